Background: an optimization exercise with open tools, aiming at small area. Do not read the settings as production practice. Where RTL was checked, it was by simulation tests only, not by an equivalence proof against the original. Order is by start time. A run may have started before the one above it ended, and the first run may already hold edits. Not every run is shown, and edits may drop behaviour that the tests do not exercise. For runs 1, 4 to 6 and 14, only the layout was checked, not whether the RTL still works. No driver is modelled on the clock port, so clocking that relies on it looks cheaper here than on a real chip.

<file path="design/flow/run.sh">
#!/bin/bash
# synth_recipe.tcl (not shown) runs the flow's synth.tcl, then flattens the netlist and writes it again
# the make line also repeats each setting of config.mk as NAME=value (left out here)
make -C /OpenROAD-flow-scripts/flow DESIGN_CONFIG=/design/flow/config.mk WORK_HOME=/design/flow/orfs CLKGATE_MAP_FILE= SYNTH_SCRIPT=/design/flow/synth_recipe.tcl finish
</file>
<file path="design/flow/config.mk">
export PLATFORM = sky130hd
export DESIGN_NAME = viterbi
export DESIGN_NICKNAME = viterbi
export VERILOG_FILES = /design/flow/design.v
export SDC_FILE = /design/flow/constraint.sdc
export NUM_CORES = 4
export LEC_CHECK = 0
export CAP_MARGIN = 20
export CORE_MARGIN = 2
export CORE_UTILIZATION = 40
export SLEW_MARGIN = 20
</file>
<file path="design/flow/constraint.sdc">
create_clock -name core_clock -period 12.0 [get_ports {clk}]
set_input_delay 2.4000 -clock core_clock [delete_from_list [all_inputs] [get_ports {clk}]]
set_output_delay 2.4000 -clock core_clock [all_outputs]
set_load 0.01 [all_outputs]
</file>
<file path="design/flow/design.v">
module dff(D, Q, Clock, Reset);
	parameter CARDINALITY = 1;
	input  [CARDINALITY-1:0] D;
	output reg [CARDINALITY-1:0] Q;
	input Clock;
	input Reset;
	always @(posedge Clock)
		if (Reset != 0) Q <= D;
		else Q <= 0;
endmodule
`timescale 1ns / 1ps
module subset_decode(in0, in1, in2, in3, in4, in5, in6, in7, s0, s1, s2, s3, sout0, sout1, sout2, sout3, clk, reset);
    input [2:0] in0;
    input [2:0] in1;
    input [2:0] in2;
    input [2:0] in3;
    input [2:0] in4;
    input [2:0] in5;
    input [2:0] in6;
    input [2:0] in7;
    output [2:0] s0;
    output [2:0] s1;
    output [2:0] s2;
    output [2:0] s3;
    output sout0;
    output sout1;
    output sout2;
    output sout3;
    input clk;
    input reset;
	 wire [2:0] sub0,sub1,sub2,sub3,sub4,sub5,sub6,sub7;
	dff #(3) subout0(in0, sub0, clk, reset);
	dff #(3) subout1(in1, sub1, clk, reset);
	dff #(3) subout2(in2, sub2, clk, reset);
	dff #(3) subout3(in3, sub3, clk, reset);
	dff #(3) subout4(in4, sub4, clk, reset);
	dff #(3) subout5(in5, sub5, clk, reset);
	dff #(3) subout6(in6, sub6, clk, reset);
	dff #(3) subout7(in7, sub7, clk, reset);
	function [2:0] subset_decode; input [2:0] a,b;
	begin
	subset_decode = 0;
	if (a<=b) subset_decode = a; else subset_decode = b;
	end
	endfunction
	function set_control; input [2:0] a,b;
	begin
	if (a<=b) set_control = 0; else set_control = 1;
	end
	endfunction
	assign s0 = subset_decode (sub0,sub4);
	assign s1 = subset_decode (sub1,sub5);
	assign s2 = subset_decode (sub2,sub6);
	assign s3 = subset_decode (sub3,sub7);
	assign sout0 = set_control(sub0,sub4);
	assign sout1 = set_control(sub1,sub5);
	assign sout2 = set_control(sub2,sub6);
	assign sout3 = set_control(sub3,sub7);
endmodule
`timescale 1ns / 1ps
module metric(m_in0, m_in1, m_in2, m_in3, m_out0, m_out1, m_out2, m_out3, clk, reset);
    input [4:0] m_in0;
    input [4:0] m_in1;
    input [4:0] m_in2;
    input [4:0] m_in3;
    output [4:0] m_out0;
    output [4:0] m_out1;
    output [4:0] m_out2;
    output [4:0] m_out3;
    input clk;
    input reset;
	dff #(5) metric3(m_in3, m_out3, clk, reset);
	dff #(5) metric2(m_in2, m_out2, clk, reset);
	dff #(5) metric1(m_in1, m_out1, clk, reset);
	dff #(5) metric0(m_in0, m_out0, clk, reset);
endmodule
`timescale 1ns / 1ps
module compute_metric(m_out0, m_out1, m_out2, m_out3, s0, s1, s2, s3, p0_0, p2_0, p0_1, p2_1, p1_2, p3_2, p1_3, p3_3, error);
    input [4:0] m_out0;
    input [4:0] m_out1;
    input [4:0] m_out2;
    input [4:0] m_out3;
    input [2:0] s0;
    input [2:0] s1;
    input [2:0] s2;
    input [2:0] s3;
    output [4:0] p0_0;
    output [4:0] p2_0;
    output [4:0] p0_1;
    output [4:0] p2_1;
    output [4:0] p1_2;
    output [4:0] p3_2;
    output [4:0] p1_3;
    output [4:0] p3_3;
    output error;
	 assign
	p0_0 = m_out0 + s0,
	p2_0 = m_out2 + s2,
	p0_1 = m_out0 + s2,
	p2_1 = m_out2 + s0,
	p1_2 = m_out1 + s1,
	p3_2 = m_out3 + s3,
	p1_3 = m_out1 + s3,
	p3_3 = m_out3 + s1;
	function is_error; input x1,x2,x3,x4,x5,x6,x7,x8;
	begin
	if (x1||x2||x3||x4||x5||x6||x7||x8) is_error = 1;
	else is_error = 0;
	end
	endfunction
	assign 
	error = is_error(p0_0[4],p2_0[4],p0_1[4],p2_1[4],
	p1_2[4],p3_2[4],p1_3[4],p3_3[4]);
endmodule
`timescale 1ns / 1ps
module compare_select(p0_0, p2_0, p0_1, p2_1, p1_2, p3_2, p1_3, p3_3, out0, out1, out2, out3, ACS0, ACS1, ACS2, ACS3);
    input [4:0] p0_0;
    input [4:0] p2_0;
    input [4:0] p0_1;
    input [4:0] p2_1;
    input [4:0] p1_2;
    input [4:0] p3_2;
    input [4:0] p1_3;
    input [4:0] p3_3;
    output [4:0] out0;
    output [4:0] out1;
    output [4:0] out2;
    output [4:0] out3;
    output ACS0;
    output ACS1;
    output ACS2;
    output ACS3;
	function [4:0] find_min_metric; input [4:0] a,b;
		begin
			if (a <= b) find_min_metric = a; else find_min_metric = b;
		end
	endfunction
	function set_control; input [4:0] a,b;
		begin
			if (a <= b) set_control = 0; else set_control = 1;
		end
	endfunction
	assign out0 = find_min_metric(p0_0,p2_0);
	assign out1 = find_min_metric(p0_1,p2_1);
	assign out2 = find_min_metric(p1_2,p3_2);
	assign out3 = find_min_metric(p1_3,p3_3);
	assign ACS0 = set_control (p0_0,p2_0);
	assign ACS1 = set_control (p0_1,p2_1);
	assign ACS2 = set_control (p1_2,p3_2);
	assign ACS3 = set_control (p1_3,p3_3);
endmodule
`timescale 1ns / 1ps
module reduce(in0, in1, in2, in3, m_in0, m_in1, m_in2, m_in3, control);
    input [4:0] in0;
    input [4:0] in1;
    input [4:0] in2;
    input [4:0] in3;
    output [4:0] m_in0;
    output [4:0] m_in1;
    output [4:0] m_in2;
    output [4:0] m_in3;
    output [1:0] control;
	wire [4:0] smallest;
function [4:0] find_smallest;
input [4:0] in0,in1,in2,in3; reg [4:0] a,b;
begin
if(in0 <= in1) a = in0; else a = in1;
if(in2 <= in3) b = in2; else b = in3;
if(a <= b) find_smallest = a;
else find_smallest = b;
end
endfunction
function [1:0] smallest_no;
input [4:0] in0,in1,in2,in3,smallest;
begin
if(smallest == in0) smallest_no = 0;
else if (smallest == in1) smallest_no = 1;
else if (smallest == in2) smallest_no = 2;
else smallest_no = 3;
end
endfunction
assign smallest = find_smallest(in0,in1,in2,in3);
assign m_in0 = in0 - smallest;
assign m_in1 = in1 - smallest;
assign m_in2 = in2 - smallest;
assign m_in3 = in3 - smallest;
assign control = smallest_no(in0,in1,in2,in3,smallest);
endmodule
`timescale 1ns / 1ps
module pathin(sout0, sout1, sout2, sout3, ACS0, ACS1, ACS2, ACS3, path0, clk, reset);
    input sout0;
    input sout1;
    input sout2;
    input sout3;
    input ACS0;
    input ACS1;
    input ACS2;
    input ACS3;
    input clk;
    input reset;
    output [11:0] path0;
	wire [2:0] sig0,sig1,sig2,sig3; wire [11:0] path_in;
	dff #(12) firstpath(path_in,path0,clk,reset);
	function [2:0] subset0; input sout0;
	begin
	if(sout0 == 0) subset0 = 0; else subset0 = 4;
	end
	endfunction
	function [2:0] subset1; input sout1;
	begin
	if(sout1 == 0) subset1 = 1; else subset1 = 5;
	end
	endfunction
	function [2:0] subset2; input sout2;
	begin
	if(sout2 == 0) subset2 = 2; else subset2 = 6;
	end
	endfunction
	function [2:0] subset3; input sout3;
	begin
	if(sout3 == 0) subset3 = 3; else subset3 = 7;
	end
	endfunction
	function [2:0] find_path; input [2:0] a,b; input control;
	begin
	if(control==0) find_path = a; else find_path = b;
	end
	endfunction
	assign sig0 = subset0(sout0);
	assign sig1 = subset1(sout1);
	assign sig2 = subset2(sout2);
	assign sig3 = subset3(sout3);
	assign path_in[11:9] = find_path(sig0,sig2,ACS0);
	assign path_in[ 8:6] = find_path(sig2,sig0,ACS1);
	assign path_in[ 5:3] = find_path(sig1,sig3,ACS2);
	assign path_in[ 2:0] = find_path(sig3,sig1,ACS3);
endmodule
`timescale 1ns / 1ps
module path(in, out, clk, reset, ACS0, ACS1, ACS2, ACS3);
    input [11:0] in;
    output [11:0] out;
    input clk;
    input reset;
    input ACS0;
    input ACS1;
    input ACS2;
    input ACS3;
	 wire [11:0] p_in;
	dff #(12) path0(p_in,out,clk,reset);
	function [2:0] shift_path; input [2:0] a,b; input control;
	begin
	if (control == 0) shift_path = a; else shift_path = b;
	end
	endfunction
	assign p_in[11:9] = shift_path(in[11:9],in[5:3],ACS0);
	assign p_in[ 8:6] = shift_path(in[11:9],in[5:3],ACS1);
	assign p_in[ 5:3] = shift_path(in[8: 6],in[2:0],ACS2);
	assign p_in[ 2:0] = shift_path(in[8: 6],in[2:0],ACS3);
endmodule
`timescale 1ns / 1ps
module path_memory(p0, p1, p2, p3, path0, clk, reset, ACS0, ACS1, ACS2, ACS3);
    output [2:0] p0;
    output [2:0] p1;
    output [2:0] p2;
    output [2:0] p3;
    input [11:0] path0;
    input clk;
    input reset;
    input ACS0;
    input ACS1;
    input ACS2;
    input ACS3;
	 wire [11:0]out1,out2,out3,out4,out5,out6,out7,out8,out9,out10,out11;
	path x1 (path0,out1 ,clk,reset,ACS0,ACS1,ACS2,ACS3),
	x2 (out1, out2 ,clk,reset,ACS0,ACS1,ACS2,ACS3),
	x3 (out2, out3 ,clk,reset,ACS0,ACS1,ACS2,ACS3),
	x4 (out3, out4 ,clk,reset,ACS0,ACS1,ACS2,ACS3),
	x5 (out4, out5 ,clk,reset,ACS0,ACS1,ACS2,ACS3),
	x6 (out5, out6 ,clk,reset,ACS0,ACS1,ACS2,ACS3),
	x7 (out6, out7 ,clk,reset,ACS0,ACS1,ACS2,ACS3),
	x8 (out7, out8 ,clk,reset,ACS0,ACS1,ACS2,ACS3),
	x9 (out8, out9 ,clk,reset,ACS0,ACS1,ACS2,ACS3),
	x10(out9, out10,clk,reset,ACS0,ACS1,ACS2,ACS3),
	x11(out10,out11,clk,reset,ACS0,ACS1,ACS2,ACS3);
	assign p0 = out11[11:9];
	assign p1 = out11[ 8:6];
	assign p2 = out11[ 5:3];
	assign p3 = out11[ 2:0];
endmodule
`timescale 1ns / 1ps
module out_decision(p0, p1, p2, p3, control, out);
    input [2:0] p0;
    input [2:0] p1;
    input [2:0] p2;
    input [2:0] p3;
    input [1:0] control;
    output [2:0] out;
		function [2:0] decide;
	input [2:0] p0,p1,p2,p3; input [1:0] control;
	begin
	if(control == 0) decide = p0;
	else if(control == 1) decide = p1;
	else if(control == 2) decide = p2;
	else decide = p3;
	end
	endfunction
	assign out = decide(p0,p1,p2,p3,control);
endmodule
`timescale 1ns / 1ps
module viterbi(in0, in1, in2, in3, in4, in5, in6, in7, out, clk, reset, error);
    input [2:0] in0;
    input [2:0] in1;
    input [2:0] in2;
    input [2:0] in3;
    input [2:0] in4;
    input [2:0] in5;
    input [2:0] in6;
    input [2:0] in7;
    output [2:0] out;
    input clk;
    input reset;
    output error;
	 wire sout0,sout1,sout2,sout3;
    wire [2:0] s0,s1,s2,s3;
    wire [4:0] m_in0,m_in1,m_in2,m_in3;
    wire [4:0] m_out0,m_out1,m_out2,m_out3;
    wire [4:0] p0_0,p2_0,p0_1,p2_1,p1_2,p3_2,p1_3,p3_3;
    wire ACS0,ACS1,ACS2,ACS3;
    wire [4:0] out0,out1,out2,out3;
    wire [1:0] control;
    wire [2:0] p0,p1,p2,p3;
    wire [11:0] path0;
    subset_decode u1(in0,in1,in2,in3,in4,in5,in6,in7,
	s0,s1,s2,s3,sout0,sout1,sout2,sout3,clk,reset);
	metric u2(m_in0,m_in1,m_in2,m_in3,m_out0,
	m_out1,m_out2,m_out3,clk,reset);
	compute_metric u3(m_out0,m_out1,m_out2,m_out3,s0,s1,s2,s3,
	p0_0,p2_0,p0_1,p2_1,p1_2,p3_2,p1_3,p3_3,error);
	compare_select u4(p0_0,p2_0,p0_1,p2_1,p1_2,p3_2,p1_3,p3_3,
	out0,out1,out2,out3,ACS0,ACS1,ACS2,ACS3);
	reduce u5(out0,out1,out2,out3,
	m_in0,m_in1,m_in2,m_in3,control);
	pathin u6(sout0,sout1,sout2,sout3,
	ACS0,ACS1,ACS2,ACS3,path0,clk,reset);
	path_memory u7(p0,p1,p2,p3,path0,clk,reset,
	ACS0,ACS1,ACS2,ACS3);
	out_decision u8(p0,p1,p2,p3,control,out);
endmodule
</file>
==> results of run 1 <==
[per-stage QoR]
step / setup WS, ns / instances / instance area [um2] / hold WS (ns)
2_1_floorplan: 0.836 / 1168 / 10100 / 0.432
3_3_place_gp: 0.210 / 1501 / 10800 / 0.439
3_5_place_dp: 0.125 / 1501 / 10800 / 0.441
4_1_cts: 0.00905 / 1533 / 11400 / 0.450
5_1_grt: 0.118 / 1541 / 11600 / 0.471
6_report: 0.663 / 1541 / 11600 / 0.448
[Yosys cell counts (13+ instances only)]
cell type    n  area share [%]
xnor2_1     18             1.6
xor2_1      13             1.1
nand2_1    172             6.4
a21o_1      21             1.6
and2_1      31             1.9
nor3_1      14            0.70
a21oi_1    102             5.1
inv_1       72             2.7
nor2b_1     15            0.93
mux2i_1     71             7.1
nor2_1     107             4.0
dfxtp_1    185              37
clkbuf_1    36             1.3
ha_1        77             9.6
nand3_1     13            0.65
o21ai_0     23             1.1
[state kept, by name, summed over array words and instances (netlist names), 5 cells and up]
signal	flops
u7.x9.path0.Q	12
u2.metric2.Q	5
u7.x10.path0.Q	12
u7.x11.path0.Q	12
u2.metric0.Q	5
u7.x4.path0.Q	12
u7.x1.path0.Q	12
u2.metric3.Q	5
u7.x7.path0.Q	12
u7.x2.path0.Q	12
u7.x5.path0.Q	12
u7.x3.path0.Q	12
u2.metric1.Q	5
u7.x8.path0.Q	12
u7.x6.path0.Q	12
u6.firstpath.Q	9
[worst min-delay path by stage]
stage	from	endpoint	cells past startpoint
3_3_place_gp	u7.x8.path0.Q[1]	u7.x9.path0.Q[1]	2
2_1_floorplan	u6.firstpath.Q[1]	u7.x1.path0.Q[1]	2
3_5_place_dp	u7.x9.path0.Q[1]	u7.x10.path0.Q[1]	2
6_report	u7.x7.path0.Q[2]	u7.x8.path0.Q[2]	2
4_1_cts	u7.x7.path0.Q[2]	u7.x8.path0.Q[2]	2
5_1_grt	u7.x10.path0.Q[2]	u7.x11.path0.Q[5]	2
[timing repair]
action / 4_1_cts / 5_1_grt
endpoints found under the setup margin: 3 / 3
pin swaps: 0 / 5
endpoints found under the hold margin: 0 / 0
setup buffers: 0 / 8
gates resized for setup: 12 / 43
[layer usage]
layer	routed length [um]	track usage, %	part of all wire [%]
met3	706	2.57	2.9
met2	11800	33.1	49
met4	715	7.20	2.9
met1	11100	23.8	46
met5	0	0	0
[critical path: cells and delay by family, from the launching register on]
family / cells / cell delay [ns]
multiplexers: 2 / 0.65
AO/OA/AOI/OAI: 16 / 2.95
AND/OR/NAND/NOR: 7 / 1.51
flip-flops: 1 / 0.32
buffers and inverters: 6 / 0.63
adder cells (fa/ha/maj): 7 / 2.43
[area by class of cell]
type	count	area share, %
multi-input combinational	864	52.7
sequential	185	31.8
timing repair buffer	57	4.46
clock buffer	19	3.80
tap	330	3.55
inverter	73	2.37
clock inverter	13	1.34
[cell families (layout without fill, tap and decap cells)]
kind of cell / after synthesis / in the layout / synth area share [%]
AOI/OAI and AO/OA: 256 / 256 / 17.6
xor gates and xnor gates: 31 / 31 / 2.69
adders and majority gates: 90 / 90 / 12.0
buffers and inverters: 119 / 162 / 4.57
DFF: 185 / 185 / 36.8
muxes: 80 / 80 / 8.06
and+or+nand+nor: 407 / 407 / 18.4
==> results.py, run 1 <==
metrics = {
    "place": {
        "post-dp-hpwl_mm": 17.2,
        "io_buffers": 29,
        "place.gp.congestion": 0.879,
    },
    "critical_path": {
        "crit_path_max_incr_delay_ns": 0.58,
        "critPathSlowestCell": "fa_2",
        "rr_endpoint": "u2.metric3.Q[4]",
        "arrival_ns": 8.94,
        "rr_worst_depth": 40,
        "crit_fanout": 7,
        "cp-end-kind": "primary output",
        "cp-start-kind": "flop",
        "r2r_slack_ns": 3.23,
        "worstSetupPathType": "reg2out",
        "crit_path_end": "out[1]",
        "reg2reg_from": "u1.subout6.Q[1]",
        "path_common_cell": "ha_1",
        "required_ns": 9.60,
        "crit_path_start": "u1.subout6.Q[1]",
    },
    "sta": {
        "grt_setup_unrepaired": "no",
        "slew_headroom_pct": 32.3,
        "setup_violations": 0,
        "fin_crit_ns": 11.34,
        "tightest_slew_ns": 1.01,
        "fin_setup_tns_ns": 0,
        "finalClockSkew_ns": 0.0173,
        "finalCritPeriodShare_pct": 94.5,
        "finalHoldViolations": 0,
        "final_max_slew_viol_count": 0,
        "max_freq_mhz": 88.2,
    },
    "clocking": {
        "clk_path_buf_depth": 2,
        "ctsHoldBuffers": 0,
        "cts_sinks": 185,
        "cts.clk_slew.worst_paths_ns": 0.07,
        "cts-root-buf": "clkbuf_16",
        "clk_latency_ns": 0.43,
        "cts_made_buffers": 17,
        "htree_levels": 4,
        "cts_tree": "yes",
    },
    "grt": {
        "grt_first_pass_wirelength_mm": 40.1,
        "grt_max_degree": 115,
        "grt_usage_pct": 19.0,
        "grt_pass1_vias": 8093,
        "antenna_found_initial": 0,
        "grt-ovfl-total": 0,
    },
    "die": {
        "die_area_mm2": 0.0265,
        "core_mm2": 0.0250,
        "ioPinCount": 30,
        "die_w_um": 163,
        "rows": 58,
        "die_h_um": 163,
        "start_util_pct": 40.4,
    },
    "finish": {
        "fill_cells": 2398,
        "multi_input_area_mm2": 0.00613,
        "drive_gt1_share_pct": 10.4,
        "antennaDiodeCount": 0,
        "synthToLayoutAreaGrowth_pct": 15.6,
        "utilization_pct": 46.6,
        "seq_area_mm2": 0.00370,
        "fin_nets": 1312,
        "mostFrequentLayoutCells": "dfxtp_1 (185), nand2_1 (172), nor2_1 (107), a21oi_1 (95), ha_1 (77)",
        "layout_commonest_cell": "dfxtp_1",
    },
    "yosys": {
        "ys_seq_elements": 185,
        "yosysSeqAreaShare_pct": 36.8,
        "synthCells": 1168,
        "avgSynthCellArea_um2": 8.63,
        "yosysWarnings": 10,
        "netlist_area_mm2": 0.0101,
        "async_flop_share_pct": 0,
        "synthFlopType": "dfxtp_1",
        "synth_edf_count": 0,
        "synthesis.nets": 1282,
        "ys_types": 85,
    },
    "detailed_routing": {
        "via_per_inst": 5.28,
        "ant_nets": 0,
        "wirelength_mm": 24.3,
        "drc": 0,
        "vias": 8138,
        "drtPass1Iterations": 7,
        "drt-initial-drc-count": 436,
        "route.detailed.wl_per_inst_um": 15.8,
    },
    "outcome": {
        "status": "no timing/DRC/antenna violations",
    },
    "run": {
        "cap_violations": 0,
    },
    "worst_hold_path": {
        "hold_class": "reg2reg",
    },
}
Power of run 1 is left out: the tool's default activity adds up to more than one toggle a clock period on the data nets, which glitch-free logic cannot reach.
==> run 2: changes to the inputs <==
==> design/flow/design.v (replaced) <==
module viterbi(in0, in1, in2, in3, in4, in5, in6, in7, out, clk, reset, error);
    input [2:0] in0;
    input [2:0] in1;
    input [2:0] in2;
    input [2:0] in3;
    input [2:0] in4;
    input [2:0] in5;
    input [2:0] in6;
    input [2:0] in7;
    output [2:0] out;
    input clk;
    input reset;
    output error;
    wire sl0 = in0 > in4;
    wire sl1 = in1 > in5;
    wire sl2 = in2 > in6;
    wire sl3 = in3 > in7;
    reg [2:0] s0, s1, s2, s3;
    reg [3:0] sel;                   
    always @(posedge clk) begin
        if (!reset) begin
            s0 <= 3'd0; s1 <= 3'd0; s2 <= 3'd0; s3 <= 3'd0; sel <= 4'd0;
        end else begin
            s0 <= sl0 ? in4 : in0;
            s1 <= sl1 ? in5 : in1;
            s2 <= sl2 ? in6 : in2;
            s3 <= sl3 ? in7 : in3;
            sel <= {sl3, sl2, sl1, sl0};
        end
    end
    reg [3:0] m0, m1, m2, m3;
    wire [4:0] p0_0 = m0 + s0;
    wire [4:0] p2_0 = m2 + s2;
    wire [4:0] p0_1 = m0 + s2;
    wire [4:0] p2_1 = m2 + s0;
    wire [4:0] p1_2 = m1 + s1;
    wire [4:0] p3_2 = m3 + s3;
    wire [4:0] p1_3 = m1 + s3;
    wire [4:0] p3_3 = m3 + s1;
    assign error = p0_0[4] | p2_0[4] | p0_1[4] | p2_1[4] |
                   p1_2[4] | p3_2[4] | p1_3[4] | p3_3[4];
    wire a0 = p0_0 > p2_0;
    wire a1 = p0_1 > p2_1;
    wire a2 = p1_2 > p3_2;
    wire a3 = p1_3 > p3_3;
    wire [4:0] n0 = a0 ? p2_0 : p0_0;
    wire [4:0] n1 = a1 ? p2_1 : p0_1;
    wire [4:0] n2 = a2 ? p3_2 : p1_2;
    wire [4:0] n3 = a3 ? p3_3 : p1_3;
    wire b01 = n0 > n1;
    wire b23 = n2 > n3;
    wire [4:0] na = b01 ? n1 : n0;
    wire [4:0] nb = b23 ? n3 : n2;
    wire bab = na > nb;
    wire [4:0] mn = bab ? nb : na;
    wire [1:0] control = {bab, bab ? b23 : b01};
    wire [4:0] d0 = n0 - mn;
    wire [4:0] d1 = n1 - mn;
    wire [4:0] d2 = n2 - mn;
    wire [4:0] d3 = n3 - mn;
    always @(posedge clk) begin
        if (!reset) begin
            m0 <= 4'd0; m1 <= 4'd0; m2 <= 4'd0; m3 <= 4'd0;
        end else begin
            m0 <= d0[3:0]; m1 <= d1[3:0]; m2 <= d2[3:0]; m3 <= d3[3:0];
        end
    end
    reg [3:0] ah [0:11];
    reg [3:0] sh [0:11];
    integer i;
    always @(posedge clk) begin
        ah[0] <= {a3, a2, a1, a0};
        sh[0] <= sel;
        for (i = 1; i < 12; i = i + 1) begin
            ah[i] <= ah[i-1];
            sh[i] <= sh[i-1];
        end
    end
    reg [3:0] cnt;
    always @(posedge clk) begin
        if (!reset) cnt <= 4'd0;
        else if (cnt != 4'd12) cnt <= cnt + 4'd1;
    end
    wire valid = cnt == 4'd12;
    wire [1:0] idx [0:11];
    assign idx[0] = control;
    genvar g;
    generate
        for (g = 0; g < 11; g = g + 1) begin : tb
            assign idx[g+1] = {ah[g][idx[g]], idx[g][1]};
        end
    endgenerate
    wire [1:0] j = idx[11];
    wire [1:0] k = {ah[11][j] ^ j[0], j[1]};
    wire [2:0] pt = {sh[11][k], k};
    assign out = valid ? pt : 3'd0;
endmodule
==> run 2 against run 1 <==
- non-clock buffer count shrank 16
- die area shrank 35%
- highest routed layer unchanged
- global-route usage shrank 2.1 points
- critical path depth fell by 2
- critical path type unchanged
- final cell count fell by 41%
- wire length decreased by 46%
==> results.py, run 2 <==
metrics = {
    "die": {
        "rows": 46,
        "die_h_um": 131,
        "die_w_um": 131,
        "die_area_mm2": 0.0171,
        "start_util_pct": 40.8,
        "core_mm2": 0.0158,
        "ioPinCount": 30,
    },
    "detailed_routing": {
        "drc": 0,
        "route.detailed.wl_per_inst_um": 14.2,
        "via_per_inst": 4.93,
        "wirelength_mm": 13.0,
        "ant_nets": 0,
        "drt-initial-drc-count": 118,
        "drtPass1Iterations": 4,
        "vias": 4514,
    },
    "critical_path": {
        "cp-end-kind": "primary output",
        "rr_endpoint": "m0[3]",
        "worstSetupPathType": "reg2out",
        "crit_buf_inv": 3,
        "arrival_ns": 9.13,
        "critPathSlowestCell": "fa_1",
        "crit_path_max_incr_delay_ns": 0.56,
        "critical_path.top_delay_family": "compound AO/OA/AOI/OAI gates",
        "required_ns": 9.60,
        "reg2reg_from": "s3[0]",
        "cp-start-kind": "flop",
        "crit_fanout": 9,
        "r2r_slack_ns": 5.35,
        "path_common_cell": "ha_1",
        "rr_worst_depth": 30,
    },
    "yosys": {
        "synthCells": 630,
        "synthTopCellsByCount": "dfxtp_1 (132), ha_1 (86), inv_1 (66)",
        "synthFlopType": "dfxtp_1",
        "synth.most_common_cell": "dfxtp_1",
        "avgSynthCellArea_um2": 10.2,
        "netlist_area_mm2": 0.00643,
        "synth.area.top_cells": "dfxtp_1 (41%), ha_1 (17%), mux2i_1 (6.1%)",
        "ys_types": 52,
        "yosys.area.top_type_share_pct": 41.1,
        "ys_seq_elements": 132,
        "yosysSeqAreaShare_pct": 41.1,
        "synthesis.nets": 754,
        "yosysWarnings": 3,
        "async_flop_share_pct": 0,
        "synth_edf_count": 0,
        "synth_top_cell_by_area": "dfxtp_1",
    },
    "clocking": {
        "htree_levels": 4,
        "cts_tree": "yes",
        "clk_latency_ns": 0.42,
        "cts-root-buf": "clkbuf_16",
        "ctsHoldBuffers": 0,
        "cts_made_buffers": 17,
        "cts_sinks": 132,
        "clk_path_buf_depth": 2,
        "cts.clk_slew.worst_paths_ns": 0.06,
    },
    "finish": {
        "mostFrequentLayoutCells": "dfxtp_1 (130), ha_1 (86), inv_1 (66), nor2_1 (44), a21oi_1 (38)",
        "fin_nets": 811,
        "synthToLayoutAreaGrowth_pct": 23.2,
        "layout_commonest_cell": "dfxtp_1",
        "fill_cells": 1419,
        "top_regs": "ah: 48 flops, sh: 48 flops",
        "drive_gt1_share_pct": 13.3,
        "antennaDiodeCount": 0,
        "finalInstanceArea_mm2": 0.00792,
    },
    "sta": {
        "max_freq_mhz": 86.7,
        "setup_violations": 0,
        "tightest_slew_ns": 0.723,
        "finalCritPeriodShare_pct": 96.1,
        "finalClockSkew_ns": 0.00466,
        "slew_headroom_pct": 51.3,
        "final_max_slew_viol_count": 0,
        "fin_crit_ns": 11.53,
        "finalHoldViolations": 0,
    },
    "worst_hold_path": {
        "hold_class": "reg2reg",
        "timing.hold.worst.start": "sel[0]",
        "holdPathEnd": "sh[0][0]",
        "hold_depth": 0,
    },
    "grt": {
        "grt_usage_pct": 16.9,
        "grt_max_degree": 32,
        "grt-ovfl-total": 0,
        "grt_pass1_vias": 4802,
        "grt_first_pass_wirelength_mm": 22.2,
        "antenna_found_initial": 0,
    },
    "run": {
        "cap_violations": 0,
    },
    "place": {
        "place_area_mm2": 0.00700,
        "place.gp.congestion": 0.865,
        "post-dp-hpwl_mm": 9.91,
        "io_buffers": 29,
    },
    "outcome": {
        "status": "no timing/DRC/antenna violations",
    },
}
[run 2: what timing repair did]
action                                  4_1_cts  5_1_grt
cloned                                        0        1
setup buffers                                 3        4
endpoints found under the setup margin        3        3
resized for setup                            12       35
pin swaps                                     0        3
[run 2: layout make-up]
cell class	count	area, um2	area share (%)
clock buffer	18	439	5.54
multi-input combinational	429	3730	47.1
timing repair buffer	41	403	5.09
inverter	66	248	3.13
tap	216	270	3.41
sequential	132	2650	33.4
clock inverter	14	188	2.37
[run 2: cells by family after synthesis]
group / after synthesis / synth area share [%]
AO/OA/AOI/OAI: 121 / 12.0
adder cells (fa/ha/maj): 98 / 20.5
XOR/XNOR: 29 / 3.95
AND/OR/NAND/NOR: 134 / 10.8
flip-flops: 132 / 41.1
multiplexers: 46 / 7.57
buffers and inverters: 70 / 4.09
[run 2: worst max path at each step]
stage | start | endpoint | cells after the start
floorplan | s3[0] | out[2] | 34
global placement | s1[0] | out[2] | 35
detailed placement | s1[0] | out[2] | 36
CTS | s3[0] | out[2] | 36
global route | m2[1] | out[1] | 36
finish | s3[0] | out[1] | 36
[run 2: layer usage]
| layer | global-route usage [%] | vias to the layer above | wire length [um] |
|---|---|---|---|
| met5 | 0 | - | 0 |
| met4 | 6.95 | 0 | 273 |
| met1 | 19.8 | 2114 | 5930 |
| met2 | 29.2 | 66 | 6460 |
| li1 | - | 2314 | - |
| met3 | 4.72 | 20 | 380 |
[run 2: through the flow]
| step | hold slack (ns) | setup slack (ns) | utilization, % | std cells | TNS (ns) |
|---|---|---|---|---|---|
| 3_5_place_dp | 0.312 | 0.0628 | 44.4 | 875 | 0 |
| 6_report | 0.324 | 0.469 | 50.2 | 916 | 0 |
| 4_1_cts | 0.326 | 0.0174 | 48.9 | 910 | 0 |
| 5_1_grt | 0.332 | -0.00312 | 50.2 | 916 | -0.00312 |
| 2_1_floorplan | 0.310 | 1.57 | - | 630 | 0 |
| 3_3_place_gp | 0.310 | 0.490 | 44.4 | 875 | 0 |
Power of run 2 is left out for the same reason.
==> run 3: changes to the inputs <==
==> design/flow/flow/run.sh (new file) <==
#!/bin/bash
# Own layout flow: the standard layout (standard.sh), with one change in
# synthesis: ABC maps the logic with an area-oriented script (flow/area.abc)
# instead of ORFS's delay-oriented one, and without ORFS's Kogge-Stone adder
# map and full/half-adder extraction.  Everything else, flip-flops and their
# names included, is the standard synthesis and layout.
set -euo pipefail
W=$(pwd)
ORIG=$(grep -o 'SYNTH_SCRIPT=[^ ]*' standard.sh | head -1 | cut -d= -f2- | tr -d "'\"")
sed "s#SYNTH_SCRIPT=[^ ]*#SYNTH_SCRIPT=$W/flow/synth_wrap.tcl#" standard.sh > my_standard.sh
export ORIG_SYNTH_SCRIPT="$ORIG"
export MY_ABC_SCRIPT="$W/flow/area.abc"
export ADDER_MAP_FILE=
export SYNTH_OPERATIONS_ARGS=-noshare
bash my_standard.sh synth > synth.log 2>&1
bash my_standard.sh > layout.log 2>&1
==> design/flow/flow/area.abc (new file) <==
strash
dch -f
amap
topo
==> design/flow/flow/synth_wrap.tcl (new file) <==
# Runs the standard flow's synthesis script unchanged, except that the abc call uses
# MY_ABC_SCRIPT (area-oriented) in place of its -script, without -D.
proc abc {args} {
  set out {}
  set skip 0
  foreach a $args {
    if { $skip } { set skip 0; continue }
    if { $a eq "-script" || $a eq "-D" } { set skip 1; continue }
    lappend out $a
  }
  yosys abc -script $::env(MY_ABC_SCRIPT) {*}$out
}
source $::env(ORIG_SYNTH_SCRIPT)
==> design/flow/standard.sh (new file) <==
#!/bin/bash
# synth_recipe.tcl (not shown) runs the flow's synth.tcl, then flattens the netlist and writes it again
# the make line also repeats each setting of config.mk as NAME=value (left out here)
make -C /OpenROAD-flow-scripts/flow DESIGN_CONFIG=/design/flow/config.mk WORK_HOME=/design/flow/orfs CLKGATE_MAP_FILE= SYNTH_SCRIPT=/design/flow/synth_recipe.tcl "${@:-finish}"
removed: design/flow/run.sh
==> run 3 against run 2 <==
- sequential share of layout area rose by 5.4 points
- critical path depth is 16 higher
- still clean on timing, DRC and antenna
- highest routed layer unchanged
- wire length decreased by 6.8%
- area after synthesis shrank 22%
- flip-flop and latch count did not move
- clock-buffer cell count is 1 lower
- worst hold slack worse by 0.0024 ns
- synthesized cell count decreased by 5.1%
==> results.py, run 3 <==
metrics = {
    "sta": {
        "max_freq_mhz": 86.8,
        "fin_setup_tns_ns": 0,
        "setup_violations": 0,
        "tightest_slew_ns": 0.847,
        "finalClockSkew_ns": 0.00553,
        "slew_headroom_pct": 42.9,
        "fin_crit_ns": 11.52,
        "finalCritPeriodShare_pct": 96.0,
        "finalHoldViolations": 0,
        "final_max_slew_viol_count": 0,
    },
    "critical_path": {
        "path_common_cell": "buf_4",
        "cp-end-kind": "primary output",
        "crit_fanout": 7,
        "rr_worst_depth": 32,
        "required_ns": 9.60,
        "crit_buf_inv": 17,
        "critPathSlowestCell": "dfxtp_1",
        "arrival_ns": 9.12,
        "reg2reg_from": "s0[1]",
        "rr_endpoint": "m1[3]",
        "crit_path_max_incr_delay_ns": 0.39,
        "r2r_slack_ns": 5.45,
        "worstSetupPathType": "reg2out",
        "cp-start-kind": "flop",
        "critical_path.top_delay_family": "compound AO/OA/AOI/OAI gates",
    },
    "yosys": {
        "synthTopCellsByCount": "dfxtp_1 (132), clkinv_1 (98), nor2_1 (73)",
        "avgSynthCellArea_um2": 8.37,
        "yosysWarnings": 3,
        "synth_mux_area_share_pct": 0,
        "synth_top_cell_by_area": "dfxtp_1",
        "async_flop_share_pct": 0,
        "synth_compound_area_share_pct": 27.5,
        "synth_top_family_by_area": "compound AO/OA/AOI/OAI gates",
        "synth-xor-area-share_pct": 0,
        "synthAdderAreaFrac_pct": 0,
        "synth.most_common_cell": "dfxtp_1",
        "netlist_area_mm2": 0.00500,
        "synthesis.nets": 624,
        "synth.area.top_cells": "dfxtp_1 (53%), o22ai_1 (8.9%), clkinv_1 (7.4%)",
        "yosysSeqAreaShare_pct": 52.8,
        "synth-simple-area-share_pct": 12.3,
        "synthCells": 598,
        "yosys.area.top_type_share_pct": 52.8,
        "ys_seq_elements": 132,
        "synth_edf_count": 0,
        "ys_types": 26,
        "synthFlopType": "dfxtp_1",
    },
    "detailed_routing": {
        "via_per_inst": 5.22,
        "wirelength_mm": 12.2,
        "route.detailed.wl_per_inst_um": 14.1,
        "drt-initial-drc-count": 268,
        "vias": 4497,
        "ant_nets": 0,
        "drtPass1Iterations": 5,
        "drc": 0,
    },
    "run": {
        "cap_violations": 0,
    },
    "finish": {
        "synthToLayoutAreaGrowth_pct": 36.1,
        "top_regs": "ah: 48 flops, sh: 48 flops",
        "antennaDiodeCount": 0,
        "drive_gt1_share_pct": 23.3,
        "layout_commonest_cell": "dfxtp_1",
        "mostFrequentLayoutCells": "dfxtp_1 (130), clkinv_1 (69), nor2_1 (65), o21ai_0 (47), o22ai_1 (43)",
        "fin_nets": 707,
        "finalInstanceArea_mm2": 0.00681,
    },
    "place": {
        "place.gp.congestion": 0.914,
        "io_buffers": 29,
        "place_area_mm2": 0.00572,
        "post-dp-hpwl_mm": 8.39,
    },
    "die": {
        "start_util_pct": 41.3,
        "rows": 40,
        "die_area_mm2": 0.0134,
        "die_h_um": 116,
        "core_mm2": 0.0121,
        "die_w_um": 116,
        "ioPinCount": 30,
    },
    "grt": {
        "grt-ovfl-total": 0,
        "grt_first_pass_wirelength_mm": 19.1,
        "grt_max_degree": 26,
        "antenna_found_initial": 0,
        "grt_pass1_vias": 4256,
        "grt_usage_pct": 18.5,
    },
    "outcome": {
        "status": "no timing/DRC/antenna violations",
    },
    "clocking": {
        "clk_path_buf_depth": 2,
        "clk_latency_ns": 0.42,
        "cts_made_buffers": 17,
        "cts.clk_slew.worst_paths_ns": 0.06,
        "cts-root-buf": "clkbuf_16",
        "cts_tree": "yes",
        "htree_levels": 4,
        "cts_sinks": 132,
    },
    "worst_hold_path": {
        "hold_depth": 0,
        "holdPathEnd": "sh[2][1]",
        "hold_class": "reg2reg",
        "timing.hold.worst.start": "sh[1][1]",
    },
}
==> run 3: cell count changes in the layout (fill, tap and decap cells not counted), sizes merged, moves of 12 or more <==
cell	previous run	this run
mux2i	40	0
a22oi	1	24
a31oi	12	0
clkinv	3	80
fa	12	0
o21ai	22	61
inv	74	26
xnor2	19	0
ha	86	0
nor2	47	73
a21o	25	0
buf	12	35
o22ai	2	71
==> run 3: worst reg2reg max path, delay by kind of cell, from the launching register on <==
kind	cells	cell delay (ns)
compound gates	19	3.91
buf+inv	7	1.25
flops	1	0.39
simple gates	6	0.89
==> run 3: timing repair <==
| action | 4_1_cts | 5_1_grt |
|---|---|---|
| resized for setup | 27 | 93 |
| pin swaps | 1 | 15 |
| hold buffers | 0 | 0 |
| setup buffers | 0 | 13 |
| endpoints found under the setup margin | 3 | 3 |
| hold endpoints to repair | 0 | 0 |
==> run 3: worst max-delay path by stage <==
stage          startpoint      to  cells after the start
4_1_cts             s2[1]  out[2]                     55
2_1_floorplan       s2[1]  out[2]                     53
3_5_place_dp        s2[1]  out[2]                     50
6_report            s0[1]  out[2]                     52
3_3_place_gp        s2[1]  out[2]                     49
5_1_grt             m3[1]  out[2]                     53
==> run 3: metrics by stage <==
stage / utilization (%) / hold WS [ns] / setup slack (ns) / instances
2_1_floorplan: - / 0.310 / 0.0730 / 598
3_3_place_gp: 47.2 / 0.310 / 0.0122 / 817
3_5_place_dp: 47.2 / 0.312 / -0.540 / 817
4_1_cts: 53.1 / 0.322 / 0.0389 / 849
5_1_grt: 56.2 / 0.326 / -0.0646 / 862
6_report: 56.2 / 0.321 / 0.484 / 862
==> run 3: logic make-up (layout without fill, tap and decap cells) <==
group | count (synthesis) | in the layout
AND/OR/NAND/NOR | 147 | 147
AO/OA/AOI/OAI | 221 | 221
buffers and inverters | 98 | 194
flip-flops | 132 | 132
==> run 3: cell type report <==
type	instances	area (um2)
clock buffers	17	425
clock inverters	15	158
fillers	1071	5300
inverters	98	403
multi-input cells	368	2410
flip-flops and latches	132	2650
well taps	168	210
repair buffers	64	554
==> run 3: metal layers <==
layer,part of all wire [%],wire (um),GRT usage (%)
met3,4.7,567,6.17
met4,2.5,301,9.21
met5,0,0,0
met2,50,6040,30.8
met1,43,5240,21.4
Power of run 3 is left out for the same reason.
==> run 4: changes to the inputs <==
==> design/flow/design.v (replaced) <==
module viterbi(in0, in1, in2, in3, in4, in5, in6, in7, out, clk, reset, error);
    input [2:0] in0;
    input [2:0] in1;
    input [2:0] in2;
    input [2:0] in3;
    input [2:0] in4;
    input [2:0] in5;
    input [2:0] in6;
    input [2:0] in7;
    output [2:0] out;
    input clk;
    input reset;
    output error;
    wire sl0 = in0 > in4;
    wire sl1 = in1 > in5;
    wire sl2 = in2 > in6;
    wire sl3 = in3 > in7;
    reg [2:0] s0, s1, s2, s3;
    reg [3:0] sel;                   
    always @(posedge clk) begin
        if (!reset) begin
            s0 <= 3'd0; s1 <= 3'd0; s2 <= 3'd0; s3 <= 3'd0; sel <= 4'd0;
        end else begin
            s0 <= sl0 ? in4 : in0;
            s1 <= sl1 ? in5 : in1;
            s2 <= sl2 ? in6 : in2;
            s3 <= sl3 ? in7 : in3;
            sel <= {sl3, sl2, sl1, sl0};
        end
    end
    reg [3:0] m0, m1, m2, m3;
    wire smA = m0 > m2, ssA = s0 > s2;
    wire smB = m1 > m3, ssB = s1 > s3;
    wire [3:0] mlA = smA ? m2 : m0, mhA = smA ? m0 : m2;
    wire [3:0] mlB = smB ? m3 : m1, mhB = smB ? m1 : m3;
    wire [2:0] slA = ssA ? s2 : s0, shA = ssA ? s0 : s2;
    wire [2:0] slB = ssB ? s3 : s1, shB = ssB ? s1 : s3;
    wire [3:0] dA = mhA - mlA, dB = mhB - mlB;
    wire [2:0] eA = shA - slA, eB = shB - slB;
    wire [4:0] baseA = mlA + slA, baseB = mlB + slB;     
    wire [4:0] topA = mhA + shA, topB = mhB + shB;       
    assign error = topA[4] | topB[4];
    wire dgtA = dA > eA, dltA = dA < eA;
    wire dgtB = dB > eB, dltB = dB < eB;
    wire [3:0] dlA = dgtA ? eA : dA, dlB = dgtB ? eB : dB;    
    wire a0 = smA ? (ssA | dgtA) : (ssA & dltA);
    wire a1 = smA ? (~ssA | dgtA) : (~ssA & dltA);
    wire a2 = smB ? (ssB | dgtB) : (ssB & dltB);
    wire a3 = smB ? (~ssB | dgtB) : (~ssB & dltB);
    wire b01 = (smA & (s0 < s2)) | (ssA & (m0 < m2));       
    wire b23 = (smB & (s1 < s3)) | (ssB & (m1 < m3));       
    wire bab = baseA > baseB;
    wire [1:0] control = {bab, bab ? b23 : b01};
    wire [4:0] hi = bab ? baseA : baseB, lo = bab ? baseB : baseA;
    wire [4:0] o = hi - lo;
    wire [3:0] oA = bab ? o[3:0] : 4'd0, oB = bab ? 4'd0 : o[3:0];
    wire [3:0] hA = oA + dlA, hB = oB + dlB;
    wire alA = smA == ssA, alB = smB == ssB;                   
    always @(posedge clk) begin
        if (!reset) begin
            m0 <= 4'd0; m1 <= 4'd0; m2 <= 4'd0; m3 <= 4'd0;
        end else begin
            m0 <= alA ? oA : hA;
            m1 <= alA ? hA : oA;
            m2 <= alB ? oB : hB;
            m3 <= alB ? hB : oB;
        end
    end
    reg [3:0] ah [0:11];
    reg [3:0] sh [0:11];
    integer i;
    always @(posedge clk) begin
        ah[0] <= {a3, a2, a1, a0};
        sh[0] <= sel;
        for (i = 1; i < 12; i = i + 1) begin
            ah[i] <= ah[i-1];
            sh[i] <= sh[i-1];
        end
    end
    reg [3:0] cnt;
    always @(posedge clk) begin
        if (!reset) cnt <= 4'd0;
        else if (cnt != 4'd12) cnt <= cnt + 4'd1;
    end
    wire valid = cnt == 4'd12;
    wire [12:0] h;
    assign h[0] = control[0];
    assign h[1] = control[1];
    genvar g;
    generate
        for (g = 0; g < 11; g = g + 1) begin : trace
            wire t1 = h[g] ? ah[g][3] : ah[g][2];
            wire t0 = h[g] ? ah[g][1] : ah[g][0];
            assign h[g+2] = h[g+1] ? t1 : t0;
        end
    endgenerate
    wire x = h[12] ? (h[11] ? ~ah[11][3] : ah[11][2]) : (h[11] ? ~ah[11][1] : ah[11][0]);
    wire sb = x ? (h[12] ? sh[11][3] : sh[11][2]) : (h[12] ? sh[11][1] : sh[11][0]);
    assign out = valid ? {sb, x, h[12]} : 3'd0;
endmodule
==> design/flow/flow/run.sh (replaced) <==
#!/bin/bash
# Own layout flow: the standard layout (standard.sh) with these changes:
#  * synthesis: ABC maps the logic with an area-oriented script (flow/area.abc)
#    instead of ORFS's delay-oriented one, without ORFS's Kogge-Stone adder
#    map and full/half-adder extraction.  Flip-flops, their names and cells
#    are the standard synthesis's.
#  * port buffers are the smallest buffer, sky130_fd_sc_hd__buf_1 (every port
#    is still buffered);
#  * CTS uses small clock buffers and no dummy loads.
# Each tool's output goes to a log file in this folder.
set -euo pipefail
W=$(pwd)
ORIG=$(grep -o 'SYNTH_SCRIPT=[^ ]*' standard.sh | head -1 | cut -d= -f2- | tr -d "'\"")
sed "s#SYNTH_SCRIPT=[^ ]*#SYNTH_SCRIPT=$W/flow/synth_wrap.tcl#" standard.sh > my_standard.sh
export ORIG_SYNTH_SCRIPT="$ORIG"
export MY_ABC_SCRIPT="$W/flow/area.abc"
export ADDER_MAP_FILE=
export SYNTH_OPERATIONS_ARGS=-noshare
export BUFFER_PORTS_ARGS="-buffer_cell sky130_fd_sc_hd__buf_1"
export CTS_ARGS="-sink_clustering_enable -repair_clock_nets -dont_use_dummy_load -buf_list sky130_fd_sc_hd__clkbuf_2 sky130_fd_sc_hd__clkbuf_4"
bash my_standard.sh synth > synth.log 2>&1
bash my_standard.sh > layout.log 2>&1
==> run 4 against run 3 <==
- the flow now stops in clock tree synthesis (4_1_cts)
- area after synthesis decreased by 2.4%
- synthesized cell count down 2.8%
==> results.py, run 4 <==
metrics = {
    "outcome": {
        "toolErrorMsg": "[ERROR STA-0564] clock_tree_synthesis positional arguments not supported.",
        "status": "did not finish",
        "haltStage": "clock tree synthesis (4_1_cts)",
    },
    "yosys": {
        "synthTopCellsByCount": "dfxtp_1 (132), nor2_1 (95), clkinv_1 (79)",
        "avgSynthCellArea_um2": 8.41,
        "async_flop_share_pct": 0,
        "yosysWarnings": 3,
        "netlist_area_mm2": 0.00488,
        "synth.area.top_cells": "dfxtp_1 (54%), o22ai_1 (7.9%), nor2_1 (7.3%)",
        "synth.most_common_cell": "dfxtp_1",
        "synthesis.nets": 607,
        "ys_seq_elements": 132,
        "synthFlopType": "dfxtp_1",
        "synth_top_cell_by_area": "dfxtp_1",
        "ys_types": 24,
        "yosys.area.top_type_share_pct": 54.1,
        "synth_edf_count": 0,
        "synthCells": 581,
        "yosysSeqAreaShare_pct": 54.1,
    },
    "place": {
        "place.gp.congestion": 0.888,
        "post-dp-hpwl_mm": 7.65,
        "io_buffers": 29,
    },
    "die": {
        "rows": 40,
        "die_w_um": 115,
        "ioPinCount": 30,
        "die_h_um": 115,
        "start_util_pct": 40.8,
    },
}
run 4: cell count changes after synthesis, sizes merged, moves of 8 or more:
cell    previous run  this run
clkinv            98        79
nand2             42        50
o21ai             61        43
nor2              73        95
o22ai             71        62
run 4: worst max path at each step:
stage / endpoint / slack (ns) / cells past startpoint
global placement: out[2] / 0.33 / 44
floorplan: out[2] / 0.51 / 43
detailed placement: out[2] / -0.37 / 44
run 4: stage by stage:
step / cells / instance area [um2] / setup WS [ns]
after floorplan: 581 / 4880 / 0.506
after global placement: 764 / 5230 / 0.334
after detailed placement: 764 / 5230 / -0.372
run 4: cell families after synthesis:
group	share of synthesized area [%]
compound gates	24.9
simple gates	14.9
buf+inv	6.07
flops	54.1
==> run 5: changes to the inputs <==
==> design/flow/flow/run.sh (replaced) <==
#!/bin/bash
# Own layout flow: the standard layout (standard.sh), with one change in
# synthesis: ABC maps the logic with an area-oriented script (flow/area.abc)
# instead of ORFS's delay-oriented one, and without ORFS's Kogge-Stone adder
# map and full/half-adder extraction.  Everything else, flip-flops and their
# names included, is the standard synthesis and layout.
set -euo pipefail
W=$(pwd)
ORIG=$(grep -o 'SYNTH_SCRIPT=[^ ]*' standard.sh | head -1 | cut -d= -f2- | tr -d "'\"")
sed "s#SYNTH_SCRIPT=[^ ]*#SYNTH_SCRIPT=$W/flow/synth_wrap.tcl#" standard.sh > my_standard.sh
export ORIG_SYNTH_SCRIPT="$ORIG"
export MY_ABC_SCRIPT="$W/flow/area.abc"
export ADDER_MAP_FILE=
export SYNTH_OPERATIONS_ARGS=-noshare
bash my_standard.sh synth > synth.log 2>&1
bash my_standard.sh > layout.log 2>&1
==> run 5 against run 4 <==
- now clean on timing, DRC and antenna
- area after synthesis did not move
- synthesized cell count is the same
==> results.py, run 5 <==
metrics = {
    "die": {
        "die_area_mm2": 0.0131,
        "die_h_um": 115,
        "ioPinCount": 30,
        "start_util_pct": 40.8,
        "rows": 40,
        "core_mm2": 0.0120,
        "die_w_um": 115,
    },
    "critical_path": {
        "crit_fanout": 8,
        "path_common_cell": "clkinv_1",
        "required_ns": 9.60,
        "crit_path_start": "s1[2]",
        "crit_path_max_incr_delay_ns": 0.48,
        "cp-end-kind": "primary output",
        "arrival_ns": 8.78,
        "critPathSlowestCell": "clkdlybuf4s50_1",
        "reg2reg_from": "s1[2]",
        "cp-start-kind": "flop",
        "worstSetupPathType": "reg2out",
    },
    "finish": {
        "fin_nets": 667,
        "synthToLayoutAreaGrowth_pct": 27.6,
        "antennaDiodeCount": 0,
        "mostFrequentLayoutCells": "dfxtp_1 (132), nor2_1 (95), clkinv_1 (72), nand2_1 (50), o22ai_1 (49)",
        "utilization_pct": 52.1,
        "drive_gt1_share_pct": 10.4,
        "layout_commonest_cell": "dfxtp_1",
        "top_regs": "ah: 48 flops, sh: 48 flops",
    },
    "sta": {
        "final_max_slew_viol_count": 0,
        "tightest_slew_ns": 0.895,
        "fin_crit_ns": 11.18,
        "fin_setup_tns_ns": 0,
        "max_freq_mhz": 89.4,
        "finalCritPeriodShare_pct": 93.2,
        "finalClockSkew_ns": 0.00848,
        "setup_violations": 0,
        "slew_headroom_pct": 39.9,
        "finalHoldViolations": 0,
        "hold_ws_ns": 0.323,
    },
    "yosys": {
        "synth.area.top_cells": "dfxtp_1 (54%), o22ai_1 (7.9%), nor2_1 (7.3%)",
        "ys_seq_elements": 132,
        "synth-xor-area-share_pct": 0,
        "async_flop_share_pct": 0,
        "ys_types": 24,
        "netlist_area_mm2": 0.00488,
        "synth_mux_area_share_pct": 0,
        "synthesis.nets": 607,
        "synth_edf_count": 0,
        "avgSynthCellArea_um2": 8.41,
        "synthFlopType": "dfxtp_1",
        "synth.most_common_cell": "dfxtp_1",
        "synth_top_family_by_area": "compound AO/OA/AOI/OAI gates",
        "synth-simple-area-share_pct": 14.9,
        "synthAdderAreaFrac_pct": 0,
        "yosysWarnings": 3,
        "yosys.area.top_type_share_pct": 54.1,
        "synthTopCellsByCount": "dfxtp_1 (132), nor2_1 (95), clkinv_1 (79)",
        "synth_top_cell_by_area": "dfxtp_1",
        "synth_compound_area_share_pct": 24.9,
        "yosysSeqAreaShare_pct": 54.1,
        "synthCells": 581,
    },
    "clocking": {
        "clk_latency_ns": 0.42,
        "cts_sinks": 132,
        "cts.clk_slew.worst_paths_ns": 0.06,
        "htree_levels": 4,
        "cts-root-buf": "clkbuf_16",
        "clk_path_buf_depth": 2,
        "cts_made_buffers": 17,
        "cts_tree": "yes",
    },
    "run": {
        "cap_violations": 0,
    },
    "detailed_routing": {
        "route.detailed.wl_per_inst_um": 13.3,
        "drt-initial-drc-count": 316,
        "vias": 4160,
        "drtPass1Iterations": 5,
        "via_per_inst": 5.19,
        "drc": 0,
        "ant_nets": 0,
        "wirelength_mm": 10.6,
    },
    "worst_hold_path": {
        "hold_class": "reg2reg",
        "timing.hold.worst.start": "sh[6][1]",
    },
    "grt": {
        "antenna_found_initial": 0,
        "grt_max_degree": 32,
        "grt-ovfl-total": 0,
        "grt_first_pass_wirelength_mm": 17.0,
        "grt_usage_pct": 16.9,
        "grt_pass1_vias": 3812,
    },
    "place": {
        "io_buffers": 29,
        "post-dp-hpwl_mm": 7.65,
        "place.gp.congestion": 0.846,
    },
    "outcome": {
        "status": "no timing/DRC/antenna violations",
    },
}
-- run 5: cell counts after synthesis --
Identical to the previous run, type by type.
-- run 5: logic make-up (layout without fill, tap and decap cells) --
group,Yosys count,count (layout)
AO/OA/AOI/OAI,195,195
buffers and inverters,79,152
flip-flops,132,132
AND/OR/NAND/NOR,175,175
-- run 5: layer usage --
metal,track usage (%),up-vias,wire [um]
li1,-,2178,-
met1,20.7,1851,4860
met2,26.6,107,4940
met3,4.76,24,493
met4,9.59,0,328
met5,0,-,0
-- run 5: path summary, 6_finish.rpt --
kind         endpoint  slack (ns)  cells after the start
max reg2reg     m2[3]        6.46                     31
max            out[2]        0.82                     44
min          sh[7][1]        0.32                      0
min reg2reg  sh[7][1]        0.32                      0
-- run 5: cell type report --
cell class	instances	area, um2
Clock buffer	20	447
Sequential cell	132	2640
Timing Repair Buffer	41	380
Inverter	79	299
Tap cell	147	184
Fill cell	1100	5730
Clock inverter	12	131
Multi-Input combinational cell	370	2150
-- run 5: per-stage QoR --
stage | instances | cell area [um2] | worst slack, ns
CTS | 797 | 6070 | 0.0412
detailed placement | 765 | 5420 | -0.718
global placement | 765 | 5420 | 0.122
global route | 801 | 6230 | -0.100
finish | 801 | 6230 | 0.818
floorplan | 581 | 4880 | 0.506
-- run 5: repair_timing --
item	CTS	global route
setup endpoints to repair	3	3
pin swaps	0	2
gates cloned	0	0
hold buffers	0	0
setup buffers	0	4
gates resized for setup	13	31
-- run 5: critical path: cells and delay by family (launching register included) --
family | cells | cell delay [ns]
compound gates | 22 | 4.79
buf+inv | 15 | 2.38
simple gates | 7 | 0.80
flops | 1 | 0.38
Power of run 5 is left out for the same reason.
==> run 6: changes to the inputs <==
==> design/flow/flow/run.sh (replaced) <==
#!/bin/bash
# Own layout flow: the standard layout (standard.sh) with these changes:
#  * synthesis: ABC maps the logic with an area-oriented script (flow/area.abc)
#    instead of ORFS's delay-oriented one, without ORFS's Kogge-Stone adder
#    map and full/half-adder extraction.  Flip-flops, their names and cells
#    are the standard synthesis's.
#  * port buffers are the smallest buffer, sky130_fd_sc_hd__buf_1 (every port
#    is still buffered);
#  * CTS uses small clock buffers and no dummy loads.
# Each tool's output goes to a log file in this folder.
set -euo pipefail
W=$(pwd)
ORIG=$(grep -o 'SYNTH_SCRIPT=[^ ]*' standard.sh | head -1 | cut -d= -f2- | tr -d "'\"")
sed "s#SYNTH_SCRIPT=[^ ]*#SYNTH_SCRIPT=$W/flow/synth_wrap.tcl#" standard.sh > my_standard.sh
export ORIG_SYNTH_SCRIPT="$ORIG"
export MY_ABC_SCRIPT="$W/flow/area.abc"
export ADDER_MAP_FILE=
export SYNTH_OPERATIONS_ARGS=-noshare
export BUFFER_PORTS_ARGS="-buffer_cell sky130_fd_sc_hd__buf_1"
export CTS_ARGS="-sink_clustering_enable -repair_clock_nets -dont_use_dummy_load -buf_list sky130_fd_sc_hd__clkbuf_4"
bash my_standard.sh synth > synth.log 2>&1
bash my_standard.sh > layout.log 2>&1
==> run 6 against run 5 <==
- critical path depth increased by 2
- area after synthesis unchanged
- highest routed layer unchanged
- critical path type unchanged
- global-route usage is essentially flat
- clock-buffer cell count fell by 3
- still clean
- worst hold slack worse by 0.038 ns
- fmax grew 1.2%
- via count grew 0.41%
==> results.py, run 6 <==
metrics = {
    "outcome": {
        "status": "no timing/DRC/antenna violations",
    },
    "yosys": {
        "ys_seq_elements": 132,
        "yosys.area.top_type_share_pct": 54.1,
        "synthFlopType": "dfxtp_1",
        "synth.area.top_cells": "dfxtp_1 (54%), o22ai_1 (7.9%), nor2_1 (7.3%)",
        "async_flop_share_pct": 0,
        "synth-simple-area-share_pct": 14.9,
        "synth_mux_area_share_pct": 0,
        "synth_edf_count": 0,
        "synth_compound_area_share_pct": 24.9,
        "synthAdderAreaFrac_pct": 0,
        "synthTopCellsByCount": "dfxtp_1 (132), nor2_1 (95), clkinv_1 (79)",
        "netlist_area_mm2": 0.00488,
        "synthesis.nets": 607,
        "synthCells": 581,
        "avgSynthCellArea_um2": 8.41,
        "synth-xor-area-share_pct": 0,
        "synth_top_cell_by_area": "dfxtp_1",
        "synth_top_family_by_area": "compound AO/OA/AOI/OAI gates",
        "yosysWarnings": 3,
        "synth.most_common_cell": "dfxtp_1",
        "yosysSeqAreaShare_pct": 54.1,
        "ys_types": 24,
    },
    "clocking": {
        "cts_sinks": 132,
        "cts.clk_slew.worst_paths_ns": 0.12,
        "cts_tree": "yes",
        "clk_latency_ns": 0.53,
        "htree_levels": 4,
        "cts-root-buf": "clkbuf_4",
        "cts_made_buffers": 17,
        "clk_path_buf_depth": 2,
    },
    "sta": {
        "finalCritPeriodShare_pct": 92.1,
        "setup_violations": 0,
        "hold_ws_ns": 0.285,
        "slew_headroom_pct": 40.4,
        "fin_crit_ns": 11.05,
        "max_freq_mhz": 90.5,
        "final_max_slew_viol_count": 0,
        "tightest_slew_ns": 0.889,
        "finalHoldViolations": 0,
        "finalClockSkew_ns": 0.0367,
    },
    "grt": {
        "grt-ovfl-total": 0,
        "antenna_found_initial": 0,
        "grt_pass1_vias": 3896,
        "grt_first_pass_wirelength_mm": 17.2,
        "grt_max_degree": 32,
        "grt_usage_pct": 16.9,
    },
    "die": {
        "rows": 40,
        "die_h_um": 115,
        "start_util_pct": 40.8,
        "die_w_um": 115,
        "core_mm2": 0.0120,
        "ioPinCount": 30,
        "die_area_mm2": 0.0131,
    },
    "detailed_routing": {
        "ant_nets": 0,
        "route.detailed.wl_per_inst_um": 13.2,
        "drtPass1Iterations": 4,
        "via_per_inst": 5.31,
        "wirelength_mm": 10.4,
        "drc": 0,
        "vias": 4177,
        "drt-initial-drc-count": 324,
    },
    "critical_path": {
        "crit_buf_inv": 17,
        "cp-start-kind": "flop",
        "cp-end-kind": "primary output",
        "crit_path_max_incr_delay_ns": 0.39,
        "critPathSlowestCell": "dfxtp_1",
        "critical_path.top_delay_family": "compound AO/OA/AOI/OAI gates",
        "arrival_ns": 8.65,
        "worstSetupPathType": "reg2out",
        "required_ns": 9.60,
        "crit_fanout": 9,
    },
    "place": {
        "post-dp-hpwl_mm": 7.65,
        "place.gp.congestion": 0.888,
        "io_buffers": 29,
        "dpl.cell_count": 764,
        "place_area_mm2": 0.00523,
    },
    "finish": {
        "antennaDiodeCount": 0,
        "top_regs": "ah: 48 flops, sh: 48 flops",
        "layout_commonest_cell": "dfxtp_1",
        "fin_nets": 668,
        "mostFrequentLayoutCells": "dfxtp_1 (132), nor2_1 (95), clkinv_1 (71), nand2_1 (50), o22ai_1 (48)",
        "seq_area_mm2": 0.00264,
        "fill_cells": 1139,
        "fin_cells": 787,
        "utilization_pct": 47.0,
        "finalInstanceArea_mm2": 0.00562,
        "multi_input_area_mm2": 0.00216,
        "synthToLayoutAreaGrowth_pct": 15.1,
        "drive_gt1_share_pct": 9.06,
    },
    "worst_hold_path": {
        "hold_class": "reg2reg",
    },
    "run": {
        "cap_violations": 0,
    },
}
run 6: cell count changes in the layout (fill, tap and decap cells not counted), moves of 2 or more:
| cell | before | now |
|---|---|---|
| clkinv_4 | 2 | 0 |
| clkdlybuf4s50_1 | 29 | 0 |
| buf_1 | 0 | 29 |
| clkbuf_1 | 2 | 0 |
| clkbuf_16 | 17 | 0 |
| clkbuf_4 | 0 | 17 |
| clkinvlp_4 | 4 | 0 |
| bufinv_16 | 2 | 0 |
| clkinv_2 | 3 | 1 |
run 6: worst reg2reg max path: cells and delay by family (launching register included):
kind / cells / cell delay [ns]
compound gates: 16 / 2.95
buf+inv: 5 / 0.83
simple gates: 11 / 1.32
flops: 1 / 0.39
run 6: path summary, 6_finish.rpt:
| check | from | endpoint | slack, ns | depth (start not counted) |
|---|---|---|---|---|
| min reg2reg | sh[4][2] | sh[5][2] | 0.28 | 0 |
| min | sh[4][2] | sh[5][2] | 0.28 | 0 |
| max | m2[1] | out[2] | 0.95 | 46 |
| max reg2reg | m2[1] | m0[3] | 6.41 | 32 |
run 6: cell type report:
cell class	instances	area share [%]
Clock buffer	17	2.27
Multi-Input combinational cell	370	38.5
Sequential cell	132	47.0
Tap cell	147	3.27
Timing Repair Buffer	42	3.67
Inverter	79	5.30
run 6: logic make-up after synthesis:
family | Yosys count
flops | 132
buf+inv | 79
compound gates | 195
simple gates | 175
run 6: through the flow:
step / setup slack [ns] / setup TNS, ns
finish: 0.946 / 0
global route: -0.0345 / -0.0345
CTS: 0.00334 / 0
detailed placement: -0.372 / -0.572
global placement: 0.334 / 0
floorplan: 0.506 / 0
run 6: what timing repair did:
item / in CTS / in global routing
endpoints found under the setup margin: 3 / 3
resized for setup: 11 / 34
pin swaps: 0 / 2
buffers inserted: 0 / 6
hold buffers: 0 / 0
run 6: routing by layer:
layer / vias to the layer above / GRT usage (%) / part of all wire [%]
li1: 2160 / - / -
met1: 1904 / 19.5 / 45
met2: 95 / 28.0 / 49
met3: 18 / 5.61 / 5.0
met4: 0 / 8.29 / 1.6
met5: - / 0 / 0
Power of run 6 is left out for the same reason.
==> run 7: changes to the inputs <==
--- a/design/flow/design.v
+++ b/design/flow/design.v
@@ -15,19 +15,10 @@
     wire sl1 = in1 > in5;
     wire sl2 = in2 > in6;
     wire sl3 = in3 > in7;
-    reg [2:0] s0, s1, s2, s3;
-    reg [3:0] sel;                   
-    always @(posedge clk) begin
-        if (!reset) begin
-            s0 <= 3'd0; s1 <= 3'd0; s2 <= 3'd0; s3 <= 3'd0; sel <= 4'd0;
-        end else begin
-            s0 <= sl0 ? in4 : in0;
-            s1 <= sl1 ? in5 : in1;
-            s2 <= sl2 ? in6 : in2;
-            s3 <= sl3 ? in7 : in3;
-            sel <= {sl3, sl2, sl1, sl0};
-        end
-    end
+    wire [2:0] s0 = sl0 ? in4 : in0;
+    wire [2:0] s1 = sl1 ? in5 : in1;
+    wire [2:0] s2 = sl2 ? in6 : in2;
+    wire [2:0] s3 = sl3 ? in7 : in3;
     reg [3:0] m0, m1, m2, m3;
     wire smA = m0 > m2, ssA = s0 > s2;
     wire smB = m1 > m3, ssB = s1 > s3;
@@ -39,7 +30,7 @@
     wire [2:0] eA = shA - slA, eB = shB - slB;
     wire [4:0] baseA = mlA + slA, baseB = mlB + slB;     
     wire [4:0] topA = mhA + shA, topB = mhB + shB;       
-    assign error = topA[4] | topB[4];
+    wire err_n = topA[4] | topB[4];
     wire dgtA = dA > eA, dltA = dA < eA;
     wire dgtB = dB > eB, dltB = dB < eB;
     wire [3:0] dlA = dgtA ? eA : dA, dlB = dgtB ? eB : dB;    
@@ -50,27 +41,37 @@
     wire b01 = (smA & (s0 < s2)) | (ssA & (m0 < m2));       
     wire b23 = (smB & (s1 < s3)) | (ssB & (m1 < m3));       
     wire bab = baseA > baseB;
-    wire [1:0] control = {bab, bab ? b23 : b01};
+    wire [1:0] ctl_n = {bab, bab ? b23 : b01};
     wire [4:0] hi = bab ? baseA : baseB, lo = bab ? baseB : baseA;
     wire [4:0] o = hi - lo;
     wire [3:0] oA = bab ? o[3:0] : 4'd0, oB = bab ? 4'd0 : o[3:0];
     wire [3:0] hA = oA + dlA, hB = oB + dlB;
     wire alA = smA == ssA, alB = smB == ssB;                   
+    reg [1:0] control;    
+    reg err;
+    reg [3:0] acs;        
+    reg [3:0] sel;        
     always @(posedge clk) begin
         if (!reset) begin
             m0 <= 4'd0; m1 <= 4'd0; m2 <= 4'd0; m3 <= 4'd0;
+            control <= 2'd0; err <= 1'b0; acs <= 4'd0; sel <= 4'd0;
         end else begin
             m0 <= alA ? oA : hA;
             m1 <= alA ? hA : oA;
             m2 <= alB ? oB : hB;
             m3 <= alB ? hB : oB;
+            control <= ctl_n;
+            err <= err_n;
+            acs <= {a3, a2, a1, a0};
+            sel <= {sl3, sl2, sl1, sl0};
         end
     end
+    assign error = err;
     reg [3:0] ah [0:11];
     reg [3:0] sh [0:11];
     integer i;
     always @(posedge clk) begin
-        ah[0] <= {a3, a2, a1, a0};
+        ah[0] <= acs;
         sh[0] <= sel;
         for (i = 1; i < 12; i = i + 1) begin
             ah[i] <= ah[i-1];
--- a/design/flow/flow/run.sh
+++ b/design/flow/flow/run.sh
@@ -17,6 +17,6 @@
 export ADDER_MAP_FILE=
 export SYNTH_OPERATIONS_ARGS=-noshare
 export BUFFER_PORTS_ARGS="-buffer_cell sky130_fd_sc_hd__buf_1"
-export CTS_ARGS="-sink_clustering_enable -repair_clock_nets -dont_use_dummy_load -buf_list sky130_fd_sc_hd__clkbuf_4"
+export CTS_ARGS="-sink_clustering_enable -repair_clock_nets -dont_use_dummy_load -buf_list {sky130_fd_sc_hd__clkbuf_4 sky130_fd_sc_hd__clkbuf_8}"
 bash my_standard.sh synth > synth.log 2>&1
 bash my_standard.sh > layout.log 2>&1
--- a/design/flow/config.mk
+++ b/design/flow/config.mk
@@ -7,5 +7,5 @@
 export LEC_CHECK = 0
 export CAP_MARGIN = 20
 export CORE_MARGIN = 2
-export CORE_UTILIZATION = 40
+export CORE_UTILIZATION = 65
 export SLEW_MARGIN = 20
==> run 7 against run 6 <==
- register-to-register slack got worse by 1.9 ns
- critical path type is now in2reg
- highest routed layer unchanged
- still clean on timing, DRC and antenna
- global-route usage rose by 9.6 points
- first-iteration DRC count fell by 49%
- non-clock buffer count fell by 13
- fmax rose by 12%
- critical path depth fell by 7
- worst hold slack improved by 0.020 ns
- design area fell by 7.6%
- area after synthesis fell by 3.2%
- critical endpoint is now m2[3]
- largest cell class unchanged
==> results.py, run 7 <==
metrics = {
    "finish": {
        "drive_gt1_share_pct": 2.80,
        "multi_input_area_mm2": 0.00190,
        "seq_area_mm2": 0.00254,
        "antennaDiodeCount": 0,
        "fin_nets": 635,
        "finalInstanceArea_mm2": 0.00519,
        "synthToLayoutAreaGrowth_pct": 9.87,
        "top_regs": "ah: 48 flops, sh: 48 flops",
        "fin_cells": 706,
        "fill_cells": 577,
        "mostFrequentLayoutCells": "dfxtp_1 (127), nor2_1 (93), clkinv_1 (75), o22ai_1 (65), nand2_1 (45)",
        "utilization_pct": 72.8,
        "layout_commonest_cell": "dfxtp_1",
    },
    "yosys": {
        "ys_types": 31,
        "yosys.area.top_type_share_pct": 53.8,
        "async_flop_share_pct": 0,
        "synth_edf_count": 0,
        "netlist_area_mm2": 0.00473,
        "avgSynthCellArea_um2": 8.43,
        "synthCells": 561,
        "synthFlopType": "dfxtp_1",
        "yosysSeqAreaShare_pct": 53.8,
        "ys_seq_elements": 127,
        "synth.most_common_cell": "dfxtp_1",
        "synthTopCellsByCount": "dfxtp_1 (127), nor2_1 (93), clkinv_1 (75)",
        "synth_top_cell_by_area": "dfxtp_1",
        "synth.area.top_cells": "dfxtp_1 (54%), o22ai_1 (8.6%), nor2_1 (7.4%)",
        "synthesis.nets": 587,
        "yosysWarnings": 3,
    },
    "clocking": {
        "cts.clk_slew.worst_paths_ns": 0.07,
        "cts_made_buffers": 17,
        "ctsResizeCount": 0,
        "cts_tree": "yes",
        "post_cts_buffers": 0,
        "ctsHoldBuffers": 0,
        "cts-root-buf": "clkbuf_8",
        "clk_path_buf_depth": 2,
        "htree_levels": 4,
        "cts_sinks": 127,
        "clk_latency_ns": 0.41,
    },
    "detailed_routing": {
        "route.detailed.wl_per_inst_um": 14.0,
        "wirelength_mm": 9.88,
        "drtPass1Iterations": 6,
        "ant_nets": 0,
        "vias": 4038,
        "via_per_inst": 5.72,
        "drc": 0,
        "drt-initial-drc-count": 166,
    },
    "grt": {
        "grt_pass1_vias": 3773,
        "use_met2_pct": 46.7,
        "grt_usage_pct": 26.5,
        "grt-ovfl-total": 0,
        "antenna_found_initial": 0,
        "grt_first_pass_wirelength_mm": 16.1,
        "top_usage_layer": "met2",
        "grtUsageMet1_pct": 31.0,
        "grt_use_met3_pct": 6.28,
        "grt_max_degree": 27,
    },
    "outcome": {
        "status": "no timing/DRC/antenna violations",
    },
    "critical_path": {
        "crit_path_max_incr_delay_ns": 0.53,
        "worstSetupPathType": "in2reg",
        "arrival_ns": 10.14,
        "cp-start-kind": "input pin",
        "critPathSlowestCell": "a21oi_1",
        "crit_fanout": 9,
        "required_ns": 12.30,
        "cp-end-kind": "flop",
        "path_common_cell": "o21ai_0",
    },
    "sta": {
        "max_freq_mhz": 102,
        "finalCritPeriodShare_pct": 82.0,
        "fin_setup_tns_ns": 0,
        "tightest_slew_ns": 1.09,
        "finalClockSkew_ns": 0.0280,
        "slew_headroom_pct": 26.6,
        "grt_setup_unrepaired": "no",
        "final_max_slew_viol_count": 0,
        "finalHoldViolations": 0,
        "fin_crit_ns": 9.84,
        "setup_violations": 0,
    },
    "place": {
        "place_area_mm2": 0.00496,
        "post-dp-hpwl_mm": 7.41,
        "io_buffers": 29,
        "place.gp.congestion": 0.959,
        "dpl.cell_count": 689,
    },
    "run": {
        "cap_violations": 0,
    },
    "die": {
        "ioPinCount": 30,
        "core_mm2": 0.00714,
        "die_h_um": 89.3,
        "rows": 31,
        "die_w_um": 89.3,
        "die_area_mm2": 0.00797,
        "start_util_pct": 66.3,
    },
    "worst_hold_path": {
        "hold_class": "reg2reg",
    },
}
-- run 7: cell count changes after synthesis, moves of 5 or more --
| cell | change |
|---|---|
| nand2_1 | -5 |
| o32ai_1 | +5 |
| nor3_1 | -6 |
| a21oi_1 | +5 |
| dfxtp_1 | -5 |
| a22oi_1 | -7 |
-- run 7: cells by family after synthesis --
family / after synthesis / share of synthesized area (%)
AO/OA/AOI/OAI: 201 / 26.7
AND/OR/NAND/NOR: 158 / 13.6
buffers and inverters: 75 / 5.95
flip-flops: 127 / 53.8
-- run 7: per-layer routing --
layer  up-vias  share of wire (%)
met5         -                  0
met4         0                2.4
met3        27                4.3
met2       100                 50
met1      1821                 43
li1       2090                  -
-- run 7: final timing paths --
kind / from / to / slack (ns) / cells after the start
worst min-delay path: sh[3][1] / sh[4][1] / 0.31 / 0
worst min register to register: sh[3][1] / sh[4][1] / 0.31 / 0
worst max-delay path: in3[0] / m2[3] / 2.16 / 39
worst max register to register: m2[3] / m2[3] / 4.48 / 32
-- run 7: worst max-delay path: cells and delay by family --
family / cells / cell delay, ns
compound gates: 20 / 4.83
buf+inv: 8 / 1.47
simple gates: 11 / 1.43
-- run 7: metrics by stage --
step           setup slack [ns]  hold slack [ns]
2_1_floorplan              3.43            0.310
3_3_place_gp               2.35            0.310
3_5_place_dp               1.93            0.312
4_1_cts                    2.22            0.305
5_1_grt                    1.25            0.305
6_report                   2.16            0.305
-- run 7: area by class of cell --
class,count,area share (%)
tap,99,2.38
clock buffer,17,4.50
sequential,127,48.9
timing repair buffer,29,2.10
multi-input combinational,359,36.7
inverter,75,5.42
Power of run 7 is left out for the same reason.
==> run 8: changes to the inputs <==
--- a/design/flow/flow/run.sh
+++ b/design/flow/flow/run.sh
@@ -17,6 +17,6 @@
 export ADDER_MAP_FILE=
 export SYNTH_OPERATIONS_ARGS=-noshare
 export BUFFER_PORTS_ARGS="-buffer_cell sky130_fd_sc_hd__buf_1"
-export CTS_ARGS="-sink_clustering_enable -repair_clock_nets -dont_use_dummy_load -buf_list {sky130_fd_sc_hd__clkbuf_4 sky130_fd_sc_hd__clkbuf_8}"
+export CTS_ARGS="-sink_clustering_enable -repair_clock_nets -dont_use_dummy_load -buf_list sky130_fd_sc_hd__clkbuf_4"
 bash my_standard.sh synth > synth.log 2>&1
 bash my_standard.sh > layout.log 2>&1
--- a/design/flow/config.mk
+++ b/design/flow/config.mk
@@ -7,5 +7,5 @@
 export LEC_CHECK = 0
 export CAP_MARGIN = 20
 export CORE_MARGIN = 2
-export CORE_UTILIZATION = 65
+export CORE_UTILIZATION = 40
 export SLEW_MARGIN = 20
==> run 8 against run 7 <==
- final cell count up 6.4%
- die area up 59%
- wire length down 4.8%
- first-iteration DRC count up 87%
- worst setup slack worse by 0.13 ns
- via count down 0.77%
- clock-buffer cell count unchanged
- clock skew up 0.012 ns
- worst hold slack worse by 0.0045 ns
- sequential share of layout area up 0.42 points
==> results.py, run 8 <==
metrics = {
    "grt": {
        "grt_first_pass_wirelength_mm": 15.7,
        "antenna_found_initial": 0,
        "grt_max_degree": 27,
        "grt-ovfl-total": 0,
        "grt_pass1_vias": 3573,
        "grt_usage_pct": 15.2,
    },
    "die": {
        "ioPinCount": 30,
        "die_h_um": 113,
        "die_w_um": 113,
        "core_mm2": 0.0115,
        "start_util_pct": 41.2,
        "rows": 39,
        "die_area_mm2": 0.0127,
    },
    "clocking": {
        "ctsHoldBuffers": 0,
        "clk_path_buf_depth": 2,
        "cts_made_buffers": 17,
        "cts_sinks": 127,
        "post_cts_buffers": 0,
        "cts_tree": "yes",
        "clk_latency_ns": 0.48,
        "cts-root-buf": "clkbuf_4",
        "htree_levels": 4,
        "cts.clk_slew.worst_paths_ns": 0.12,
        "ctsResizeCount": 0,
    },
    "critical_path": {
        "cp-start-kind": "input pin",
        "crit_fanout": 9,
        "critPathSlowestCell": "a31oi_1",
        "crit_path_max_incr_delay_ns": 0.58,
        "worstSetupPathType": "in2reg",
        "cp-end-kind": "flop",
        "path_common_cell": "o21ai_0",
        "r2r_slack_ns": 4.79,
        "required_ns": 12.36,
        "rr_worst_depth": 34,
        "rr_endpoint": "m0[3]",
        "arrival_ns": 10.33,
        "reg2reg_from": "m1[1]",
    },
    "yosys": {
        "synth_top_family_by_area": "compound AO/OA/AOI/OAI gates",
        "synthesis.nets": 587,
        "yosysSeqAreaShare_pct": 53.8,
        "synth_mux_area_share_pct": 0,
        "synthTopCellsByCount": "dfxtp_1 (127), nor2_1 (93), clkinv_1 (75)",
        "synthFlopType": "dfxtp_1",
        "avgSynthCellArea_um2": 8.43,
        "netlist_area_mm2": 0.00473,
        "synth_compound_area_share_pct": 26.7,
        "synth-simple-area-share_pct": 13.6,
        "synth.area.top_cells": "dfxtp_1 (54%), o22ai_1 (8.6%), nor2_1 (7.4%)",
        "synth_top_cell_by_area": "dfxtp_1",
        "async_flop_share_pct": 0,
        "yosysWarnings": 3,
        "ys_types": 31,
        "yosys.area.top_type_share_pct": 53.8,
        "synthAdderAreaFrac_pct": 0,
        "ys_seq_elements": 127,
        "synthCells": 561,
        "synth.most_common_cell": "dfxtp_1",
        "synth-xor-area-share_pct": 0,
        "synth_edf_count": 0,
    },
    "finish": {
        "top_regs": "ah: 48 flops, sh: 48 flops",
        "mostFrequentLayoutCells": "dfxtp_1 (127), nor2_1 (93), clkinv_1 (75), o22ai_1 (65), nand2_1 (45)",
        "fin_nets": 636,
        "fill_cells": 1133,
        "antennaDiodeCount": 0,
        "seq_area_mm2": 0.00254,
        "drive_gt1_share_pct": 2.96,
        "layout_commonest_cell": "dfxtp_1",
        "multi_input_area_mm2": 0.00190,
        "fin_cells": 751,
        "synthToLayoutAreaGrowth_pct": 8.94,
    },
    "sta": {
        "fin_setup_tns_ns": 0,
        "finalCritPeriodShare_pct": 83.1,
        "fin_crit_ns": 9.97,
        "setup_violations": 0,
        "final_max_slew_viol_count": 0,
        "setup_slack_ns": 2.03,
        "finalHoldViolations": 0,
        "hold_ws_ns": 0.301,
        "tightest_slew_ns": 0.826,
        "max_freq_mhz": 100,
        "slew_headroom_pct": 44.6,
        "grt_setup_unrepaired": "no",
        "finalClockSkew_ns": 0.0403,
    },
    "worst_hold_path": {
        "hold_depth": 0,
        "holdPathEnd": "ah[6][1]",
        "timing.hold.worst.start": "ah[5][1]",
        "hold_class": "reg2reg",
    },
    "detailed_routing": {
        "vias": 4007,
        "via_per_inst": 5.34,
        "wirelength_mm": 9.40,
        "ant_nets": 0,
        "route.detailed.wl_per_inst_um": 12.5,
        "drc": 0,
        "drtPass1Iterations": 5,
        "drt-initial-drc-count": 310,
    },
    "run": {
        "cap_violations": 0,
    },
    "outcome": {
        "status": "no timing/DRC/antenna violations",
    },
    "place": {
        "place.gp.congestion": 0.881,
        "dpl.cell_count": 734,
        "post-dp-hpwl_mm": 7.09,
        "pre_cts_slack_ns": 1.86,
        "io_buffers": 29,
    },
}
==> run 8: how the worst max path moves through the flow <==
| stage | startpoint | end | slack, ns | depth (start not counted) |
|---|---|---|---|---|
| 3_5_place_dp | in3[0] | m2[3] | 1.86 | 41 |
| 2_1_floorplan | in4[1] | m0[3] | 3.43 | 40 |
| 4_1_cts | in3[0] | m0[3] | 2.29 | 39 |
| 6_report | in3[0] | m0[3] | 2.03 | 39 |
| 3_3_place_gp | in3[0] | m2[3] | 2.19 | 41 |
| 5_1_grt | in3[0] | m0[3] | 1.22 | 39 |
==> run 8: logic make-up after synthesis <==
| kind of cell | count (synthesis) |
|---|---|
| compound gates | 201 |
| buf+inv | 75 |
| flops | 127 |
| simple gates | 158 |
==> run 8: final cells by class <==
cell class / instances / area share [%]
multi-input combinational: 359 / 37.0
clock buffer: 17 / 2.48
tap: 143 / 3.47
inverter: 75 / 5.47
sequential: 127 / 49.4
timing repair buffer: 30 / 2.26
==> run 8: layer usage <==
metal	up-vias	wire, um	GRT usage [%]
li1	2092	-	-
met1	1808	4410	19.1
met4	0	181	5.45
met5	-	0	0
met3	18	401	4.50
met2	89	4420	24.9
==> run 8: metrics by stage <==
step / instance area [um2] / utilization, %
2_1_floorplan: 4730 / -
3_3_place_gp: 5020 / 43.8
3_5_place_dp: 5020 / 43.8
4_1_cts: 5150 / 44.9
5_1_grt: 5150 / 44.9
6_report: 5150 / 44.9
==> run 8: worst max-delay path: cells and delay by family <==
family                 cells  cell delay (ns)
buffers and inverters      8             1.63
AND/OR/NAND/NOR           11             1.37
AO/OA/AOI/OAI             20             4.93
Power of run 8 is left out for the same reason.
==> run 9: changes to the inputs <==
--- a/design/flow/flow/run.sh
+++ b/design/flow/flow/run.sh
@@ -17,6 +17,6 @@
 export ADDER_MAP_FILE=
 export SYNTH_OPERATIONS_ARGS=-noshare
 export BUFFER_PORTS_ARGS="-buffer_cell sky130_fd_sc_hd__buf_1"
-export CTS_ARGS="-sink_clustering_enable -repair_clock_nets -dont_use_dummy_load -buf_list sky130_fd_sc_hd__clkbuf_4"
+export CTS_ARGS="-sink_clustering_enable -repair_clock_nets -dont_use_dummy_load -sink_clustering_size 16 -sink_clustering_max_diameter 200 -buf_list sky130_fd_sc_hd__clkbuf_4"
 bash my_standard.sh synth > synth.log 2>&1
 bash my_standard.sh > layout.log 2>&1
==> run 9 against run 8 <==
- register-to-register slack is essentially flat
- first-iteration DRC count stayed put
- still clean
- fmax unchanged
- non-clock buffer count did not move
- worst setup slack unchanged
- worst hold slack did not move
- synthesized cell count unchanged
- area after synthesis unchanged
- highest routed layer unchanged
==> results.py, run 9 <==
metrics = {
    "yosys": {
        "synthesis.nets": 587,
        "yosysWarnings": 3,
        "synthFlopType": "dfxtp_1",
        "async_flop_share_pct": 0,
        "ys_seq_elements": 127,
        "synth.most_common_cell": "dfxtp_1",
        "synthTopCellsByCount": "dfxtp_1 (127), nor2_1 (93), clkinv_1 (75)",
        "avgSynthCellArea_um2": 8.43,
        "synth_top_cell_by_area": "dfxtp_1",
        "netlist_area_mm2": 0.00473,
        "yosys.area.top_type_share_pct": 53.8,
        "synth_edf_count": 0,
        "synth.area.top_cells": "dfxtp_1 (54%), o22ai_1 (8.6%), nor2_1 (7.4%)",
        "ys_types": 31,
        "synthCells": 561,
        "yosysSeqAreaShare_pct": 53.8,
    },
    "clocking": {
        "ctsResizeCount": 0,
        "cts_tree": "yes",
        "clk_path_buf_depth": 2,
        "cts.clk_slew.worst_paths_ns": 0.12,
        "ctsHoldBuffers": 0,
        "cts-root-buf": "clkbuf_4",
        "cts_sinks": 127,
        "clk_latency_ns": 0.48,
        "post_cts_buffers": 0,
        "htree_levels": 4,
        "cts_made_buffers": 17,
    },
    "die": {
        "die_area_mm2": 0.0127,
        "die_w_um": 113,
        "core_mm2": 0.0115,
        "rows": 39,
        "die_h_um": 113,
        "start_util_pct": 41.2,
        "ioPinCount": 30,
    },
    "finish": {
        "drive_gt1_share_pct": 2.96,
        "layout_commonest_cell": "dfxtp_1",
        "fin_nets": 636,
        "mostFrequentLayoutCells": "dfxtp_1 (127), nor2_1 (93), clkinv_1 (75), o22ai_1 (65), nand2_1 (45)",
        "antennaDiodeCount": 0,
        "utilization_pct": 44.9,
        "top_regs": "ah: 48 flops, sh: 48 flops",
        "synthToLayoutAreaGrowth_pct": 8.94,
    },
    "place": {
        "post-dp-hpwl_mm": 7.09,
        "place.gp.congestion": 0.881,
        "io_buffers": 29,
    },
    "critical_path": {
        "path_common_cell": "o21ai_0",
        "cp-start-kind": "input pin",
        "crit_path_max_incr_delay_ns": 0.58,
        "critPathSlowestCell": "a31oi_1",
        "cp-end-kind": "flop",
        "worstSetupPathType": "in2reg",
        "arrival_ns": 10.33,
        "crit_fanout": 9,
        "required_ns": 12.36,
    },
    "detailed_routing": {
        "route.detailed.wl_per_inst_um": 12.5,
        "via_per_inst": 5.34,
        "drc": 0,
        "vias": 4007,
        "ant_nets": 0,
        "drtPass1Iterations": 5,
        "wirelength_mm": 9.40,
        "drt-initial-drc-count": 310,
    },
    "grt": {
        "grt_first_pass_wirelength_mm": 15.7,
        "grt-ovfl-total": 0,
        "grt_usage_pct": 15.2,
        "grt_pass1_vias": 3573,
        "antenna_found_initial": 0,
        "grt_max_degree": 27,
    },
    "sta": {
        "finalCritPeriodShare_pct": 83.1,
        "grt_setup_unrepaired": "no",
        "final_max_slew_viol_count": 0,
        "finalClockSkew_ns": 0.0403,
        "max_freq_mhz": 100,
        "tightest_slew_ns": 0.826,
        "finalHoldViolations": 0,
        "fin_crit_ns": 9.97,
        "setup_violations": 0,
        "fin_setup_tns_ns": 0,
        "slew_headroom_pct": 44.6,
    },
    "outcome": {
        "status": "no timing/DRC/antenna violations",
    },
    "run": {
        "cap_violations": 0,
    },
    "worst_hold_path": {
        "hold_class": "reg2reg",
    },
}
## run 9: cell counts after synthesis
No cell type changed its count.
## run 9: per-stage QoR
step / setup WS [ns] / instances / instance area [um2] / hold slack [ns]
2_1_floorplan: 3.43 / 561 / 4730 / 0.310
3_3_place_gp: 2.19 / 734 / 5020 / 0.310
3_5_place_dp: 1.86 / 734 / 5020 / 0.312
4_1_cts: 2.29 / 751 / 5150 / 0.307
5_1_grt: 1.22 / 751 / 5150 / 0.305
6_report: 2.03 / 751 / 5150 / 0.301
## run 9: worst max-delay path: cells and delay by family
family	cells	cell delay, ns
simple gates	11	1.37
compound gates	20	4.93
buf+inv	8	1.63
## run 9: cell type report
| cell class | count | area, um2 |
|---|---|---|
| Sequential cell | 127 | 2540 |
| Clock buffer | 17 | 128 |
| Multi-Input combinational cell | 359 | 1900 |
| Timing Repair Buffer | 30 | 116 |
| Tap cell | 143 | 179 |
| Inverter | 75 | 282 |
| Fill cell | 1133 | 6320 |
## run 9: path summary, 6_finish.rpt
check,to,from,cells past startpoint,slack [ns]
max reg2reg,m0[3],m1[1],34,4.79
min,ah[6][1],ah[5][1],0,0.30
min reg2reg,ah[6][1],ah[5][1],0,0.30
max,m0[3],in3[0],39,2.03
## run 9: kinds of logic after synthesis
kind of cell	after synthesis	synth area share, %
simple gates	158	13.6
compound gates	201	26.7
flops	127	53.8
buf+inv	75	5.95
## run 9: per-layer routing
metal / up-vias / share of wire (%) / global-route usage, %
met3: 18 / 4.3 / 4.50
met4: 0 / 1.9 / 5.45
met1: 1808 / 47 / 19.1
met2: 89 / 47 / 24.9
li1: 2092 / - / -
met5: - / 0 / 0
Power of run 9 is left out for the same reason.
==> run 10: changes to the inputs <==
--- a/design/flow/flow/run.sh
+++ b/design/flow/flow/run.sh
@@ -17,6 +17,6 @@
 export ADDER_MAP_FILE=
 export SYNTH_OPERATIONS_ARGS=-noshare
 export BUFFER_PORTS_ARGS="-buffer_cell sky130_fd_sc_hd__buf_1"
-export CTS_ARGS="-sink_clustering_enable -repair_clock_nets -dont_use_dummy_load -sink_clustering_size 16 -sink_clustering_max_diameter 200 -buf_list sky130_fd_sc_hd__clkbuf_4"
+export CTS_ARGS="-sink_clustering_enable -repair_clock_nets -dont_use_dummy_load -sink_clustering_size 32 -sink_clustering_max_diameter 300 -buf_list sky130_fd_sc_hd__clkbuf_8"
 bash my_standard.sh synth > synth.log 2>&1
 bash my_standard.sh > layout.log 2>&1
==> run 10 against run 9 <==
- via count rose by 0.57%
- wire length rose by 0.80%
- still clean
- flip-flop and latch count did not move
- core utilization rose by 0.93 points
- final cell count did not move
- sequential share of layout area fell by 1.0 points
- clock-buffer cell count did not move
- worst setup slack got worse by 0.065 ns
- register-to-register slack got worse by 0.05 ns
- non-clock buffer count did not move
- synthesized cell count did not move
==> results.py, run 10 <==
metrics = {
    "sta": {
        "finalCritPeriodShare_pct": 83.6,
        "fin_crit_ns": 10.04,
        "grt_setup_unrepaired": "no",
        "fin_setup_tns_ns": 0,
        "finalClockSkew_ns": 0.0247,
        "tightest_slew_ns": 0.814,
        "final_max_slew_viol_count": 0,
        "setup_violations": 0,
        "setup_slack_ns": 1.96,
        "slew_headroom_pct": 45.4,
        "max_freq_mhz": 99.6,
        "finalHoldViolations": 0,
    },
    "yosys": {
        "async_flop_share_pct": 0,
        "yosysWarnings": 3,
        "synth.area.top_cells": "dfxtp_1 (54%), o22ai_1 (8.6%), nor2_1 (7.4%)",
        "synthFlopType": "dfxtp_1",
        "synth.most_common_cell": "dfxtp_1",
        "avgSynthCellArea_um2": 8.43,
        "synthTopCellsByCount": "dfxtp_1 (127), nor2_1 (93), clkinv_1 (75)",
        "synthesis.nets": 587,
        "synthCells": 561,
        "netlist_area_mm2": 0.00473,
        "ys_seq_elements": 127,
        "yosys.area.top_type_share_pct": 53.8,
        "synth_top_cell_by_area": "dfxtp_1",
        "ys_types": 31,
        "yosysSeqAreaShare_pct": 53.8,
        "synth_edf_count": 0,
    },
    "detailed_routing": {
        "drt-initial-drc-count": 272,
        "route.detailed.wl_per_inst_um": 12.6,
        "via_per_inst": 5.37,
        "wirelength_mm": 9.48,
        "ant_nets": 0,
        "drc": 0,
        "vias": 4030,
        "drtPass1Iterations": 5,
    },
    "place": {
        "io_buffers": 29,
        "place.gp.congestion": 0.881,
        "place_area_mm2": 0.00502,
        "pre_cts_slack_ns": 1.86,
        "post-dp-hpwl_mm": 7.09,
    },
    "clocking": {
        "cts_sinks": 127,
        "cts_made_buffers": 17,
        "clk_latency_ns": 0.42,
        "clk_path_buf_depth": 2,
        "cts-root-buf": "clkbuf_8",
        "post_cts_buffers": 0,
        "htree_levels": 4,
        "cts_tree": "yes",
        "cts.clk_slew.worst_paths_ns": 0.08,
        "ctsHoldBuffers": 0,
        "ctsResizeCount": 0,
    },
    "finish": {
        "fin_nets": 636,
        "antennaDiodeCount": 0,
        "mostFrequentLayoutCells": "dfxtp_1 (127), nor2_1 (93), clkinv_1 (75), o22ai_1 (65), nand2_1 (45)",
        "finalInstanceArea_mm2": 0.00526,
        "drive_gt1_share_pct": 2.96,
        "top_regs": "ah: 48 flops, sh: 48 flops",
        "layout_commonest_cell": "dfxtp_1",
        "utilization_pct": 45.8,
        "synthToLayoutAreaGrowth_pct": 11.2,
    },
    "grt": {
        "grt_first_pass_wirelength_mm": 15.8,
        "antenna_found_initial": 0,
        "grt-ovfl-total": 0,
        "grt_pass1_vias": 3594,
        "grt_usage_pct": 15.2,
        "grtUsageMet1_pct": 19.1,
        "use_met2_pct": 24.8,
        "grt_max_degree": 27,
        "grt_use_met3_pct": 3.91,
        "top_usage_layer": "met2",
    },
    "critical_path": {
        "required_ns": 12.31,
        "cp-start-kind": "input pin",
        "critPathSlowestCell": "a31oi_1",
        "path_common_cell": "o21ai_0",
        "worstSetupPathType": "in2reg",
        "crit_path_max_incr_delay_ns": 0.59,
        "arrival_ns": 10.34,
        "critical_path.top_delay_family": "compound AO/OA/AOI/OAI gates",
        "crit_buf_inv": 8,
        "crit_fanout": 9,
        "cp-end-kind": "flop",
    },
    "outcome": {
        "status": "no timing/DRC/antenna violations",
    },
    "die": {
        "start_util_pct": 41.2,
        "core_mm2": 0.0115,
        "die_area_mm2": 0.0127,
        "die_w_um": 113,
        "rows": 39,
        "ioPinCount": 30,
        "die_h_um": 113,
    },
    "worst_hold_path": {
        "hold_class": "reg2reg",
    },
    "run": {
        "cap_violations": 0,
    },
}
run 10: worst paths after layout:
path | depth (start not counted) | endpoint | start | slack [ns]
max | 39 | m0[3] | in3[0] | 1.96
min | 0 | sh[11][3] | sh[10][3] | 0.31
max reg2reg | 34 | m0[3] | m1[1] | 4.74
min reg2reg | 0 | sh[11][3] | sh[10][3] | 0.31
run 10: cell type report:
type,count,area (um2)
fillers,1106,6210
flip-flops and latches,127,2540
inverters,75,282
repair buffers,30,116
clock buffers,17,234
well taps,143,179
multi-input cells,359,1900
run 10: logic make-up (layout without fill, tap and decap cells):
family	count (synthesis)	after routing	synth area share [%]
buffers and inverters	75	122	5.95
AND/OR/NAND/NOR	158	158	13.6
flip-flops	127	127	53.8
AO/OA/AOI/OAI	201	201	26.7
run 10: layer usage:
metal,part of all wire [%],vias to the layer above
met5,0,-
met4,1.8,0
met3,4.3,15
met2,47,87
met1,47,1837
li1,-,2091
run 10: per-stage QoR:
| stage | hold slack [ns] | std cells |
|---|---|---|
| 2_1_floorplan | 0.310 | 561 |
| 5_1_grt | 0.317 | 751 |
| 3_5_place_dp | 0.312 | 734 |
| 4_1_cts | 0.315 | 751 |
| 3_3_place_gp | 0.310 | 734 |
| 6_report | 0.310 | 751 |
Power of run 10 is left out for the same reason.
==> run 11: changes to the inputs <==
--- a/design/flow/flow/run.sh
+++ b/design/flow/flow/run.sh
@@ -17,6 +17,6 @@
 export ADDER_MAP_FILE=
 export SYNTH_OPERATIONS_ARGS=-noshare
 export BUFFER_PORTS_ARGS="-buffer_cell sky130_fd_sc_hd__buf_1"
-export CTS_ARGS="-sink_clustering_enable -repair_clock_nets -dont_use_dummy_load -sink_clustering_size 32 -sink_clustering_max_diameter 300 -buf_list sky130_fd_sc_hd__clkbuf_8"
+export CTS_ARGS="-sink_clustering_enable -repair_clock_nets -dont_use_dummy_load -buf_list sky130_fd_sc_hd__clkbuf_4"
 bash my_standard.sh synth > synth.log 2>&1
 bash my_standard.sh > layout.log 2>&1
--- a/design/flow/config.mk
+++ b/design/flow/config.mk
@@ -7,5 +7,5 @@
 export LEC_CHECK = 0
 export CAP_MARGIN = 20
 export CORE_MARGIN = 2
-export CORE_UTILIZATION = 40
+export CORE_UTILIZATION = 70
 export SLEW_MARGIN = 20
==> run 11 against run 10 <==
- clock-buffer cell count unchanged
- via count increased by 3.9%
- critical path depth decreased by 13
- final cell count decreased by 8.8%
- first-iteration DRC count decreased by 10%
- fmax decreased by 1.2%
- still clean on timing, DRC and antenna
- largest cell class unchanged
- flip-flop and latch count unchanged
- clock skew increased by 0.012 ns
- worst setup slack got worse by 0.12 ns
==> results.py, run 11 <==
metrics = {
    "finish": {
        "mostFrequentLayoutCells": "dfxtp_1 (127), nor2_1 (93), clkinv_1 (75), o22ai_1 (65), nand2_1 (45)",
        "drive_gt1_share_pct": 2.96,
        "fin_nets": 636,
        "fin_cells": 685,
        "top_regs": "ah: 48 flops, sh: 48 flops",
        "synthToLayoutAreaGrowth_pct": 7.20,
        "layout_commonest_cell": "dfxtp_1",
        "antennaDiodeCount": 0,
    },
    "critical_path": {
        "crit_path_start": "control[1]",
        "worstSetupPathType": "reg2out",
        "r2r_slack_ns": 4.74,
        "required_ns": 9.60,
        "path_common_cell": "clkinv_1",
        "crit_fanout": 6,
        "crit_path_max_incr_delay_ns": 0.40,
        "critPathSlowestCell": "dfxtp_1",
        "cp-end-kind": "primary output",
        "reg2reg_from": "m1[1]",
        "cp-start-kind": "flop",
        "arrival_ns": 7.76,
    },
    "worst_hold_path": {
        "timing.hold.worst.start": "sh[6][1]",
        "hold_class": "reg2reg",
    },
    "die": {
        "ioPinCount": 30,
        "die_w_um": 86.2,
        "start_util_pct": 73.2,
        "die_area_mm2": 0.00743,
        "core_mm2": 0.00646,
        "die_h_um": 86.2,
        "rows": 29,
    },
    "yosys": {
        "synth_top_cell_by_area": "dfxtp_1",
        "synthesis.nets": 587,
        "yosys.area.top_type_share_pct": 53.8,
        "synth_edf_count": 0,
        "synthFlopType": "dfxtp_1",
        "yosysWarnings": 3,
        "synth.area.top_cells": "dfxtp_1 (54%), o22ai_1 (8.6%), nor2_1 (7.4%)",
        "synth.most_common_cell": "dfxtp_1",
        "avgSynthCellArea_um2": 8.43,
        "async_flop_share_pct": 0,
        "netlist_area_mm2": 0.00473,
        "synthCells": 561,
        "synthTopCellsByCount": "dfxtp_1 (127), nor2_1 (93), clkinv_1 (75)",
        "ys_types": 31,
        "yosysSeqAreaShare_pct": 53.8,
        "ys_seq_elements": 127,
    },
    "grt": {
        "grt_max_degree": 27,
        "grt_pass1_vias": 4117,
        "grt_usage_pct": 30.8,
        "grt_first_pass_wirelength_mm": 17.8,
        "grt-ovfl-total": 0,
        "antenna_found_initial": 0,
    },
    "run": {
        "cap_violations": 0,
    },
    "place": {
        "place.gp.congestion": 0.920,
        "dpl.cell_count": 668,
        "post-dp-hpwl_mm": 8.04,
        "io_buffers": 29,
    },
    "sta": {
        "grt_setup_unrepaired": "no",
        "finalClockSkew_ns": 0.0370,
        "fin_crit_ns": 10.16,
        "final_max_slew_viol_count": 0,
        "max_freq_mhz": 98.5,
        "finalHoldViolations": 0,
        "fin_setup_tns_ns": 0,
        "tightest_slew_ns": 0.798,
        "finalCritPeriodShare_pct": 84.6,
        "setup_violations": 0,
        "slew_headroom_pct": 46.3,
    },
    "clocking": {
        "clk_latency_ns": 0.51,
        "htree_levels": 4,
        "cts.clk_slew.worst_paths_ns": 0.10,
        "ctsHoldBuffers": 0,
        "cts_sinks": 127,
        "ctsResizeCount": 0,
        "post_cts_buffers": 0,
        "cts_tree": "yes",
        "cts-root-buf": "clkbuf_4",
        "cts_made_buffers": 17,
        "clk_path_buf_depth": 2,
    },
    "outcome": {
        "status": "no timing/DRC/antenna violations",
    },
    "detailed_routing": {
        "route.detailed.wl_per_inst_um": 15.4,
        "wirelength_mm": 10.6,
        "drt-initial-drc-count": 244,
        "drc": 0,
        "vias": 4189,
        "ant_nets": 0,
        "via_per_inst": 6.12,
        "drtPass1Iterations": 5,
    },
}
==> run 11: cell families after synthesis <==
kind of cell / share of synthesized area (%)
AOI/OAI and AO/OA: 26.7
buffers and inverters: 5.95
DFF: 53.8
and+or+nand+nor: 13.6
==> run 11: routing by layer <==
metal / part of all wire, % / vias to the layer above / global-route usage, %
met2: 50 / 160 / 53.6
met4: 4.2 / 0 / 16.1
li1: - / 2085 / -
met1: 40 / 1897 / 34.0
met5: 0 / - / 0
met3: 6.0 / 47 / 8.86
==> run 11: layout make-up <==
type                    count  area, um2
inverters                  75        282
well taps                  77       96.3
multi-input cells         359       1900
fillers                   443       1390
flip-flops and latches    127       2540
repair buffers             30        116
clock buffers              17        128
==> run 11: path summary, 6_finish.rpt <==
check / endpoint / cells past startpoint
setup / recovery: out[2] / 26
hold / removal: sh[7][1] / 0
setup reg to reg: m0[3] / 36
hold reg to reg: sh[7][1] / 0
==> run 11: critical path: cells and delay by family, from the launching register on <==
kind | cells | cell delay [ns]
compound gates | 13 | 4.40
flops | 1 | 0.40
buf+inv | 13 | 2.46
==> run 11: through the flow <==
step	utilization (%)	instance area (um2)	hold slack, ns	worst slack (ns)
after detailed placement	76.5	4940	0.312	1.93
after CTS	78.5	5070	0.298	1.83
final	78.5	5070	0.301	1.84
after global placement	76.5	4940	0.310	2.37
after global routing	78.5	5070	0.296	0.927
after floorplan	-	4730	0.310	3.43
Power of run 11 is left out for the same reason.
==> run 12: changes to the inputs <==
--- a/design/flow/design.v
+++ b/design/flow/design.v
@@ -22,13 +22,15 @@
     reg [3:0] m0, m1, m2, m3;
     wire smA = m0 > m2, ssA = s0 > s2;
     wire smB = m1 > m3, ssB = s1 > s3;
-    wire [3:0] mlA = smA ? m2 : m0, mhA = smA ? m0 : m2;
-    wire [3:0] mlB = smB ? m3 : m1, mhB = smB ? m1 : m3;
+    wire [3:0] mhA = smA ? m0 : m2;
+    wire [2:0] mlA = smA ? m2[2:0] : m0[2:0];     
+    wire [3:0] mhB = smB ? m1 : m3;
+    wire [2:0] mlB = smB ? m3[2:0] : m1[2:0];
     wire [2:0] slA = ssA ? s2 : s0, shA = ssA ? s0 : s2;
     wire [2:0] slB = ssB ? s3 : s1, shB = ssB ? s1 : s3;
-    wire [3:0] dA = mhA - mlA, dB = mhB - mlB;
+    wire [3:0] dA = mhA - {1'b0, mlA}, dB = mhB - {1'b0, mlB};
     wire [2:0] eA = shA - slA, eB = shB - slB;
-    wire [4:0] baseA = mlA + slA, baseB = mlB + slB;     
+    wire [3:0] baseA = mlA + slA, baseB = mlB + slB;       
     wire [4:0] topA = mhA + shA, topB = mhB + shB;       
     wire err_n = topA[4] | topB[4];
     wire dgtA = dA > eA, dltA = dA < eA;
@@ -42,8 +44,8 @@
     wire b23 = (smB & (s1 < s3)) | (ssB & (m1 < m3));       
     wire bab = baseA > baseB;
     wire [1:0] ctl_n = {bab, bab ? b23 : b01};
-    wire [4:0] hi = bab ? baseA : baseB, lo = bab ? baseB : baseA;
-    wire [4:0] o = hi - lo;
+    wire [3:0] hi = bab ? baseA : baseB, lo = bab ? baseB : baseA;
+    wire [3:0] o = hi - lo;
     wire [3:0] oA = bab ? o[3:0] : 4'd0, oB = bab ? 4'd0 : o[3:0];
     wire [3:0] hA = oA + dlA, hB = oB + dlB;
     wire alA = smA == ssA, alB = smB == ssB;                   
--- a/design/flow/config.mk
+++ b/design/flow/config.mk
@@ -7,5 +7,5 @@
 export LEC_CHECK = 0
 export CAP_MARGIN = 20
 export CORE_MARGIN = 2
-export CORE_UTILIZATION = 70
+export CORE_UTILIZATION = 40
 export SLEW_MARGIN = 20
==> run 12 against run 11 <==
- worst setup slack improved by 0.79 ns
- critical path type unchanged
- synthesized cell count fell by 1.4%
- flip-flop and latch count did not move
- register-to-register slack improved by 0.50 ns
- fmax rose by 8.4%
- still clean on timing, DRC and antenna
- critical path depth did not move
- design area rose by 0.72%
==> results.py, run 12 <==
metrics = {
    "outcome": {
        "status": "no timing/DRC/antenna violations",
    },
    "critical_path": {
        "required_ns": 9.60,
        "critPathSlowestCell": "o22ai_1",
        "path_common_cell": "clkinv_1",
        "crit_path_max_incr_delay_ns": 0.41,
        "worstSetupPathType": "reg2out",
        "cp-start-kind": "flop",
        "arrival_ns": 6.97,
        "crit_fanout": 6,
        "r2r_slack_ns": 5.24,
        "critical_path.top_delay_family": "compound AO/OA/AOI/OAI gates",
        "cp-end-kind": "primary output",
        "crit_buf_inv": 13,
    },
    "detailed_routing": {
        "drc": 0,
        "drtPass1Iterations": 4,
        "ant_nets": 0,
        "wirelength_mm": 8.85,
        "drt-initial-drc-count": 164,
        "via_per_inst": 5.24,
        "vias": 3889,
        "route.detailed.wl_per_inst_um": 11.9,
    },
    "worst_hold_path": {
        "hold_class": "reg2reg",
    },
    "clocking": {
        "cts-root-buf": "clkbuf_4",
        "clk_latency_ns": 0.49,
        "cts_made_buffers": 17,
        "cts_sinks": 127,
        "cts_tree": "yes",
        "ctsHoldBuffers": 0,
        "ctsResizeCount": 0,
        "post_cts_buffers": 0,
        "cts.clk_slew.worst_paths_ns": 0.09,
        "htree_levels": 4,
        "clk_path_buf_depth": 2,
    },
    "yosys": {
        "yosysWarnings": 3,
        "synth.most_common_cell": "dfxtp_1",
        "ys_types": 28,
        "synthesis.nets": 579,
        "yosys.area.top_type_share_pct": 54.2,
        "async_flop_share_pct": 0,
        "synth_top_cell_by_area": "dfxtp_1",
        "synth.area.top_cells": "dfxtp_1 (54%), o22ai_1 (8.5%), nor2_1 (7.0%)",
        "synthFlopType": "dfxtp_1",
        "synth_edf_count": 0,
        "synthCells": 553,
        "yosysSeqAreaShare_pct": 54.2,
        "netlist_area_mm2": 0.00469,
        "avgSynthCellArea_um2": 8.48,
        "synthTopCellsByCount": "dfxtp_1 (127), nor2_1 (88), clkinv_1 (77)",
        "ys_seq_elements": 127,
    },
    "die": {
        "die_w_um": 112,
        "rows": 39,
        "start_util_pct": 41.1,
        "die_h_um": 112,
        "core_mm2": 0.0114,
        "ioPinCount": 30,
        "die_area_mm2": 0.0126,
    },
    "sta": {
        "slew_headroom_pct": 42.3,
        "max_freq_mhz": 107,
        "fin_setup_tns_ns": 0,
        "finalHoldViolations": 0,
        "setup_slack_ns": 2.63,
        "finalClockSkew_ns": 0.0335,
        "finalCritPeriodShare_pct": 78.1,
        "setup_violations": 0,
        "tightest_slew_ns": 0.862,
        "fin_crit_ns": 9.37,
        "grt_setup_unrepaired": "no",
        "hold_ws_ns": 0.310,
        "final_max_slew_viol_count": 0,
    },
    "place": {
        "io_buffers": 29,
        "post-dp-hpwl_mm": 6.87,
        "place.gp.congestion": 0.832,
        "pre_cts_slack_ns": 2.62,
    },
    "grt": {
        "top_usage_layer": "met2",
        "grt_use_met3_pct": 4.75,
        "grt_first_pass_wirelength_mm": 15.0,
        "grt_pass1_vias": 3477,
        "use_met2_pct": 25.0,
        "grt_max_degree": 27,
        "grtUsageMet1_pct": 17.6,
        "grt_usage_pct": 14.8,
        "grt-ovfl-total": 0,
        "antenna_found_initial": 0,
    },
    "finish": {
        "mostFrequentLayoutCells": "dfxtp_1 (127), nor2_1 (88), clkinv_1 (77), o22ai_1 (64), nand2_1 (43)",
        "drive_gt1_share_pct": 2.84,
        "synthToLayoutAreaGrowth_pct": 8.86,
        "top_regs": "ah: 48 flops, sh: 48 flops",
        "antennaDiodeCount": 0,
        "layout_commonest_cell": "dfxtp_1",
        "fin_nets": 627,
    },
    "run": {
        "cap_violations": 0,
    },
}
-- run 12: cell count changes after synthesis, moves of 3 or more --
cell | before | now
a31oi_1 | 3 | 6
a211oi_1 | 1 | 5
o21ai_0 | 41 | 38
or2_0 | 4 | 0
nor2_1 | 93 | 88
-- run 12: final cells by class --
type	count	area, um2
Clock buffer	17	128
Fill cell	1161	6310
Inverter	77	289
Multi-Input combinational cell	349	1860
Sequential cell	127	2540
Tap cell	143	179
Timing Repair Buffer	29	109
-- run 12: cell families (layout without fill, tap and decap cells) --
family	after synthesis	after routing	synth area share (%)
simple gates	148	148	12.7
buf+inv	77	123	6.16
flops	127	127	54.2
compound gates	201	201	26.9
-- run 12: worst paths after layout --
path	depth (start not counted)	end	start
worst max-delay path	26	out[2]	control[1]
worst min-delay path	0	sh[8][1]	sh[7][1]
worst max register to register	26	m2[2]	m1[1]
worst min register to register	0	sh[8][1]	sh[7][1]
-- run 12: per-stage QoR --
step,utilization [%],cell area [um2],cells
6_report,44.7,5100,742
3_5_place_dp,43.6,4980,725
3_3_place_gp,43.6,4980,725
5_1_grt,44.7,5100,742
4_1_cts,44.7,5100,742
2_1_floorplan,-,4690,553
-- run 12: routing by layer --
| metal | up-vias | wire length (um) |
|---|---|---|
| met5 | - | 0 |
| met4 | 0 | 129 |
| met3 | 10 | 372 |
| met2 | 65 | 4260 |
| met1 | 1740 | 4090 |
| li1 | 2074 | - |
Power of run 12 is left out for the same reason.
==> run 13: changes to the inputs <==
--- a/design/flow/design.v
+++ b/design/flow/design.v
@@ -40,35 +40,31 @@
     wire a1 = smA ? (~ssA | dgtA) : (~ssA & dltA);
     wire a2 = smB ? (ssB | dgtB) : (ssB & dltB);
     wire a3 = smB ? (~ssB | dgtB) : (~ssB & dltB);
-    wire b01 = (smA & (s0 < s2)) | (ssA & (m0 < m2));       
-    wire b23 = (smB & (s1 < s3)) | (ssB & (m1 < m3));       
     wire bab = baseA > baseB;
-    wire [1:0] ctl_n = {bab, bab ? b23 : b01};
     wire [3:0] hi = bab ? baseA : baseB, lo = bab ? baseB : baseA;
     wire [3:0] o = hi - lo;
     wire [3:0] oA = bab ? o[3:0] : 4'd0, oB = bab ? 4'd0 : o[3:0];
     wire [3:0] hA = oA + dlA, hB = oB + dlB;
     wire alA = smA == ssA, alB = smB == ssB;                   
-    reg [1:0] control;    
     reg err;
     reg [3:0] acs;        
     reg [3:0] sel;        
     always @(posedge clk) begin
         if (!reset) begin
             m0 <= 4'd0; m1 <= 4'd0; m2 <= 4'd0; m3 <= 4'd0;
-            control <= 2'd0; err <= 1'b0; acs <= 4'd0; sel <= 4'd0;
+            err <= 1'b0; acs <= 4'd0; sel <= 4'd0;
         end else begin
             m0 <= alA ? oA : hA;
             m1 <= alA ? hA : oA;
             m2 <= alB ? oB : hB;
             m3 <= alB ? hB : oB;
-            control <= ctl_n;
             err <= err_n;
             acs <= {a3, a2, a1, a0};
             sel <= {sl3, sl2, sl1, sl0};
         end
     end
     assign error = err;
+    wire [1:0] control = (m0 == 4'd0) ? 2'd0 : (m1 == 4'd0) ? 2'd1 : (m2 == 4'd0) ? 2'd2 : 2'd3;
     reg [3:0] ah [0:11];
     reg [3:0] sh [0:11];
     integer i;
--- a/design/flow/flow/run.sh
+++ b/design/flow/flow/run.sh
@@ -6,8 +6,6 @@
 #    are the standard synthesis's.
 #  * port buffers are the smallest buffer, sky130_fd_sc_hd__buf_1 (every port
 #    is still buffered);
-#  * CTS uses small clock buffers and no dummy loads.
-# Each tool's output goes to a log file in this folder.
 set -euo pipefail
 W=$(pwd)
 ORIG=$(grep -o 'SYNTH_SCRIPT=[^ ]*' standard.sh | head -1 | cut -d= -f2- | tr -d "'\"")
@@ -18,5 +16,6 @@
 export SYNTH_OPERATIONS_ARGS=-noshare
 export BUFFER_PORTS_ARGS="-buffer_cell sky130_fd_sc_hd__buf_1"
 export CTS_ARGS="-sink_clustering_enable -repair_clock_nets -dont_use_dummy_load -buf_list sky130_fd_sc_hd__clkbuf_4"
+export POST_CTS_TCL="$W/flow/post_cts.tcl"
 bash my_standard.sh synth > synth.log 2>&1
 bash my_standard.sh > layout.log 2>&1
==> design/flow/flow/post_cts.tcl (new file) <==
set clk_slew_target 0.105
proc clkfix_is_clkbuf { inst } {
  return [string match "sky130_fd_sc_hd__clkbuf_*" [get_property $inst ref_name]]
}
proc clkfix_loads { inst } {
  set o [get_pins -of_objects $inst -filter "direction==output"]
  return [get_pins -of_objects [get_nets -of_objects $o] -filter "direction==input"]
}
proc clkfix_worst_slew { inst } {
  set worst 0
  foreach p [clkfix_loads $inst] {
    set s [get_property $p slew_max]
    if { $s > $worst } { set worst $s }
  }
  return $worst
}
set clkfix_bufs {}
foreach inst [get_cells *] { if { [clkfix_is_clkbuf $inst] } { lappend clkfix_bufs $inst } }
set clkfix_leaves {}
foreach b $clkfix_bufs {
  set drives_buf 0
  foreach p [clkfix_loads $b] {
    if { [clkfix_is_clkbuf [get_cells -of_objects $p]] } { set drives_buf 1 }
  }
  if { $drives_buf } {
    replace_cell $b sky130_fd_sc_hd__clkbuf_8
  } else {
    lappend clkfix_leaves $b
  }
}
estimate_parasitics -placement
foreach b $clkfix_leaves {
  foreach sz {sky130_fd_sc_hd__clkbuf_2 sky130_fd_sc_hd__clkbuf_4 sky130_fd_sc_hd__clkbuf_8 sky130_fd_sc_hd__clkbuf_16} {
    replace_cell $b $sz
    estimate_parasitics -placement
    if { [clkfix_worst_slew $b] < $clk_slew_target } { break }
  }
}
detailed_placement
check_placement -verbose
estimate_parasitics -placement
set clkfix_max 0
foreach p [get_pins -hierarchical */CLK] { set s [get_property $p slew_max]; if { $s > $clkfix_max } { set clkfix_max $s } }
puts "clock buffer sizing: worst flip-flop clock slew [format %.3f [expr { $clkfix_max * 1000 }]] ps (estimate)"
==> run 13 against run 12 <==
- area after synthesis shrank 1.3%
- first-iteration DRC count grew 68%
- largest cell class unchanged
- clock-buffer cell count is the same
- die area shrank 1.2%
- highest routed layer unchanged
- worst hold slack lost 0.021 ns
- still clean on timing, DRC and antenna
- critical endpoint unchanged
- core utilization shrank 0.24 points
- worst setup slack lost 0.79 ns
- register-to-register slack gained 0.39 ns
- design area shrank 0.96%
==> results.py, run 13 <==
metrics = {
    "outcome": {
        "status": "no timing/DRC/antenna violations",
    },
    "grt": {
        "grt_use_met3_pct": 4.52,
        "top_usage_layer": "met2",
        "grt-ovfl-total": 0,
        "grt_usage_pct": 15.0,
        "grt_pass1_vias": 3554,
        "grt_first_pass_wirelength_mm": 15.4,
        "antenna_found_initial": 0,
        "grt_max_degree": 25,
        "grtUsageMet1_pct": 18.6,
        "use_met2_pct": 24.2,
    },
    "detailed_routing": {
        "drtPass1Iterations": 4,
        "via_per_inst": 5.35,
        "ant_nets": 0,
        "route.detailed.wl_per_inst_um": 12.4,
        "vias": 3942,
        "drc": 0,
        "drt-initial-drc-count": 276,
        "wirelength_mm": 9.17,
    },
    "critical_path": {
        "critPathSlowestCell": "o22ai_1",
        "rr_worst_depth": 26,
        "cp-start-kind": "flop",
        "worstSetupPathType": "reg2out",
        "required_ns": 9.60,
        "crit_fanout": 6,
        "arrival_ns": 7.76,
        "crit_path_max_incr_delay_ns": 0.37,
        "cp-end-kind": "primary output",
        "path_common_cell": "clkinv_1",
    },
    "run": {
        "cap_violations": 0,
    },
    "yosys": {
        "synthCells": 548,
        "yosysWarnings": 3,
        "yosys.area.top_type_share_pct": 54.1,
        "synth_compound_area_share_pct": 26.6,
        "synthesis.nets": 574,
        "synthFlopType": "dfxtp_1",
        "ys_types": 30,
        "yosysSeqAreaShare_pct": 54.1,
        "synth-simple-area-share_pct": 13.1,
        "synth.area.top_cells": "dfxtp_1 (54%), o22ai_1 (8.4%), nor2_1 (7.6%)",
        "synth.most_common_cell": "dfxtp_1",
        "synth_top_family_by_area": "compound AO/OA/AOI/OAI gates",
        "synth-xor-area-share_pct": 0.189,
        "avgSynthCellArea_um2": 8.45,
        "synthAdderAreaFrac_pct": 0,
        "synthTopCellsByCount": "dfxtp_1 (125), nor2_1 (94), clkinv_1 (75)",
        "netlist_area_mm2": 0.00463,
        "ys_seq_elements": 125,
        "synth_edf_count": 0,
        "async_flop_share_pct": 0,
        "synth_top_cell_by_area": "dfxtp_1",
        "synth_mux_area_share_pct": 0,
    },
    "sta": {
        "slew_headroom_pct": 39.3,
        "fin_crit_ns": 10.16,
        "setup_violations": 0,
        "max_freq_mhz": 98.5,
        "final_max_slew_viol_count": 0,
        "grt_setup_unrepaired": "no",
        "fin_setup_tns_ns": 0,
        "finalClockSkew_ns": 0.0413,
        "finalCritPeriodShare_pct": 84.6,
        "tightest_slew_ns": 0.901,
        "finalHoldViolations": 0,
    },
    "finish": {
        "top_regs": "ah: 48 flops, sh: 48 flops",
        "mostFrequentLayoutCells": "dfxtp_1 (125), nor2_1 (94), clkinv_1 (75), o22ai_1 (62), a21oi_1 (40)",
        "antennaDiodeCount": 0,
        "finalInstanceArea_mm2": 0.00506,
        "layout_commonest_cell": "dfxtp_1",
        "drive_gt1_share_pct": 2.86,
        "fin_nets": 622,
        "synthToLayoutAreaGrowth_pct": 9.22,
    },
    "place": {
        "place.gp.congestion": 0.912,
        "io_buffers": 29,
        "post-dp-hpwl_mm": 6.99,
        "place_area_mm2": 0.00492,
    },
    "worst_hold_path": {
        "hold_class": "reg2reg",
        "hold_depth": 0,
    },
    "die": {
        "start_util_pct": 40.7,
        "die_h_um": 112,
        "die_w_um": 112,
        "die_area_mm2": 0.0125,
        "core_mm2": 0.0114,
        "rows": 39,
        "ioPinCount": 30,
    },
    "clocking": {
        "cts.clk_slew.worst_paths_ns": 0.09,
        "cts_tree": "yes",
        "cts_sinks": 125,
        "clk_latency_ns": 0.39,
    },
}
-- run 13: cell types whose count changed after synthesis, sizes merged, moves of 3 or more --
cell and change:
nand2 -8, a21oi +6, nor2 +6, a31oi -5
a211oi -4, o32ai +3
-- run 13: cell families (layout without fill, tap and decap cells) --
group                  Yosys count  after routing
AND/OR/NAND/NOR                150            150
AO/OA/AOI/OAI                  197            197
buffers and inverters           75            121
flip-flops                     125            125
XOR/XNOR                         1              1
-- run 13: path summary, 6_finish.rpt --
check | startpoint | to | slack [ns]
min reg2reg | sh[3][2] | sh[4][2] | 0.29
max | m1[2] | out[2] | 1.84
min | sh[3][2] | sh[4][2] | 0.29
max reg2reg | m1[2] | m2[3] | 5.63
-- run 13: routing by layer --
metal | routed length [um] | up-vias
met2 | 4310 | 106
met5 | 0 | -
met1 | 4220 | 1785
met3 | 455 | 16
met4 | 187 | 0
li1 | - | 2035
-- run 13: stage by stage --
stage	std cells	setup slack (ns)	hold slack, ns	utilization [%]
floorplan	548	3.34	0.310	-
global placement	720	2.81	0.311	43.2
detailed placement	720	2.39	0.312	43.2
global route	737	0.911	0.308	44.5
finish	737	1.84	0.289	44.5
-- run 13: worst max-delay path: cells and delay by family (launching register included) --
kind / cells / cell delay, ns
AOI/OAI and AO/OA: 15 / 4.21
and+or+nand+nor: 3 / 0.65
DFF: 1 / 0.35
buffers and inverters: 13 / 2.16
-- run 13: cell type report --
type	instances	area, um2
fillers	1133	6310
flip-flops and latches	125	2500
multi-input cells	348	1850
inverters	75	282
well taps	143	179
clock buffers	17	139
repair buffers	29	109
Power of run 13 is left out for the same reason.
==> run 14: changes to the inputs <==
--- a/design/flow/design.v
+++ b/design/flow/design.v
@@ -19,7 +19,15 @@
     wire [2:0] s1 = sl1 ? in5 : in1;
     wire [2:0] s2 = sl2 ? in6 : in2;
     wire [2:0] s3 = sl3 ? in7 : in3;
-    reg [3:0] m0, m1, m2, m3;
+    reg [4:0] db;
+    reg [2:0] dlAr, dlBr;
+    reg alAr, alBr;
+    wire [3:0] mag = db[4] ? -db[3:0] : db[3:0];
+    wire [3:0] loA = db[4] ? 4'd0 : mag, loB = db[4] ? mag : 4'd0;
+    wire [3:0] m0 = loA + (alAr ? 3'd0 : dlAr);
+    wire [3:0] m1 = loA + (alAr ? dlAr : 3'd0);
+    wire [3:0] m2 = loB + (alBr ? 3'd0 : dlBr);
+    wire [3:0] m3 = loB + (alBr ? dlBr : 3'd0);
     wire smA = m0 > m2, ssA = s0 > s2;
     wire smB = m1 > m3, ssB = s1 > s3;
     wire [3:0] mhA = smA ? m0 : m2;
@@ -40,24 +48,19 @@
     wire a1 = smA ? (~ssA | dgtA) : (~ssA & dltA);
     wire a2 = smB ? (ssB | dgtB) : (ssB & dltB);
     wire a3 = smB ? (~ssB | dgtB) : (~ssB & dltB);
-    wire bab = baseA > baseB;
-    wire [3:0] hi = bab ? baseA : baseB, lo = bab ? baseB : baseA;
-    wire [3:0] o = hi - lo;
-    wire [3:0] oA = bab ? o[3:0] : 4'd0, oB = bab ? 4'd0 : o[3:0];
-    wire [3:0] hA = oA + dlA, hB = oB + dlB;
+    wire [4:0] dAB = {1'b0, baseA} - {1'b0, baseB};      
     wire alA = smA == ssA, alB = smB == ssB;                   
     reg err;
     reg [3:0] acs;        
     reg [3:0] sel;        
     always @(posedge clk) begin
         if (!reset) begin
-            m0 <= 4'd0; m1 <= 4'd0; m2 <= 4'd0; m3 <= 4'd0;
+            db <= 5'd0; dlAr <= 3'd0; dlBr <= 3'd0; alAr <= 1'b0; alBr <= 1'b0;
             err <= 1'b0; acs <= 4'd0; sel <= 4'd0;
         end else begin
-            m0 <= alA ? oA : hA;
-            m1 <= alA ? hA : oA;
-            m2 <= alB ? oB : hB;
-            m3 <= alB ? hB : oB;
+            db <= dAB;
+            dlAr <= dlA[2:0]; dlBr <= dlB[2:0];
+            alAr <= alA; alBr <= alB;
             err <= err_n;
             acs <= {a3, a2, a1, a0};
             sel <= {sl3, sl2, sl1, sl0};
==> run 14 against run 13 <==
- non-clock buffer count stayed put
- critical path type unchanged
- clock-buffer cell count unchanged
- highest routed layer unchanged
- still clean
- synthesized cell count increased by 2.4%
- global-route usage is 1.1 points higher
- core utilization increased by 0.40 points
- critical path depth rose by 9
==> results.py, run 14 <==
metrics = {
    "die": {
        "die_w_um": 111,
        "start_util_pct": 40.7,
        "core_mm2": 0.0113,
        "die_h_um": 111,
        "rows": 39,
        "die_area_mm2": 0.0124,
        "ioPinCount": 30,
    },
    "sta": {
        "setup_violations": 0,
        "finalClockSkew_ns": 0.0330,
        "hold_ws_ns": 0.297,
        "fin_setup_tns_ns": 0,
        "fin_crit_ns": 10.89,
        "max_freq_mhz": 91.9,
        "finalHoldViolations": 0,
        "tightest_slew_ns": 0.694,
        "slew_headroom_pct": 53.5,
        "finalCritPeriodShare_pct": 90.7,
        "final_max_slew_viol_count": 0,
    },
    "grt": {
        "antenna_found_initial": 0,
        "grt_pass1_vias": 3793,
        "grt_max_degree": 18,
        "grt_usage_pct": 16.2,
        "grt_first_pass_wirelength_mm": 16.3,
        "grt-ovfl-total": 0,
    },
    "place": {
        "io_buffers": 29,
        "place.gp.congestion": 0.833,
        "post-dp-hpwl_mm": 6.99,
    },
    "detailed_routing": {
        "vias": 3889,
        "drc": 0,
        "drtPass1Iterations": 4,
        "route.detailed.wl_per_inst_um": 12.4,
        "wirelength_mm": 9.30,
        "ant_nets": 0,
        "via_per_inst": 5.19,
        "drt-initial-drc-count": 199,
    },
    "finish": {
        "top_regs": "ah: 48 flops, sh: 48 flops, db: 5 flops",
        "layout_commonest_cell": "dfxtp_1",
        "synthToLayoutAreaGrowth_pct": 10.1,
        "mostFrequentLayoutCells": "dfxtp_1 (122), clkinv_1 (93), nor2_1 (76), o22ai_1 (67), o21ai_0 (52)",
        "fill_cells": 1139,
        "fin_nets": 635,
        "drive_gt1_share_pct": 4.12,
        "antennaDiodeCount": 0,
        "utilization_pct": 44.9,
    },
    "critical_path": {
        "rr_endpoint": "dlBr[1]",
        "critPathSlowestCell": "dfxtp_1",
        "rr_worst_depth": 20,
        "r2r_slack_ns": 6.43,
        "path_common_cell": "clkinv_1",
        "crit_fanout": 6,
        "cp-start-kind": "flop",
        "arrival_ns": 8.49,
        "reg2reg_from": "db[0]",
        "required_ns": 9.60,
        "crit_path_start": "alAr",
        "cp-end-kind": "primary output",
        "crit_path_max_incr_delay_ns": 0.40,
        "worstSetupPathType": "reg2out",
    },
    "yosys": {
        "avgSynthCellArea_um2": 8.22,
        "synthTopCellsByCount": "dfxtp_1 (122), clkinv_1 (93), nor2_1 (76)",
        "yosys.area.top_type_share_pct": 53.0,
        "synth.area.top_cells": "dfxtp_1 (53%), o22ai_1 (10%), clkinv_1 (7.6%)",
        "ys_types": 28,
        "synth_top_cell_by_area": "dfxtp_1",
        "synthCells": 561,
        "synthFlopType": "dfxtp_1",
        "async_flop_share_pct": 0,
        "ys_seq_elements": 122,
        "synthesis.nets": 587,
        "synth_edf_count": 0,
        "yosysWarnings": 3,
        "synth.most_common_cell": "dfxtp_1",
        "netlist_area_mm2": 0.00461,
        "yosysSeqAreaShare_pct": 53.0,
    },
    "worst_hold_path": {
        "hold_depth": 0,
        "hold_class": "reg2reg",
        "holdPathEnd": "sh[5][1]",
        "timing.hold.worst.start": "sh[4][1]",
    },
    "run": {
        "cap_violations": 0,
    },
    "clocking": {
        "cts.clk_slew.worst_paths_ns": 0.08,
        "cts_sinks": 122,
        "cts_tree": "yes",
        "clk_latency_ns": 0.38,
    },
    "outcome": {
        "status": "no timing/DRC/antenna violations",
    },
}
[run 14: cell count changes after synthesis, moves of 6 or more]
| cell | change |
|---|---|
| o21ai_0 | +13 |
| o21a_1 | -8 |
| clkinv_1 | +18 |
| a22oi_1 | -17 |
| o32ai_1 | -6 |
| o22ai_1 | +12 |
| nor2_1 | -18 |
[run 14: kinds of logic after synthesis]
group | synth area share, %
compound gates | 26.0
simple gates | 13.5
flops | 53.0
buf+inv | 7.57
[run 14: critical path: cells and delay by family, from the launching register on]
family / cells / cell delay (ns)
AOI/OAI and AO/OA: 17 / 4.19
buffers and inverters: 16 / 2.58
DFF: 1 / 0.40
and+or+nand+nor: 7 / 0.92
[run 14: per-stage QoR]
stage | instances | area (um2) | worst slack (ns)
2_1_floorplan | 561 | 4610 | 2.47
3_5_place_dp | 733 | 4900 | 1.11
6_report | 750 | 5080 | 1.11
5_1_grt | 750 | 5080 | -0.0743
3_3_place_gp | 733 | 4900 | 1.60
[run 14: how the worst max path moves through the flow]
stage | endpoint | depth (start not counted)
2_1_floorplan | out[2] | 39
3_3_place_gp | out[2] | 40
3_5_place_dp | out[2] | 40
5_1_grt | out[2] | 40
6_report | out[2] | 40
[run 14: routing by layer]
| metal | vias to the layer above | track usage (%) | part of all wire (%) | wire length [um] |
|---|---|---|---|---|
| met5 | - | 0 | 0 | 0 |
| met4 | 0 | 8.23 | 3.3 | 305 |
| met1 | 1716 | 19.4 | 47 | 4330 |
| met2 | 72 | 25.8 | 45 | 4220 |
| met3 | 25 | 5.66 | 4.8 | 448 |
| li1 | 2076 | - | - | - |
[run 14: cell type report]
cell class,instances,area (um2),area share (%)
clock buffers,17,130,2.56
inverters,93,349,6.87
multi-input cells,346,1870,36.8
flip-flops and latches,122,2440,48.1
well taps,143,179,3.52
repair buffers,29,109,2.14
Power of run 14 is left out for the same reason.
==> run 15: changes to the inputs <==
--- a/design/flow/design.v
+++ b/design/flow/design.v
@@ -67,7 +67,10 @@
         end
     end
     assign error = err;
-    wire [1:0] control = (m0 == 4'd0) ? 2'd0 : (m1 == 4'd0) ? 2'd1 : (m2 == 4'd0) ? 2'd2 : 2'd3;
+    wire zA = db[4] | (db == 5'd0), zB = ~db[4];
+    wire zdA = dlAr == 3'd0, zdB = dlBr == 3'd0;
+    wire [1:0] control = (zA & (alAr | zdA)) ? 2'd0 : (zA & (~alAr | zdA)) ? 2'd1 :
+                         (zB & (alBr | zdB)) ? 2'd2 : 2'd3;
     reg [3:0] ah [0:11];
     reg [3:0] sh [0:11];
     integer i;
==> run 15 against run 14 <==
- clock skew increased by 0.019 ns
- via count shrank 1.5%
- worst hold slack got worse by 0.00059 ns
- sequential share of layout area increased by 0.73 points
- non-clock buffer count is the same
- flip-flop and latch count unchanged
- wire length shrank 3.2%
- clock-buffer cell count unchanged
- design area shrank 1.5%
==> results.py, run 15 <==
metrics = {
    "critical_path": {
        "crit_fanout": 6,
        "path_common_cell": "clkinv_1",
        "arrival_ns": 7.82,
        "crit_path_max_incr_delay_ns": 0.39,
        "worstSetupPathType": "reg2out",
        "reg2reg_from": "db[4]",
        "r2r_slack_ns": 6.06,
        "required_ns": 9.60,
        "cp-end-kind": "primary output",
        "critPathSlowestCell": "o22ai_1",
        "rr_worst_depth": 30,
        "cp-start-kind": "flop",
        "rr_endpoint": "db[3]",
    },
    "yosys": {
        "avgSynthCellArea_um2": 8.32,
        "synthesis.nets": 577,
        "synth.area.top_cells": "dfxtp_1 (53%), o22ai_1 (9.8%), clkinv_1 (6.6%)",
        "async_flop_share_pct": 0,
        "yosysSeqAreaShare_pct": 53.3,
        "synth_edf_count": 0,
        "netlist_area_mm2": 0.00458,
        "synth_top_cell_by_area": "dfxtp_1",
        "ys_types": 29,
        "yosys.area.top_type_share_pct": 53.3,
        "ys_seq_elements": 122,
        "synthFlopType": "dfxtp_1",
        "synthTopCellsByCount": "dfxtp_1 (122), clkinv_1 (81), nor2_1 (81)",
        "yosysWarnings": 3,
        "synthCells": 551,
        "synth.most_common_cell": "dfxtp_1",
    },
    "detailed_routing": {
        "ant_nets": 0,
        "wirelength_mm": 9.00,
        "drc": 0,
        "route.detailed.wl_per_inst_um": 12.2,
        "via_per_inst": 5.18,
        "drt-initial-drc-count": 215,
        "vias": 3830,
        "drtPass1Iterations": 5,
    },
    "grt": {
        "grt_usage_pct": 15.6,
        "grt_pass1_vias": 3503,
        "antenna_found_initial": 0,
        "grt-ovfl-total": 0,
        "grt_first_pass_wirelength_mm": 15.5,
        "grt_max_degree": 18,
    },
    "finish": {
        "antennaDiodeCount": 0,
        "mostFrequentLayoutCells": "dfxtp_1 (122), nor2_1 (81), clkinv_1 (81), o22ai_1 (72), o21ai_0 (50)",
        "synthToLayoutAreaGrowth_pct": 9.17,
        "top_regs": "ah: 48 flops, sh: 48 flops, db: 5 flops",
        "fin_nets": 625,
        "drive_gt1_share_pct": 2.85,
        "fill_cells": 1103,
        "layout_commonest_cell": "dfxtp_1",
    },
    "outcome": {
        "status": "no timing/DRC/antenna violations",
    },
    "sta": {
        "finalHoldViolations": 0,
        "slew_headroom_pct": 55.1,
        "finalCritPeriodShare_pct": 85.2,
        "fin_crit_ns": 10.22,
        "grt_setup_unrepaired": "no",
        "final_max_slew_viol_count": 0,
        "tightest_slew_ns": 0.667,
        "setup_violations": 0,
        "finalClockSkew_ns": 0.0517,
        "max_freq_mhz": 97.8,
        "fin_setup_tns_ns": 0,
    },
    "worst_hold_path": {
        "hold_class": "reg2reg",
        "hold_depth": 0,
        "holdPathEnd": "ah[2][3]",
        "timing.hold.worst.start": "ah[1][3]",
    },
    "die": {
        "die_w_um": 111,
        "die_area_mm2": 0.0123,
        "rows": 39,
        "die_h_um": 111,
        "start_util_pct": 40.5,
        "ioPinCount": 30,
        "core_mm2": 0.0113,
    },
    "clocking": {
        "cts_sinks": 122,
        "clk_latency_ns": 0.39,
        "cts_tree": "yes",
        "cts.clk_slew.worst_paths_ns": 0.09,
    },
    "place": {
        "place.gp.congestion": 0.889,
        "post-dp-hpwl_mm": 7.01,
        "io_buffers": 29,
    },
    "run": {
        "cap_violations": 0,
    },
}
## run 15: changes by cell type after synthesis, sizes merged, moves of 2 or more
| cell | before | now |
|---|---|---|
| clkinv | 93 | 81 |
| nor2 | 76 | 81 |
| a211oi | 4 | 7 |
| a31oi | 4 | 1 |
| o21a | 2 | 5 |
| a311oi | 0 | 2 |
| nand3 | 3 | 1 |
| o21ai | 52 | 50 |
| o22ai | 74 | 72 |
| or3 | 3 | 1 |
## run 15: how the worst max path moves through the flow
stage,start,endpoint,slack (ns),depth (start not counted)
floorplan,db[0],out[2],3.31,31
global placement,db[0],out[2],2.83,33
detailed placement,db[0],out[2],2.32,32
global route,db[0],out[2],0.71,33
finish,db[0],out[2],1.78,33
## run 15: final cells by class
cell class | instances | area [um2] | area share, %
clock buffer | 17 | 133 | 2.65
inverter | 81 | 304 | 6.08
multi-input combinational | 348 | 1840 | 36.7
sequential | 122 | 2440 | 48.8
tap | 143 | 179 | 3.58
timing repair buffer | 29 | 109 | 2.18
## run 15: logic make-up (layout without fill, tap and decap cells)
| kind of cell | count (synthesis) | after routing | share of synthesized area (%) |
|---|---|---|---|
| buffers and inverters | 81 | 127 | 6.63 |
| DFF | 122 | 122 | 53.3 |
| and+or+nand+nor | 149 | 149 | 13.7 |
| AOI/OAI and AO/OA | 199 | 199 | 26.4 |
## run 15: per-layer routing
layer	global-route usage, %	up-vias	wire length [um]
li1	-	2053	-
met1	19.1	1676	4220
met2	25.4	85	4260
met3	5.03	16	335
met4	6.67	0	189
met5	0	-	0
## run 15: worst max-delay path: cells and delay by family (launching register included)
family                 cells  cell delay, ns
DFF                        1            0.38
and+or+nand+nor            4            0.46
buffers and inverters     13            2.24
AOI/OAI and AO/OA         16            4.35
## run 15: metrics by stage
| step | setup WS [ns] | area [um2] | instances | hold WS [ns] | utilization [%] |
|---|---|---|---|---|---|
| floorplan | 3.31 | 4580 | 551 | 0.310 | - |
| global placement | 2.83 | 4870 | 723 | 0.311 | 43.0 |
| detailed placement | 2.32 | 4870 | 723 | 0.312 | 43.0 |
| global route | 0.709 | 5000 | 740 | 0.302 | 44.2 |
| finish | 1.78 | 5000 | 740 | 0.297 | 44.2 |
Power of run 15 is left out for the same reason.
==> run 16: changes to the inputs <==
--- a/design/flow/design.v
+++ b/design/flow/design.v
@@ -24,10 +24,14 @@
     reg alAr, alBr;
     wire [3:0] mag = db[4] ? -db[3:0] : db[3:0];
     wire [3:0] loA = db[4] ? 4'd0 : mag, loB = db[4] ? mag : 4'd0;
-    wire [3:0] m0 = loA + (alAr ? 3'd0 : dlAr);
-    wire [3:0] m1 = loA + (alAr ? dlAr : 3'd0);
-    wire [3:0] m2 = loB + (alBr ? 3'd0 : dlBr);
-    wire [3:0] m3 = loB + (alBr ? dlBr : 3'd0);
+    wire [2:0] xA = alAr ? 3'd0 : dlAr, yA = alAr ? dlAr : 3'd0;
+    wire [2:0] xB = alBr ? 3'd0 : dlBr, yB = alBr ? dlBr : 3'd0;
+    wire gA = ~db[4];
+    wire [3:0] hx = mag + (gA ? xA : xB), hy = mag + (gA ? yA : yB);
+    wire [3:0] m0 = gA ? hx : {1'b0, xA};
+    wire [3:0] m1 = gA ? hy : {1'b0, yA};
+    wire [3:0] m2 = gA ? {1'b0, xB} : hx;
+    wire [3:0] m3 = gA ? {1'b0, yB} : hy;
     wire smA = m0 > m2, ssA = s0 > s2;
     wire smB = m1 > m3, ssB = s1 > s3;
     wire [3:0] mhA = smA ? m0 : m2;
==> run 16 against run 15 <==
- clock-buffer cell count unchanged
- critical path depth down 3
- worst hold slack better by 0.019 ns
- area after synthesis decreased by 1.6%
- sequential share of layout area rose by 0.58 points
- via count decreased by 1.4%
- final cell count is 3.1% lower
- global-route usage increased by 0.38 points
- first-iteration DRC count grew 3.3%
- core utilization grew 1.0 points
- synthesized cell count decreased by 3.8%
- worst setup slack got worse by 0.48 ns
- largest cell class unchanged
==> results.py, run 16 <==
metrics = {
    "critical_path": {
        "r2r_slack_ns": 5.62,
        "worstSetupPathType": "reg2out",
        "crit_fanout": 23,
        "required_ns": 9.60,
        "cp-start-kind": "flop",
        "rr_worst_depth": 31,
        "critical_path.top_delay_family": "compound AO/OA/AOI/OAI gates",
        "critPathSlowestCell": "dfxtp_2",
        "crit_buf_inv": 14,
        "path_common_cell": "clkinv_1",
        "reg2reg_from": "db[4]",
        "crit_path_max_incr_delay_ns": 0.60,
        "arrival_ns": 8.30,
        "cp-end-kind": "primary output",
        "rr_endpoint": "db[4]",
    },
    "sta": {
        "fin_setup_tns_ns": 0,
        "slew_headroom_pct": 51.5,
        "finalCritPeriodShare_pct": 89.2,
        "setup_violations": 0,
        "final_max_slew_viol_count": 0,
        "fin_crit_ns": 10.70,
        "max_freq_mhz": 93.4,
        "finalClockSkew_ns": 0.0262,
        "finalHoldViolations": 0,
        "setup_slack_ns": 1.30,
        "grt_setup_unrepaired": "no",
        "tightest_slew_ns": 0.721,
    },
    "place": {
        "pre_cts_slack_ns": 1.14,
        "place.gp.congestion": 0.844,
        "dpl.cell_count": 699,
        "io_buffers": 29,
        "post-dp-hpwl_mm": 6.65,
    },
    "yosys": {
        "synthFlopType": "dfxtp_1",
        "synthCells": 530,
        "ys_seq_elements": 122,
        "synth_top_cell_by_area": "dfxtp_1",
        "synth.most_common_cell": "dfxtp_1",
        "synthTopCellsByCount": "dfxtp_1 (122), o22ai_1 (76), nor2_1 (69)",
        "yosysSeqAreaShare_pct": 54.2,
        "netlist_area_mm2": 0.00451,
        "synthesis.nets": 556,
        "synth.area.top_cells": "dfxtp_1 (54%), o22ai_1 (11%), nor2_1 (5.7%)",
        "yosys.area.top_type_share_pct": 54.2,
        "ys_types": 27,
        "avgSynthCellArea_um2": 8.51,
        "yosysWarnings": 3,
        "synth_edf_count": 0,
        "async_flop_share_pct": 0,
    },
    "detailed_routing": {
        "drt-initial-drc-count": 222,
        "route.detailed.wl_per_inst_um": 12.5,
        "via_per_inst": 5.27,
        "ant_nets": 0,
        "vias": 3776,
        "drc": 0,
        "drtPass1Iterations": 5,
        "met3WireLength_um": 420,
        "wl_met1_mm": 4.32,
        "dr.max_layer_used": "met4",
        "wl_met2_mm": 4.05,
        "wirelength_mm": 8.95,
    },
    "die": {
        "die_h_um": 110,
        "start_util_pct": 41.2,
        "core_mm2": 0.0109,
        "ioPinCount": 30,
        "die_area_mm2": 0.0121,
        "rows": 38,
        "die_w_um": 110,
    },
    "run": {
        "cap_violations": 0,
    },
    "grt": {
        "grt_max_degree": 23,
        "grt_pass1_vias": 3380,
        "grt_first_pass_wirelength_mm": 14.9,
        "grt_usage_pct": 16.0,
        "grt-ovfl-total": 0,
        "antenna_found_initial": 0,
    },
    "finish": {
        "mostFrequentLayoutCells": "dfxtp_1 (121), o22ai_1 (76), nor2_1 (69), clkinv_1 (59), o21ai_0 (47)",
        "layout_commonest_cell": "dfxtp_1",
        "drive_gt1_share_pct": 3.47,
        "top_regs": "ah: 48 flops, sh: 48 flops, db: 5 flops",
        "seq_area_mm2": 0.00244,
        "fin_cells": 717,
        "fin_nets": 605,
        "multi_input_area_mm2": 0.00184,
        "antennaDiodeCount": 0,
        "fill_cells": 1093,
        "synthToLayoutAreaGrowth_pct": 9.71,
    },
    "clocking": {
        "cts_tree": "yes",
        "clk_latency_ns": 0.39,
        "cts.clk_slew.worst_paths_ns": 0.10,
        "cts_sinks": 122,
    },
    "worst_hold_path": {
        "timing.hold.worst.start": "sh[3][0]",
        "hold_class": "reg2reg",
        "holdPathEnd": "sh[4][0]",
        "hold_depth": 0,
    },
    "outcome": {
        "status": "no timing/DRC/antenna violations",
    },
}
run 16: changes by cell type after synthesis, sizes merged, moves of 3 or more:
cell / before / now
nand2: 39 / 44
clkinv: 81 / 60
nor3: 6 / 9
o22ai: 72 / 76
nor2: 81 / 69
a21oi: 39 / 45
o21ai: 50 / 47
a221oi: 10 / 6
run 16: cell type report:
type | count | area share, %
Sequential cell | 122 | 49.4
Tap cell | 140 | 3.54
Timing Repair inverter | 1 | 0.101
Inverter | 60 | 4.63
Clock buffer | 17 | 2.91
Timing Repair Buffer | 29 | 2.20
Multi-Input combinational cell | 348 | 37.2
run 16: stage by stage:
step / util [%] / cell area (um2) / hold slack, ns
finish: 45.2 / 4950 / 0.316
floorplan: - / 4510 / 0.310
global placement: 43.8 / 4790 / 0.311
global route: 45.2 / 4950 / 0.314
detailed placement: 43.8 / 4790 / 0.312
run 16: worst max path at each step:
stage / startpoint / endpoint / slack, ns / cells after the start
finish: db[4] / out[2] / 1.30 / 30
floorplan: db[4] / out[2] / 2.48 / 29
global placement: db[4] / out[2] / 1.82 / 30
global route: db[4] / out[2] / 0.02 / 30
detailed placement: db[4] / out[2] / 1.14 / 30
run 16: layer usage:
layer,global-route usage (%),vias up
met5,0,-
met4,6.07,0
met3,5.29,12
met2,25.9,96
met1,19.8,1654
li1,-,2014
run 16: worst register-to-register path: cells and delay by family, from the launching register on:
| kind | cells | cell delay, ns |
|---|---|---|
| AOI/OAI and AO/OA | 17 | 3.46 |
| and+or+nand+nor | 11 | 1.38 |
| buffers and inverters | 3 | 0.81 |
| DFF | 1 | 0.60 |
run 16: cell families (layout without fill, tap and decap cells):
family,Yosys count,after routing,synth area share [%]
AO/OA/AOI/OAI,206,206,27.6
AND/OR/NAND/NOR,142,142,13.3
flip-flops,122,122,54.2
buffers and inverters,60,107,4.99
Power of run 16 is left out for the same reason.
==> run 17: changes to the inputs <==
--- a/design/flow/config.mk
+++ b/design/flow/config.mk
@@ -7,5 +7,5 @@
 export LEC_CHECK = 0
 export CAP_MARGIN = 20
 export CORE_MARGIN = 2
-export CORE_UTILIZATION = 40
+export CORE_UTILIZATION = 55
 export SLEW_MARGIN = 20
==> run 17 against run 16 <==
- final cell count is 4.9% lower
- global-route usage is 5.6 points higher
- via count is 0.16% higher
- area after synthesis stayed put
- core utilization is 15 points higher
==> results.py, run 17 <==
metrics = {
    "sta": {
        "finalHoldViolations": 0,
        "grt_setup_unrepaired": "no",
        "final_max_slew_viol_count": 0,
        "fin_setup_tns_ns": 0,
        "finalCritPeriodShare_pct": 90.0,
        "tightest_slew_ns": 0.791,
        "finalClockSkew_ns": 0.0425,
        "slew_headroom_pct": 46.8,
        "setup_violations": 0,
        "fin_crit_ns": 10.80,
        "max_freq_mhz": 92.6,
    },
    "critical_path": {
        "rr_worst_depth": 31,
        "path_common_cell": "clkinv_1",
        "rr_endpoint": "db[4]",
        "cp-start-kind": "flop",
        "reg2reg_from": "db[4]",
        "worstSetupPathType": "reg2out",
        "critical_path.top_delay_family": "compound AO/OA/AOI/OAI gates",
        "required_ns": 9.60,
        "crit_fanout": 23,
        "cp-end-kind": "primary output",
        "arrival_ns": 8.40,
        "r2r_slack_ns": 5.63,
        "crit_buf_inv": 14,
        "crit_path_max_incr_delay_ns": 0.58,
        "critPathSlowestCell": "dfxtp_2",
    },
    "place": {
        "io_buffers": 29,
        "post-dp-hpwl_mm": 6.71,
        "place.gp.congestion": 0.858,
    },
    "finish": {
        "synthToLayoutAreaGrowth_pct": 8.77,
        "fin_nets": 605,
        "layout_commonest_cell": "dfxtp_1",
        "antennaDiodeCount": 0,
        "drive_gt1_share_pct": 3.64,
        "top_regs": "ah: 48 flops, sh: 48 flops, db: 5 flops",
        "mostFrequentLayoutCells": "dfxtp_1 (121), o22ai_1 (75), nor2_1 (69), clkinv_1 (59), o21ai_0 (47)",
    },
    "yosys": {
        "yosysSeqAreaShare_pct": 54.2,
        "async_flop_share_pct": 0,
        "synthCells": 530,
        "synth.most_common_cell": "dfxtp_1",
        "ys_seq_elements": 122,
        "synthTopCellsByCount": "dfxtp_1 (122), o22ai_1 (76), nor2_1 (69)",
        "ys_types": 27,
        "synth_edf_count": 0,
        "yosys.area.top_type_share_pct": 54.2,
        "yosysWarnings": 3,
        "synthesis.nets": 556,
        "synth_top_cell_by_area": "dfxtp_1",
        "netlist_area_mm2": 0.00451,
        "synth.area.top_cells": "dfxtp_1 (54%), o22ai_1 (11%), nor2_1 (5.7%)",
        "avgSynthCellArea_um2": 8.51,
        "synthFlopType": "dfxtp_1",
    },
    "outcome": {
        "status": "no timing/DRC/antenna violations",
    },
    "worst_hold_path": {
        "holdPathEnd": "sh[6][2]",
        "hold_class": "reg2reg",
        "timing.hold.worst.start": "sh[5][2]",
        "hold_depth": 0,
    },
    "detailed_routing": {
        "ant_nets": 0,
        "route.detailed.wl_per_inst_um": 13.0,
        "drtPass1Iterations": 5,
        "vias": 3782,
        "wirelength_mm": 8.90,
        "via_per_inst": 5.55,
        "drt-initial-drc-count": 207,
        "drc": 0,
    },
    "die": {
        "rows": 33,
        "die_w_um": 94.5,
        "start_util_pct": 55.7,
        "die_h_um": 94.5,
        "core_mm2": 0.00809,
        "die_area_mm2": 0.00894,
        "ioPinCount": 30,
    },
    "clocking": {
        "cts_tree": "yes",
        "cts.clk_slew.worst_paths_ns": 0.09,
        "clk_latency_ns": 0.39,
        "cts_sinks": 122,
    },
    "run": {
        "cap_violations": 0,
    },
    "grt": {
        "grt_first_pass_wirelength_mm": 14.9,
        "grt-ovfl-total": 0,
        "antenna_found_initial": 0,
        "grt_usage_pct": 21.6,
        "grt_max_degree": 23,
        "grt_pass1_vias": 3408,
    },
}
[run 17: cell counts after synthesis]
No cell type changed its count.
[run 17: cell type report]
type                            count  area (um2)
Fill cell                         735        3190
Sequential cell                   122        2440
Multi-Input combinational cell    348        1850
Inverter                           60         229
Clock buffer                       17         139
Tap cell                          105         131
Timing Repair Buffer               29         109
Timing Repair inverter              1        5.00
[run 17: metal layers]
layer | share of wire, % | up-vias | GRT usage, % | wire (um)
met5 | 0 | - | 0 | 0
met4 | 1.9 | 0 | 9.18 | 167
met3 | 4.2 | 17 | 5.83 | 378
met2 | 47 | 101 | 36.8 | 4210
met1 | 46 | 1657 | 25.6 | 4140
li1 | - | 2007 | - | -
[run 17: kinds of logic (layout without fill, tap and decap cells)]
| group | Yosys count | after routing | share of synthesized area (%) |
|---|---|---|---|
| AND/OR/NAND/NOR | 142 | 142 | 13.3 |
| AO/OA/AOI/OAI | 206 | 206 | 27.6 |
| buffers and inverters | 60 | 107 | 4.99 |
| flip-flops | 122 | 122 | 54.2 |
[run 17: metrics by stage]
step | setup WS (ns) | instance area [um2] | std cells | util, % | hold WS (ns)
detailed placement | 1.06 | 4750 | 664 | 58.7 | 0.312
floorplan | 2.48 | 4510 | 530 | - | 0.310
global placement | 1.86 | 4750 | 664 | 58.7 | 0.310
global route | 0.0552 | 4900 | 682 | 60.6 | 0.313
finish | 1.20 | 4900 | 682 | 60.6 | 0.314
[run 17: worst max path at each step]
stage | to | start | cells after the start | slack, ns
2_1_floorplan | out[2] | db[4] | 29 | 2.48
3_3_place_gp | out[2] | db[4] | 30 | 1.86
3_5_place_dp | out[2] | db[4] | 30 | 1.06
5_1_grt | out[2] | db[4] | 30 | 0.06
6_report | out[2] | db[4] | 30 | 1.20
Power of run 17 is left out for the same reason.
==> run 18: changes to the inputs <==
--- a/design/flow/config.mk
+++ b/design/flow/config.mk
@@ -7,5 +7,5 @@
 export LEC_CHECK = 0
 export CAP_MARGIN = 20
 export CORE_MARGIN = 2
-export CORE_UTILIZATION = 55
+export CORE_UTILIZATION = 30
 export SLEW_MARGIN = 20
==> run 18 against run 17 <==
- worst setup slack improved by 0.072 ns
- critical path depth unchanged
- final cell count is 12% higher
- via count grew 2.5%
- critical endpoint unchanged
- highest routed layer unchanged
==> results.py, run 18 <==
metrics = {
    "grt": {
        "grt_pass1_vias": 3475,
        "grt_first_pass_wirelength_mm": 15.2,
        "grt_usage_pct": 11.6,
        "grt_max_degree": 23,
        "antenna_found_initial": 0,
        "grt-ovfl-total": 0,
    },
    "worst_hold_path": {
        "hold_depth": 0,
        "timing.hold.worst.start": "sh[4][0]",
        "holdPathEnd": "sh[5][0]",
        "hold_class": "reg2reg",
    },
    "detailed_routing": {
        "drt-initial-drc-count": 201,
        "drtPass1Iterations": 8,
        "vias": 3877,
        "ant_nets": 0,
        "via_per_inst": 5.09,
        "wirelength_mm": 9.12,
        "drc": 0,
        "route.detailed.wl_per_inst_um": 12.0,
    },
    "sta": {
        "finalCritPeriodShare_pct": 89.4,
        "max_freq_mhz": 93.2,
        "finalClockSkew_ns": 0.0349,
        "final_max_slew_viol_count": 0,
        "fin_crit_ns": 10.73,
        "fin_setup_tns_ns": 0,
        "setup_violations": 0,
        "grt_setup_unrepaired": "no",
        "slew_headroom_pct": 45.8,
        "tightest_slew_ns": 0.806,
        "finalHoldViolations": 0,
        "setup_slack_ns": 1.27,
    },
    "yosys": {
        "synthTopCellsByCount": "dfxtp_1 (122), o22ai_1 (76), nor2_1 (69)",
        "synthesis.nets": 556,
        "synth_top_cell_by_area": "dfxtp_1",
        "yosysSeqAreaShare_pct": 54.2,
        "async_flop_share_pct": 0,
        "synthFlopType": "dfxtp_1",
        "yosys.area.top_type_share_pct": 54.2,
        "netlist_area_mm2": 0.00451,
        "avgSynthCellArea_um2": 8.51,
        "synth_edf_count": 0,
        "synthCells": 530,
        "yosysWarnings": 3,
        "ys_types": 27,
        "synth.most_common_cell": "dfxtp_1",
        "synth.area.top_cells": "dfxtp_1 (54%), o22ai_1 (11%), nor2_1 (5.7%)",
        "ys_seq_elements": 122,
    },
    "critical_path": {
        "arrival_ns": 8.33,
        "worstSetupPathType": "reg2out",
        "reg2reg_from": "db[4]",
        "critPathSlowestCell": "dfxtp_2",
        "crit_path_max_incr_delay_ns": 0.60,
        "critical_path.top_delay_family": "compound AO/OA/AOI/OAI gates",
        "rr_endpoint": "db[4]",
        "cp-start-kind": "flop",
        "crit_buf_inv": 14,
        "cp-end-kind": "primary output",
        "crit_fanout": 23,
        "path_common_cell": "clkinv_1",
        "r2r_slack_ns": 5.55,
        "required_ns": 9.60,
        "rr_worst_depth": 31,
    },
    "finish": {
        "drive_gt1_share_pct": 3.47,
        "synthToLayoutAreaGrowth_pct": 10.6,
        "fill_cells": 1503,
        "utilization_pct": 34.2,
        "antennaDiodeCount": 0,
        "layout_commonest_cell": "dfxtp_1",
        "top_regs": "ah: 48 flops, sh: 48 flops, db: 5 flops",
        "fin_nets": 605,
        "finalInstanceArea_mm2": 0.00499,
        "mostFrequentLayoutCells": "dfxtp_1 (121), o22ai_1 (76), nor2_1 (69), clkinv_1 (59), o21ai_0 (47)",
    },
    "place": {
        "place_area_mm2": 0.00485,
        "io_buffers": 29,
        "pre_cts_slack_ns": 1.20,
        "post-dp-hpwl_mm": 6.93,
        "place.gp.congestion": 0.811,
    },
    "die": {
        "ioPinCount": 30,
        "core_mm2": 0.0146,
        "start_util_pct": 30.9,
        "rows": 44,
        "die_area_mm2": 0.0160,
        "die_w_um": 127,
        "die_h_um": 127,
    },
    "clocking": {
        "clk_latency_ns": 0.38,
        "cts_sinks": 122,
        "cts.clk_slew.worst_paths_ns": 0.08,
        "cts_tree": "yes",
    },
    "run": {
        "cap_violations": 0,
    },
    "outcome": {
        "status": "no timing/DRC/antenna violations",
    },
}
==> run 18: cell counts after synthesis <==
Identical to the previous run, type by type.
==> run 18: logic make-up (layout without fill, tap and decap cells) <==
kind of cell / count (synthesis) / count (layout) / synth area share (%)
buffers and inverters: 60 / 107 / 4.99
AND/OR/NAND/NOR: 142 / 142 / 13.3
AO/OA/AOI/OAI: 206 / 206 / 27.6
flip-flops: 122 / 122 / 54.2
==> run 18: metal layers <==
layer / GRT usage, % / wire length [um] / vias to the layer above
met5: 0 / 0 / -
met3: 4.05 / 391 / 4
met2: 19.3 / 4320 / 87
li1: - / - / 2020
met4: 2.65 / 47 / 0
met1: 14.6 / 4370 / 1766
==> run 18: metrics by stage <==
stage | instances | hold WS (ns)
final | 761 | 0.295
after global routing | 761 | 0.313
after detailed placement | 743 | 0.312
after global placement | 743 | 0.312
after floorplan | 530 | 0.310
==> run 18: how the worst max path moves through the flow <==
stage,start,end,slack [ns],depth (start not counted)
2_1_floorplan,db[4],out[2],2.48,29
3_3_place_gp,db[4],out[2],1.76,30
3_5_place_dp,db[4],out[2],1.20,30
5_1_grt,db[4],out[2],0.11,31
6_report,db[4],out[2],1.27,30
==> run 18: layout make-up <==
cell class	instances	area [um2]	area share, %
repair inverters	1	5.00	0.100
well taps	184	230	4.62
clock buffers	17	130	2.61
multi-input cells	348	1840	36.9
inverters	60	229	4.59
repair buffers	29	109	2.18
flip-flops and latches	122	2440	49.0
Power of run 18 is left out for the same reason.
==> run 19: changes to the inputs <==
--- a/design/flow/design.v
+++ b/design/flow/design.v
@@ -23,27 +23,23 @@
     reg [2:0] dlAr, dlBr;
     reg alAr, alBr;
     wire [3:0] mag = db[4] ? -db[3:0] : db[3:0];
-    wire [3:0] loA = db[4] ? 4'd0 : mag, loB = db[4] ? mag : 4'd0;
     wire [2:0] xA = alAr ? 3'd0 : dlAr, yA = alAr ? dlAr : 3'd0;
     wire [2:0] xB = alBr ? 3'd0 : dlBr, yB = alBr ? dlBr : 3'd0;
     wire gA = ~db[4];
-    wire [3:0] hx = mag + (gA ? xA : xB), hy = mag + (gA ? yA : yB);
-    wire [3:0] m0 = gA ? hx : {1'b0, xA};
-    wire [3:0] m1 = gA ? hy : {1'b0, yA};
-    wire [3:0] m2 = gA ? {1'b0, xB} : hx;
-    wire [3:0] m3 = gA ? {1'b0, yB} : hy;
-    wire smA = m0 > m2, ssA = s0 > s2;
-    wire smB = m1 > m3, ssB = s1 > s3;
-    wire [3:0] mhA = smA ? m0 : m2;
-    wire [2:0] mlA = smA ? m2[2:0] : m0[2:0];     
-    wire [3:0] mhB = smB ? m1 : m3;
-    wire [2:0] mlB = smB ? m3[2:0] : m1[2:0];
+    wire [3:0] pA = mag + (gA ? xA : xB), pB = mag + (gA ? yA : yB);
+    wire [2:0] qA = gA ? xB : xA, qB = gA ? yB : yA;
+    wire cA = pA > {1'b0, qA}, eqA = pA == {1'b0, qA};
+    wire cB = pB > {1'b0, qB}, eqB = pB == {1'b0, qB};
+    wire smA = gA ? cA : ~(cA | eqA), ssA = s0 > s2;      
+    wire smB = gA ? cB : ~(cB | eqB), ssB = s1 > s3;      
+    wire [3:0] mhA = cA ? pA : {1'b0, qA}, mhB = cB ? pB : {1'b0, qB};
+    wire [2:0] mlA = cA ? qA : pA[2:0], mlB = cB ? qB : pB[2:0];
     wire [2:0] slA = ssA ? s2 : s0, shA = ssA ? s0 : s2;
     wire [2:0] slB = ssB ? s3 : s1, shB = ssB ? s1 : s3;
     wire [3:0] dA = mhA - {1'b0, mlA}, dB = mhB - {1'b0, mlB};
     wire [2:0] eA = shA - slA, eB = shB - slB;
     wire [3:0] baseA = mlA + slA, baseB = mlB + slB;       
-    wire [4:0] topA = mhA + shA, topB = mhB + shB;       
+    wire [4:0] topA = pA + shA, topB = pB + shB;       
     wire err_n = topA[4] | topB[4];
     wire dgtA = dA > eA, dltA = dA < eA;
     wire dgtB = dB > eB, dltB = dB < eB;
--- a/design/flow/config.mk
+++ b/design/flow/config.mk
@@ -7,5 +7,5 @@
 export LEC_CHECK = 0
 export CAP_MARGIN = 20
 export CORE_MARGIN = 2
-export CORE_UTILIZATION = 30
+export CORE_UTILIZATION = 40
 export SLEW_MARGIN = 20
==> run 19 against run 18 <==
- area after synthesis down 1.0%
- fmax down 1.9%
- register-to-register slack better by 0.34 ns
- clock skew up 0.015 ns
- first-iteration DRC count up 32%
- die area down 25%
- synthesized cell count down 0.94%
- worst setup slack worse by 0.21 ns
- critical path type unchanged
- critical endpoint unchanged
==> results.py, run 19 <==
metrics = {
    "yosys": {
        "synth.area.top_cells": "dfxtp_1 (55%), o22ai_1 (9.8%), clkinv_1 (5.9%)",
        "yosys.area.top_type_share_pct": 54.7,
        "synthesis.nets": 551,
        "synth_edf_count": 0,
        "yosysWarnings": 3,
        "synthFlopType": "dfxtp_1",
        "netlist_area_mm2": 0.00446,
        "async_flop_share_pct": 0,
        "ys_types": 28,
        "yosysSeqAreaShare_pct": 54.7,
        "synth_top_cell_by_area": "dfxtp_1",
        "synthTopCellsByCount": "dfxtp_1 (122), clkinv_1 (70), o22ai_1 (70)",
        "avgSynthCellArea_um2": 8.50,
        "synthCells": 525,
        "ys_seq_elements": 122,
        "synth.most_common_cell": "dfxtp_1",
    },
    "place": {
        "io_buffers": 29,
        "dpl.cell_count": 694,
        "post-dp-hpwl_mm": 6.71,
        "place.gp.congestion": 0.898,
    },
    "grt": {
        "grt_max_degree": 20,
        "grt_usage_pct": 15.9,
        "grt_pass1_vias": 3383,
        "grt_first_pass_wirelength_mm": 14.6,
        "antenna_found_initial": 0,
        "grt-ovfl-total": 0,
    },
    "run": {
        "cap_violations": 0,
    },
    "sta": {
        "finalHoldViolations": 0,
        "final_max_slew_viol_count": 0,
        "max_freq_mhz": 91.4,
        "fin_crit_ns": 10.94,
        "fin_setup_tns_ns": 0,
        "tightest_slew_ns": 0.728,
        "slew_headroom_pct": 51.2,
        "setup_violations": 0,
        "finalClockSkew_ns": 0.0503,
        "grt_setup_unrepaired": "no",
        "finalCritPeriodShare_pct": 91.2,
        "hold_ws_ns": 0.304,
    },
    "detailed_routing": {
        "ant_nets": 0,
        "drt-initial-drc-count": 266,
        "vias": 3730,
        "via_per_inst": 5.25,
        "wirelength_mm": 8.84,
        "drc": 0,
        "route.detailed.wl_per_inst_um": 12.4,
        "drtPass1Iterations": 7,
    },
    "critical_path": {
        "critPathSlowestCell": "dfxtp_1",
        "required_ns": 9.60,
        "cp-start-kind": "flop",
        "worstSetupPathType": "reg2out",
        "crit_fanout": 17,
        "crit_path_max_incr_delay_ns": 0.66,
        "arrival_ns": 8.54,
        "cp-end-kind": "primary output",
        "rr_worst_depth": 28,
        "path_common_cell": "clkinv_1",
    },
    "finish": {
        "top_regs": "ah: 48 flops, sh: 48 flops, db: 5 flops",
        "seq_area_mm2": 0.00244,
        "multi_input_area_mm2": 0.00176,
        "synthToLayoutAreaGrowth_pct": 9.28,
        "fill_cells": 1085,
        "antennaDiodeCount": 0,
        "mostFrequentLayoutCells": "dfxtp_1 (122), o22ai_1 (70), clkinv_1 (69), nor2_1 (68), o21ai_0 (47)",
        "fin_cells": 711,
        "drive_gt1_share_pct": 3.15,
        "fin_nets": 599,
        "layout_commonest_cell": "dfxtp_1",
    },
    "clocking": {
        "cts.clk_slew.worst_paths_ns": 0.09,
        "cts_sinks": 122,
        "clk_latency_ns": 0.38,
        "cts_tree": "yes",
    },
    "outcome": {
        "status": "no timing/DRC/antenna violations",
    },
    "die": {
        "die_w_um": 110,
        "rows": 38,
        "die_h_um": 110,
        "core_mm2": 0.0108,
        "start_util_pct": 41.2,
        "ioPinCount": 30,
        "die_area_mm2": 0.0120,
    },
    "worst_hold_path": {
        "hold_class": "reg2reg",
        "hold_depth": 0,
    },
}
==> run 19: cell types whose count changed in the layout (fill, tap and decap cells not counted), sizes merged, moves of 3 or more <==
| cell | change |
|---|---|
| clkinv | +10 |
| o22ai | -6 |
| a21oi | -5 |
| a221oi | +5 |
| nor2b | -4 |
| nor3 | -3 |
| o21a | -3 |
| or2 | +3 |
==> run 19: routing by layer <==
metal	global-route usage, %	part of all wire, %	routed length, um	vias to the layer above
li1	-	-	-	1986
met1	18.9	47	4150	1662
met2	26.4	48	4230	74
met3	5.51	3.8	334	8
met4	6.06	1.5	129	0
met5	0	0	0	-
==> run 19: kinds of logic (layout without fill, tap and decap cells) <==
logic type | Yosys count | in the layout | share of synthesized area (%)
buffers and inverters | 70 | 116 | 5.89
AND/OR/NAND/NOR | 137 | 137 | 12.7
flip-flops | 122 | 122 | 54.7
AO/OA/AOI/OAI | 196 | 196 | 26.7
==> run 19: area by class of cell <==
cell class              instances  share of cell area, %
flip-flops and latches        122                   50.1
multi-input cells             333                   36.0
inverters                      70                   5.46
well taps                     140                   3.59
clock buffers                  17                   2.59
repair buffers                 29                   2.23
==> run 19: final timing paths <==
kind                              from  endpoint  slack, ns
worst max register to register   db[4]     db[3]       5.89
worst min register to register  acs[1]  ah[0][1]       0.30
worst max-delay path             db[4]    out[2]       1.06
worst min-delay path            acs[1]  ah[0][1]       0.30
==> run 19: through the flow <==
stage	worst slack, ns	utilization (%)	area, um2
2_1_floorplan	2.77	-	4460
3_3_place_gp	2.14	43.8	4750
3_5_place_dp	1.54	43.8	4750
5_1_grt	0.0417	45.0	4880
6_report	1.06	45.0	4880
==> run 19: worst max-delay path, delay by kind of cell (launching register included) <==
family,cells,cell delay [ns]
AOI/OAI and AO/OA,16,4.63
buffers and inverters,15,2.76
DFF,1,0.66
and+or+nand+nor,1,0.08
Power of run 19 is left out for the same reason.

==> afterwards: timing with drivers on the ports <==
How much do the figures lean on ideal ports? The routed layouts below were timed once more, with nothing changed but the port constraints.
Step 1: set_driving_cell puts a clkbuf_16 on clk and a buf_2 on each other input, an assumption about the parent block.
Step 2, shift: input delay + t, output delay - t, t = (earliest + latest rising clock arrival at the registers) / 2. This alone moves slack from input paths to output paths.
Slacks: ideal ports / drivers / drivers and shift; pairs: ideal ports / drivers.
run | t, ns | setup slack, ns | slew at the worst register clock pin (ns) | worst data-port slew with drivers (ns)
run 1 | 0.472 | 0.663 / 0.617 / 1.089 | 0.07 / 0.07 | 0.04
run 2 | 0.458 | 0.469 / 0.427 / 0.885 | 0.06 / 0.06 | 0.04
run 3 | 0.453 | 0.484 / 0.446 / 0.899 | 0.06 / 0.06 | 0.04
run 5 | 0.453 | 0.818 / 0.780 / 1.233 | 0.06 / 0.06 | 0.03
run 6 | 0.551 | 0.946 / 0.910 / 1.462 | 0.12 / 0.12 | 0.04
run 7 | 0.430 | 2.161 / 2.170 / 1.740 | 0.08 / 0.08 | 0.05
run 8 | 0.491 | 2.029 / 2.038 / 1.547 | 0.12 / 0.12 | 0.03
run 9 | 0.491 | 2.029 / 2.038 / 1.547 | 0.12 / 0.12 | 0.03
run 10 | 0.436 | 1.964 / 1.975 / 1.539 | 0.08 / 0.08 | 0.03
run 11 | 0.520 | 1.843 / 1.816 / 1.678 | 0.13 / 0.13 | 0.04
run 12 | 0.490 | 2.630 / 2.603 / 2.434 | 0.12 / 0.12 | 0.03
run 13 | 0.397 | 1.844 / 1.812 / 2.210 | 0.10 / 0.10 | 0.03
run 14 | 0.408 | 1.115 / 1.081 / 1.489 | 0.10 / 0.10 | 0.04
run 15 | 0.398 | 1.779 / 1.748 / 2.146 | 0.10 / 0.10 | 0.04
run 16 | 0.409 | 1.298 / 1.266 / 1.675 | 0.10 / 0.10 | 0.04
run 17 | 0.406 | 1.198 / 1.165 / 1.571 | 0.10 / 0.10 | 0.03
run 18 | 0.394 | 1.270 / 1.239 / 1.633 | 0.10 / 0.10 | 0.05
run 19 | 0.392 | 1.060 / 1.028 / 1.421 | 0.10 / 0.10 | 0.04
After both steps setup and hold are still met in every run listed.
